Source: an optimization exercise on an open RTL-to-GDS flow (aim: small area, a short achievable clock period and few clock cycles per item). Production flows keep margins and buffers that such runs may drop. In this exercise RTL edits were held to simulation tests only and were not proved equivalent to the original. Order is by start time. A run may have started before the one above it ended, and the first run may already hold edits. Some runs may be left out. An edit can pass the tests and still lose a function that they never use.

===== design/flow/design.v =====
module mult18;
endmodule
module karatsuba34;
endmodule
module karatsuba64 (
    input  logic         clk,
    input  logic         rst,
    input  logic         start,
    input  logic [63:0]  A,
    input  logic [63:0]  B,
    output logic [127:0] P,
    output logic         valid_out
);
    always_ff @(posedge clk) P <= A * B;
    always_ff @(posedge clk or posedge rst)
        if (rst) valid_out <= 1'b0;
        else     valid_out <= start;
endmodule

===== design/flow/run.sh =====
#!/bin/bash
# synth_recipe.tcl (not shown) runs the flow's synth.tcl, then flattens the netlist and writes it again
# the make line also repeats each setting of config.mk as NAME=value (left out here)
make -C /OpenROAD-flow-scripts/flow DESIGN_CONFIG=/design/flow/config.mk WORK_HOME=/design/flow/orfs CLKGATE_MAP_FILE= SYNTH_SCRIPT=/design/flow/synth_recipe.tcl finish

===== design/flow/config.mk =====
export PLATFORM = sky130hd
export DESIGN_NAME = karatsuba64
export DESIGN_NICKNAME = karatsuba64
export VERILOG_FILES = /design/flow/design.v
export SDC_FILE = /design/flow/constraint.sdc
export NUM_CORES = 4
export LEC_CHECK = 0
export CAP_MARGIN = 20
export CORE_MARGIN = 2
export CORE_UTILIZATION = 40
export SLEW_MARGIN = 20

===== design/flow/constraint.sdc =====
create_clock -name core_clock -period 14.0 [get_ports {clk}]
set_input_delay 2.8000 -clock core_clock [delete_from_list [all_inputs] [get_ports {clk}]]
set_output_delay 2.8000 -clock core_clock [all_outputs]
set_load 0.01 [all_outputs]

==> reports/summary.txt, run 1 <==
Status - timing/DRC/antenna clean
Area leader, netlist - fa_1
Main flop type after synthesis - dfxtp_1
Vias in the first global route - 104838
Slowest-stage cell, CP - fa_1
Clk slew on worst S/H paths - 0.08 ns
Part of the cycle the worst path needs - 92.0%
Max Freq - 0.0777 GHz
# Post-CTS Setup Buffers - 0
FILL cells - 32621
CP required - 14.40 ns
Largest cells by area after synthesis - fa_1, inv_1, and2_1
Post-synth EDFFs - 0
Worst setup EP type - flip-flop
Count leader, synth - fa_1
Cell mode on critical path - fa_1
Ratio of cells with drive above 1 in the final layout - 3.37%
Clock Sinks - 129
Seq cells post-synth - 129
Post-Syn Instances - 14353
Synth cell types - 73
Die Y - 577 microns
Clock root buffer - clkbuf_16
Iter 0 DRT Violations - 6396
Sequential element share of the synthesized area - 1.97%
Post-Route WL - 431000 microns
Arr. time, crit path - 13.27 ns
Resized cells post-CTS - 0
Floorplan Core Area - 327000 sq um
Crit path largest cell delay - 0.66 ns
Area growth syn-to-layout - 5.25%
Critical path peak fanout - 33
CTS H-tree depth - 4
DR vias - 94758
CTS Hold Buffers Added - 0
Worst Tran Pin Value - 1.15 ns
Post-synthesis async set-or-reset flop share - 0.775%
Tmin final - 12.87 ns
Setup_tns - 0 ns
Final hold viol count - 0
Final Setup Violations - 0
Synth top area share - 58.5%
Number of port buffers - 259
Final ANT Viol Nets - 0
Initial Util - 40.2%
RSZ-0062 raised after global routing - no
DRT Pass-1 Iters - 5
Die Area - 333000 sq um
CP startpoint kind - primary input
Nets - 18586
Largest net degree at the start of global routing - 65
Via density per instance - 5.17
IO Pins - 260
Commonest cells post-synth - fa_1, inv_1, nand2_1
Max Slew Vio Count - 0
Gr usage total - 26.7%
WL per Instance - 23.5 microns
Hpwl dp - 364000 microns
Post-Syn Area - 131000 sq um
Die span in x - 577 microns
CTS tree - yes
Setup Crit Path Kind - primary input to flip-flop
Slew headroom - 23.4%
Grt ovf - 0
Num CTS Buffers - 25
Routability cong. - 0.950
Hold Path Class - primary input to asynchronous set/reset pin
CTS Buffer Depth - 3
Mapped Avg Cell Area - 9.15 sq um
Number of synthesis warnings - 1
First-pass GRT wire length - 660000 microns
Multi-input logic area - 112000 sq um
Max Cap Viol - 0
Register area - 2590 sq um
Number of remaining DRC errors - 0
Row count - 210
Initial antenna violation count - 35
==> registers in the layout (all words and copies together) (netlist names) <==
name and count:
P 128, valid_out 1
==> layout by cell type, fill, tap and decap left out, types with 7 or more instances in the layout <==
master	Yosys	layout
a21oi_1	208	208
diode_2	0	13
inv_1	3564	3564
buf_2	18	122
o31ai_1	9	9
nor3_1	34	34
clkdlybuf4s50_1	0	131
nor4_1	11	11
nand2_1	2320	2320
or3_1	8	8
nand4_1	65	65
ha_1	654	654
a21boi_0	11	11
and3_1	8	8
a211oi_1	8	8
clkbuf_16	0	25
o21ai_0	107	107
and2_1	1938	1938
buf_12	0	19
buf_4	0	284
nand2b_1	7	7
fa_1	3837	3837
dfxtp_1	128	128
o21bai_1	48	48
nor2_1	99	99
o21a_1	15	15
nand3_1	24	24
xnor2_1	86	86
a21o_1	37	37
xor2_1	43	43
nor2b_1	10	10
a31oi_1	22	22
==> per-layer routing <==
metal	wire [microns]	up-vias	GRT usage, %
met5	48	-	0
met4	28300	8	14.5
met3	31600	967	4.80
met2	212000	3773	45.4
met1	159000	50575	32.2
li1	-	39435	-
==> final cells by class <==
cell class	count	area share, %
Antenna cell	13	0.0235
Clock buffer	30	0.488
Inverter	3564	9.68
Multi-Input combinational cell	9688	80.8
Sequential cell	129	1.87
Tap cell	4346	3.93
Timing Repair Buffer	556	3.21
==> critical path: cells and delay by family <==
kind                       cells  cell delay [ns]
xor gates and xnor gates       1             0.14
adders and majority gates     11             5.73
and+or+nand+nor                5             1.83
buffers and inverters          7             1.40
AOI/OAI and AO/OA              5             1.29
==> kinds of logic (layout without fill, tap and decap cells) <==
group / after synthesis / count (layout) / share of synthesized area (%)
xor gates and xnor gates: 129 / 129 / 0.860
adders and majority gates: 4491 / 4491 / 64.7
buffers and inverters: 4536 / 4150 / 13.0
and+or+nand+nor: 4537 / 4537 / 17.0
DFF: 129 / 129 / 1.97
other: 0 / 13 / 0
AOI/OAI and AO/OA: 530 / 530 / 2.52
muxes: 1 / 1 / 0.00762
==> path summary, 6_finish.rpt <==
kind / from / end / slack [ns] / cells past startpoint
min in group core_clock: start / valid_out / 2.71 / 1
max in group asynchronous: rst / valid_out / 11.51 / 2
worst max-delay path: B[14] / P[119] / 1.13 / 29
worst min-delay path: rst / valid_out / 2.41 / 2
==> metrics by stage <==
stage | hold slack (ns) | util [%] | setup WS, ns | area [sq um] | instances
4_1_cts | 2.37 | 42.3 | 1.34 | 138000 | 18313
2_1_floorplan | 2.53 | - | 2.78 | 131000 | 14353
3_3_place_gp | 2.94 | 42.1 | 0.801 | 138000 | 18283
6_report | 2.41 | 42.3 | 1.13 | 138000 | 18326
3_5_place_dp | 2.95 | 42.1 | 0.790 | 138000 | 18283
5_1_grt | 2.39 | 42.3 | 0.757 | 138000 | 18316
Testbench counts, summed over its fixed seeds: cycles 1,200, items 1,200.
Power of run 1 is left out: the tool's default activity adds up to more than one toggle a clock period on the data nets, which glitch-free logic cannot reach.
==> run 2: too many edits to list; what changed since run 1 <==
design/flow/design.v: 18 -> 13484 lines; modules unchanged: 0
  karatsuba64: edited, 14 -> 13456 lines, shown in part
  k64_fa: new, 4 lines
  k64_ha: new, 4 lines
  k64_benc: new, 5 lines
  k64_bsel: new, 7 lines
  k64_pfx_n: new, 4 lines
  k64_pfx_p: new, 4 lines
  removed: mult18, karatsuba34
==> module karatsuba64, changes in run 2, first 100 of 13451 lines <==
@@ -7,7 +7,13449 @@
     output logic [127:0] P,
     output logic         valid_out
 );
-    always_ff @(posedge clk) P <= A * B;
+    wire bo0_0;
+    wire bt0_0;
+    wire bn0_0;
+    wire bo0_1;
+    wire bt0_1;
+    wire bn0_1;
+    wire bo0_2;
+    wire bt0_2;
+    wire bn0_2;
+    wire bo0_3;
+    wire bt0_3;
+    wire bn0_3;
+    wire pp0_0;
+    wire pp0_1;
+    wire pp0_2;
+    wire pp0_3;
+    wire pp0_4;
+    wire pp0_5;
+    wire pp0_6;
+    wire pp0_7;
+    wire pp0_8;
+    wire pp0_9;
+    wire pp0_10;
+    wire pp0_11;
+    wire pp0_12;
+    wire pp0_13;
+    wire pp0_14;
+    wire pp0_15;
+    wire pp0_16;
+    wire pp0_17;
+    wire pp0_18;
+    wire pp0_19;
+    wire pp0_20;
+    wire pp0_21;
+    wire pp0_22;
+    wire pp0_23;
+    wire pp0_24;
+    wire pp0_25;
+    wire pp0_26;
+    wire pp0_27;
+    wire pp0_28;
+    wire pp0_29;
+    wire pp0_30;
+    wire pp0_31;
+    wire pp0_32;
+    wire pp0_33;
+    wire pp0_34;
+    wire pp0_35;
+    wire pp0_36;
+    wire pp0_37;
+    wire pp0_38;
+    wire pp0_39;
+    wire pp0_40;
+    wire pp0_41;
+    wire pp0_42;
+    wire pp0_43;
+    wire pp0_44;
+    wire pp0_45;
+    wire pp0_46;
+    wire pp0_47;
+    wire pp0_48;
+    wire pp0_49;
+    wire pp0_50;
+    wire pp0_51;
+    wire pp0_52;
+    wire pp0_53;
+    wire pp0_54;
+    wire pp0_55;
+    wire pp0_56;
+    wire pp0_57;
+    wire pp0_58;
+    wire pp0_59;
+    wire pp0_60;
+    wire pp0_61;
+    wire pp0_62;
+    wire pp0_63;
+    wire pp0_64;
+    wire pn0;
+    wire bo1_0;
+    wire bt1_0;
+    wire bn1_0;
+    wire bo1_1;
+    wire bt1_1;
+    wire bn1_1;
+    wire bo1_2;
+    wire bt1_2;
+    wire bn1_2;
+    wire bo1_3;
+    wire bt1_3;
+    wire bn1_3;
+    wire pp1_0;
+    wire pp1_1;
+    wire pp1_2;
+    wire pp1_3;
+    wire pp1_4;
==> module k64_fa as of run 2 <==
module k64_fa (input logic a, b, c, output logic s, co);
    assign s  = a ^ b ^ c;
    assign co = (a & b) | (a & c) | (b & c);
endmodule
==> module k64_ha as of run 2 <==
module k64_ha (input logic a, b, output logic s, co);
    assign s  = a ^ b;
    assign co = a & b;
endmodule
==> module k64_benc as of run 2 <==
module k64_benc (input logic b2, b1, b0, output logic one, two, neg);
    assign one = b1 ^ b0;
    assign two = (b2 & ~b1 & ~b0) | (~b2 & b1 & b0);
    assign neg = b2;
endmodule
==> module k64_bsel as of run 2 <==
module k64_bsel #(parameter W = 4) (
    input  logic         one, two, neg,
    input  logic [W:0]   a,
    output logic [W-1:0] p
);
    assign p = (({W{one}} & a[W:1]) | ({W{two}} & a[W-1:0])) ^ {W{neg}};
endmodule
==> module k64_pfx_n as of run 2 <==
module k64_pfx_n (input logic g1, p1, g0, p0, output logic gn, pn);
    assign gn = ~(g1 | (p1 & g0));
    assign pn = ~(p1 & p0);
endmodule
==> module k64_pfx_p as of run 2 <==
module k64_pfx_p (input logic gn1, pn1, gn0, pn0, output logic g, p);
    assign g = ~(gn1 & (pn1 | gn0));
    assign p = ~(pn1 | pn0);
endmodule
removed: design/flow/run.sh
==> design/flow/flow/run.sh (new file) <==
#!/bin/bash
# The standard layout (standard.sh), with the port buffers made from
# buf_2 cells instead of the flow's default pick (a slow delay buffer).
set -euo pipefail
bash standard.sh "BUFFER_PORTS_ARGS=-buffer_cell sky130_fd_sc_hd__buf_2" finish > standard.log 2>&1
==> design/flow/standard.sh (new file) <==
#!/bin/bash
# synth_recipe.tcl (not shown) runs the flow's synth.tcl, then flattens the netlist and writes it again
# the make line also repeats each setting of config.mk as NAME=value (left out here)
make -C /OpenROAD-flow-scripts/flow DESIGN_CONFIG=/design/flow/config.mk WORK_HOME=/design/flow/orfs CLKGATE_MAP_FILE= SYNTH_SCRIPT=/design/flow/synth_recipe.tcl "${@:-finish}"
--- a/design/flow/config.mk
+++ b/design/flow/config.mk
@@ -9,3 +9,5 @@
 export CORE_MARGIN = 2
 export CORE_UTILIZATION = 40
 export SLEW_MARGIN = 20
+export SYNTH_HIERARCHICAL = 1
+export SYNTH_MINIMUM_KEEP_SIZE = 0
==> run 2 against run 1 <==
Effect of this change:
- still clean
- first-iteration DRC count grew 100%
- maximum frequency grew 54%
- die area shrank 19%
- worst hold slack lost 0.49 ns
- global-route usage grew 8.8 points
- core utilization grew 0.55 points
- sequential share of layout area grew 7.0 points
- count of clock-buffer cells in the layout grew 59
- flip-flop and latch count grew 371
- final cell count shrank 27%
- worst setup slack gained 4.5 ns
- critical path type is now flip-flop to primary output
==> reports/summary.txt, run 2 <==
Status - timing/DRC/antenna clean
Highest routed metal layer - met5
Post-Syn Area - 106000 sq um
Max Slew Vio Count - 0
Worst Tran Pin Value - 1.24 ns
CTS tree - yes
Row count - 188
Number of synthesis warnings - 7
Routed met1 length - 188000 microns
Arr. time, crit path - 5.54 ns
RSZ-0062 raised after global routing - no
Hold Path Class - primary input to asynchronous set/reset pin
FILL cells - 25114
Critical path origin - st[23]
Gr usage total - 35.6%
WL per Instance - 36.6 microns
Initial antenna violation count - 16
Clock root buffer - clkbuf_16
Slew headroom - 17.0%
Routability cong. - 1.01
Max reg flops - 499
Vias in the first global route - 90439
Tmin final - 8.34 ns
Clk slew on worst S/H paths - 0.06 ns
Grt ovf - 0
Post-Route WL - 488000 microns
Final hold viol count - 0
Number of port buffers - 259
IO Pins - 260
Ratio of cells with drive above 1 in the final layout - 16.4%
First-pass GRT wire length - 693000 microns
Via density per instance - 6.57
Routed wl met3 - 61700 microns
Commonest non-fill, non-tap cell in the layout - xnor2_1
Die Area - 269000 sq um
Top reg by flops - st
Final ANT Viol Nets - 0
Die span in x - 518 microns
Number of remaining DRC errors - 0
DR vias - 87497
Final Setup Violations - 0
Die Y - 518 microns
Worst setup EP type - primary output
Initial Util - 40.3%
Area growth syn-to-layout - 6.27%
Critical path peak fanout - 4
Part of the cycle the worst path needs - 59.6%
# Post-CTS Setup Buffers - 0
Num CTS Buffers - 67
Final Core Density - 42.8%
CTS Buffer Depth - 3
CTS H-tree depth - 3
Setup Crit Path Kind - flip-flop to primary output
Largest regs - st: 499 flops, valid_out: 1 flops
CP required - 11.20 ns
CP startpoint kind - flip-flop
Largest net degree at the start of global routing - 90
Mapped Avg Cell Area - 10.8 sq um
Post-Syn Instances - 9808
Nets - 12076
Clock Sinks - 500
DRT Pass-1 Iters - 9
Setup_tns - 0 ns
CTS Hold Buffers Added - 0
Hold Slack - 1.92 ns
WL met2 - 208000 microns
Resized cells post-CTS - 0
Placed insts - 13183
Highest-count cells in the layout ignoring fill and taps - xnor2_1, a22oi_1, fa_1
Non-Filler Instances - 13313
Floorplan Core Area - 263000 sq um
Hpwl dp - 374000 microns
Max Freq - 0.120 GHz
Max Cap Viol - 0
Iter 0 DRT Violations - 12814
[run 2: metrics by stage]
step                setup slack (ns)  area (sq um)
floorplan                       7.30        106000
global placement                5.22        110000
detailed placement              5.30        110000
CTS                             5.74        112000
global route                    5.65        112000
finish                          5.66        113000
[run 2: path summary, 6_finish.rpt]
| check | slack (ns) | endpoint | cells past startpoint |
|---|---|---|---|
| worst max-delay path | 5.66 | P[58] | 11 |
| worst min-delay path | 1.92 | valid_out | 2 |
| max in group asynchronous | 11.99 | valid_out | 2 |
| min in group core_clock | 2.20 | valid_out | 1 |
[run 2: area by class of cell]
cell class	instances	area, sq um	area share (%)
antenna	8	20.0	0.0178
clock buffer	89	1920	1.71
clock inverter	30	373	0.331
inverter	65	244	0.217
multi-input combinational	8576	92000	81.8
sequential	500	10000	8.90
tap	3515	4400	3.91
timing repair buffer	530	3500	3.11
[run 2: metal layers]
layer  GRT usage, %  vias to the layer above
met3           11.4                     1206
met1           46.8                    45638
met2           52.3                     6761
met4           17.9                       16
li1               -                    33876
met5              0                        -
[run 2: critical path, cell delays in order (launching register included)]
cell and delay (ns):
dfxtp_1 0.32, fa_1 0.58, fa_1 0.44, ha_1 0.44, nand2_1 0.14, nor2_1 0.33, nand2_1 0.17, o21ai_2 0.51
a21oi_2 0.27, o21ai_2 0.45, xor2_1 0.87, buf_2 0.28
Testbench counts for the RTL of run 2, summed over its fixed seeds: cycles 1,200, items 1,200.
Power of run 2 is left out for the same reason.
## Run 3: large edit since run 2, in outline
design/flow/design.v: 13484 -> 12800 lines; modules unchanged: 4
  karatsuba64: edited, 13456 -> 12754 lines, shown in part
  k64_pfx_n: edited, 4 -> 7 lines
  k64_pfx_p: edited, 4 -> 7 lines
  k64_gry_n: new, 6 lines
  k64_gry_p: new, 6 lines
==> module karatsuba64, changes in run 3, first 99 of 2202 lines <==
@@ -7230,75 +7230,9 @@
     wire pp2204;
     wire pg2205;
     wire pp2205;
-    wire pi2206;
-    wire pg2207;
-    wire pg2208;
-    wire pg2209;
-    wire pp2209;
-    wire pg2210;
-    wire pp2210;
-    wire pg2211;
-    wire pp2211;
-    wire pg2212;
-    wire pp2212;
-    wire pg2213;
-    wire pp2213;
-    wire pg2214;
-    wire pp2214;
-    wire pg2215;
-    wire pp2215;
-    wire pg2216;
-    wire pp2216;
-    wire pg2217;
-    wire pp2217;
-    wire pg2218;
-    wire pp2218;
-    wire pg2219;
-    wire pp2219;
-    wire pg2220;
-    wire pp2220;
-    wire pg2221;
-    wire pp2221;
-    wire pg2222;
-    wire pp2222;
-    wire pg2223;
-    wire pp2223;
-    wire pg2224;
-    wire pp2224;
-    wire pg2225;
-    wire pp2225;
-    wire pg2226;
-    wire pp2226;
-    wire pg2227;
-    wire pp2227;
-    wire pg2228;
-    wire pp2228;
-    wire pg2229;
-    wire pp2229;
-    wire pg2230;
-    wire pp2230;
-    wire pg2231;
-    wire pp2231;
-    wire pg2232;
-    wire pp2232;
-    wire pg2233;
-    wire pp2233;
-    wire pg2234;
-    wire pp2234;
-    wire pg2235;
-    wire pp2235;
-    wire pg2236;
-    wire pp2236;
-    wire pg2237;
-    wire pp2237;
-    wire pg2238;
-    wire pp2238;
-    wire pg2239;
-    wire pp2239;
+    wire pi2239;
     wire pg2240;
-    wire pp2240;
     wire pg2241;
-    wire pp2241;
     wire pg2242;
     wire pp2242;
     wire pg2243;
@@ -7482,10 +7416,15 @@
     wire pg2332;
     wire pp2332;
     wire pg2333;
-    wire pi2334;
+    wire pp2333;
+    wire pg2334;
+    wire pp2334;
     wire pg2335;
+    wire pp2335;
     wire pg2336;
+    wire pp2336;
     wire pg2337;
+    wire pp2337;
     wire pg2338;
     wire pp2338;
     wire pg2339;
@@ -7542,80 +7481,11 @@
     wire pp2364;
     wire pg2365;
     wire pp2365;
-    wire pg2366;
==> module k64_pfx_n as of run 3 <==
module k64_pfx_n #(parameter W = 4) (
    input  logic [W-1:0] g1, p1, g0, p0,
    output logic [W-1:0] go, po
);
    assign go = ~(g1 | (p1 & g0));
    assign po = ~(p1 & p0);
endmodule
==> module k64_pfx_p as of run 3 <==
module k64_pfx_p #(parameter W = 4) (
    input  logic [W-1:0] g1, p1, g0, p0,
    output logic [W-1:0] go, po
);
    assign go = ~(g1 & (p1 | g0));
    assign po = ~(p1 | p0);
endmodule
==> module k64_gry_n as of run 3 <==
module k64_gry_n #(parameter W = 4) (
    input  logic [W-1:0] g1, p1, g0,
    output logic [W-1:0] go
);
    assign go = ~(g1 | (p1 & g0));
endmodule
==> module k64_gry_p as of run 3 <==
module k64_gry_p #(parameter W = 4) (
    input  logic [W-1:0] g1, p1, g0,
    output logic [W-1:0] go
);
    assign go = ~(g1 & (p1 | g0));
endmodule
==> design/flow/flow/run.sh (replaced) <==
#!/bin/bash
# The standard layout (standard.sh), with two changes to how it is
# made: the port buffers are buf_2 cells instead of the flow's default pick
# (a slow delay buffer), and timing repair aims 6.5 ns below the clock period
# (the SDC and its period are unchanged).
set -euo pipefail
bash standard.sh "BUFFER_PORTS_ARGS=-buffer_cell sky130_fd_sc_hd__buf_2" SETUP_SLACK_MARGIN=6.5 finish > standard.log 2>&1
==> run 3 against run 2 <==
Effect of this change:
- non-clock buffer count increased by 54
- core utilization grew 1.4 points
- synthesized area is 2.7% lower
- die area down 2.7%
- via count is 0.90% higher
- sequential share of layout area is 0.079 points lower
- worst setup slack better by 0.75 ns
- synthesized cell count fell by 1.3%
- maximum frequency up 9.9%
- critical path depth decreased by 1
- worst hold slack got worse by 0.0039 ns
- routed wire length up 0.96%
==> reports/summary.txt, run 3 <==
Initial Util - 40.2%
Num CTS Buffers - 69
Commonest non-fill, non-tap cell in the layout - xnor2_1
Top delay family on crit path - adder cells
DR vias - 88282
Gr usage total - 37.0%
CP required - 11.20 ns
First-pass GRT wire length - 700000 microns
Max reg flops - 499
Die Y - 511 microns
Max Slew Vio Count - 0
CTS H-tree depth - 3
Clk slew on worst S/H paths - 0.06 ns
Status - timing/DRC/antenna clean
End of the critical path - P[29]
Final hold viol count - 0
Post-Route WL - 493000 microns
Floorplan Core Area - 256000 sq um
Post-Syn Instances - 9681
CTS Hold Buffers Added - 0
Nets - 12132
Via density per instance - 6.67
Hold Path Class - primary input to asynchronous set/reset pin
CTS tree - yes
Vias in the first global route - 91739
CP Depth - 10
Max Freq - 0.132 GHz
Grt ovf - 0
Number of synthesis warnings - 7
IO Pins - 260
Hpwl dp - 379000 microns
Final Setup Violations - 0
Number of remaining DRC errors - 0
Arr. time, crit path - 4.79 ns
Die span in x - 511 microns
Setup Crit Path Kind - flip-flop to primary output
Critical path peak fanout - 4
CP startpoint kind - flip-flop
Mapped Avg Cell Area - 10.6 sq um
Max Cap Viol - 0
Worst Tran Pin Value - 1.22 ns
Number of port buffers - 259
Highest-count cells in the layout ignoring fill and taps - xnor2_1, a22oi_1, fa_1
WL per Instance - 37.2 microns
Top reg by flops - st
DRT Pass-1 Iters - 7
Final ANT Viol Nets - 0
Area growth syn-to-layout - 10.2%
Ratio of cells with drive above 1 in the final layout - 15.3%
Hold Slack - 1.91 ns
Largest net degree at the start of global routing - 66
Clock root buffer - clkbuf_16
CP Cell Sequence - fa_1 -> fa_1 -> ha_1 -> nand2_1 -> nor2_1 -> nand2_1 -> nor2_1 -> a21oi_2 -> xnor2_1 -> buf_2
Initial antenna violation count - 15
Setup_tns - 0 ns
Iter 0 DRT Violations - 12603
Clock Sinks - 500
Routability cong. - 1.01
Post-Syn Area - 103000 sq um
Critical path origin - st[63]
Tmin final - 7.59 ns
Row count - 186
Worst setup EP type - primary output
Slowest-stage cell, CP - xnor2_1
Buffers and inverters on the worst path - 1
RSZ-0062 raised after global routing - yes
Crit path largest cell delay - 0.82 ns
Slew headroom - 18.8%
Part of the cycle the worst path needs - 54.2%
CTS Buffer Depth - 3
Largest regs - st: 499 flops, valid_out: 1 flops
Die Area - 262000 sq um
Placed Area - 108000 sq um
Post-layout instance area - 114000 sq um
run 3: area by class of cell:
type                       instances  area (sq um)
fill                           24386        143000
multi-input combinational       8576         92600
sequential                       500         10000
tap                             3384          4230
timing repair buffer             584          4110
clock buffer                      93          1970
clock inverter                    30           324
inverter                          65           244
antenna                            8          20.0
run 3: repair_timing:
action	4_1_cts	5_1_grt
pin swaps	18	17
buffers inserted	17	13
resized for setup	334	175
endpoints found under the setup margin	166	156
run 3: worst min path at each step:
stage,slack (ns),start,cells after the start,endpoint
4_1_cts,1.87,rst,2,valid_out
5_1_grt,1.90,rst,2,valid_out
2_1_floorplan,2.53,rst,1,valid_out
3_3_place_gp,2.63,rst,2,valid_out
6_report,1.91,rst,2,valid_out
3_5_place_dp,2.64,rst,2,valid_out
run 3: stage by stage:
step                worst slack [ns]  cells  utilization, %
floorplan                       7.30   9789               -
global placement                5.54  13079            42.1
detailed placement              5.48  13079            42.1
CTS                             6.30  13219            43.8
global route                    6.40  13237            44.3
finish                          6.41  13240            44.3
run 3: routing by layer:
metal	vias up	global-route usage, %	share of wire [%]
met2	7008	55.1	43
li1	33980	-	-
met3	1338	10.7	12
met4	14	21.2	6.9
met1	45942	47.9	38
met5	-	0	0.017
Testbench counts for the RTL of run 3, summed over its fixed seeds: cycles 1,200, items 1,200.
Power of run 3 is left out for the same reason.
==> inputs of run 4 (changes only) <==
--- a/design/flow/design.v
+++ b/design/flow/design.v
@@ -8420,7 +8420,7 @@
     wire pg3055;
     wire pg3056;
     wire pg3057;
-    logic [498:0] st;
+    logic [379:0] st;
     k64_benc u_be0_0 (.b2(B[1]), .b1(B[0]), .b0(1'b0), .one(bo0_0), .two(bt0_0), .neg(bn0_0));
     k64_benc u_be0_1 (.b2(B[1]), .b1(B[0]), .b0(1'b0), .one(bo0_1), .two(bt0_1), .neg(bn0_1));
     k64_benc u_be0_2 (.b2(B[1]), .b1(B[0]), .b0(1'b0), .one(bo0_2), .two(bt0_2), .neg(bn0_2));
@@ -11018,255 +11018,255 @@
     k64_ha u_ha1827 (.a(pp31_60), .b(pl_58), .s(s1827), .co(c1827));
     k64_fa u_fa1828 (.a(pn29), .b(pp30_63), .c(pp31_61), .s(s1828), .co(c1828));
     k64_ha u_ha1829 (.a(1'b1), .b(pp30_64), .s(s1829), .co(c1829));
-    k64_ha u_ha1830 (.a(r8), .b(r9), .s(s1830), .co(c1830));
-    k64_ha u_ha1831 (.a(r12), .b(r13), .s(s1831), .co(c1831));
-    k64_fa u_fa1832 (.a(r15), .b(r16), .c(r17), .s(s1832), .co(c1832));
-    k64_fa u_fa1833 (.a(r19), .b(r20), .c(r21), .s(s1833), .co(c1833));
-    k64_fa u_fa1834 (.a(r23), .b(r24), .c(r25), .s(s1834), .co(c1834));
-    k64_fa u_fa1835 (.a(r27), .b(r28), .c(r29), .s(s1835), .co(c1835));
-    k64_fa u_fa1836 (.a(r31), .b(r32), .c(r33), .s(s1836), .co(c1836));
-    k64_fa u_fa1837 (.a(r35), .b(r36), .c(r37), .s(s1837), .co(c1837));
-    k64_fa u_fa1838 (.a(r39), .b(r40), .c(r41), .s(s1838), .co(c1838));
-    k64_fa u_fa1839 (.a(r43), .b(r44), .c(r45), .s(s1839), .co(c1839));
-    k64_fa u_fa1840 (.a(r47), .b(r48), .c(r49), .s(s1840), .co(c1840));
-    k64_fa u_fa1841 (.a(r51), .b(r52), .c(r53), .s(s1841), .co(c1841));
-    k64_fa u_fa1842 (.a(r55), .b(r56), .c(r57), .s(s1842), .co(c1842));
-    k64_fa u_fa1843 (.a(r59), .b(r60), .c(r61), .s(s1843), .co(c1843));
-    k64_fa u_fa1844 (.a(r63), .b(r64), .c(r65), .s(s1844), .co(c1844));
-    k64_fa u_fa1845 (.a(r67), .b(r68), .c(r69), .s(s1845), .co(c1845));
-    k64_fa u_fa1846 (.a(r71), .b(r72), .c(r73), .s(s1846), .co(c1846));
-    k64_fa u_fa1847 (.a(r75), .b(r76), .c(r77), .s(s1847), .co(c1847));
-    k64_fa u_fa1848 (.a(r79), .b(r80), .c(r81), .s(s1848), .co(c1848));
-    k64_fa u_fa1849 (.a(r83), .b(r84), .c(r85), .s(s1849), .co(c1849));
-    k64_fa u_fa1850 (.a(r87), .b(r88), .c(r89), .s(s1850), .co(c1850));
-    k64_fa u_fa1851 (.a(r91), .b(r92), .c(r93), .s(s1851), .co(c1851));
-    k64_fa u_fa1852 (.a(r95), .b(r96), .c(r97), .s(s1852), .co(c1852));
-    k64_fa u_fa1853 (.a(r99), .b(r100), .c(r101), .s(s1853), .co(c1853));
-    k64_fa u_fa1854 (.a(r103), .b(r104), .c(r105), .s(s1854), .co(c1854));
-    k64_fa u_fa1855 (.a(r107), .b(r108), .c(r109), .s(s1855), .co(c1855));
-    k64_fa u_fa1856 (.a(r111), .b(r112), .c(r113), .s(s1856), .co(c1856));
-    k64_fa u_fa1857 (.a(r115), .b(r116), .c(r117), .s(s1857), .co(c1857));
-    k64_fa u_fa1858 (.a(r119), .b(r120), .c(r121), .s(s1858), .co(c1858));
-    k64_fa u_fa1859 (.a(r123), .b(r124), .c(r125), .s(s1859), .co(c1859));
-    k64_fa u_fa1860 (.a(r127), .b(r128), .c(r129), .s(s1860), .co(c1860));
-    k64_fa u_fa1861 (.a(r131), .b(r132), .c(r133), .s(s1861), .co(c1861));
-    k64_fa u_fa1862 (.a(r135), .b(r136), .c(r137), .s(s1862), .co(c1862));
-    k64_fa u_fa1863 (.a(r139), .b(r140), .c(r141), .s(s1863), .co(c1863));
-    k64_fa u_fa1864 (.a(r143), .b(r144), .c(r145), .s(s1864), .co(c1864));
-    k64_fa u_fa1865 (.a(r147), .b(r148), .c(r149), .s(s1865), .co(c1865));
-    k64_fa u_fa1866 (.a(r151), .b(r152), .c(r153), .s(s1866), .co(c1866));
-    k64_fa u_fa1867 (.a(r155), .b(r156), .c(r157), .s(s1867), .co(c1867));
-    k64_fa u_fa1868 (.a(r159), .b(r160), .c(r161), .s(s1868), .co(c1868));
-    k64_fa u_fa1869 (.a(r163), .b(r164), .c(r165), .s(s1869), .co(c1869));
-    k64_fa u_fa1870 (.a(r167), .b(r168), .c(r169), .s(s1870), .co(c1870));
-    k64_fa u_fa1871 (.a(r171), .b(r172), .c(r173), .s(s1871), .co(c1871));
-    k64_fa u_fa1872 (.a(r175), .b(r176), .c(r177), .s(s1872), .co(c1872));
-    k64_fa u_fa1873 (.a(r179), .b(r180), .c(r181), .s(s1873), .co(c1873));
-    k64_fa u_fa1874 (.a(r183), .b(r184), .c(r185), .s(s1874), .co(c1874));
-    k64_fa u_fa1875 (.a(r187), .b(r188), .c(r189), .s(s1875), .co(c1875));
-    k64_fa u_fa1876 (.a(r191), .b(r192), .c(r193), .s(s1876), .co(c1876));
-    k64_fa u_fa1877 (.a(r195), .b(r196), .c(r197), .s(s1877), .co(c1877));
-    k64_fa u_fa1878 (.a(r199), .b(r200), .c(r201), .s(s1878), .co(c1878));
-    k64_fa u_fa1879 (.a(r203), .b(r204), .c(r205), .s(s1879), .co(c1879));
-    k64_fa u_fa1880 (.a(r207), .b(r208), .c(r209), .s(s1880), .co(c1880));
-    k64_fa u_fa1881 (.a(r211), .b(r212), .c(r213), .s(s1881), .co(c1881));
-    k64_fa u_fa1882 (.a(r215), .b(r216), .c(r217), .s(s1882), .co(c1882));
-    k64_fa u_fa1883 (.a(r219), .b(r220), .c(r221), .s(s1883), .co(c1883));
-    k64_fa u_fa1884 (.a(r223), .b(r224), .c(r225), .s(s1884), .co(c1884));
-    k64_fa u_fa1885 (.a(r227), .b(r228), .c(r229), .s(s1885), .co(c1885));
-    k64_fa u_fa1886 (.a(r231), .b(r232), .c(r233), .s(s1886), .co(c1886));
-    k64_fa u_fa1887 (.a(r235), .b(r236), .c(r237), .s(s1887), .co(c1887));
-    k64_fa u_fa1888 (.a(r239), .b(r240), .c(r241), .s(s1888), .co(c1888));
-    k64_fa u_fa1889 (.a(r243), .b(r244), .c(r245), .s(s1889), .co(c1889));
-    k64_fa u_fa1890 (.a(r247), .b(r248), .c(r249), .s(s1890), .co(c1890));
-    k64_fa u_fa1891 (.a(r251), .b(r252), .c(r253), .s(s1891), .co(c1891));
-    k64_fa u_fa1892 (.a(r255), .b(r256), .c(r257), .s(s1892), .co(c1892));
-    k64_fa u_fa1893 (.a(r259), .b(r260), .c(r261), .s(s1893), .co(c1893));
-    k64_fa u_fa1894 (.a(r263), .b(r264), .c(r265), .s(s1894), .co(c1894));
-    k64_fa u_fa1895 (.a(r267), .b(r268), .c(r269), .s(s1895), .co(c1895));
-    k64_fa u_fa1896 (.a(r271), .b(r272), .c(r273), .s(s1896), .co(c1896));
-    k64_fa u_fa1897 (.a(r275), .b(r276), .c(r277), .s(s1897), .co(c1897));
-    k64_fa u_fa1898 (.a(r279), .b(r280), .c(r281), .s(s1898), .co(c1898));
-    k64_fa u_fa1899 (.a(r283), .b(r284), .c(r285), .s(s1899), .co(c1899));
-    k64_fa u_fa1900 (.a(r287), .b(r288), .c(r289), .s(s1900), .co(c1900));
-    k64_fa u_fa1901 (.a(r291), .b(r292), .c(r293), .s(s1901), .co(c1901));
-    k64_fa u_fa1902 (.a(r295), .b(r296), .c(r297), .s(s1902), .co(c1902));
-    k64_fa u_fa1903 (.a(r299), .b(r300), .c(r301), .s(s1903), .co(c1903));
-    k64_fa u_fa1904 (.a(r303), .b(r304), .c(r305), .s(s1904), .co(c1904));
-    k64_fa u_fa1905 (.a(r307), .b(r308), .c(r309), .s(s1905), .co(c1905));
-    k64_fa u_fa1906 (.a(r311), .b(r312), .c(r313), .s(s1906), .co(c1906));
-    k64_fa u_fa1907 (.a(r315), .b(r316), .c(r317), .s(s1907), .co(c1907));
-    k64_fa u_fa1908 (.a(r319), .b(r320), .c(r321), .s(s1908), .co(c1908));
-    k64_fa u_fa1909 (.a(r323), .b(r324), .c(r325), .s(s1909), .co(c1909));
-    k64_fa u_fa1910 (.a(r327), .b(r328), .c(r329), .s(s1910), .co(c1910));
-    k64_fa u_fa1911 (.a(r331), .b(r332), .c(r333), .s(s1911), .co(c1911));
-    k64_fa u_fa1912 (.a(r335), .b(r336), .c(r337), .s(s1912), .co(c1912));
-    k64_fa u_fa1913 (.a(r339), .b(r340), .c(r341), .s(s1913), .co(c1913));
-    k64_fa u_fa1914 (.a(r343), .b(r344), .c(r345), .s(s1914), .co(c1914));
-    k64_fa u_fa1915 (.a(r347), .b(r348), .c(r349), .s(s1915), .co(c1915));
-    k64_fa u_fa1916 (.a(r351), .b(r352), .c(r353), .s(s1916), .co(c1916));
-    k64_fa u_fa1917 (.a(r355), .b(r356), .c(r357), .s(s1917), .co(c1917));
-    k64_fa u_fa1918 (.a(r359), .b(r360), .c(r361), .s(s1918), .co(c1918));
-    k64_fa u_fa1919 (.a(r363), .b(r364), .c(r365), .s(s1919), .co(c1919));
-    k64_fa u_fa1920 (.a(r367), .b(r368), .c(r369), .s(s1920), .co(c1920));
-    k64_fa u_fa1921 (.a(r371), .b(r372), .c(r373), .s(s1921), .co(c1921));
-    k64_fa u_fa1922 (.a(r375), .b(r376), .c(r377), .s(s1922), .co(c1922));
-    k64_fa u_fa1923 (.a(r379), .b(r380), .c(r381), .s(s1923), .co(c1923));
-    k64_fa u_fa1924 (.a(r383), .b(r384), .c(r385), .s(s1924), .co(c1924));
-    k64_fa u_fa1925 (.a(r387), .b(r388), .c(r389), .s(s1925), .co(c1925));
-    k64_fa u_fa1926 (.a(r391), .b(r392), .c(r393), .s(s1926), .co(c1926));
-    k64_fa u_fa1927 (.a(r395), .b(r396), .c(r397), .s(s1927), .co(c1927));
-    k64_fa u_fa1928 (.a(r399), .b(r400), .c(r401), .s(s1928), .co(c1928));
-    k64_fa u_fa1929 (.a(r403), .b(r404), .c(r405), .s(s1929), .co(c1929));
-    k64_fa u_fa1930 (.a(r407), .b(r408), .c(r409), .s(s1930), .co(c1930));
-    k64_fa u_fa1931 (.a(r411), .b(r412), .c(r413), .s(s1931), .co(c1931));
-    k64_fa u_fa1932 (.a(r415), .b(r416), .c(r417), .s(s1932), .co(c1932));
-    k64_fa u_fa1933 (.a(r419), .b(r420), .c(r421), .s(s1933), .co(c1933));
-    k64_fa u_fa1934 (.a(r423), .b(r424), .c(r425), .s(s1934), .co(c1934));
-    k64_fa u_fa1935 (.a(r427), .b(r428), .c(r429), .s(s1935), .co(c1935));
-    k64_fa u_fa1936 (.a(r431), .b(r432), .c(r433), .s(s1936), .co(c1936));
-    k64_fa u_fa1937 (.a(r435), .b(r436), .c(r437), .s(s1937), .co(c1937));
-    k64_fa u_fa1938 (.a(r439), .b(r440), .c(r441), .s(s1938), .co(c1938));
-    k64_fa u_fa1939 (.a(r443), .b(r444), .c(r445), .s(s1939), .co(c1939));
-    k64_fa u_fa1940 (.a(r447), .b(r448), .c(r449), .s(s1940), .co(c1940));
-    k64_fa u_fa1941 (.a(r451), .b(r452), .c(r453), .s(s1941), .co(c1941));
-    k64_fa u_fa1942 (.a(r455), .b(r456), .c(r457), .s(s1942), .co(c1942));
-    k64_fa u_fa1943 (.a(r459), .b(r460), .c(r461), .s(s1943), .co(c1943));
-    k64_fa u_fa1944 (.a(r463), .b(r464), .c(r465), .s(s1944), .co(c1944));
-    k64_fa u_fa1945 (.a(r467), .b(r468), .c(r469), .s(s1945), .co(c1945));
-    k64_fa u_fa1946 (.a(r471), .b(r472), .c(r473), .s(s1946), .co(c1946));
-    k64_fa u_fa1947 (.a(r475), .b(r476), .c(r477), .s(s1947), .co(c1947));
-    k64_fa u_fa1948 (.a(r479), .b(r480), .c(r481), .s(s1948), .co(c1948));
-    k64_fa u_fa1949 (.a(r483), .b(r484), .c(r485), .s(s1949), .co(c1949));
-    k64_fa u_fa1950 (.a(r487), .b(r488), .c(r489), .s(s1950), .co(c1950));
-    k64_fa u_fa1951 (.a(r491), .b(r492), .c(r493), .s(s1951), .co(c1951));
-    k64_ha u_ha1952 (.a(1'b1), .b(r495), .s(s1952), .co(c1952));
+    k64_ha u_ha1830 (.a(pp0_4), .b(pp1_2), .s(s1830), .co(c1830));
+    k64_ha u_ha1831 (.a(pp0_5), .b(pp1_3), .s(s1831), .co(c1831));
+    k64_fa u_fa1832 (.a(pp2_2), .b(pp3_0), .c(B[7]), .s(s1832), .co(c1832));
+    k64_fa u_fa1833 (.a(pp2_3), .b(pp3_1), .c(c1596), .s(s1833), .co(c1833));
+    k64_fa u_fa1834 (.a(B[9]), .b(c1597), .c(s1599), .s(s1834), .co(c1834));
+    k64_fa u_fa1835 (.a(c1599), .b(s1601), .c(c1598), .s(s1835), .co(c1835));
+    k64_fa u_fa1836 (.a(c1601), .b(c1600), .c(s1602), .s(s1836), .co(c1836));
+    k64_fa u_fa1837 (.a(c1602), .b(s1604), .c(c1603), .s(s1837), .co(c1837));
+    k64_fa u_fa1838 (.a(c1604), .b(s1606), .c(c1605), .s(s1838), .co(c1838));
+    k64_fa u_fa1839 (.a(c1606), .b(s1608), .c(c1607), .s(s1839), .co(c1839));
+    k64_fa u_fa1840 (.a(c1608), .b(s1610), .c(c1609), .s(s1840), .co(c1840));
+    k64_fa u_fa1841 (.a(c1610), .b(c1611), .c(s1612), .s(s1841), .co(c1841));
+    k64_fa u_fa1842 (.a(c1612), .b(c1613), .c(s1614), .s(s1842), .co(c1842));
+    k64_fa u_fa1843 (.a(c1614), .b(s1616), .c(c1615), .s(s1843), .co(c1843));
+    k64_fa u_fa1844 (.a(c1616), .b(s1618), .c(c1617), .s(s1844), .co(c1844));
+    k64_fa u_fa1845 (.a(c1618), .b(s1620), .c(c1619), .s(s1845), .co(c1845));
+    k64_fa u_fa1846 (.a(c1620), .b(s1622), .c(c1621), .s(s1846), .co(c1846));
+    k64_fa u_fa1847 (.a(c1622), .b(s1624), .c(c1623), .s(s1847), .co(c1847));
+    k64_fa u_fa1848 (.a(c1624), .b(s1626), .c(c1625), .s(s1848), .co(c1848));
+    k64_fa u_fa1849 (.a(c1626), .b(s1628), .c(c1627), .s(s1849), .co(c1849));
+    k64_fa u_fa1850 (.a(c1628), .b(c1629), .c(s1630), .s(s1850), .co(c1850));
+    k64_fa u_fa1851 (.a(c1630), .b(c1631), .c(s1632), .s(s1851), .co(c1851));
+    k64_fa u_fa1852 (.a(c1632), .b(s1634), .c(c1633), .s(s1852), .co(c1852));
+    k64_fa u_fa1853 (.a(c1634), .b(s1636), .c(c1635), .s(s1853), .co(c1853));
+    k64_fa u_fa1854 (.a(c1636), .b(s1638), .c(c1637), .s(s1854), .co(c1854));
+    k64_fa u_fa1855 (.a(c1638), .b(s1640), .c(c1639), .s(s1855), .co(c1855));
+    k64_fa u_fa1856 (.a(c1640), .b(s1642), .c(c1641), .s(s1856), .co(c1856));
+    k64_fa u_fa1857 (.a(c1642), .b(s1644), .c(c1643), .s(s1857), .co(c1857));
+    k64_fa u_fa1858 (.a(c1644), .b(s1646), .c(c1645), .s(s1858), .co(c1858));
+    k64_fa u_fa1859 (.a(c1646), .b(s1648), .c(c1647), .s(s1859), .co(c1859));
+    k64_fa u_fa1860 (.a(c1648), .b(s1650), .c(c1649), .s(s1860), .co(c1860));
+    k64_fa u_fa1861 (.a(c1650), .b(s1652), .c(c1651), .s(s1861), .co(c1861));
+    k64_fa u_fa1862 (.a(c1652), .b(s1654), .c(c1653), .s(s1862), .co(c1862));
+    k64_fa u_fa1863 (.a(c1654), .b(s1656), .c(c1655), .s(s1863), .co(c1863));
+    k64_fa u_fa1864 (.a(c1656), .b(s1658), .c(c1657), .s(s1864), .co(c1864));
+    k64_fa u_fa1865 (.a(c1658), .b(s1660), .c(c1659), .s(s1865), .co(c1865));
+    k64_fa u_fa1866 (.a(c1660), .b(s1662), .c(c1661), .s(s1866), .co(c1866));
+    k64_fa u_fa1867 (.a(c1662), .b(s1664), .c(c1663), .s(s1867), .co(c1867));
+    k64_fa u_fa1868 (.a(c1664), .b(s1666), .c(c1665), .s(s1868), .co(c1868));
+    k64_fa u_fa1869 (.a(c1666), .b(s1668), .c(c1667), .s(s1869), .co(c1869));
+    k64_fa u_fa1870 (.a(c1668), .b(s1670), .c(c1669), .s(s1870), .co(c1870));
+    k64_fa u_fa1871 (.a(c1670), .b(s1672), .c(c1671), .s(s1871), .co(c1871));
+    k64_fa u_fa1872 (.a(c1672), .b(s1674), .c(c1673), .s(s1872), .co(c1872));
+    k64_fa u_fa1873 (.a(c1674), .b(s1676), .c(c1675), .s(s1873), .co(c1873));
+    k64_fa u_fa1874 (.a(c1676), .b(s1678), .c(c1677), .s(s1874), .co(c1874));
+    k64_fa u_fa1875 (.a(c1678), .b(s1680), .c(c1679), .s(s1875), .co(c1875));
+    k64_fa u_fa1876 (.a(c1680), .b(s1682), .c(c1681), .s(s1876), .co(c1876));
+    k64_fa u_fa1877 (.a(c1682), .b(s1684), .c(c1683), .s(s1877), .co(c1877));
+    k64_fa u_fa1878 (.a(c1684), .b(s1686), .c(c1685), .s(s1878), .co(c1878));
+    k64_fa u_fa1879 (.a(c1686), .b(s1688), .c(c1687), .s(s1879), .co(c1879));
+    k64_fa u_fa1880 (.a(c1688), .b(s1690), .c(c1689), .s(s1880), .co(c1880));
+    k64_fa u_fa1881 (.a(c1690), .b(s1692), .c(c1691), .s(s1881), .co(c1881));
+    k64_fa u_fa1882 (.a(c1692), .b(s1694), .c(c1693), .s(s1882), .co(c1882));
+    k64_fa u_fa1883 (.a(c1694), .b(s1696), .c(c1695), .s(s1883), .co(c1883));
+    k64_fa u_fa1884 (.a(c1696), .b(s1698), .c(c1697), .s(s1884), .co(c1884));
+    k64_fa u_fa1885 (.a(c1698), .b(s1700), .c(c1699), .s(s1885), .co(c1885));
+    k64_fa u_fa1886 (.a(c1700), .b(s1702), .c(c1701), .s(s1886), .co(c1886));
+    k64_fa u_fa1887 (.a(c1702), .b(s1704), .c(c1703), .s(s1887), .co(c1887));
+    k64_fa u_fa1888 (.a(c1704), .b(s1706), .c(c1705), .s(s1888), .co(c1888));
+    k64_fa u_fa1889 (.a(c1706), .b(s1708), .c(c1707), .s(s1889), .co(c1889));
+    k64_fa u_fa1890 (.a(c1708), .b(s1710), .c(c1709), .s(s1890), .co(c1890));
+    k64_fa u_fa1891 (.a(c1710), .b(s1712), .c(c1711), .s(s1891), .co(c1891));
+    k64_fa u_fa1892 (.a(c1712), .b(s1714), .c(c1713), .s(s1892), .co(c1892));
+    k64_fa u_fa1893 (.a(c1714), .b(s1716), .c(c1715), .s(s1893), .co(c1893));
+    k64_fa u_fa1894 (.a(c1716), .b(s1718), .c(c1717), .s(s1894), .co(c1894));
+    k64_fa u_fa1895 (.a(s1720), .b(c1718), .c(c1719), .s(s1895), .co(c1895));
+    k64_fa u_fa1896 (.a(c1720), .b(s1722), .c(c1721), .s(s1896), .co(c1896));
+    k64_fa u_fa1897 (.a(c1722), .b(s1724), .c(c1723), .s(s1897), .co(c1897));
+    k64_fa u_fa1898 (.a(c1724), .b(s1726), .c(c1725), .s(s1898), .co(c1898));
+    k64_fa u_fa1899 (.a(c1726), .b(s1728), .c(c1727), .s(s1899), .co(c1899));
+    k64_fa u_fa1900 (.a(c1728), .b(s1730), .c(c1729), .s(s1900), .co(c1900));
+    k64_fa u_fa1901 (.a(c1730), .b(s1732), .c(c1731), .s(s1901), .co(c1901));
+    k64_fa u_fa1902 (.a(c1732), .b(s1734), .c(c1733), .s(s1902), .co(c1902));
+    k64_fa u_fa1903 (.a(c1734), .b(s1736), .c(c1735), .s(s1903), .co(c1903));
+    k64_fa u_fa1904 (.a(c1736), .b(s1738), .c(s1739), .s(s1904), .co(c1904));
+    k64_fa u_fa1905 (.a(c1738), .b(s1740), .c(s1741), .s(s1905), .co(c1905));
+    k64_fa u_fa1906 (.a(c1740), .b(s1742), .c(c1741), .s(s1906), .co(c1906));
+    k64_fa u_fa1907 (.a(c1742), .b(s1744), .c(c1743), .s(s1907), .co(c1907));
+    k64_fa u_fa1908 (.a(c1744), .b(s1746), .c(c1745), .s(s1908), .co(c1908));
+    k64_fa u_fa1909 (.a(c1746), .b(s1748), .c(c1747), .s(s1909), .co(c1909));
+    k64_fa u_fa1910 (.a(c1748), .b(s1750), .c(c1749), .s(s1910), .co(c1910));
+    k64_fa u_fa1911 (.a(c1750), .b(s1752), .c(c1751), .s(s1911), .co(c1911));
+    k64_fa u_fa1912 (.a(c1752), .b(s1754), .c(c1753), .s(s1912), .co(c1912));
+    k64_fa u_fa1913 (.a(c1754), .b(s1756), .c(c1755), .s(s1913), .co(c1913));
+    k64_fa u_fa1914 (.a(c1756), .b(s1758), .c(c1757), .s(s1914), .co(c1914));
+    k64_fa u_fa1915 (.a(s1760), .b(c1758), .c(c1759), .s(s1915), .co(c1915));
+    k64_fa u_fa1916 (.a(s1762), .b(c1760), .c(c1761), .s(s1916), .co(c1916));
+    k64_fa u_fa1917 (.a(c1762), .b(s1764), .c(c1763), .s(s1917), .co(c1917));
+    k64_fa u_fa1918 (.a(c1764), .b(s1766), .c(c1765), .s(s1918), .co(c1918));
+    k64_fa u_fa1919 (.a(c1766), .b(s1768), .c(c1767), .s(s1919), .co(c1919));
+    k64_fa u_fa1920 (.a(c1768), .b(s1770), .c(c1769), .s(s1920), .co(c1920));
+    k64_fa u_fa1921 (.a(c1770), .b(s1772), .c(c1771), .s(s1921), .co(c1921));
+    k64_fa u_fa1922 (.a(c1772), .b(s1774), .c(s1775), .s(s1922), .co(c1922));
+    k64_fa u_fa1923 (.a(c1774), .b(s1776), .c(s1777), .s(s1923), .co(c1923));
+    k64_fa u_fa1924 (.a(c1776), .b(s1778), .c(c1777), .s(s1924), .co(c1924));
+    k64_fa u_fa1925 (.a(c1778), .b(s1780), .c(c1779), .s(s1925), .co(c1925));
+    k64_fa u_fa1926 (.a(c1780), .b(s1782), .c(c1781), .s(s1926), .co(c1926));
+    k64_fa u_fa1927 (.a(c1782), .b(s1784), .c(c1783), .s(s1927), .co(c1927));
+    k64_fa u_fa1928 (.a(c1784), .b(s1786), .c(c1785), .s(s1928), .co(c1928));
+    k64_fa u_fa1929 (.a(s1788), .b(c1786), .c(c1787), .s(s1929), .co(c1929));
+    k64_fa u_fa1930 (.a(s1790), .b(c1788), .c(c1789), .s(s1930), .co(c1930));
+    k64_fa u_fa1931 (.a(c1790), .b(s1792), .c(c1791), .s(s1931), .co(c1931));
+    k64_fa u_fa1932 (.a(c1792), .b(s1794), .c(c1793), .s(s1932), .co(c1932));
+    k64_fa u_fa1933 (.a(c1794), .b(s1796), .c(c1795), .s(s1933), .co(c1933));
+    k64_fa u_fa1934 (.a(c1796), .b(s1798), .c(s1799), .s(s1934), .co(c1934));
+    k64_fa u_fa1935 (.a(c1798), .b(s1800), .c(s1801), .s(s1935), .co(c1935));
+    k64_fa u_fa1936 (.a(c1800), .b(s1802), .c(c1801), .s(s1936), .co(c1936));
+    k64_fa u_fa1937 (.a(c1802), .b(s1804), .c(c1803), .s(s1937), .co(c1937));
+    k64_fa u_fa1938 (.a(s1806), .b(c1804), .c(c1805), .s(s1938), .co(c1938));
+    k64_fa u_fa1939 (.a(s1808), .b(c1806), .c(c1807), .s(s1939), .co(c1939));
+    k64_fa u_fa1940 (.a(c1808), .b(s1810), .c(c1809), .s(s1940), .co(c1940));
+    k64_fa u_fa1941 (.a(c1810), .b(s1812), .c(c1811), .s(s1941), .co(c1941));
+    k64_fa u_fa1942 (.a(c1812), .b(s1814), .c(s1815), .s(s1942), .co(c1942));
+    k64_fa u_fa1943 (.a(c1814), .b(s1816), .c(s1817), .s(s1943), .co(c1943));
+    k64_fa u_fa1944 (.a(s1818), .b(c1816), .c(c1817), .s(s1944), .co(c1944));
+    k64_fa u_fa1945 (.a(s1820), .b(c1818), .c(c1819), .s(s1945), .co(c1945));
+    k64_fa u_fa1946 (.a(c1820), .b(s1822), .c(c1821), .s(s1946), .co(c1946));
+    k64_fa u_fa1947 (.a(c1822), .b(s1824), .c(s1825), .s(s1947), .co(c1947));
+    k64_fa u_fa1948 (.a(s1827), .b(c1824), .c(s1826), .s(s1948), .co(c1948));
+    k64_fa u_fa1949 (.a(pl_59), .b(c1827), .c(c1826), .s(s1949), .co(c1949));
+    k64_fa u_fa1950 (.a(pp31_62), .b(pl_60), .c(s1829), .s(s1950), .co(c1950));
+    k64_fa u_fa1951 (.a(pn30), .b(pp31_63), .c(pl_61), .s(s1951), .co(c1951));
+    k64_ha u_ha1952 (.a(1'b1), .b(pp31_64), .s(s1952), .co(c1952));
     k64_ha u_ha1953 (.a(r3), .b(r4), .s(s1953), .co(c1953));
     k64_ha u_ha1954 (.a(r6), .b(r7), .s(s1954), .co(c1954));
-    k64_fa u_fa1955 (.a(r10), .b(r11), .c(s1830), .s(s1955), .co(c1955));
-    k64_fa u_fa1956 (.a(r14), .b(c1830), .c(s1831), .s(s1956), .co(c1956));
-    k64_fa u_fa1957 (.a(r18), .b(c1831), .c(s1832), .s(s1957), .co(c1957));
-    k64_fa u_fa1958 (.a(r22), .b(c1832), .c(s1833), .s(s1958), .co(c1958));
-    k64_fa u_fa1959 (.a(r26), .b(c1833), .c(s1834), .s(s1959), .co(c1959));
-    k64_fa u_fa1960 (.a(r30), .b(c1834), .c(s1835), .s(s1960), .co(c1960));
-    k64_fa u_fa1961 (.a(r34), .b(c1835), .c(s1836), .s(s1961), .co(c1961));
-    k64_fa u_fa1962 (.a(r38), .b(c1836), .c(s1837), .s(s1962), .co(c1962));
-    k64_fa u_fa1963 (.a(r42), .b(c1837), .c(s1838), .s(s1963), .co(c1963));
-    k64_fa u_fa1964 (.a(r46), .b(c1838), .c(s1839), .s(s1964), .co(c1964));
-    k64_fa u_fa1965 (.a(r50), .b(c1839), .c(s1840), .s(s1965), .co(c1965));
-    k64_fa u_fa1966 (.a(r54), .b(c1840), .c(s1841), .s(s1966), .co(c1966));
-    k64_fa u_fa1967 (.a(r58), .b(c1841), .c(s1842), .s(s1967), .co(c1967));
-    k64_fa u_fa1968 (.a(r62), .b(c1842), .c(s1843), .s(s1968), .co(c1968));
-    k64_fa u_fa1969 (.a(r66), .b(c1843), .c(s1844), .s(s1969), .co(c1969));
-    k64_fa u_fa1970 (.a(r70), .b(c1844), .c(s1845), .s(s1970), .co(c1970));
-    k64_fa u_fa1971 (.a(r74), .b(c1845), .c(s1846), .s(s1971), .co(c1971));
-    k64_fa u_fa1972 (.a(r78), .b(c1846), .c(s1847), .s(s1972), .co(c1972));
-    k64_fa u_fa1973 (.a(r82), .b(c1847), .c(s1848), .s(s1973), .co(c1973));
-    k64_fa u_fa1974 (.a(r86), .b(c1848), .c(s1849), .s(s1974), .co(c1974));
-    k64_fa u_fa1975 (.a(r90), .b(c1849), .c(s1850), .s(s1975), .co(c1975));
-    k64_fa u_fa1976 (.a(r94), .b(c1850), .c(s1851), .s(s1976), .co(c1976));
-    k64_fa u_fa1977 (.a(r98), .b(c1851), .c(s1852), .s(s1977), .co(c1977));
-    k64_fa u_fa1978 (.a(r102), .b(c1852), .c(s1853), .s(s1978), .co(c1978));
-    k64_fa u_fa1979 (.a(r106), .b(c1853), .c(s1854), .s(s1979), .co(c1979));
-    k64_fa u_fa1980 (.a(r110), .b(c1854), .c(s1855), .s(s1980), .co(c1980));
-    k64_fa u_fa1981 (.a(r114), .b(c1855), .c(s1856), .s(s1981), .co(c1981));
-    k64_fa u_fa1982 (.a(r118), .b(c1856), .c(s1857), .s(s1982), .co(c1982));
-    k64_fa u_fa1983 (.a(r122), .b(c1857), .c(s1858), .s(s1983), .co(c1983));
-    k64_fa u_fa1984 (.a(r126), .b(c1858), .c(s1859), .s(s1984), .co(c1984));
-    k64_fa u_fa1985 (.a(r130), .b(c1859), .c(s1860), .s(s1985), .co(c1985));
-    k64_fa u_fa1986 (.a(r134), .b(c1860), .c(s1861), .s(s1986), .co(c1986));
-    k64_fa u_fa1987 (.a(r138), .b(c1861), .c(s1862), .s(s1987), .co(c1987));
-    k64_fa u_fa1988 (.a(r142), .b(c1862), .c(s1863), .s(s1988), .co(c1988));
-    k64_fa u_fa1989 (.a(r146), .b(c1863), .c(s1864), .s(s1989), .co(c1989));
-    k64_fa u_fa1990 (.a(r150), .b(c1864), .c(s1865), .s(s1990), .co(c1990));
-    k64_fa u_fa1991 (.a(r154), .b(c1865), .c(s1866), .s(s1991), .co(c1991));
-    k64_fa u_fa1992 (.a(r158), .b(c1866), .c(s1867), .s(s1992), .co(c1992));
-    k64_fa u_fa1993 (.a(r162), .b(c1867), .c(s1868), .s(s1993), .co(c1993));
-    k64_fa u_fa1994 (.a(r166), .b(c1868), .c(s1869), .s(s1994), .co(c1994));
-    k64_fa u_fa1995 (.a(r170), .b(c1869), .c(s1870), .s(s1995), .co(c1995));
-    k64_fa u_fa1996 (.a(r174), .b(c1870), .c(s1871), .s(s1996), .co(c1996));
-    k64_fa u_fa1997 (.a(r178), .b(c1871), .c(s1872), .s(s1997), .co(c1997));
-    k64_fa u_fa1998 (.a(r182), .b(c1872), .c(s1873), .s(s1998), .co(c1998));
-    k64_fa u_fa1999 (.a(r186), .b(c1873), .c(s1874), .s(s1999), .co(c1999));
-    k64_fa u_fa2000 (.a(r190), .b(c1874), .c(s1875), .s(s2000), .co(c2000));
-    k64_fa u_fa2001 (.a(r194), .b(c1875), .c(s1876), .s(s2001), .co(c2001));
-    k64_fa u_fa2002 (.a(r198), .b(c1876), .c(s1877), .s(s2002), .co(c2002));
-    k64_fa u_fa2003 (.a(r202), .b(c1877), .c(s1878), .s(s2003), .co(c2003));
-    k64_fa u_fa2004 (.a(r206), .b(c1878), .c(s1879), .s(s2004), .co(c2004));
-    k64_fa u_fa2005 (.a(r210), .b(c1879), .c(s1880), .s(s2005), .co(c2005));
-    k64_fa u_fa2006 (.a(r214), .b(c1880), .c(s1881), .s(s2006), .co(c2006));
-    k64_fa u_fa2007 (.a(r218), .b(c1881), .c(s1882), .s(s2007), .co(c2007));
-    k64_fa u_fa2008 (.a(r222), .b(c1882), .c(s1883), .s(s2008), .co(c2008));
-    k64_fa u_fa2009 (.a(r226), .b(c1883), .c(s1884), .s(s2009), .co(c2009));
-    k64_fa u_fa2010 (.a(r230), .b(c1884), .c(s1885), .s(s2010), .co(c2010));
-    k64_fa u_fa2011 (.a(r234), .b(c1885), .c(s1886), .s(s2011), .co(c2011));
-    k64_fa u_fa2012 (.a(r238), .b(c1886), .c(s1887), .s(s2012), .co(c2012));
-    k64_fa u_fa2013 (.a(r242), .b(c1887), .c(s1888), .s(s2013), .co(c2013));
-    k64_fa u_fa2014 (.a(r246), .b(c1888), .c(s1889), .s(s2014), .co(c2014));
-    k64_fa u_fa2015 (.a(r250), .b(c1889), .c(s1890), .s(s2015), .co(c2015));
-    k64_fa u_fa2016 (.a(r254), .b(c1890), .c(s1891), .s(s2016), .co(c2016));
-    k64_fa u_fa2017 (.a(r258), .b(c1891), .c(s1892), .s(s2017), .co(c2017));
-    k64_fa u_fa2018 (.a(r262), .b(c1892), .c(s1893), .s(s2018), .co(c2018));
-    k64_fa u_fa2019 (.a(r266), .b(c1893), .c(s1894), .s(s2019), .co(c2019));
-    k64_fa u_fa2020 (.a(r270), .b(c1894), .c(s1895), .s(s2020), .co(c2020));
-    k64_fa u_fa2021 (.a(r274), .b(c1895), .c(s1896), .s(s2021), .co(c2021));
-    k64_fa u_fa2022 (.a(r278), .b(c1896), .c(s1897), .s(s2022), .co(c2022));
-    k64_fa u_fa2023 (.a(r282), .b(c1897), .c(s1898), .s(s2023), .co(c2023));
-    k64_fa u_fa2024 (.a(r286), .b(c1898), .c(s1899), .s(s2024), .co(c2024));
-    k64_fa u_fa2025 (.a(r290), .b(c1899), .c(s1900), .s(s2025), .co(c2025));
-    k64_fa u_fa2026 (.a(r294), .b(c1900), .c(s1901), .s(s2026), .co(c2026));
-    k64_fa u_fa2027 (.a(r298), .b(c1901), .c(s1902), .s(s2027), .co(c2027));
-    k64_fa u_fa2028 (.a(r302), .b(c1902), .c(s1903), .s(s2028), .co(c2028));
-    k64_fa u_fa2029 (.a(r306), .b(c1903), .c(s1904), .s(s2029), .co(c2029));
-    k64_fa u_fa2030 (.a(r310), .b(c1904), .c(s1905), .s(s2030), .co(c2030));
-    k64_fa u_fa2031 (.a(r314), .b(c1905), .c(s1906), .s(s2031), .co(c2031));
-    k64_fa u_fa2032 (.a(r318), .b(c1906), .c(s1907), .s(s2032), .co(c2032));
-    k64_fa u_fa2033 (.a(r322), .b(c1907), .c(s1908), .s(s2033), .co(c2033));
-    k64_fa u_fa2034 (.a(r326), .b(c1908), .c(s1909), .s(s2034), .co(c2034));
-    k64_fa u_fa2035 (.a(r330), .b(c1909), .c(s1910), .s(s2035), .co(c2035));
-    k64_fa u_fa2036 (.a(r334), .b(c1910), .c(s1911), .s(s2036), .co(c2036));
-    k64_fa u_fa2037 (.a(r338), .b(c1911), .c(s1912), .s(s2037), .co(c2037));
-    k64_fa u_fa2038 (.a(r342), .b(c1912), .c(s1913), .s(s2038), .co(c2038));
-    k64_fa u_fa2039 (.a(r346), .b(c1913), .c(s1914), .s(s2039), .co(c2039));
-    k64_fa u_fa2040 (.a(r350), .b(c1914), .c(s1915), .s(s2040), .co(c2040));
-    k64_fa u_fa2041 (.a(r354), .b(c1915), .c(s1916), .s(s2041), .co(c2041));
-    k64_fa u_fa2042 (.a(r358), .b(c1916), .c(s1917), .s(s2042), .co(c2042));
-    k64_fa u_fa2043 (.a(r362), .b(c1917), .c(s1918), .s(s2043), .co(c2043));
-    k64_fa u_fa2044 (.a(r366), .b(c1918), .c(s1919), .s(s2044), .co(c2044));
-    k64_fa u_fa2045 (.a(r370), .b(c1919), .c(s1920), .s(s2045), .co(c2045));
-    k64_fa u_fa2046 (.a(r374), .b(c1920), .c(s1921), .s(s2046), .co(c2046));
-    k64_fa u_fa2047 (.a(r378), .b(c1921), .c(s1922), .s(s2047), .co(c2047));
-    k64_fa u_fa2048 (.a(r382), .b(c1922), .c(s1923), .s(s2048), .co(c2048));
-    k64_fa u_fa2049 (.a(r386), .b(c1923), .c(s1924), .s(s2049), .co(c2049));
-    k64_fa u_fa2050 (.a(r390), .b(c1924), .c(s1925), .s(s2050), .co(c2050));
-    k64_fa u_fa2051 (.a(r394), .b(c1925), .c(s1926), .s(s2051), .co(c2051));
-    k64_fa u_fa2052 (.a(r398), .b(c1926), .c(s1927), .s(s2052), .co(c2052));
-    k64_fa u_fa2053 (.a(r402), .b(c1927), .c(s1928), .s(s2053), .co(c2053));
-    k64_fa u_fa2054 (.a(r406), .b(c1928), .c(s1929), .s(s2054), .co(c2054));
-    k64_fa u_fa2055 (.a(r410), .b(c1929), .c(s1930), .s(s2055), .co(c2055));
-    k64_fa u_fa2056 (.a(r414), .b(c1930), .c(s1931), .s(s2056), .co(c2056));
-    k64_fa u_fa2057 (.a(r418), .b(c1931), .c(s1932), .s(s2057), .co(c2057));
-    k64_fa u_fa2058 (.a(r422), .b(c1932), .c(s1933), .s(s2058), .co(c2058));
-    k64_fa u_fa2059 (.a(r426), .b(c1933), .c(s1934), .s(s2059), .co(c2059));
-    k64_fa u_fa2060 (.a(r430), .b(c1934), .c(s1935), .s(s2060), .co(c2060));
-    k64_fa u_fa2061 (.a(r434), .b(c1935), .c(s1936), .s(s2061), .co(c2061));
-    k64_fa u_fa2062 (.a(r438), .b(c1936), .c(s1937), .s(s2062), .co(c2062));
-    k64_fa u_fa2063 (.a(r442), .b(c1937), .c(s1938), .s(s2063), .co(c2063));
-    k64_fa u_fa2064 (.a(r446), .b(c1938), .c(s1939), .s(s2064), .co(c2064));
-    k64_fa u_fa2065 (.a(r450), .b(c1939), .c(s1940), .s(s2065), .co(c2065));
-    k64_fa u_fa2066 (.a(r454), .b(c1940), .c(s1941), .s(s2066), .co(c2066));
-    k64_fa u_fa2067 (.a(r458), .b(c1941), .c(s1942), .s(s2067), .co(c2067));
-    k64_fa u_fa2068 (.a(r462), .b(c1942), .c(s1943), .s(s2068), .co(c2068));
-    k64_fa u_fa2069 (.a(r466), .b(c1943), .c(s1944), .s(s2069), .co(c2069));
-    k64_fa u_fa2070 (.a(r470), .b(c1944), .c(s1945), .s(s2070), .co(c2070));
-    k64_fa u_fa2071 (.a(r474), .b(c1945), .c(s1946), .s(s2071), .co(c2071));
-    k64_fa u_fa2072 (.a(r478), .b(c1946), .c(s1947), .s(s2072), .co(c2072));
-    k64_fa u_fa2073 (.a(r482), .b(c1947), .c(s1948), .s(s2073), .co(c2073));
-    k64_fa u_fa2074 (.a(r486), .b(c1948), .c(s1949), .s(s2074), .co(c2074));
-    k64_fa u_fa2075 (.a(r490), .b(c1949), .c(s1950), .s(s2075), .co(c2075));
-    k64_fa u_fa2076 (.a(r494), .b(c1950), .c(s1951), .s(s2076), .co(c2076));
-    k64_fa u_fa2077 (.a(r496), .b(s1952), .c(c1951), .s(s2077), .co(c2077));
-    k64_fa u_fa2078 (.a(r497), .b(r498), .c(c1952), .s(s2078), .co(c2078));
+    k64_fa u_fa1955 (.a(r8), .b(r9), .c(r10), .s(s1955), .co(c1955));
+    k64_fa u_fa1956 (.a(r11), .b(r12), .c(r13), .s(s1956), .co(c1956));
+    k64_fa u_fa1957 (.a(r14), .b(r15), .c(r16), .s(s1957), .co(c1957));
+    k64_fa u_fa1958 (.a(r17), .b(r18), .c(r19), .s(s1958), .co(c1958));
+    k64_fa u_fa1959 (.a(r20), .b(r21), .c(r22), .s(s1959), .co(c1959));
+    k64_fa u_fa1960 (.a(r23), .b(r24), .c(r25), .s(s1960), .co(c1960));
+    k64_fa u_fa1961 (.a(r26), .b(r27), .c(r28), .s(s1961), .co(c1961));
+    k64_fa u_fa1962 (.a(r29), .b(r30), .c(r31), .s(s1962), .co(c1962));
+    k64_fa u_fa1963 (.a(r32), .b(r33), .c(r34), .s(s1963), .co(c1963));
+    k64_fa u_fa1964 (.a(r35), .b(r36), .c(r37), .s(s1964), .co(c1964));
+    k64_fa u_fa1965 (.a(r38), .b(r39), .c(r40), .s(s1965), .co(c1965));
+    k64_fa u_fa1966 (.a(r41), .b(r42), .c(r43), .s(s1966), .co(c1966));
+    k64_fa u_fa1967 (.a(r44), .b(r45), .c(r46), .s(s1967), .co(c1967));
+    k64_fa u_fa1968 (.a(r47), .b(r48), .c(r49), .s(s1968), .co(c1968));
+    k64_fa u_fa1969 (.a(r50), .b(r51), .c(r52), .s(s1969), .co(c1969));
+    k64_fa u_fa1970 (.a(r53), .b(r54), .c(r55), .s(s1970), .co(c1970));
+    k64_fa u_fa1971 (.a(r56), .b(r57), .c(r58), .s(s1971), .co(c1971));
+    k64_fa u_fa1972 (.a(r59), .b(r60), .c(r61), .s(s1972), .co(c1972));
+    k64_fa u_fa1973 (.a(r62), .b(r63), .c(r64), .s(s1973), .co(c1973));
+    k64_fa u_fa1974 (.a(r65), .b(r66), .c(r67), .s(s1974), .co(c1974));
+    k64_fa u_fa1975 (.a(r68), .b(r69), .c(r70), .s(s1975), .co(c1975));
+    k64_fa u_fa1976 (.a(r71), .b(r72), .c(r73), .s(s1976), .co(c1976));
+    k64_fa u_fa1977 (.a(r74), .b(r75), .c(r76), .s(s1977), .co(c1977));
+    k64_fa u_fa1978 (.a(r77), .b(r78), .c(r79), .s(s1978), .co(c1978));
+    k64_fa u_fa1979 (.a(r80), .b(r81), .c(r82), .s(s1979), .co(c1979));
+    k64_fa u_fa1980 (.a(r83), .b(r84), .c(r85), .s(s1980), .co(c1980));
+    k64_fa u_fa1981 (.a(r86), .b(r87), .c(r88), .s(s1981), .co(c1981));
+    k64_fa u_fa1982 (.a(r89), .b(r90), .c(r91), .s(s1982), .co(c1982));
+    k64_fa u_fa1983 (.a(r92), .b(r93), .c(r94), .s(s1983), .co(c1983));
+    k64_fa u_fa1984 (.a(r95), .b(r96), .c(r97), .s(s1984), .co(c1984));
+    k64_fa u_fa1985 (.a(r98), .b(r99), .c(r100), .s(s1985), .co(c1985));
+    k64_fa u_fa1986 (.a(r101), .b(r102), .c(r103), .s(s1986), .co(c1986));
+    k64_fa u_fa1987 (.a(r104), .b(r105), .c(r106), .s(s1987), .co(c1987));
+    k64_fa u_fa1988 (.a(r107), .b(r108), .c(r109), .s(s1988), .co(c1988));
+    k64_fa u_fa1989 (.a(r110), .b(r111), .c(r112), .s(s1989), .co(c1989));
+    k64_fa u_fa1990 (.a(r113), .b(r114), .c(r115), .s(s1990), .co(c1990));
+    k64_fa u_fa1991 (.a(r116), .b(r117), .c(r118), .s(s1991), .co(c1991));
+    k64_fa u_fa1992 (.a(r119), .b(r120), .c(r121), .s(s1992), .co(c1992));
+    k64_fa u_fa1993 (.a(r122), .b(r123), .c(r124), .s(s1993), .co(c1993));
+    k64_fa u_fa1994 (.a(r125), .b(r126), .c(r127), .s(s1994), .co(c1994));
+    k64_fa u_fa1995 (.a(r128), .b(r129), .c(r130), .s(s1995), .co(c1995));
+    k64_fa u_fa1996 (.a(r131), .b(r132), .c(r133), .s(s1996), .co(c1996));
+    k64_fa u_fa1997 (.a(r134), .b(r135), .c(r136), .s(s1997), .co(c1997));
+    k64_fa u_fa1998 (.a(r137), .b(r138), .c(r139), .s(s1998), .co(c1998));
+    k64_fa u_fa1999 (.a(r140), .b(r141), .c(r142), .s(s1999), .co(c1999));
+    k64_fa u_fa2000 (.a(r143), .b(r144), .c(r145), .s(s2000), .co(c2000));
+    k64_fa u_fa2001 (.a(r146), .b(r147), .c(r148), .s(s2001), .co(c2001));
+    k64_fa u_fa2002 (.a(r149), .b(r150), .c(r151), .s(s2002), .co(c2002));
+    k64_fa u_fa2003 (.a(r152), .b(r153), .c(r154), .s(s2003), .co(c2003));
+    k64_fa u_fa2004 (.a(r155), .b(r156), .c(r157), .s(s2004), .co(c2004));
+    k64_fa u_fa2005 (.a(r158), .b(r159), .c(r160), .s(s2005), .co(c2005));
+    k64_fa u_fa2006 (.a(r161), .b(r162), .c(r163), .s(s2006), .co(c2006));
+    k64_fa u_fa2007 (.a(r164), .b(r165), .c(r166), .s(s2007), .co(c2007));
+    k64_fa u_fa2008 (.a(r167), .b(r168), .c(r169), .s(s2008), .co(c2008));
+    k64_fa u_fa2009 (.a(r170), .b(r171), .c(r172), .s(s2009), .co(c2009));
+    k64_fa u_fa2010 (.a(r173), .b(r174), .c(r175), .s(s2010), .co(c2010));
+    k64_fa u_fa2011 (.a(r176), .b(r177), .c(r178), .s(s2011), .co(c2011));
+    k64_fa u_fa2012 (.a(r179), .b(r180), .c(r181), .s(s2012), .co(c2012));
+    k64_fa u_fa2013 (.a(r182), .b(r183), .c(r184), .s(s2013), .co(c2013));
+    k64_fa u_fa2014 (.a(r185), .b(r186), .c(r187), .s(s2014), .co(c2014));
+    k64_fa u_fa2015 (.a(r188), .b(r189), .c(r190), .s(s2015), .co(c2015));
+    k64_fa u_fa2016 (.a(r191), .b(r192), .c(r193), .s(s2016), .co(c2016));
+    k64_fa u_fa2017 (.a(r194), .b(r195), .c(r196), .s(s2017), .co(c2017));
+    k64_fa u_fa2018 (.a(r197), .b(r198), .c(r199), .s(s2018), .co(c2018));
+    k64_fa u_fa2019 (.a(r200), .b(r201), .c(r202), .s(s2019), .co(c2019));
+    k64_fa u_fa2020 (.a(r203), .b(r204), .c(r205), .s(s2020), .co(c2020));
+    k64_fa u_fa2021 (.a(r206), .b(r207), .c(r208), .s(s2021), .co(c2021));
+    k64_fa u_fa2022 (.a(r209), .b(r210), .c(r211), .s(s2022), .co(c2022));
+    k64_fa u_fa2023 (.a(r212), .b(r213), .c(r214), .s(s2023), .co(c2023));
+    k64_fa u_fa2024 (.a(r215), .b(r216), .c(r217), .s(s2024), .co(c2024));
+    k64_fa u_fa2025 (.a(r218), .b(r219), .c(r220), .s(s2025), .co(c2025));
+    k64_fa u_fa2026 (.a(r221), .b(r222), .c(r223), .s(s2026), .co(c2026));
+    k64_fa u_fa2027 (.a(r224), .b(r225), .c(r226), .s(s2027), .co(c2027));
+    k64_fa u_fa2028 (.a(r227), .b(r228), .c(r229), .s(s2028), .co(c2028));
+    k64_fa u_fa2029 (.a(r230), .b(r231), .c(r232), .s(s2029), .co(c2029));
+    k64_fa u_fa2030 (.a(r233), .b(r234), .c(r235), .s(s2030), .co(c2030));
+    k64_fa u_fa2031 (.a(r236), .b(r237), .c(r238), .s(s2031), .co(c2031));
+    k64_fa u_fa2032 (.a(r239), .b(r240), .c(r241), .s(s2032), .co(c2032));
+    k64_fa u_fa2033 (.a(r242), .b(r243), .c(r244), .s(s2033), .co(c2033));
+    k64_fa u_fa2034 (.a(r245), .b(r246), .c(r247), .s(s2034), .co(c2034));
+    k64_fa u_fa2035 (.a(r248), .b(r249), .c(r250), .s(s2035), .co(c2035));
+    k64_fa u_fa2036 (.a(r251), .b(r252), .c(r253), .s(s2036), .co(c2036));
+    k64_fa u_fa2037 (.a(r254), .b(r255), .c(r256), .s(s2037), .co(c2037));
+    k64_fa u_fa2038 (.a(r257), .b(r258), .c(r259), .s(s2038), .co(c2038));
+    k64_fa u_fa2039 (.a(r260), .b(r261), .c(r262), .s(s2039), .co(c2039));
+    k64_fa u_fa2040 (.a(r263), .b(r264), .c(r265), .s(s2040), .co(c2040));
+    k64_fa u_fa2041 (.a(r266), .b(r267), .c(r268), .s(s2041), .co(c2041));
+    k64_fa u_fa2042 (.a(r269), .b(r270), .c(r271), .s(s2042), .co(c2042));
+    k64_fa u_fa2043 (.a(r272), .b(r273), .c(r274), .s(s2043), .co(c2043));
+    k64_fa u_fa2044 (.a(r275), .b(r276), .c(r277), .s(s2044), .co(c2044));
+    k64_fa u_fa2045 (.a(r278), .b(r279), .c(r280), .s(s2045), .co(c2045));
+    k64_fa u_fa2046 (.a(r281), .b(r282), .c(r283), .s(s2046), .co(c2046));
+    k64_fa u_fa2047 (.a(r284), .b(r285), .c(r286), .s(s2047), .co(c2047));
+    k64_fa u_fa2048 (.a(r287), .b(r288), .c(r289), .s(s2048), .co(c2048));
+    k64_fa u_fa2049 (.a(r290), .b(r291), .c(r292), .s(s2049), .co(c2049));
+    k64_fa u_fa2050 (.a(r293), .b(r294), .c(r295), .s(s2050), .co(c2050));
+    k64_fa u_fa2051 (.a(r296), .b(r297), .c(r298), .s(s2051), .co(c2051));
+    k64_fa u_fa2052 (.a(r299), .b(r300), .c(r301), .s(s2052), .co(c2052));
+    k64_fa u_fa2053 (.a(r302), .b(r303), .c(r304), .s(s2053), .co(c2053));
+    k64_fa u_fa2054 (.a(r305), .b(r306), .c(r307), .s(s2054), .co(c2054));
+    k64_fa u_fa2055 (.a(r308), .b(r309), .c(r310), .s(s2055), .co(c2055));
+    k64_fa u_fa2056 (.a(r311), .b(r312), .c(r313), .s(s2056), .co(c2056));
+    k64_fa u_fa2057 (.a(r314), .b(r315), .c(r316), .s(s2057), .co(c2057));
+    k64_fa u_fa2058 (.a(r317), .b(r318), .c(r319), .s(s2058), .co(c2058));
+    k64_fa u_fa2059 (.a(r320), .b(r321), .c(r322), .s(s2059), .co(c2059));
+    k64_fa u_fa2060 (.a(r323), .b(r324), .c(r325), .s(s2060), .co(c2060));
+    k64_fa u_fa2061 (.a(r326), .b(r327), .c(r328), .s(s2061), .co(c2061));
+    k64_fa u_fa2062 (.a(r329), .b(r330), .c(r331), .s(s2062), .co(c2062));
+    k64_fa u_fa2063 (.a(r332), .b(r333), .c(r334), .s(s2063), .co(c2063));
+    k64_fa u_fa2064 (.a(r335), .b(r336), .c(r337), .s(s2064), .co(c2064));
+    k64_fa u_fa2065 (.a(r338), .b(r339), .c(r340), .s(s2065), .co(c2065));
+    k64_fa u_fa2066 (.a(r341), .b(r342), .c(r343), .s(s2066), .co(c2066));
+    k64_fa u_fa2067 (.a(r344), .b(r345), .c(r346), .s(s2067), .co(c2067));
+    k64_fa u_fa2068 (.a(r347), .b(r348), .c(r349), .s(s2068), .co(c2068));
+    k64_fa u_fa2069 (.a(r350), .b(r351), .c(r352), .s(s2069), .co(c2069));
+    k64_fa u_fa2070 (.a(r353), .b(r354), .c(r355), .s(s2070), .co(c2070));
+    k64_fa u_fa2071 (.a(r356), .b(r357), .c(r358), .s(s2071), .co(c2071));
+    k64_fa u_fa2072 (.a(r359), .b(r360), .c(r361), .s(s2072), .co(c2072));
+    k64_fa u_fa2073 (.a(r362), .b(r363), .c(r364), .s(s2073), .co(c2073));
+    k64_fa u_fa2074 (.a(r365), .b(r366), .c(r367), .s(s2074), .co(c2074));
+    k64_fa u_fa2075 (.a(r368), .b(r369), .c(r370), .s(s2075), .co(c2075));
+    k64_fa u_fa2076 (.a(r371), .b(r372), .c(r373), .s(s2076), .co(c2076));
+    k64_fa u_fa2077 (.a(r374), .b(r375), .c(r376), .s(s2077), .co(c2077));
+    k64_fa u_fa2078 (.a(r377), .b(r378), .c(r379), .s(s2078), .co(c2078));
     k64_ha u_pg0 (.a(r0), .b(r1), .s(kp0), .co(kg0));
     k64_ha u_pg2 (.a(s1953), .b(r5), .s(kp2), .co(kg2));
     k64_ha u_pg3 (.a(c1953), .b(s1954), .s(kp3), .co(kg3));
@@ -12127,125 +12127,6 @@
     wire r377 = st[377];
     wire r378 = st[378];
     wire r379 = st[379];
-    wire r380 = st[380];
-    wire r381 = st[381];
-    wire r382 = st[382];
-    wire r383 = st[383];
-    wire r384 = st[384];
-    wire r385 = st[385];
-    wire r386 = st[386];
-    wire r387 = st[387];
-    wire r388 = st[388];
-    wire r389 = st[389];
-    wire r390 = st[390];
-    wire r391 = st[391];
-    wire r392 = st[392];
-    wire r393 = st[393];
-    wire r394 = st[394];
-    wire r395 = st[395];
-    wire r396 = st[396];
-    wire r397 = st[397];
-    wire r398 = st[398];
-    wire r399 = st[399];
-    wire r400 = st[400];
-    wire r401 = st[401];
-    wire r402 = st[402];
-    wire r403 = st[403];
-    wire r404 = st[404];
-    wire r405 = st[405];
-    wire r406 = st[406];
-    wire r407 = st[407];
-    wire r408 = st[408];
-    wire r409 = st[409];
-    wire r410 = st[410];
-    wire r411 = st[411];
-    wire r412 = st[412];
-    wire r413 = st[413];
-    wire r414 = st[414];
-    wire r415 = st[415];
-    wire r416 = st[416];
-    wire r417 = st[417];
-    wire r418 = st[418];
-    wire r419 = st[419];
-    wire r420 = st[420];
-    wire r421 = st[421];
-    wire r422 = st[422];
-    wire r423 = st[423];
-    wire r424 = st[424];
-    wire r425 = st[425];
-    wire r426 = st[426];
-    wire r427 = st[427];
-    wire r428 = st[428];
-    wire r429 = st[429];
-    wire r430 = st[430];
-    wire r431 = st[431];
-    wire r432 = st[432];
-    wire r433 = st[433];
-    wire r434 = st[434];
-    wire r435 = st[435];
-    wire r436 = st[436];
-    wire r437 = st[437];
-    wire r438 = st[438];
-    wire r439 = st[439];
-    wire r440 = st[440];
-    wire r441 = st[441];
-    wire r442 = st[442];
-    wire r443 = st[443];
-    wire r444 = st[444];
-    wire r445 = st[445];
-    wire r446 = st[446];
-    wire r447 = st[447];
-    wire r448 = st[448];
-    wire r449 = st[449];
-    wire r450 = st[450];
-    wire r451 = st[451];
-    wire r452 = st[452];
-    wire r453 = st[453];
-    wire r454 = st[454];
-    wire r455 = st[455];
-    wire r456 = st[456];
-    wire r457 = st[457];
-    wire r458 = st[458];
-    wire r459 = st[459];
-    wire r460 = st[460];
-    wire r461 = st[461];
-    wire r462 = st[462];
-    wire r463 = st[463];
-    wire r464 = st[464];
-    wire r465 = st[465];
-    wire r466 = st[466];
-    wire r467 = st[467];
-    wire r468 = st[468];
-    wire r469 = st[469];
-    wire r470 = st[470];
-    wire r471 = st[471];
-    wire r472 = st[472];
-    wire r473 = st[473];
-    wire r474 = st[474];
-    wire r475 = st[475];
-    wire r476 = st[476];
-    wire r477 = st[477];
-    wire r478 = st[478];
-    wire r479 = st[479];
-    wire r480 = st[480];
-    wire r481 = st[481];
-    wire r482 = st[482];
-    wire r483 = st[483];
-    wire r484 = st[484];
-    wire r485 = st[485];
-    wire r486 = st[486];
-    wire r487 = st[487];
-    wire r488 = st[488];
-    wire r489 = st[489];
-    wire r490 = st[490];
-    wire r491 = st[491];
-    wire r492 = st[492];
-    wire r493 = st[493];
-    wire r494 = st[494];
-    wire r495 = st[495];
-    wire r496 = st[496];
-    wire r497 = st[497];
-    wire r498 = st[498];
     always_ff @(posedge clk) begin
         st[0] <= pp0_0;
         st[1] <= B[1];
@@ -12255,497 +12136,378 @@
         st[5] <= B[3];
         st[6] <= pp0_3;
         st[7] <= pp1_1;
-        st[8] <= pp0_4;
-        st[9] <= pp1_2;
-        st[10] <= pp2_0;
-        st[11] <= B[5];
-        st[12] <= pp0_5;
-        st[13] <= pp1_3;
-        st[14] <= pp2_1;
-        st[15] <= s1596;
-        st[16] <= pp2_2;
-        st[17] <= pp3_0;
-        st[18] <= B[7];
-        st[19] <= c1596;
-        st[20] <= s1597;
-        st[21] <= pp2_3;
-        st[22] <= pp3_1;
-        st[23] <= c1597;
-        st[24] <= s1598;
-        st[25] <= s1599;
-        st[26] <= B[9];
-        st[27] <= c1598;
-        st[28] <= c1599;
-        st[29] <= s1600;
-        st[30] <= s1601;
-        st[31] <= c1600;
-        st[32] <= c1601;
-        st[33] <= s1602;
-        st[34] <= s1603;
-        st[35] <= c1602;
-        st[36] <= c1603;
-        st[37] <= s1604;
-        st[38] <= s1605;
-        st[39] <= c1604;
-        st[40] <= c1605;
-        st[41] <= s1606;
-        st[42] <= s1607;
-        st[43] <= c1606;
-        st[44] <= c1607;
-        st[45] <= s1608;
-        st[46] <= s1609;
-        st[47] <= c1608;
-        st[48] <= c1609;
-        st[49] <= s1610;
-        st[50] <= s1611;
-        st[51] <= c1610;
-        st[52] <= c1611;
-        st[53] <= s1612;
-        st[54] <= s1613;
-        st[55] <= c1612;
-        st[56] <= c1613;
-        st[57] <= s1614;
-        st[58] <= s1615;
-        st[59] <= c1614;
-        st[60] <= c1615;
-        st[61] <= s1616;
-        st[62] <= s1617;
-        st[63] <= c1616;
-        st[64] <= c1617;
-        st[65] <= s1618;
-        st[66] <= s1619;
-        st[67] <= c1618;
-        st[68] <= c1619;
-        st[69] <= s1620;
-        st[70] <= s1621;
-        st[71] <= c1620;
-        st[72] <= c1621;
-        st[73] <= s1622;
-        st[74] <= s1623;
-        st[75] <= c1622;
-        st[76] <= c1623;
-        st[77] <= s1624;
-        st[78] <= s1625;
-        st[79] <= c1624;
-        st[80] <= c1625;
-        st[81] <= s1626;
-        st[82] <= s1627;
-        st[83] <= c1626;
-        st[84] <= c1627;
-        st[85] <= s1628;
-        st[86] <= s1629;
-        st[87] <= c1628;
-        st[88] <= c1629;
-        st[89] <= s1630;
-        st[90] <= s1631;
-        st[91] <= c1630;
-        st[92] <= c1631;
-        st[93] <= s1632;
-        st[94] <= s1633;
-        st[95] <= c1632;
-        st[96] <= c1633;
-        st[97] <= s1634;
-        st[98] <= s1635;
-        st[99] <= c1634;
-        st[100] <= c1635;
-        st[101] <= s1636;
-        st[102] <= s1637;
-        st[103] <= c1636;
-        st[104] <= c1637;
-        st[105] <= s1638;
-        st[106] <= s1639;
-        st[107] <= c1638;
-        st[108] <= c1639;
-        st[109] <= s1640;
-        st[110] <= s1641;
-        st[111] <= c1640;
-        st[112] <= c1641;
-        st[113] <= s1642;
-        st[114] <= s1643;
-        st[115] <= c1642;
-        st[116] <= c1643;
-        st[117] <= s1644;
-        st[118] <= s1645;
-        st[119] <= c1644;
-        st[120] <= c1645;
-        st[121] <= s1646;
-        st[122] <= s1647;
-        st[123] <= c1646;
-        st[124] <= c1647;
-        st[125] <= s1648;
-        st[126] <= s1649;
-        st[127] <= c1648;
-        st[128] <= c1649;
-        st[129] <= s1650;
-        st[130] <= s1651;
-        st[131] <= c1650;
-        st[132] <= c1651;
-        st[133] <= s1652;
-        st[134] <= s1653;
-        st[135] <= c1652;
-        st[136] <= c1653;
-        st[137] <= s1654;
-        st[138] <= s1655;
-        st[139] <= c1654;
-        st[140] <= c1655;
-        st[141] <= s1656;
-        st[142] <= s1657;
-        st[143] <= c1656;
-        st[144] <= c1657;
-        st[145] <= s1658;
-        st[146] <= s1659;
-        st[147] <= c1658;
-        st[148] <= c1659;
-        st[149] <= s1660;
-        st[150] <= s1661;
-        st[151] <= c1660;
-        st[152] <= c1661;
-        st[153] <= s1662;
-        st[154] <= s1663;
-        st[155] <= c1662;
-        st[156] <= c1663;
-        st[157] <= s1664;
-        st[158] <= s1665;
-        st[159] <= c1664;
-        st[160] <= c1665;
-        st[161] <= s1666;
-        st[162] <= s1667;
-        st[163] <= c1666;
-        st[164] <= c1667;
-        st[165] <= s1668;
-        st[166] <= s1669;
-        st[167] <= c1668;
-        st[168] <= c1669;
-        st[169] <= s1670;
-        st[170] <= s1671;
-        st[171] <= c1670;
-        st[172] <= c1671;
-        st[173] <= s1672;
-        st[174] <= s1673;
-        st[175] <= c1672;
-        st[176] <= c1673;
-        st[177] <= s1674;
-        st[178] <= s1675;
-        st[179] <= c1674;
-        st[180] <= c1675;
-        st[181] <= s1676;
-        st[182] <= s1677;
-        st[183] <= c1676;
-        st[184] <= c1677;
-        st[185] <= s1678;
-        st[186] <= s1679;
-        st[187] <= c1678;
-        st[188] <= c1679;
-        st[189] <= s1680;
-        st[190] <= s1681;
-        st[191] <= c1680;
-        st[192] <= c1681;
-        st[193] <= s1682;
-        st[194] <= s1683;
-        st[195] <= c1682;
-        st[196] <= c1683;
-        st[197] <= s1684;
-        st[198] <= s1685;
-        st[199] <= c1684;
-        st[200] <= c1685;
-        st[201] <= s1686;
-        st[202] <= s1687;
-        st[203] <= c1686;
-        st[204] <= c1687;
-        st[205] <= s1688;
-        st[206] <= s1689;
-        st[207] <= c1688;
-        st[208] <= c1689;
-        st[209] <= s1690;
-        st[210] <= s1691;
-        st[211] <= c1690;
-        st[212] <= c1691;
-        st[213] <= s1692;
-        st[214] <= s1693;
-        st[215] <= c1692;
-        st[216] <= c1693;
-        st[217] <= s1694;
-        st[218] <= s1695;
-        st[219] <= c1694;
-        st[220] <= c1695;
-        st[221] <= s1696;
-        st[222] <= s1697;
-        st[223] <= c1696;
-        st[224] <= c1697;
-        st[225] <= s1698;
-        st[226] <= s1699;
-        st[227] <= c1698;
-        st[228] <= c1699;
-        st[229] <= s1700;
-        st[230] <= s1701;
-        st[231] <= c1700;
-        st[232] <= c1701;
-        st[233] <= s1702;
-        st[234] <= s1703;
-        st[235] <= c1702;
-        st[236] <= c1703;
-        st[237] <= s1704;
-        st[238] <= s1705;
-        st[239] <= c1704;
-        st[240] <= c1705;
-        st[241] <= s1706;
-        st[242] <= s1707;
-        st[243] <= c1706;
-        st[244] <= c1707;
-        st[245] <= s1708;
-        st[246] <= s1709;
-        st[247] <= c1708;
-        st[248] <= c1709;
-        st[249] <= s1710;
-        st[250] <= s1711;
-        st[251] <= c1710;
-        st[252] <= c1711;
-        st[253] <= s1712;
-        st[254] <= s1713;
-        st[255] <= c1712;
-        st[256] <= c1713;
-        st[257] <= s1714;
-        st[258] <= s1715;
-        st[259] <= c1714;
-        st[260] <= c1715;
-        st[261] <= s1716;
-        st[262] <= s1717;
-        st[263] <= c1716;
-        st[264] <= c1717;
-        st[265] <= s1718;
-        st[266] <= s1719;
-        st[267] <= c1718;
-        st[268] <= c1719;
-        st[269] <= s1720;
-        st[270] <= s1721;
-        st[271] <= c1720;
-        st[272] <= c1721;
-        st[273] <= s1722;
-        st[274] <= s1723;
-        st[275] <= c1722;
-        st[276] <= c1723;
-        st[277] <= s1724;
-        st[278] <= s1725;
-        st[279] <= c1724;
-        st[280] <= c1725;
-        st[281] <= s1726;
-        st[282] <= s1727;
-        st[283] <= c1726;
-        st[284] <= c1727;
-        st[285] <= s1728;
-        st[286] <= s1729;
-        st[287] <= c1728;
-        st[288] <= c1729;
-        st[289] <= s1730;
-        st[290] <= s1731;
-        st[291] <= c1730;
-        st[292] <= c1731;
-        st[293] <= s1732;
-        st[294] <= s1733;
-        st[295] <= c1732;
-        st[296] <= c1733;
-        st[297] <= s1734;
-        st[298] <= s1735;
-        st[299] <= c1734;
-        st[300] <= c1735;
-        st[301] <= s1736;
-        st[302] <= s1737;
-        st[303] <= c1736;
-        st[304] <= c1737;
-        st[305] <= s1738;
-        st[306] <= s1739;
-        st[307] <= c1738;
-        st[308] <= c1739;
-        st[309] <= s1740;
-        st[310] <= s1741;
-        st[311] <= c1740;
-        st[312] <= c1741;
-        st[313] <= s1742;
-        st[314] <= s1743;
-        st[315] <= c1742;
-        st[316] <= c1743;
-        st[317] <= s1744;
-        st[318] <= s1745;
-        st[319] <= c1744;
-        st[320] <= c1745;
-        st[321] <= s1746;
-        st[322] <= s1747;
-        st[323] <= c1746;
-        st[324] <= c1747;
-        st[325] <= s1748;
-        st[326] <= s1749;
-        st[327] <= c1748;
-        st[328] <= c1749;
-        st[329] <= s1750;
-        st[330] <= s1751;
-        st[331] <= c1750;
-        st[332] <= c1751;
-        st[333] <= s1752;
-        st[334] <= s1753;
-        st[335] <= c1752;
-        st[336] <= c1753;
-        st[337] <= s1754;
-        st[338] <= s1755;
-        st[339] <= c1754;
-        st[340] <= c1755;
-        st[341] <= s1756;
-        st[342] <= s1757;
-        st[343] <= c1756;
-        st[344] <= c1757;
-        st[345] <= s1758;
-        st[346] <= s1759;
-        st[347] <= c1758;
-        st[348] <= c1759;
-        st[349] <= s1760;
-        st[350] <= s1761;
-        st[351] <= c1760;
-        st[352] <= c1761;
-        st[353] <= s1762;
-        st[354] <= s1763;
-        st[355] <= c1762;
-        st[356] <= c1763;
-        st[357] <= s1764;
-        st[358] <= s1765;
-        st[359] <= c1764;
-        st[360] <= c1765;
-        st[361] <= s1766;
-        st[362] <= s1767;
-        st[363] <= c1766;
-        st[364] <= c1767;
-        st[365] <= s1768;
-        st[366] <= s1769;
-        st[367] <= c1768;
-        st[368] <= c1769;
-        st[369] <= s1770;
-        st[370] <= s1771;
-        st[371] <= c1770;
-        st[372] <= c1771;
-        st[373] <= s1772;
-        st[374] <= s1773;
-        st[375] <= c1772;
-        st[376] <= c1773;
-        st[377] <= s1774;
-        st[378] <= s1775;
-        st[379] <= c1774;
-        st[380] <= c1775;
-        st[381] <= s1776;
-        st[382] <= s1777;
-        st[383] <= c1776;
-        st[384] <= c1777;
-        st[385] <= s1778;
-        st[386] <= s1779;
-        st[387] <= c1778;
-        st[388] <= c1779;
-        st[389] <= s1780;
-        st[390] <= s1781;
-        st[391] <= c1780;
-        st[392] <= c1781;
-        st[393] <= s1782;
-        st[394] <= s1783;
-        st[395] <= c1782;
-        st[396] <= c1783;
-        st[397] <= s1784;
-        st[398] <= s1785;
-        st[399] <= c1784;
-        st[400] <= c1785;
-        st[401] <= s1786;
-        st[402] <= s1787;
-        st[403] <= c1786;
-        st[404] <= c1787;
-        st[405] <= s1788;
-        st[406] <= s1789;
-        st[407] <= c1788;
-        st[408] <= c1789;
-        st[409] <= s1790;
-        st[410] <= s1791;
-        st[411] <= c1790;
-        st[412] <= c1791;
-        st[413] <= s1792;
-        st[414] <= s1793;
-        st[415] <= c1792;
-        st[416] <= c1793;
-        st[417] <= s1794;
-        st[418] <= s1795;
-        st[419] <= c1794;
-        st[420] <= c1795;
-        st[421] <= s1796;
-        st[422] <= s1797;
-        st[423] <= c1796;
-        st[424] <= c1797;
-        st[425] <= s1798;
-        st[426] <= s1799;
-        st[427] <= c1798;
-        st[428] <= c1799;
-        st[429] <= s1800;
-        st[430] <= s1801;
-        st[431] <= c1800;
-        st[432] <= c1801;
-        st[433] <= s1802;
-        st[434] <= s1803;
-        st[435] <= c1802;
-        st[436] <= c1803;
-        st[437] <= s1804;
-        st[438] <= s1805;
-        st[439] <= c1804;
-        st[440] <= c1805;
-        st[441] <= s1806;
-        st[442] <= s1807;
-        st[443] <= c1806;
-        st[444] <= c1807;
-        st[445] <= s1808;
-        st[446] <= s1809;
-        st[447] <= c1808;
-        st[448] <= c1809;
-        st[449] <= s1810;
-        st[450] <= s1811;
-        st[451] <= c1810;
-        st[452] <= c1811;
-        st[453] <= s1812;
-        st[454] <= s1813;
-        st[455] <= c1812;
-        st[456] <= c1813;
-        st[457] <= s1814;
-        st[458] <= s1815;
-        st[459] <= c1814;
-        st[460] <= c1815;
-        st[461] <= s1816;
-        st[462] <= s1817;
-        st[463] <= c1816;
-        st[464] <= c1817;
-        st[465] <= s1818;
-        st[466] <= s1819;
-        st[467] <= c1818;
-        st[468] <= c1819;
-        st[469] <= s1820;
-        st[470] <= s1821;
-        st[471] <= c1820;
-        st[472] <= c1821;
-        st[473] <= s1822;
-        st[474] <= s1823;
-        st[475] <= c1822;
-        st[476] <= c1823;
-        st[477] <= s1824;
-        st[478] <= s1825;
-        st[479] <= c1824;
-        st[480] <= c1825;
-        st[481] <= s1826;
-        st[482] <= s1827;
-        st[483] <= c1826;
-        st[484] <= c1827;
-        st[485] <= s1828;
-        st[486] <= pl_59;
-        st[487] <= c1828;
-        st[488] <= s1829;
-        st[489] <= pp31_62;
-        st[490] <= pl_60;
-        st[491] <= c1829;
-        st[492] <= pn30;
-        st[493] <= pp31_63;
-        st[494] <= pl_61;
-        st[495] <= pp31_64;
-        st[496] <= pl_62;
-        st[497] <= pn31;
-        st[498] <= pl_63;
+        st[8] <= s1830;
+        st[9] <= pp2_0;
+        st[10] <= B[5];
+        st[11] <= c1830;
+        st[12] <= s1831;
+        st[13] <= pp2_1;
+        st[14] <= c1831;
+        st[15] <= s1832;
+        st[16] <= s1596;
+        st[17] <= c1832;
+        st[18] <= s1833;
+        st[19] <= s1597;
+        st[20] <= c1833;
+        st[21] <= s1834;
+        st[22] <= s1598;
+        st[23] <= c1834;
+        st[24] <= s1835;
+        st[25] <= s1600;
+        st[26] <= c1835;
+        st[27] <= s1836;
+        st[28] <= s1603;
+        st[29] <= c1836;
+        st[30] <= s1837;
+        st[31] <= s1605;
+        st[32] <= c1837;
+        st[33] <= s1838;
+        st[34] <= s1607;
+        st[35] <= c1838;
+        st[36] <= s1839;
+        st[37] <= s1609;
+        st[38] <= c1839;
+        st[39] <= s1840;
+        st[40] <= s1611;
+        st[41] <= c1840;
+        st[42] <= s1841;
+        st[43] <= s1613;
+        st[44] <= c1841;
+        st[45] <= s1842;
+        st[46] <= s1615;
+        st[47] <= c1842;
+        st[48] <= s1843;
+        st[49] <= s1617;
+        st[50] <= c1843;
+        st[51] <= s1844;
+        st[52] <= s1619;
+        st[53] <= c1844;
+        st[54] <= s1845;
+        st[55] <= s1621;
+        st[56] <= c1845;
+        st[57] <= s1846;
+        st[58] <= s1623;
+        st[59] <= c1846;
+        st[60] <= s1847;
+        st[61] <= s1625;
+        st[62] <= c1847;
+        st[63] <= s1848;
+        st[64] <= s1627;
+        st[65] <= c1848;
+        st[66] <= s1849;
+        st[67] <= s1629;
+        st[68] <= c1849;
+        st[69] <= s1850;
+        st[70] <= s1631;
+        st[71] <= c1850;
+        st[72] <= s1851;
+        st[73] <= s1633;
+        st[74] <= c1851;
+        st[75] <= s1852;
+        st[76] <= s1635;
+        st[77] <= c1852;
+        st[78] <= s1853;
+        st[79] <= s1637;
+        st[80] <= c1853;
+        st[81] <= s1854;
+        st[82] <= s1639;
+        st[83] <= c1854;
+        st[84] <= s1855;
+        st[85] <= s1641;
+        st[86] <= c1855;
+        st[87] <= s1856;
+        st[88] <= s1643;
+        st[89] <= c1856;
+        st[90] <= s1857;
+        st[91] <= s1645;
+        st[92] <= c1857;
+        st[93] <= s1858;
+        st[94] <= s1647;
+        st[95] <= c1858;
+        st[96] <= s1859;
+        st[97] <= s1649;
+        st[98] <= c1859;
+        st[99] <= s1860;
+        st[100] <= s1651;
+        st[101] <= c1860;
+        st[102] <= s1861;
+        st[103] <= s1653;
+        st[104] <= c1861;
+        st[105] <= s1862;
+        st[106] <= s1655;
+        st[107] <= c1862;
+        st[108] <= s1863;
+        st[109] <= s1657;
+        st[110] <= c1863;
+        st[111] <= s1864;
+        st[112] <= s1659;
+        st[113] <= c1864;
+        st[114] <= s1865;
+        st[115] <= s1661;
+        st[116] <= c1865;
+        st[117] <= s1866;
+        st[118] <= s1663;
+        st[119] <= c1866;
+        st[120] <= s1867;
+        st[121] <= s1665;
+        st[122] <= c1867;
+        st[123] <= s1868;
+        st[124] <= s1667;
+        st[125] <= c1868;
+        st[126] <= s1869;
+        st[127] <= s1669;
+        st[128] <= c1869;
+        st[129] <= s1870;
+        st[130] <= s1671;
+        st[131] <= c1870;
+        st[132] <= s1871;
+        st[133] <= s1673;
+        st[134] <= c1871;
+        st[135] <= s1872;
+        st[136] <= s1675;
+        st[137] <= c1872;
+        st[138] <= s1873;
+        st[139] <= s1677;
+        st[140] <= c1873;
+        st[141] <= s1874;
+        st[142] <= s1679;
+        st[143] <= c1874;
+        st[144] <= s1875;
+        st[145] <= s1681;
+        st[146] <= c1875;
+        st[147] <= s1876;
+        st[148] <= s1683;
+        st[149] <= c1876;
+        st[150] <= s1877;
+        st[151] <= s1685;
+        st[152] <= c1877;
+        st[153] <= s1878;
+        st[154] <= s1687;
+        st[155] <= c1878;
+        st[156] <= s1879;
+        st[157] <= s1689;
+        st[158] <= c1879;
+        st[159] <= s1880;
+        st[160] <= s1691;
+        st[161] <= c1880;
+        st[162] <= s1881;
+        st[163] <= s1693;
+        st[164] <= c1881;
+        st[165] <= s1882;
+        st[166] <= s1695;
+        st[167] <= c1882;
+        st[168] <= s1883;
+        st[169] <= s1697;
+        st[170] <= c1883;
+        st[171] <= s1884;
+        st[172] <= s1699;
+        st[173] <= c1884;
+        st[174] <= s1885;
+        st[175] <= s1701;
+        st[176] <= c1885;
+        st[177] <= s1886;
+        st[178] <= s1703;
+        st[179] <= c1886;
+        st[180] <= s1887;
+        st[181] <= s1705;
+        st[182] <= c1887;
+        st[183] <= s1888;
+        st[184] <= s1707;
+        st[185] <= c1888;
+        st[186] <= s1889;
+        st[187] <= s1709;
+        st[188] <= c1889;
+        st[189] <= s1890;
+        st[190] <= s1711;
+        st[191] <= c1890;
+        st[192] <= s1891;
+        st[193] <= s1713;
+        st[194] <= c1891;
+        st[195] <= s1892;
+        st[196] <= s1715;
+        st[197] <= c1892;
+        st[198] <= s1893;
+        st[199] <= s1717;
+        st[200] <= c1893;
+        st[201] <= s1894;
+        st[202] <= s1719;
+        st[203] <= c1894;
+        st[204] <= s1895;
+        st[205] <= s1721;
+        st[206] <= c1895;
+        st[207] <= s1896;
+        st[208] <= s1723;
+        st[209] <= c1896;
+        st[210] <= s1897;
+        st[211] <= s1725;
+        st[212] <= c1897;
+        st[213] <= s1898;
+        st[214] <= s1727;
+        st[215] <= c1898;
+        st[216] <= s1899;
+        st[217] <= s1729;
+        st[218] <= c1899;
+        st[219] <= s1900;
+        st[220] <= s1731;
+        st[221] <= c1900;
+        st[222] <= s1901;
+        st[223] <= s1733;
+        st[224] <= c1901;
+        st[225] <= s1902;
+        st[226] <= s1735;
+        st[227] <= c1902;
+        st[228] <= s1903;
+        st[229] <= s1737;
+        st[230] <= c1903;
+        st[231] <= s1904;
+        st[232] <= c1737;
+        st[233] <= c1904;
+        st[234] <= s1905;
+        st[235] <= c1739;
+        st[236] <= c1905;
+        st[237] <= s1906;
+        st[238] <= s1743;
+        st[239] <= c1906;
+        st[240] <= s1907;
+        st[241] <= s1745;
+        st[242] <= c1907;
+        st[243] <= s1908;
+        st[244] <= s1747;
+        st[245] <= c1908;
+        st[246] <= s1909;
+        st[247] <= s1749;
+        st[248] <= c1909;
+        st[249] <= s1910;
+        st[250] <= s1751;
+        st[251] <= c1910;
+        st[252] <= s1911;
+        st[253] <= s1753;
+        st[254] <= c1911;
+        st[255] <= s1912;
+        st[256] <= s1755;
+        st[257] <= c1912;
+        st[258] <= s1913;
+        st[259] <= s1757;
+        st[260] <= c1913;
+        st[261] <= s1914;
+        st[262] <= s1759;
+        st[263] <= c1914;
+        st[264] <= s1915;
+        st[265] <= s1761;
+        st[266] <= c1915;
+        st[267] <= s1916;
+        st[268] <= s1763;
+        st[269] <= c1916;
+        st[270] <= s1917;
+        st[271] <= s1765;
+        st[272] <= c1917;
+        st[273] <= s1918;
+        st[274] <= s1767;
+        st[275] <= c1918;
+        st[276] <= s1919;
+        st[277] <= s1769;
+        st[278] <= c1919;
+        st[279] <= s1920;
+        st[280] <= s1771;
+        st[281] <= c1920;
+        st[282] <= s1921;
+        st[283] <= s1773;
+        st[284] <= c1921;
+        st[285] <= s1922;
+        st[286] <= c1773;
+        st[287] <= c1922;
+        st[288] <= s1923;
+        st[289] <= c1775;
+        st[290] <= c1923;
+        st[291] <= s1924;
+        st[292] <= s1779;
+        st[293] <= c1924;
+        st[294] <= s1925;
+        st[295] <= s1781;
+        st[296] <= c1925;
+        st[297] <= s1926;
+        st[298] <= s1783;
+        st[299] <= c1926;
+        st[300] <= s1927;
+        st[301] <= s1785;
+        st[302] <= c1927;
+        st[303] <= s1928;
+        st[304] <= s1787;
+        st[305] <= c1928;
+        st[306] <= s1929;
+        st[307] <= s1789;
+        st[308] <= c1929;
+        st[309] <= s1930;
+        st[310] <= s1791;
+        st[311] <= c1930;
+        st[312] <= s1931;
+        st[313] <= s1793;
+        st[314] <= c1931;
+        st[315] <= s1932;
+        st[316] <= s1795;
+        st[317] <= c1932;
+        st[318] <= s1933;
+        st[319] <= s1797;
+        st[320] <= c1933;
+        st[321] <= s1934;
+        st[322] <= c1797;
+        st[323] <= c1934;
+        st[324] <= s1935;
+        st[325] <= c1799;
+        st[326] <= c1935;
+        st[327] <= s1936;
+        st[328] <= s1803;
+        st[329] <= c1936;
+        st[330] <= s1937;
+        st[331] <= s1805;
+        st[332] <= c1937;
+        st[333] <= s1938;
+        st[334] <= s1807;
+        st[335] <= c1938;
+        st[336] <= s1939;
+        st[337] <= s1809;
+        st[338] <= c1939;
+        st[339] <= s1940;
+        st[340] <= s1811;
+        st[341] <= c1940;
+        st[342] <= s1941;
+        st[343] <= s1813;
+        st[344] <= c1941;
+        st[345] <= s1942;
+        st[346] <= c1813;
+        st[347] <= c1942;
+        st[348] <= s1943;
+        st[349] <= c1815;
+        st[350] <= c1943;
+        st[351] <= s1944;
+        st[352] <= s1819;
+        st[353] <= c1944;
+        st[354] <= s1945;
+        st[355] <= s1821;
+        st[356] <= c1945;
+        st[357] <= s1946;
+        st[358] <= s1823;
+        st[359] <= c1946;
+        st[360] <= s1947;
+        st[361] <= c1823;
+        st[362] <= c1947;
+        st[363] <= s1948;
+        st[364] <= c1825;
+        st[365] <= c1948;
+        st[366] <= s1949;
+        st[367] <= s1828;
+        st[368] <= c1949;
+        st[369] <= s1950;
+        st[370] <= c1828;
+        st[371] <= c1950;
+        st[372] <= s1951;
+        st[373] <= c1829;
+        st[374] <= c1951;
+        st[375] <= s1952;
+        st[376] <= pl_62;
+        st[377] <= c1952;
+        st[378] <= pn31;
+        st[379] <= pl_63;
     end
     assign P[0] = kp0;
     always_ff @(posedge clk or posedge rst)
==> design/flow/flow/run.sh (replaced) <==
#!/bin/bash
# The standard layout (standard.sh), with two changes to how it is
# made: the port buffers are buf_2 cells instead of the flow's default pick
# (a slow delay buffer), and timing repair aims 7.5 ns below the clock period
# (the SDC and its period are unchanged).
set -euo pipefail
bash standard.sh "BUFFER_PORTS_ARGS=-buffer_cell sky130_fd_sc_hd__buf_2" SETUP_SLACK_MARGIN=7.5 finish > standard.log 2>&1
==> run 4 against run 3 <==
Effect of this change:
- count of clock-buffer cells in the layout shrank 30
- synthesized cell count shrank 1.2%
- synthesized area shrank 2.3%
- via count grew 9.5%
- largest cell class unchanged
- still clean
- global-route usage grew 5.2 points
- sequential share of layout area shrank 3.2 points
==> reports/summary.txt, run 4 <==
Status - timing/DRC/antenna clean
First-pass GRT wire length - 768000 microns
Area growth syn-to-layout - 34.9%
CTS H-tree depth - 2
Slew headroom - 27.9%
CP startpoint kind - primary input
Die Y - 506 microns
Final Setup Violations - 0
Via density per instance - 6.94
DRT Pass-1 Iters - 10
Mapped Avg Cell Area - 10.5 sq um
Max Cap Viol - 0
IO Pins - 260
Highest routed metal layer - met5
RSZ-0062 raised after global routing - yes
Die span in x - 506 microns
Post-Syn Area - 101000 sq um
CP required - 14.64 ns
Hpwl dp - 369000 microns
Number of synthesis warnings - 7
CTS Buffer Depth - 3
Number of remaining DRC errors - 0
Ratio of cells with drive above 1 in the final layout - 35.3%
DR vias - 96651
Setup Crit Path Kind - primary input to flip-flop
Post-Syn Instances - 9562
Commonest non-fill, non-tap cell in the layout - xnor2_1
WL per Instance - 40.6 microns
Highest-count cells in the layout ignoring fill and taps - xnor2_1, a22oi_1, fa_1
Iter 0 DRT Violations - 16458
Post-Route WL - 565000 microns
Floorplan Core Area - 251000 sq um
Worst Tran Pin Value - 1.08 ns
Die Area - 256000 sq um
Part of the cycle the worst path needs - 47.7%
Gr usage total - 42.2%
Top reg by flops - st
Routed met1 length - 187000 microns
Largest regs - st: 380 flops, valid_out: 1 flops
Arr. time, crit path - 7.32 ns
Final ANT Viol Nets - 0
Worst setup EP type - flip-flop
Number of port buffers - 259
Routed wl met3 - 88400 microns
Tmin final - 6.68 ns
Vias in the first global route - 97633
Hold Path Class - primary input to asynchronous set/reset pin
Initial Util - 40.1%
Final hold viol count - 0
Initial antenna violation count - 25
Setup WS post-layout - 7.32 ns
Row count - 184
Largest net degree at the start of global routing - 66
Clk slew on worst S/H paths - 0.06 ns
Max Freq - 0.150 GHz
CTS tree - yes
Placement Setup Slack - 5.31 ns
Routability cong. - 1.04
Setup_tns - 0 ns
CTS Hold Buffers Added - 0
Nets - 12867
Clock Sinks - 381
Critical path peak fanout - 50
Max reg flops - 380
Clock root buffer - clkbuf_16
Num CTS Buffers - 52
Max Slew Vio Count - 0
WL met2 - 232000 microns
Grt ovf - 0
[run 4: cell count changes in the layout (fill, tap and decap cells not counted), moves of 115 or more]
cell	change
a21oi_4	+144
a22oi_1	-157
a22oi_2	+157
buf_12	+233
buf_4	+387
buf_6	+115
dfxtp_1	-134
fa_1	-335
fa_2	+335
nand2_1	-204
nand2_2	+172
nor2_1	-142
nor2_4	+155
o21ai_1	-177
[run 4: final timing paths]
kind	startpoint	end	slack, ns	depth (start not counted)
setup / recovery	A[38]	st[204]	7.32	11
max in group asynchronous	rst	valid_out	11.99	2
min in group core_clock	start	valid_out	2.25	1
hold / removal	rst	valid_out	1.92	2
[run 4: cell type report]
cell class | count | area (sq um)
Multi-Input combinational cell | 8610 | 104000
Timing Repair Buffer | 1421 | 17900
Clock inverter | 34 | 534
Antenna cell | 10 | 25.0
Inverter | 65 | 244
Sequential cell | 381 | 7650
Fill cell | 20640 | 115000
Tap cell | 3348 | 4190
Clock buffer | 63 | 1400
[run 4: critical path: stages]
cell	delay (ns)
buf_4	0.29
buf_12	0.34
a22oi_1	0.17
xnor2_1	0.19
fa_1	0.47
fa_1	0.52
fa_2	0.38
fa_1	0.59
fa_1	0.48
fa_2	0.37
fa_2	0.52
[run 4: per-stage QoR]
step	area, sq um	instances	hold WS (ns)	util (%)
3_5_place_dp	107000	12829	2.64	42.8
4_1_cts	128000	13603	1.89	51.2
5_1_grt	136000	13924	1.92	54.1
6_report	136000	13932	1.92	54.2
3_3_place_gp	107000	12829	2.64	42.8
2_1_floorplan	104000	9670	2.53	-
[run 4: timing repair]
item	CTS	global route
pin swaps	456	571
gates resized for setup	1996	920
setup endpoints to repair	412	249
setup buffers	568	300
endpoints found under the hold margin	0	0
cloned	109	19
[run 4: layer usage]
layer,up-vias,GRT usage (%)
met5,-,0.582
met4,27,31.4
met3,2671,18.1
met2,9459,60.4
met1,48958,50.1
li1,35536,-
Testbench counts for the RTL of run 4, summed over its fixed seeds: cycles 1,200, items 1,200.
Power of run 4 is left out for the same reason.
==> inputs of run 5 (changes only) <==
==> design/flow/flow/run.sh (replaced) <==
#!/bin/bash
# The standard layout (standard.sh), with two changes to how it is
# made: the port buffers are buf_2 cells instead of the flow's default pick
# (a slow delay buffer), and timing repair aims 7 ns below the clock period
# (the SDC and its period are unchanged).
set -euo pipefail
bash standard.sh "BUFFER_PORTS_ARGS=-buffer_cell sky130_fd_sc_hd__buf_2" SETUP_SLACK_MARGIN=7.0 finish > standard.log 2>&1
--- a/design/flow/config.mk
+++ b/design/flow/config.mk
@@ -7,7 +7,7 @@
 export LEC_CHECK = 0
 export CAP_MARGIN = 20
 export CORE_MARGIN = 2
-export CORE_UTILIZATION = 40
+export CORE_UTILIZATION = 55
 export SLEW_MARGIN = 20
 export SYNTH_HIERARCHICAL = 1
 export SYNTH_MINIMUM_KEEP_SIZE = 0
==> run 5 against run 4 <==
Effect of this change:
- synthesized area stayed put
- global-route usage is 8.7 points higher
- non-clock buffer count shrank 707
- final cell count down 12%
- via count fell by 6.8%
- count of clock-buffer cells in the layout decreased by 2
- flip-flop and latch count did not move
- final area fell by 17%
- critical path depth decreased by 1
- maximum frequency down 8.7%
==> reports/summary.txt, run 5 <==
DRT Pass-1 Iters - 9
Number of synthesis warnings - 7
Row count - 156
Placed Area - 104000 sq um
CTS Buffer Depth - 3
Arr. time, crit path - 4.52 ns
Via density per instance - 7.37
Area growth syn-to-layout - 12.2%
Largest regs - st: 380 flops, valid_out: 1 flops
Slowest-stage cell, CP - xor2_2
Critical path peak fanout - 4
WL per Instance - 39.8 microns
IO Pins - 260
Gr usage total - 50.9%
Largest net degree at the start of global routing - 66
Commonest non-fill, non-tap cell in the layout - xnor2_1
Highest-count cells in the layout ignoring fill and taps - xnor2_1, a22oi_1, fa_1
Max Freq - 0.137 GHz
Post-Route WL - 487000 microns
Max reg flops - 380
Setup Crit Path Kind - flip-flop to primary output
Cell mode on critical path - nand2_1
Initial Util - 55.5%
Setup_tns - 0 ns
Top delay family on crit path - simple AND/OR/NAND/NOR gates
Number of port buffers - 259
Mapped Avg Cell Area - 10.5 sq um
Final ANT Viol Nets - 0
Hold Path Class - primary input to asynchronous set/reset pin
Ratio of cells with drive above 1 in the final layout - 15.6%
Clock Sinks - 381
Slew headroom - 9.93%
Post-layout instance area - 113000 sq um
Top reg by flops - st
Number of remaining DRC errors - 0
CP Cell Sequence - fa_1 -> ha_1 -> nand2_1 -> nor2_2 -> nand2_1 -> nor2_1 -> nand2_1 -> o21ai_4 -> xor2_2 -> buf_2
Status - timing/DRC/antenna clean
Worst Tran Pin Value - 1.35 ns
Worst setup EP type - primary output
RSZ-0062 raised after global routing - yes
Clock root buffer - clkbuf_16
Die Area - 186000 sq um
Crit path largest cell delay - 0.73 ns
CP startpoint kind - flip-flop
Final hold viol count - 0
Iter 0 DRT Violations - 14252
Clk slew on worst S/H paths - 0.06 ns
CTS tree - yes
Max Cap Viol - 0
Nets - 12140
Num CTS Buffers - 50
DR vias - 90039
Vias in the first global route - 91928
CTS H-tree depth - 2
Die span in x - 432 microns
CP Depth - 10
Buffers and inverters on the worst path - 1
Post-Syn Area - 101000 sq um
Tmin final - 7.32 ns
Floorplan Core Area - 181000 sq um
Hpwl dp - 351000 microns
Max Slew Vio Count - 0
Post-Syn Instances - 9562
Placed insts - 11904
Hold Slack - 1.92 ns
Grt ovf - 0
Final Setup Violations - 0
Die Y - 432 microns
Routability cong. - 1.06
Part of the cycle the worst path needs - 52.3%
Non-Filler Instances - 12224
CP required - 11.20 ns
First-pass GRT wire length - 679000 microns
Initial antenna violation count - 20
-- run 5: cell types whose count changed in the layout (fill, tap and decap cells not counted), sizes merged --
cell,change
buf,-654
bufbuf,-63
o22ai,-9
xor2,-9
clkbuf,+8
clkinv,+7
bufinv,-5
inv,-5
clkinvlp,-2
diode,+2
-- run 5: layout make-up --
type,count,area [sq um]
antenna,12,30.0
clock buffer,61,1340
clock inverter,29,383
fill,15056,68500
inverter,65,244
multi-input combinational,8592,93000
sequential,381,7630
tap,2370,2970
timing repair buffer,714,7260
-- run 5: through the flow --
| step | setup slack (ns) | utilization [%] |
|---|---|---|
| detailed placement | 5.38 | 57.4 |
| CTS | 6.89 | 60.8 |
| global placement | 5.44 | 57.4 |
| floorplan | 6.99 | - |
| global route | 6.75 | 62.2 |
| finish | 6.68 | 62.2 |
-- run 5: worst max-delay path by stage --
| stage | from | endpoint | slack, ns |
|---|---|---|---|
| final | st[146] | P[61] | 6.68 |
| after global routing | st[146] | P[61] | 6.75 |
| after CTS | st[23] | P[119] | 6.89 |
| after detailed placement | B[51] | st[204] | 5.38 |
| after global placement | B[39] | st[168] | 5.44 |
| after floorplan | B[10] | st[207] | 6.99 |
-- run 5: metal layers --
metal  vias to the layer above  global-route usage, %  routed length (microns)
met3                      2198                   19.2                    72200
met1                     45415                   61.7                   165000
met5                         -                   1.07                      324
li1                      33960                      -                        -
met4                        14                   38.9                    48700
met2                      8452                   73.1                   201000
-- run 5: repair_timing --
item	4_1_cts	5_1_grt
gates resized for setup	443	312
pin swaps	54	50
endpoints found under the setup margin	345	226
hold buffers	0	0
setup buffers	111	71
cloned	20	15
Power of run 5 is left out for the same reason.
--- run 6: outline of the changes from run 5 ---
design/flow/design.v: 12562 -> 12696 lines; modules unchanged: 8
  karatsuba64: edited, 12516 -> 12645 lines, shown in part
  k64_pg: new, 5 lines
==> module karatsuba64, changes in run 6, first 113 of 1607 lines <==
@@ -6724,264 +6724,389 @@
     wire s2078;
     wire c2078;
     wire kg0;
+    wire kt0;
     wire kp0;
     wire kg2;
+    wire kt2;
     wire kp2;
     wire kg3;
+    wire kt3;
     wire kp3;
     wire kg4;
+    wire kt4;
     wire kp4;
     wire kg5;
+    wire kt5;
     wire kp5;
     wire kg6;
+    wire kt6;
     wire kp6;
     wire kg7;
+    wire kt7;
     wire kp7;
     wire kg8;
+    wire kt8;
     wire kp8;
     wire kg9;
+    wire kt9;
     wire kp9;
     wire kg10;
+    wire kt10;
     wire kp10;
     wire kg11;
+    wire kt11;
     wire kp11;
     wire kg12;
+    wire kt12;
     wire kp12;
     wire kg13;
+    wire kt13;
     wire kp13;
     wire kg14;
+    wire kt14;
     wire kp14;
     wire kg15;
+    wire kt15;
     wire kp15;
     wire kg16;
+    wire kt16;
     wire kp16;
     wire kg17;
+    wire kt17;
     wire kp17;
     wire kg18;
+    wire kt18;
     wire kp18;
     wire kg19;
+    wire kt19;
     wire kp19;
     wire kg20;
+    wire kt20;
     wire kp20;
     wire kg21;
+    wire kt21;
     wire kp21;
     wire kg22;
+    wire kt22;
     wire kp22;
     wire kg23;
+    wire kt23;
     wire kp23;
     wire kg24;
+    wire kt24;
     wire kp24;
     wire kg25;
+    wire kt25;
     wire kp25;
     wire kg26;
+    wire kt26;
     wire kp26;
     wire kg27;
+    wire kt27;
     wire kp27;
     wire kg28;
+    wire kt28;
     wire kp28;
     wire kg29;
+    wire kt29;
     wire kp29;
     wire kg30;
+    wire kt30;
     wire kp30;
     wire kg31;
+    wire kt31;
     wire kp31;
     wire kg32;
+    wire kt32;
     wire kp32;
     wire kg33;
+    wire kt33;
     wire kp33;
     wire kg34;
+    wire kt34;
     wire kp34;
     wire kg35;
+    wire kt35;
     wire kp35;
     wire kg36;
+    wire kt36;
     wire kp36;
     wire kg37;
+    wire kt37;
==> module k64_pg as of run 6 <==
module k64_pg (input logic x, y, output logic gn, tn, p);
    assign gn = ~(x & y);
    assign tn = ~(x | y);
    assign p  = x ^ y;
endmodule
==> run 6 against run 5 <==
Effect of this change:
- worst setup slack improved by 0.23 ns
- still clean
- worst hold slack improved by 0.021 ns
- count of clock-buffer cells in the layout fell by 1
- first-iteration DRC count rose by 2.4%
- critical path type is now primary input to flip-flop
==> reports/summary.txt, run 6 <==
DRT Pass-1 Iters - 12
Largest net degree at the start of global routing - 66
Arr. time, crit path - 7.68 ns
Row count - 159
End of the critical path - st[264]
Iter 0 DRT Violations - 14600
CTS H-tree depth - 2
Floorplan Core Area - 187000 sq um
DR vias - 93460
Vias in the first global route - 94486
CTS Buffer Depth - 3
Initial Util - 55.2%
Clock root buffer - clkbuf_16
FILL cells - 15455
CP required - 14.59 ns
Post-Syn Area - 103000 sq um
Max reg flops - 380
Tmin final - 7.09 ns
Via density per instance - 7.22
Ratio of cells with drive above 1 in the final layout - 15.3%
CTS tree - yes
Final hold viol count - 0
Post-Route WL - 506000 microns
Die span in x - 438 microns
Setup_tns - 0 ns
Nets - 12860
Hpwl dp - 366000 microns
Highest-count cells in the layout ignoring fill and taps - xnor2_1, a22oi_1, fa_1
Max Slew Vio Count - 0
Clk slew on worst S/H paths - 0.06 ns
Gr usage total - 51.1%
Status - timing/DRC/antenna clean
Number of synthesis warnings - 7
Initial antenna violation count - 19
IO Pins - 260
RSZ-0062 raised after global routing - yes
CTS Hold Buffers Added - 0
Critical path peak fanout - 30
Final ANT Viol Nets - 0
Max Freq - 0.141 GHz
Num CTS Buffers - 47
Slew headroom - 13.0%
Critical path origin - B[49]
Register area - 7630 sq um
Die Area - 191000 sq um
Final Setup Violations - 0
Commonest non-fill, non-tap cell in the layout - xnor2_1
Number of port buffers - 259
Number of remaining DRC errors - 0
Worst Tran Pin Value - 1.31 ns
Max Cap Viol - 0
Post-Syn Instances - 10069
Part of the cycle the worst path needs - 50.6%
Top reg by flops - st
WL per Instance - 39.1 microns
Hold Path Class - primary input to asynchronous set/reset pin
First-pass GRT wire length - 700000 microns
Multi-input logic area - 94500 sq um
Mapped Avg Cell Area - 10.3 sq um
Grt ovf - 0
Setup Crit Path Kind - primary input to flip-flop
Worst setup EP type - flip-flop
Die Y - 438 microns
Area growth syn-to-layout - 13.4%
Routability cong. - 1.05
Largest regs - st: 380 flops, valid_out: 1 flops
CP startpoint kind - primary input
Clock Sinks - 381
==> run 6: critical path, stage by stage <==
cell and delay, ns:
buf_6 0.31, buf_6 0.52, xor2_4 0.68, a22oi_1 0.24
xnor2_1 0.27, fa_1 0.51, fa_1 0.55, fa_1 0.60
fa_1 0.51, fa_1 0.67
==> run 6: worst min path at each step <==
stage / to / slack [ns] / startpoint
6_report: valid_out / 1.94 / rst
5_1_grt: valid_out / 1.94 / rst
4_1_cts: valid_out / 1.91 / rst
3_5_place_dp: valid_out / 2.64 / rst
2_1_floorplan: valid_out / 2.53 / rst
3_3_place_gp: valid_out / 2.63 / rst
==> run 6: final cells by class <==
cell class                 count  share of cell area, %
multi-input combinational   8725                   80.6
clock inverter                21                  0.288
timing repair buffer         797                   7.38
tap                         2495                   2.66
inverter                     446                   1.43
sequential                   381                   6.51
antenna                       13                 0.0277
clock buffer                  60                   1.09
==> run 6: per-stage QoR <==
stage	instances	utilization (%)	hold WS [ns]	setup WS (ns)	cell area (sq um)
2_1_floorplan	10177	-	2.53	6.99	104000
3_3_place_gp	12522	57.1	2.63	5.00	107000
3_5_place_dp	12524	57.2	2.64	5.06	107000
4_1_cts	12785	61.0	1.91	6.91	114000
5_1_grt	12925	62.6	1.94	6.92	117000
6_report	12938	62.6	1.94	6.91	117000
==> run 6: metal layers <==
metal	up-vias	GRT usage (%)	wire [microns]
met5	-	1.64	785
met2	8912	71.5	203000
li1	35287	-	-
met4	32	30.9	42200
met3	2186	23.9	83600
met1	47043	63.6	176000
==> run 6: what timing repair did <==
action | CTS | global route
buffers inserted | 144 | 112
pin swaps | 68 | 55
gates cloned | 36 | 27
gates resized for setup | 536 | 297
setup endpoints to repair | 333 | 207
Testbench counts for the RTL of run 6, summed over its fixed seeds: cycles 1,200, items 1,200.
Power of run 6 is left out for the same reason.
--- run 7: outline of the changes from run 6 ---
design/flow/design.v: 12696 -> 12440 lines; modules unchanged: 9
  karatsuba64: edited, 12645 -> 12389 lines, shown in part
==> module karatsuba64, changes in run 7, first 104 of 1508 lines <==
@@ -13,12 +13,6 @@
     wire bo0_1;
     wire bt0_1;
     wire bn0_1;
-    wire bo0_2;
-    wire bt0_2;
-    wire bn0_2;
-    wire bo0_3;
-    wire bt0_3;
-    wire bn0_3;
     wire pp0_0;
     wire pp0_1;
     wire pp0_2;
@@ -91,12 +85,6 @@
     wire bo1_1;
     wire bt1_1;
     wire bn1_1;
-    wire bo1_2;
-    wire bt1_2;
-    wire bn1_2;
-    wire bo1_3;
-    wire bt1_3;
-    wire bn1_3;
     wire pp1_0;
     wire pp1_1;
     wire pp1_2;
@@ -169,12 +157,6 @@
     wire bo2_1;
     wire bt2_1;
     wire bn2_1;
-    wire bo2_2;
-    wire bt2_2;
-    wire bn2_2;
-    wire bo2_3;
-    wire bt2_3;
-    wire bn2_3;
     wire pp2_0;
     wire pp2_1;
     wire pp2_2;
@@ -247,12 +229,6 @@
     wire bo3_1;
     wire bt3_1;
     wire bn3_1;
-    wire bo3_2;
-    wire bt3_2;
-    wire bn3_2;
-    wire bo3_3;
-    wire bt3_3;
-    wire bn3_3;
     wire pp3_0;
     wire pp3_1;
     wire pp3_2;
@@ -325,12 +301,6 @@
     wire bo4_1;
     wire bt4_1;
     wire bn4_1;
-    wire bo4_2;
-    wire bt4_2;
-    wire bn4_2;
-    wire bo4_3;
-    wire bt4_3;
-    wire bn4_3;
     wire pp4_0;
     wire pp4_1;
     wire pp4_2;
@@ -403,12 +373,6 @@
     wire bo5_1;
     wire bt5_1;
     wire bn5_1;
-    wire bo5_2;
-    wire bt5_2;
-    wire bn5_2;
-    wire bo5_3;
-    wire bt5_3;
-    wire bn5_3;
     wire pp5_0;
     wire pp5_1;
     wire pp5_2;
@@ -481,12 +445,6 @@
     wire bo6_1;
     wire bt6_1;
     wire bn6_1;
-    wire bo6_2;
-    wire bt6_2;
-    wire bn6_2;
-    wire bo6_3;
-    wire bt6_3;
-    wire bn6_3;
     wire pp6_0;
     wire pp6_1;
     wire pp6_2;
@@ -559,12 +517,6 @@
     wire bo7_1;
     wire bt7_1;
     wire bn7_1;
-    wire bo7_2;
-    wire bt7_2;
-    wire bn7_2;
-    wire bo7_3;
-    wire bt7_3;
-    wire bn7_3;
     wire pp7_0;
     wire pp7_1;
     wire pp7_2;
==> run 7 against run 6 <==
Effect of this change:
- critical path depth grew 1
- routed wire length grew 5.7%
- final area shrank 3.6%
- synthesized area shrank 2.4%
- first-iteration DRC count grew 14%
- core utilization shrank 0.74 points
- die area shrank 2.4%
- non-clock buffer count shrank 142
- final cell count shrank 4.0%
- critical path type is now flip-flop to primary output
==> reports/summary.txt, run 7 <==
Critical path peak fanout - 4
Slowest-stage cell, CP - xnor2_2
Slew headroom - 13.6%
Die Y - 432 microns
Highest-count cells in the layout ignoring fill and taps - xnor2_1, a22oi_1, fa_1
DR vias - 95182
Non-Filler Instances - 12421
Die span in x - 432 microns
CP Cell Sequence - fa_1 -> inv_1 -> ha_1 -> nor2_1 -> nand2_1 -> nor2_1 -> a21oi_4 -> o21ai_2 -> a21oi_2 -> xnor2_2 -> buf_2
IO Pins - 260
Setup Crit Path Kind - flip-flop to primary output
CP Depth - 11
Ratio of cells with drive above 1 in the final layout - 13.9%
Max reg flops - 380
Final ANT Viol Nets - 0
Gr usage total - 56.0%
Commonest non-fill, non-tap cell in the layout - xnor2_1
Status - timing/DRC/antenna clean
Hpwl dp - 353000 microns
Clk slew on worst S/H paths - 0.06 ns
Part of the cycle the worst path needs - 50.8%
DRT Pass-1 Iters - 13
Placed insts - 12186
Iter 0 DRT Violations - 16698
Largest net degree at the start of global routing - 66
Initial antenna violation count - 32
Max Freq - 0.141 GHz
Largest regs - st: 380 flops, valid_out: 1 flops
Final Setup Violations - 0
First-pass GRT wire length - 735000 microns
Hold Path Class - primary input to asynchronous set/reset pin
Post-Syn Area - 101000 sq um
Multi-input logic area - 91900 sq um
Floorplan Core Area - 183000 sq um
CP startpoint kind - flip-flop
Grt ovf - 0
Max Cap Viol - 0
Nets - 12437
Final Core Density - 61.9%
Num CTS Buffers - 47
Final hold viol count - 0
CTS Hold Buffers Added - 0
Critical path origin - st[11]
Mapped Avg Cell Area - 10.4 sq um
Post-Route WL - 535000 microns
Crit path largest cell delay - 0.67 ns
Setup_tns - 0 ns
Number of port buffers - 259
Number of synthesis warnings - 7
Via density per instance - 7.66
Number of remaining DRC errors - 0
Area growth syn-to-layout - 12.0%
CP required - 11.20 ns
Worst Tran Pin Value - 1.30 ns
Worst setup EP type - primary output
Tmin final - 7.12 ns
Routability cong. - 1.08
FILL cells - 15242
Register area - 7630 sq um
Cell mode on critical path - nor2_1
WL per Instance - 43.0 microns
Initial Util - 55.2%
Clock Sinks - 381
Top delay family on crit path - adder cells
RSZ-0062 raised after global routing - yes
Vias in the first global route - 98505
Clock root buffer - clkbuf_16
Buffers and inverters on the worst path - 2
Top reg by flops - st
Die Area - 187000 sq um
Post-Syn Instances - 9749
CTS H-tree depth - 2
CTS Buffer Depth - 3
Max Slew Vio Count - 0
CTS tree - yes
Row count - 157
Arr. time, crit path - 4.32 ns
-- run 7: cell types whose count changed in the layout (fill, tap and decap cells not counted), sizes merged, moves of 10 or more --
cell    change
diode      +10
o22ai      -78
clkbuf     -11
nand2      -64
nand2b     -64
buf       -129
xor2       -69
-- run 7: final cells by class --
class | count | share of cell area (%)
Multi-Input combinational cell | 8444 | 81.3
Sequential cell | 381 | 6.75
Timing Repair Buffer | 655 | 6.28
Tap cell | 2385 | 2.64
Inverter | 446 | 1.49
Clock buffer | 61 | 1.17
Clock inverter | 26 | 0.352
Antenna cell | 23 | 0.0509
-- run 7: worst max-delay path by stage --
stage | end
after floorplan | st[195]
after CTS | P[123]
after global routing | P[57]
final | P[57]
after global placement | st[204]
after detailed placement | st[165]
-- run 7: metal layers --
layer / track usage, % / vias to the layer above / wire length [microns]
met5: 4.03 / - / 892
met4: 45.0 / 41 / 56800
met3: 31.6 / 3463 / 95300
met2: 74.6 / 10494 / 207000
met1: 64.9 / 47197 / 175000
li1: - / 33987 / -
-- run 7: timing repair --
item | CTS | global route
endpoints found under the hold margin | 0 | 0
setup buffers | 29 | 56
pin swaps | 20 | 35
setup endpoints to repair | 322 | 186
gates resized for setup | 432 | 303
cloned | 23 | 14
-- run 7: stage by stage --
stage | instance area [sq um] | setup WS [ns] | hold slack, ns
final | 113000 | 6.88 | 1.96
after floorplan | 103000 | 6.90 | 2.53
after CTS | 111000 | 6.86 | 1.93
after global placement | 106000 | 5.12 | 2.63
after detailed placement | 106000 | 5.05 | 2.64
after global routing | 113000 | 6.88 | 1.94
Testbench counts for the RTL of run 7, summed over its fixed seeds: cycles 1,200, items 1,200.
Power of run 7 is left out for the same reason.
## Run 8: large edit since run 7, in outline
design/flow/design.v: 12440 -> 12954 lines; modules unchanged: 6
  karatsuba64: edited, 12389 -> 12900 lines, shown in part
  k64_gt: new, 4 lines
  k64_px: new, 3 lines
  k64_benc: edited, 5 -> 6 lines
  k64_bsel: edited, 7 -> 7 lines
  removed: k64_pg
==> module karatsuba64, changes in run 8, first 103 of 2410 lines <==
@@ -8,11 +8,21 @@
     output logic         valid_out
 );
     wire bo0_0;
+    wire bo0_0n;
     wire bt0_0;
     wire bn0_0;
     wire bo0_1;
+    wire bo0_1n;
     wire bt0_1;
     wire bn0_1;
+    wire bo0_2;
+    wire bo0_2n;
+    wire bt0_2;
+    wire bn0_2;
+    wire bo0_3;
+    wire bo0_3n;
+    wire bt0_3;
+    wire bn0_3;
     wire pp0_0;
     wire pp0_1;
     wire pp0_2;
@@ -80,11 +90,21 @@
     wire pp0_64;
     wire pn0;
     wire bo1_0;
+    wire bo1_0n;
     wire bt1_0;
     wire bn1_0;
     wire bo1_1;
+    wire bo1_1n;
     wire bt1_1;
     wire bn1_1;
+    wire bo1_2;
+    wire bo1_2n;
+    wire bt1_2;
+    wire bn1_2;
+    wire bo1_3;
+    wire bo1_3n;
+    wire bt1_3;
+    wire bn1_3;
     wire pp1_0;
     wire pp1_1;
     wire pp1_2;
@@ -152,11 +172,21 @@
     wire pp1_64;
     wire pn1;
     wire bo2_0;
+    wire bo2_0n;
     wire bt2_0;
     wire bn2_0;
     wire bo2_1;
+    wire bo2_1n;
     wire bt2_1;
     wire bn2_1;
+    wire bo2_2;
+    wire bo2_2n;
+    wire bt2_2;
+    wire bn2_2;
+    wire bo2_3;
+    wire bo2_3n;
+    wire bt2_3;
+    wire bn2_3;
     wire pp2_0;
     wire pp2_1;
     wire pp2_2;
@@ -224,11 +254,21 @@
     wire pp2_64;
     wire pn2;
     wire bo3_0;
+    wire bo3_0n;
     wire bt3_0;
     wire bn3_0;
     wire bo3_1;
+    wire bo3_1n;
     wire bt3_1;
     wire bn3_1;
+    wire bo3_2;
+    wire bo3_2n;
+    wire bt3_2;
+    wire bn3_2;
+    wire bo3_3;
+    wire bo3_3n;
+    wire bt3_3;
+    wire bn3_3;
     wire pp3_0;
     wire pp3_1;
     wire pp3_2;
@@ -296,11 +336,21 @@
     wire pp3_64;
     wire pn3;
     wire bo4_0;
+    wire bo4_0n;
     wire bt4_0;
     wire bn4_0;
     wire bo4_1;
+    wire bo4_1n;
     wire bt4_1;
     wire bn4_1;
+    wire bo4_2;
+    wire bo4_2n;
+    wire bt4_2;
+    wire bn4_2;
==> module k64_gt as of run 8 <==
module k64_gt (input logic x, y, output logic gn, tn);
    assign gn = ~(x & y);
    assign tn = ~(x | y);
endmodule
==> module k64_px as of run 8 <==
module k64_px (input logic x, y, output logic p);
    assign p = x ^ y;
endmodule
==> module k64_benc as of run 8 <==
module k64_benc (input logic b2, b1, b0, output logic one, one_n, t, neg);
    assign one   = b1 ^ b0;
    assign one_n = ~(b1 ^ b0);
    assign t     = b2 ^ b1;
    assign neg   = b2;
endmodule
==> module k64_bsel as of run 8 <==
module k64_bsel #(parameter W = 4) (
    input  logic         one, one_n, t, neg,
    input  logic [W:0]   a,
    output logic [W-1:0] p
);
    assign p = (({W{one}} & a[W:1]) | ({W{one_n}} & {W{t}} & a[W-1:0])) ^ {W{neg}};
endmodule
==> design/flow/flow/run.sh (replaced) <==
#!/bin/bash
# The standard layout (standard.sh), with two changes to how it is
# made: the port buffers are buf_2 cells instead of the flow's default pick
# (a slow delay buffer), and timing repair aims 7.2 ns below the clock period
# (the SDC and its period are unchanged).
set -euo pipefail
bash standard.sh "BUFFER_PORTS_ARGS=-buffer_cell sky130_fd_sc_hd__buf_2" SETUP_SLACK_MARGIN=7.2 finish > standard.log 2>&1
==> run 8 against run 7 <==
Effect of this change:
- synthesized area up 1.1%
- non-clock buffer count up 318
- maximum frequency up 2.5%
- core utilization up 3.2 points
- count of clock-buffer cells in the layout down 2
- final area up 6.3%
- critical path depth down 1
- routed wire length down 2.7%
- global-route usage down 3.3 points
==> reports/summary.txt, run 8 <==
Setup Crit Path Kind - primary input to flip-flop
Number of port buffers - 259
Row count - 158
Clock root buffer - clkbuf_16
Commonest non-fill, non-tap cell in the layout - xnor2_1
Number of remaining DRC errors - 0
Iter 0 DRT Violations - 16552
RSZ-0062 raised after global routing - yes
Largest net degree at the start of global routing - 66
Routability cong. - 1.07
Ratio of cells with drive above 1 in the final layout - 17.1%
Hpwl dp - 376000 microns
Crit path largest cell delay - 0.57 ns
Post-Route WL - 520000 microns
CP required - 14.54 ns
Critical path peak fanout - 31
Placement Setup Slack - 5.13 ns
Final Setup Violations - 0
CP Cell Sequence - buf_4 -> buf_6 -> a32oi_1 -> xnor2_2 -> fa_1 -> fa_1 -> fa_1 -> fa_1 -> fa_1 -> fa_1
GR Layer Usage met3 - 24.5%
Via density per instance - 7.73
Hold Slack - 1.96 ns
M2 GR Usage - 72.0%
Clock Sinks - 381
Num CTS Buffers - 46
Slowest-stage cell, CP - fa_1
WL per Instance - 41.0 microns
Grt met1 use - 65.0%
Setup_tns - 0 ns
Die span in x - 435 microns
Top reg by flops - st
Top delay family on crit path - adder cells
Hold Path Class - primary input to asynchronous set/reset pin
Worst setup EP type - flip-flop
Vias in the first global route - 96748
Die Area - 189000 sq um
Part of the cycle the worst path needs - 49.6%
Mapped Avg Cell Area - 10.5 sq um
Global route hottest layer - met2
Initial antenna violation count - 15
Number of synthesis warnings - 7
CTS Buffer Depth - 3
Max reg flops - 380
Grt ovf - 0
Slew headroom - 17.0%
Max Freq - 0.144 GHz
Largest regs - st: 380 flops, valid_out: 1 flops
CTS H-tree depth - 2
Gr usage total - 52.7%
Final hold viol count - 0
Nets - 12394
Post-Syn Area - 102000 sq um
Worst Tran Pin Value - 1.24 ns
Die Y - 435 microns
Max Cap Viol - 0
Tmin final - 6.94 ns
Cell mode on critical path - fa_1
Post-Syn Instances - 9686
Setup WS post-layout - 7.06 ns
Max Slew Vio Count - 0
CTS tree - yes
Buffers and inverters on the worst path - 2
Final ANT Viol Nets - 0
CP startpoint kind - primary input
Highest-count cells in the layout ignoring fill and taps - xnor2_1, a32oi_1, fa_1
Status - timing/DRC/antenna clean
Clk slew on worst S/H paths - 0.06 ns
IO Pins - 260
Arr. time, crit path - 7.49 ns
DRT Pass-1 Iters - 10
First-pass GRT wire length - 711000 microns
Initial Util - 55.2%
Area growth syn-to-layout - 17.9%
DR vias - 98254
Floorplan Core Area - 185000 sq um
## run 8: what timing repair did
item                                    CTS  global route
setup buffers                           152           183
hold buffers                              0             0
endpoints found under the setup margin  347           205
pin swaps                                58            72
gates resized for setup                 620           403
cloned                                   36            32
## run 8: layout make-up
class	instances	area (sq um)
Inverter	66	248
Clock buffer	59	1280
Multi-Input combinational cell	8717	97100
Timing Repair Buffer	973	10600
Clock inverter	26	305
Sequential cell	381	7630
Fill cell	14764	64600
Tap cell	2480	3100
Antenna cell	7	17.5
## run 8: per-layer routing
metal	part of all wire (%)	routed length [microns]	vias to the layer above
met5	0.16	839	-
met2	39	204000	9762
met1	34	176000	49130
met4	10	51900	34
li1	-	-	36567
met3	17	87500	2761
## run 8: through the flow
stage                     std cells  util (%)  area (sq um)
after floorplan                9790         -        104000
after global placement        12211      58.3        108000
after detailed placement      12212      58.4        108000
after CTS                     12485      62.6        116000
after global routing          12702      65.0        120000
final                         12709      65.1        120000
## run 8: final timing paths
path | cells after the start | endpoint | slack (ns) | startpoint
setup / recovery | 10 | st[168] | 7.06 | A[19]
hold / removal | 2 | valid_out | 1.96 | rst
max in group asynchronous | 2 | valid_out | 11.95 | rst
min in group core_clock | 1 | valid_out | 2.24 | start
Testbench counts for the RTL of run 8, summed over its fixed seeds: cycles 1,200, items 1,200.
Power of run 8 is left out for the same reason.

[separate check: timing with driven ports]
The results above use ideal ports. As a check the final layouts listed here were re-extracted and re-timed, cells and wires unchanged.
Step 1 (the two cells are an assumption about what drives the block):
set clk [get_ports {clk}]
set_driving_cell -lib_cell sky130_fd_sc_hd__clkbuf_16 $clk
set_driving_cell -lib_cell sky130_fd_sc_hd__buf_2 [delete_from_list [all_inputs] $clk]
Step 2, shift: input delay + t, output delay - t, t = (earliest + latest rising clock arrival at the registers) / 2. This alone moves slack from input paths to output paths.
a / b / c = ideal / step 1 / step 2; a / b = the first two.
run	t (ns)	setup slack, ns	hold WS [ns]	worst data-port slew with drivers (ns)	pins driven straight from the clock port
run 1	0.597	1.126 / 1.168 / 0.571	2.406 / 2.342 / 2.939	0.23	1
run 2	0.826	5.660 / 5.555 / 5.077	1.918 / 1.833 / 2.659	0.26	1
run 3	0.802	6.410 / 6.316 / 5.762	1.914 / 1.839 / 2.641	0.19	1
run 4	0.794	7.316 / 7.042 / 6.247	1.920 / 1.850 / 2.644	0.54	1
run 5	0.783	6.678 / 6.589 / 6.004	1.919 / 1.849 / 2.632	0.42	1
run 6	0.750	6.910 / 6.753 / 6.003	1.939 / 1.876 / 2.627	0.48	1
run 7	0.752	6.884 / 6.747 / 5.996	1.955 / 1.889 / 2.640	0.46	1
run 8	0.752	7.056 / 6.727 / 5.975	1.956 / 1.883 / 2.636	0.67	1
After both steps setup and hold are still met in every run listed. The setup slack of run 8, which loses most, moves by -0.329 ns with the drivers and by -1.081 ns with both steps.
